Source: an optimization exercise on an open RTL-to-GDS flow (aim: small area). Production flows keep margins and buffers that such runs may drop. Only simulation tests tie the RTL to the original design; equivalence was not proved. Order is by start time. A run may have started before the one above it ended, and the first run may already hold edits. Some runs may be left out. An edit can pass the tests and still lose a function that they never use. No activity file was given, so power comes from the tool's default toggle rates.

File: design/flow/design.v
parameter pig_size = 50;     
parameter snack_size = 60;
parameter vegetable_size = 60;
parameter trail_width = 50;  
parameter move = 50;  
parameter growth = 8;
parameter shrink = 32;
parameter trail_points = 8;  
parameter array_size = 32;  
parameter bit_width = 4;
parameter edge_length = 5;   
parameter minX = edge_length;    
parameter minY = edge_length;    
parameter maxX = 639;            
parameter maxY = 479;            
parameter startX = 300;  
parameter startY = 250;  
parameter startX_trail = 6;
parameter startY_trail = 5;
`timescale 1ns / 1ps
module clock_divider(clk, rst, one_hz_clk, fast_clk, fast_tick, blink_clk);
    input clk, rst;
    output reg one_hz_clk, fast_clk, blink_clk;
    output wire fast_tick;   
    reg hold_1;
    reg [14:0] one_hz_clk_dv_inc;
	reg [6:0] fast_clk_inc;
	reg [12:0] blink_clk_inc;
    localparam ONE_HZ_LIMIT = 29999;   
    localparam FAST_LIMIT   = 99;      
    localparam BLINK_LIMIT  = 4999;    
    assign fast_tick = !rst && (fast_clk_inc == FAST_LIMIT) && !fast_clk;
    always @(posedge clk) begin
        if (rst) begin
          one_hz_clk <= 1'b0;
          one_hz_clk_dv_inc <= 15'b0;
          fast_clk_inc <= 7'b0;
          fast_clk <= 1'b0;
          blink_clk_inc <= 13'b0;
          blink_clk <= 1'b0;
          hold_1 <= 1'b0;
        end
        else begin
          if (one_hz_clk_dv_inc == ONE_HZ_LIMIT) begin  
              one_hz_clk_dv_inc <= 15'b0;
              one_hz_clk <= hold_1;
              hold_1 <= ~hold_1;
          end
          else begin
              one_hz_clk_dv_inc <= one_hz_clk_dv_inc+1;
              one_hz_clk <= 0;
          end
          if (fast_clk_inc == FAST_LIMIT) begin
            fast_clk_inc <= 7'b0;
            fast_clk <= ~fast_clk;
          end
          else begin
            fast_clk_inc <= fast_clk_inc + 1;
          end
          if (blink_clk_inc == BLINK_LIMIT) begin
            blink_clk_inc <= 13'b0;
            blink_clk <= ~blink_clk;
          end
          else begin
            blink_clk_inc <= blink_clk_inc + 1;
          end
        end
    end
endmodule
`timescale 1ns / 1ps
module counter(new_round, rst, clk, clk_1, count_s1, count_s0, game_over, game_state);
	input new_round, clk, clk_1, rst, game_state;
    output reg game_over;
	output wire [3:0] count_s1, count_s0;
	reg [5:0] count_s;
  always @(posedge clk) begin
		if (rst || new_round) begin  
			count_s <= 15;
            game_over <= 0;
		end
		else if (game_state && clk_1) begin  
			if (count_s == 0) begin
				game_over <= 1;
			end
			else begin
				count_s <= count_s - 1;
			end
		end
	end
	assign count_s1 = count_s / 10;
	assign count_s0 = count_s % 10;
endmodule
`timescale 1ns / 1ps
module Debouncer(rst, clk, button, press);
	input rst, clk, button;
    output reg press;
	reg state;
	reg in, in_0;
	reg [11:0] cnt;
	localparam LOCKOUT = 2999;   
    always @(posedge clk) begin
		in_0 <= button; 
	end
	always @(posedge clk) begin
		in <= in_0; 
	end
    always @ (posedge clk) begin		
        if (rst) begin
            state <= 0;
            cnt <= 0;
            press <= 0;
        end
        if (state == 0 && in == 1) begin
			state <= 1;
            press <= 1;
			cnt <= 0;
		end
        else if (state == 1) begin
			cnt <= cnt + 1;
            press <= 0;
		end
        if (cnt == LOCKOUT) begin  
			state <= 0;
			cnt <= 0;
            press <= 0;
		end
	 end
endmodule
`timescale 1ns / 1ps
module pig_locator(clk, game_over, game_state, is_fifth_round, vegetable_consumed, rst, up, down, right, left, snackX, snackY, vegetableX, vegetableY, posX, posY_end, posX_end, pig_growth, posY, score, new_round, extra_move);
parameter pig_size = 50;     
parameter snack_size = 60;
parameter vegetable_size = 60;
parameter trail_width = 50;  
parameter move = 50;  
parameter growth = 8;
parameter shrink = 32;
parameter trail_points = 8;  
parameter array_size = 32;  
parameter bit_width = 4;
parameter edge_length = 5;   
parameter minX = edge_length;    
parameter minY = edge_length;    
parameter maxX = 639;            
parameter maxY = 479;            
parameter startX = 300;  
parameter startY = 250;  
parameter startX_trail = 6;
parameter startY_trail = 5;
    input clk, game_state, is_fifth_round, rst, up, down, right, left, game_over;
	input [10:0] snackX, snackY;
  	input [10:0] vegetableX, vegetableY;
    output reg signed[10:0] posY, posX, pig_growth;
	output wire signed[10:0] posY_end, posX_end;
	output reg [7:0] score;
	output reg new_round;
    output reg vegetable_consumed;
    reg up2, down2, left2, right2;
    reg [3:0] last_dir;   
	output reg signed [10:0] extra_move;
    reg signed [10:0] extra_move_perp;   
    wire signed [10:0] posX_minus_move;
    wire signed [10:0] posY_minus_move;
    wire signed [10:0] posX_plus_move;
    wire signed [10:0] posY_plus_move;
    wire signed [10:0] posX_end_plus_move;
    wire signed [10:0] posY_end_plus_move;
    wire signed [10:0] pig_snack_overlapX_lower;
    wire signed [10:0] pig_snack_overlapX_upper;
    wire signed [10:0] pig_snack_overlapY_lower;
    wire signed [10:0] pig_snack_overlapY_upper;
    wire signed [10:0] pig_veg_overlapX_lower;
    wire signed [10:0] pig_veg_overlapX_upper;
    wire signed [10:0] pig_veg_overlapY_lower;
    wire signed [10:0] pig_veg_overlapY_upper;
    assign posX_minus_move = posX - move - extra_move;          
    assign posY_minus_move = posY - move - extra_move;          
    assign posX_plus_move = posX + move + extra_move;           
    assign posY_plus_move = posY + move + extra_move;           
    assign posX_end_plus_move = posX_end + move + extra_move;   
    assign posY_end_plus_move = posY_end + move + extra_move;   
	assign posY_end = posY + pig_size + pig_growth;
	assign posX_end = posX + pig_size + pig_growth;
    assign pig_snack_overlapX_lower = snackX - pig_size - pig_growth;
    assign pig_snack_overlapX_upper = snackX + snack_size;
    assign pig_snack_overlapY_lower = snackY - pig_size - pig_growth;
    assign pig_snack_overlapY_upper = snackY + snack_size;
    assign pig_veg_overlapX_lower = vegetableX - pig_size - pig_growth;
    assign pig_veg_overlapX_upper = vegetableX + vegetable_size;
    assign pig_veg_overlapY_lower = vegetableY - pig_size - pig_growth;
    assign pig_veg_overlapY_upper = vegetableY + vegetable_size;
    always @(posedge clk) begin
        if (rst) begin
            last_dir <= 0;
            extra_move <= 0;
            up2 <= 0;
            down2 <= 0;
            left2 <= 0;
            right2 <= 0;
        end
        else begin
            up2 <= up;
            down2 <= down;
            left2 <= left;
            right2 <= right;
            if (up2 && (posY_minus_move >= minY))
                last_dir <= 4'b1000;
            if (down2 && (posY_end_plus_move <= maxY))
                last_dir <= 4'b0100;
            if (left2 && (posX_minus_move >= minX))
                last_dir <= 4'b0010;
            if (right2 && ((posX_end_plus_move) <= maxX))
                last_dir <= 4'b0001;
        end
        if (last_dir == 4'b1000 && (left || right)) begin
            extra_move <= (pig_growth >> 1);
            extra_move_perp <= (pig_growth >> 1);
        end
        else if (last_dir == 4'b0100 && (left || right)) begin
            extra_move <= (pig_growth >> 1);
            extra_move_perp <= -(pig_growth >> 1);
        end
        else if (last_dir == 4'b0010 && (up || down)) begin
            extra_move <= (pig_growth >> 1);
            extra_move_perp <= (pig_growth >> 1);
        end
        else if (last_dir == 4'b0001 && (up || down)) begin
            extra_move <= (pig_growth >> 1);
            extra_move_perp <= -(pig_growth >> 1);
        end
        else begin
            extra_move <= 0;
            extra_move_perp <= 0;
        end
    end
    always @(posedge clk) begin
        if (rst) begin  
            posY <= startY;
            posX <= startX;
			pig_growth <= 0;
			new_round <= 0;
			score <= 0;
            vegetable_consumed <= 0;
        end
        else if (!game_over && game_state) begin
            if (up2 && (posY_minus_move >= minY)) begin
					if ((posY_minus_move) > pig_snack_overlapY_lower && (posY_minus_move) < pig_snack_overlapY_upper &&
                        posX > pig_snack_overlapX_lower && posX < pig_snack_overlapX_upper)
                    begin
						new_round <= 1;
						vegetable_consumed <= 0;
						score <= score + 1;
						pig_growth <= pig_growth + growth;
						posY <= posY - growth - move - extra_move;   
						posX <= posX - (growth>>1) + extra_move_perp;
					end
					else if ((posY_minus_move) > pig_veg_overlapY_lower && (posY_minus_move) < pig_veg_overlapY_upper &&
                        posX > pig_veg_overlapX_lower && posX < pig_veg_overlapX_upper)
                    begin
						if (is_fifth_round && !vegetable_consumed) begin
							pig_growth <= pig_growth - shrink;
							vegetable_consumed <= 1;
							posY <= posY - move + shrink - extra_move;  
							posX <= posX + (shrink >> 1) + extra_move_perp;  
						end
						else begin
							posY <= posY - move - extra_move;  
							posX <= posX + extra_move_perp;
						end
					end
					else begin 
						posY <= posY - move - extra_move;   
						posX <= posX + extra_move_perp;
					end
            end
            else if (down2 && ((posY_end_plus_move) <= maxY)) begin
                    if ((posY_plus_move) > pig_snack_overlapY_lower && (posY_plus_move) < pig_snack_overlapY_upper &&
                        posX > pig_snack_overlapX_lower && posX < pig_snack_overlapX_upper)
                    begin
                    	new_round <= 1;
						vegetable_consumed <= 0;
						score <= score + 1;
						pig_growth <= pig_growth + growth;
						posY <= posY + move + extra_move;   
						posX <= posX - (growth>>1) + extra_move_perp;
					end
					else if ((posY_plus_move) > pig_veg_overlapY_lower && (posY_plus_move) < pig_veg_overlapY_upper &&
                        posX > pig_veg_overlapX_lower && posX < pig_veg_overlapX_upper)
                    begin
						if (is_fifth_round && !vegetable_consumed) begin
                            pig_growth <= pig_growth - shrink;
							vegetable_consumed <= 1;
							posY <= posY + move + extra_move;   
							posX <= posX + (shrink >> 1) + extra_move_perp;  
						end
						else begin
							posY <= posY + move + extra_move;   
							posX <= posX + extra_move_perp;
						end
					end
					else begin
						posY <= posY + move + extra_move;   
						posX <= posX + extra_move_perp;
					end
            end
            else if (right2 && ((posX_end_plus_move) <= maxX)  ) begin
                    if (posY > pig_snack_overlapY_lower && posY < pig_snack_overlapY_upper &&
                        (posX_plus_move) > pig_snack_overlapX_lower && (posX_plus_move) < pig_snack_overlapX_upper)
                    begin
						new_round <= 1;
						vegetable_consumed <= 0;
						score <= score + 1;
						pig_growth <= pig_growth + growth;
						posX <= posX + move + extra_move;   
						posY <= posY - (growth>>1) + extra_move_perp;
					end
					else if (posY > pig_veg_overlapY_lower && posY < pig_veg_overlapY_upper &&
                        (posX_plus_move) > pig_veg_overlapX_lower && (posX_plus_move) < pig_veg_overlapX_upper)
                    begin
						if (is_fifth_round && !vegetable_consumed) begin
                            pig_growth <= pig_growth - shrink;
							vegetable_consumed <= 1;
							posX <= posX + move + extra_move;   
							posY <= posY + (shrink >> 1) + extra_move_perp;  
						end
						else begin
							posX <= posX + move + extra_move;   
							posY <= posY + extra_move_perp;
						end
					end
					else begin
						posX <= posX + move + extra_move;   
						posY <= posY + extra_move_perp;
					end
            end
            else if (left2 && (posX_minus_move >= minX)) begin
                    if (posY > pig_snack_overlapY_lower && posY < pig_snack_overlapY_upper &&
                        (posX_minus_move) > pig_snack_overlapX_lower && (posX_minus_move) < pig_snack_overlapX_upper)
                    begin
						new_round <= 1;
						vegetable_consumed <= 0;
						score <= score + 1;
						pig_growth <= pig_growth + growth;
						posX <= posX - growth - move - extra_move;  
						posY <= posY - (growth>>1) + extra_move_perp;
					end
					else if (posY > pig_veg_overlapY_lower && posY < pig_veg_overlapY_upper &&
                        (posX_minus_move) > pig_veg_overlapX_lower && (posX_minus_move) < pig_veg_overlapX_upper)
                    begin
						if (is_fifth_round && !vegetable_consumed) begin
                            pig_growth <= pig_growth - shrink;
							vegetable_consumed <= 1;
							posX <= posX - move + shrink - extra_move;   
							posY <= posY + (shrink >> 1) + extra_move_perp;
						end
						else begin
							posX <= posX - move - extra_move;   
							posY <= posY + extra_move_perp;
						end
					end
					else begin
						posX <= posX - move - extra_move;   
						posY <= posY + extra_move_perp;
					end
            end
			else begin
				new_round <= 0;
			end
        end
    end
endmodule
`timescale 1ns / 1ps
module snack_locator(clk, rst, new_round, pigX, pigY, pig_growth, posX, posY, start, posX_end, posY_end);
	input start, clk, rst, new_round;
	input wire [10:0] pigX, pigY, pig_growth;
	output reg [10:0] posX, posY;
	output wire [10:0] posX_end, posY_end;
parameter pig_size = 50;     
parameter snack_size = 60;
parameter vegetable_size = 60;
parameter trail_width = 50;  
parameter move = 50;  
parameter growth = 8;
parameter shrink = 32;
parameter trail_points = 8;  
parameter array_size = 32;  
parameter bit_width = 4;
parameter edge_length = 5;   
parameter minX = edge_length;    
parameter minY = edge_length;    
parameter maxX = 639;            
parameter maxY = 479;            
parameter startX = 300;  
parameter startY = 250;  
parameter startX_trail = 6;
parameter startY_trail = 5;
	reg[9:0] countX, countY;
	assign posX_end = posX + snack_size;
	assign posY_end = posY + snack_size;
	always @(posedge clk) begin
		if (rst) begin
			posX <= 0;
			posY <= 0;
			countX = minX;
            countY = minY;
		end
        else if (start || new_round) begin
            if (countX >= posX - snack_size - pig_growth && countX <= posX + pig_size &&
                countY >= posY - snack_size - pig_growth && countY <= posY + pig_size)                                                                            
            begin
                if (countY - pig_size > minY)
                    countY = countY - pig_size;   
                else if (countY + pig_size < maxY - snack_size)
                    countY = countY + pig_size;   
                else if (countX - pig_size > minX)
                    countX = countX - pig_size;   
                else if (countX + pig_size < maxX - snack_size)
                    countX = countX + pig_size;   
            end
            posX <= countX;	 
			posY <= countY;
        end
		else begin
			if (countX == maxX - snack_size)
				countX = minX;
			else
				countX = countX+1;
			if (countY == maxY - snack_size)
				countY = minY;
			else
				countY = countY+1;
		end
	end
endmodule
`timescale 1ns / 1ps
module vegetable_locator(clk, rst, start, new_round, pigX, pigY, pig_growth, posX, posY, posX_end, posY_end);
    input start, clk, rst, new_round;
	input wire [10:0] pigX, pigY, pig_growth;
    output reg [10:0] posX, posY;
    output wire [10:0] posX_end, posY_end;
parameter pig_size = 50;     
parameter snack_size = 60;
parameter vegetable_size = 60;
parameter trail_width = 50;  
parameter move = 50;  
parameter growth = 8;
parameter shrink = 32;
parameter trail_points = 8;  
parameter array_size = 32;  
parameter bit_width = 4;
parameter edge_length = 5;   
parameter minX = edge_length;    
parameter minY = edge_length;    
parameter maxX = 639;            
parameter maxY = 479;            
parameter startX = 300;  
parameter startY = 250;  
parameter startX_trail = 6;
parameter startY_trail = 5;
    reg[9:0] countX, countY;
    assign posX_end = posX + vegetable_size;
    assign posY_end = posY + vegetable_size;
    always @(posedge clk) begin
        if (rst) begin
            posX <= 0;
            posY <= 0;
            countX = 300;
            countY = 300;
        end
        else if (start || new_round) begin
            if (countX >= pigX - vegetable_size - pig_growth && countX <= pigX + pig_size &&
                countY >= pigY - vegetable_size - pig_growth && countY <= pigY + pig_size)                                                                            
            begin
                if (countY - pig_size > minY)
                    countY = countY - pig_size;   
                else if (countY + pig_size < maxY - vegetable_size)
                    countY = countY + pig_size;   
                else if (countX - pig_size > minX)
                    countX = countX - pig_size;   
                else if (countX + pig_size < maxX - vegetable_size)
                    countX = countX + pig_size;   
            end
            posX <= countX;   
            posY <= countY;
        end
        else begin
            if (countX == maxX - vegetable_size)
                countX = minX;
            else
                countX = countX+1;
            if (countY == maxY - vegetable_size)
                countY = minY;
            else
                countY = countY+1;
        end
    end
endmodule
`timescale 1ns / 1ps
module trail_locator(clk, rst, new_round, game_state, game_over, round, up, down, left, right, pigX, pigY, trailX, trailY, pig_growth, extra_move);
    input clk, rst, game_state, up, down, left, right, game_over, new_round;
	input [7:0] round;
    input [9:0] pigX, pigY, pig_growth;
    input signed [10:0] extra_move;
parameter pig_size = 50;     
parameter snack_size = 60;
parameter vegetable_size = 60;
parameter trail_width = 50;  
parameter move = 50;  
parameter growth = 8;
parameter shrink = 32;
parameter trail_points = 8;  
parameter array_size = 32;  
parameter bit_width = 4;
parameter edge_length = 5;   
parameter minX = edge_length;    
parameter minY = edge_length;    
parameter maxX = 639;            
parameter maxY = 479;            
parameter startX = 300;  
parameter startY = 250;  
parameter startX_trail = 6;
parameter startY_trail = 5;
    output reg [array_size-1:0] trailX, trailY;
	wire [9:0] ta;
	reg [4:0] tempX, tempY;
	reg first_move;
	reg [5:0] num_points;
	reg signed[10:0] pig_growth2;
	reg up2, down2, left2, right2;
	assign ta = bit_width*num_points;
    always @(posedge clk) begin
		if (!rst) begin
			up2<=up;
			right2<=right;
			down2<=down;
			left2<=left;
		end
        if (rst) begin
			trailX <= {array_size{1'b1}};
			trailY <= {array_size{1'b1}};
			num_points <= 0;
			tempX <= 0;
			tempY <= 0;
			up2<=0;
			right2<=0;
			down2<=0;
			left2<=0;
			first_move <= 0;
		  end
		  else if (!game_over && game_state && ((up2&&pigY>=minY+move+extra_move) || (down2&&pigY+pig_size+pig_growth+move+extra_move<=maxY) || (right2&&pigX+pig_size+pig_growth+move+extra_move<=maxX) || (left2&&pigX>=minX+move+extra_move))) begin
            if (first_move == 0) begin
				first_move <= 1;
				trailX[ta +: bit_width] <= startX_trail;
				trailY[ta +: bit_width] <= startY_trail;
				if (up2) begin
					tempX <= startX_trail;
					tempY <= startY_trail - 1;
				end
				else if (down2) begin
					tempX <= startX_trail;
					tempY <= startY_trail + 1;
				end
				if (right2) begin
					tempX <= startX_trail + 1;
					tempY <= startY_trail;
				end
				if (left2) begin
					tempX <= startX_trail - 1;
					tempY <= startY_trail;
				end
			end
			else if (up2) begin
				tempX <= tempX;
				tempY <= tempY - 1;
            end
            else if (down2) begin
				tempX <= tempX;
				tempY <= tempY + 1;
            end
            else if (right2) begin
				tempX <= tempX + 1;
				tempY <= tempY;
            end
            else if (left2) begin
				tempX <= tempX - 1;
				tempY <= tempY;
            end
			if (first_move != 0) begin
				trailX[ta +: bit_width] <= tempX;
				trailY[ta +: bit_width] <= tempY;
			end
			if (num_points == 2*round) begin
				num_points <= 0;
			end
			else if (num_points == trail_points-1) begin
				num_points <= 0;
			end
			else begin
				num_points <= num_points+1;
			end
        end
    end
endmodule
`timescale 1ns / 1ps
module ss_display(clk, fast_tick, blink_clk, game_over, rst, score, count_s1, count_s0, seg, an);
    input clk, fast_tick, blink_clk, rst, game_over;
    input wire [6:0] score;
	input wire [3:0] count_s1, count_s0;
    output reg [7:0] seg;    
    output wire [3:0] an;     
    reg [3:0] a;
    wire [3:0] score_1, score_2;
    assign score_1 = score % 10;
    assign score_2 = score / 10;
    always @(posedge clk) begin
        if (rst) begin
            a <= 1;
        end
        else if (fast_tick) begin
            if (a == 4'b1000) begin
                a <= 4'b0001;
            end
            else begin
                a <= a << 1;   
            end
        end
    end
    assign an = ~a;
    always @(*) begin
        if (rst == 1) begin
            seg = 8'b11111111;
        end
        else if (game_over && blink_clk) begin
            seg = 8'b11111111;
        end
        else if (game_over == 0) begin
            case (a)
                4'b0001: begin
                    case (count_s0)
                        0: begin
                            seg = ~8'b00111111;
                        end
                        1: begin
                            seg = ~8'b00000110;
                        end
                        2: begin
                            seg = ~8'b01011011;
                        end
                        3: begin
                            seg = ~8'b01001111;
                        end
                        4: begin
                            seg = ~8'b01100110;
                        end
                        5: begin
                            seg = ~8'b01101101;
                        end
                        6: begin
                            seg = ~8'b01111101;
                        end
                        7: begin
                            seg = ~8'b00000111;
                        end
                        8: begin
                            seg = ~8'b01111111;
                        end
                        9: begin
                            seg = ~8'b01100111;
                        end
                        default: begin
                            seg = 8'b11111111;
                        end
                    endcase
                end
                4'b0010: begin
                    case (count_s1)
                        0: begin
                            seg = ~8'b00111111;
                        end
                        1: begin
                            seg = ~8'b00000110;
                        end
                        2: begin
                            seg = ~8'b01011011;
                        end
                        3: begin
                            seg = ~8'b01001111;
                        end
                        4: begin
                            seg = ~8'b01100110;
                        end
                        5: begin
                            seg = ~8'b01101101;
                        end
                        6: begin
                            seg = ~8'b01111101;
                        end
                        7: begin
                            seg = ~8'b00000111;
                        end
                        8: begin
                            seg = ~8'b01111111;
                        end
                        9: begin
                            seg = ~8'b01100111;
                        end
                        default: begin
                            seg = 8'b11111111;
                        end
                    endcase
                end
                4'b0100: begin
                    seg = 8'b11111111;
                end
                4'b1000: begin
                    seg = 8'b11111111;
                end
                default: begin
                    seg = 8'b11111111;
                end
            endcase
        end
        else begin
            case (a)
                4'b0001: begin
                    case (score_1)
                        0: begin
                            seg = ~8'b00111111;
                        end
                        1: begin
                            seg = ~8'b00000110;
                        end
                        2: begin
                            seg = ~8'b01011011;
                        end
                        3: begin
                            seg = ~8'b01001111;
                        end
                        4: begin
                            seg = ~8'b01100110;
                        end
                        5: begin
                            seg = ~8'b01101101;
                        end
                        6: begin
                            seg = ~8'b01111101;
                        end
                        7: begin
                            seg = ~8'b00000111;
                        end
                        8: begin
                            seg = ~8'b01111111;
                        end
                        9: begin
                            seg = ~8'b01100111;
                        end
                        default: begin
                            seg = 8'b11111111;
                        end
                    endcase
                end
                4'b0010: begin
                    case (score_2)
                        0: begin
                            seg = ~8'b00111111;
                        end
                        1: begin
                            seg = ~8'b00000110;
                        end
                        2: begin
                            seg = ~8'b01011011;
                        end
                        3: begin
                            seg = ~8'b01001111;
                        end
                        4: begin
                            seg = ~8'b01100110;
                        end
                        5: begin
                            seg = ~8'b01101101;
                        end
                        6: begin
                            seg = ~8'b01111101;
                        end
                        7: begin
                            seg = ~8'b00000111;
                        end
                        8: begin
                            seg = ~8'b01111111;
                        end
                        9: begin
                            seg = ~8'b01100111;
                        end
                        default: begin
                            seg = 8'b11111111;
                        end
                       endcase
                   end
                   4'b0100: begin
                        seg = 8'b11111111;
                   end
                   4'b1000: begin
                        seg = 8'b11111111;
                   end
                   default: begin
                        seg = 8'b11111111;
                   end
             endcase
        end
    end
endmodule
`timescale 1ns / 1ps
module vga640x480(
	input wire dclk,			 
	input wire clr,	     
    input game_state,
	input game_over,
	input display_blue,
    input is_fifth_round,
    input vegetable_consumed,
	input wire [10:0] pigX,
	input wire [10:0] pigY,
	input wire [10:0] pigX_end,
	input wire [10:0] pigY_end,
	input wire [10:0] snackX,
	input wire [10:0] snackY,
	input wire [10:0] snackY_end, 
	input wire [10:0] snackX_end,
	input wire [10:0] vegetableX,
	input wire [10:0] vegetableY,
	input wire [10:0] vegetableY_end, 
	input wire [10:0] vegetableX_end,
	input wire [31:0] trailX,
	input wire [31:0] trailY,
	output wire hsync,		 
	output wire vsync,		 
	output reg [2:0] red,	 
	output reg [2:0] green,  
	output reg [1:0] blue	 
	);
parameter pig_size = 50;     
parameter snack_size = 60;
parameter vegetable_size = 60;
parameter trail_width = 50;  
parameter move = 50;  
parameter growth = 8;
parameter shrink = 32;
parameter trail_points = 8;  
parameter array_size = 32;  
parameter bit_width = 4;
parameter edge_length = 5;   
parameter minX = edge_length;    
parameter minY = edge_length;    
parameter maxX = 639;            
parameter maxY = 479;            
parameter startX = 300;  
parameter startY = 250;  
parameter startX_trail = 6;
parameter startY_trail = 5;
parameter hpixels = 800; 
parameter vlines = 521;  
parameter hpulse = 96; 	 
parameter vpulse = 2; 	 
parameter hbp = 144; 	 
parameter hfp = 784; 	 
parameter vbp = 31; 		 
parameter vfp = 511; 	 
reg [9:0] hc;
reg [9:0] vc;
wire [9:0] vga_pigX, vga_pigY;			 
wire [9:0] vga_pigX_end, vga_pigY_end;	 
wire [9:0] vga_snackX, vga_snackY;			 
wire [9:0] vga_snackX_end, vga_snackY_end;	 
wire [9:0] vga_vegetableX, vga_vegetableY;			 
wire [9:0] vga_vegetableX_end, vga_vegetableY_end;	 
reg displayPig, displaySnack, displayVegetable;
wire displayFart;
always @(posedge dclk)
begin
	if (clr == 1)
	begin
		hc <= 0;
		vc <= 0;
	end
	else
	begin
		if (hc < hpixels - 1)
			hc <= hc + 1;
		else
		begin
			hc <= 0;
			if (vc < vlines - 1)
				vc <= vc + 1;
			else
				vc <= 0;
		end
	end
end
assign hsync = (hc < hpulse) ? 0:1;
assign vsync = (vc < vpulse) ? 0:1;
assign vga_pigX = pigX + hbp;
assign vga_pigY = pigY + vbp;
assign vga_pigX_end = hbp + pigX_end;
assign vga_pigY_end = vbp + pigY_end;
assign vga_snackX = snackX + hbp;
assign vga_snackY = snackY + vbp;
assign vga_snackX_end = snackX_end + hbp;
assign vga_snackY_end = snackY_end + vbp;
assign vga_vegetableX = vegetableX + hbp;
assign vga_vegetableY = vegetableY + vbp;
assign vga_vegetableX_end = vegetableX_end + hbp;
assign vga_vegetableY_end = vegetableY_end + vbp;
reg [trail_points-1:0] TEST;
integer i;
assign displayFart = | TEST;
always @(posedge dclk) begin
	displayPig <= (hc >= vga_pigX && hc <= vga_pigX_end && vc >= vga_pigY && vc <= vga_pigY_end);
	displaySnack <= (hc >= vga_snackX && hc <= vga_snackX_end && vc >= vga_snackY && vc <= vga_snackY_end);
	if (is_fifth_round && !vegetable_consumed)
		displayVegetable <= (hc >= vga_vegetableX && hc <= vga_vegetableX_end && vc >= vga_vegetableY && vc <= vga_vegetableY_end);
	else
		displayVegetable <= 0;
	for(i = 0; i < trail_points; i=i+1) begin
		TEST[i] <= (trailX[bit_width*i +: bit_width] != 31 && trailY[bit_width*i +: bit_width] != 31 && hc >= (hbp + trail_width*trailX[bit_width*i +: bit_width]) && hc <= (hbp + trail_width*trailX[bit_width*i +: bit_width] + trail_width) && vc >= (vbp + trail_width*trailY[bit_width*i +: bit_width]) && vc <= (vbp + trail_width*trailY[bit_width*i +: bit_width] + trail_width));	
	end
end
reg [1:0] game_over_count;
always @(*) begin
	if (vc >= vbp && vc < vfp)
	begin
        if (hc >= hbp && hc < (hbp+640)) begin	 
			if (game_over && game_state && display_blue) begin   
				if (((hc >= hbp+edge_length+200 && hc <= hbp+edge_length+250) || (hc >= hbp+edge_length+384 && hc <= hbp+edge_length+434)) && vc >= vbp+edge_length+120 && vc <= vbp+edge_length+170) begin
					red = 3'b111;
					green = 3'b111;
					blue = 2'b11;
				end
				else if (hc >= hbp+edge_length+50 && hc <= hbp+edge_length+584 && vc >= vbp+edge_length+220 && vc <= vbp+edge_length+270) begin
					red = 3'b111;
					green = 3'b111;
					blue = 2'b11;
				end
				else if (((hc >= hbp+edge_length+50 && hc <= hbp+edge_length+100) || (hc >= hbp+edge_length+534 && hc <= hbp+edge_length+584)) && vc >= vbp+edge_length+270 && vc <= vbp+edge_length+320) begin
					red = 3'b111;
					green = 3'b111;
					blue = 2'b11;
				end
				else begin
					red = 3'b000;
					green = 3'b000;
					blue = 2'b11;
				end
			end
			else begin  
				if (displayPig) begin   
					red = 3'b111;
					green = 3'b000;
					blue = 2'b11;
				end
				else if (game_state && displaySnack) begin   
					red = 3'b000;
					green = 3'b000;
					blue = 2'b11;
				end
				else if (game_state && displayVegetable) begin   
					red = 3'b000;
					green = 3'b111;
					blue = 2'b00;
				end
				else if (game_state && displayFart) begin  
					red = 3'b111;
					green = 3'b100;
					blue = 2'b00;
				end
				else begin	 
					red = 3'b111;
					green = 3'b111;
					blue = 2'b11;    
				end
			end
        end
        else begin	 
            red = 0;
            green = 0;
            blue = 0;
        end
	end
	else
	begin
		red = 0;
		green = 0;
		blue = 0;
	end
end
endmodule
`timescale 1ns / 1ps
module top(rst, clk, start, btnU, btnR, btnD, btnL, seg, an, led, hsync, vsync, red, green, blue);
parameter pig_size = 50;     
parameter snack_size = 60;
parameter vegetable_size = 60;
parameter trail_width = 50;  
parameter move = 50;  
parameter growth = 8;
parameter shrink = 32;
parameter trail_points = 8;  
parameter array_size = 32;  
parameter bit_width = 4;
parameter edge_length = 5;   
parameter minX = edge_length;    
parameter minY = edge_length;    
parameter maxX = 639;            
parameter maxY = 479;            
parameter startX = 300;  
parameter startY = 250;  
parameter startX_trail = 6;
parameter startY_trail = 5;
    input rst, start, clk, btnU, btnR, btnD, btnL;
	output [7:0] seg;
	output [3:0] an;
    output reg [7:0] led;
	output wire hsync;		 
	output wire vsync;		 
	output wire [2:0] red;	 
	output wire [2:0] green;  
	output wire [1:0] blue;	 
    reg [1:0] game_over_count;
    reg display_blue;
    reg rst1, rst2, start1, start2;
    wire RST, NEW_START;
    reg game_state, START;
    wire[7:0] score;
    wire is_fifth_round, vegetable_consumed;
    wire [array_size-1:0] trailX, trailY;
    wire [3:0] s_0, s_1;
    wire clk_1, clk_fast, clk_blink, fast_tick;
    wire game_over, game_over1, new_round;
    wire btnU_press, btnD_press, btnR_press, btnL_press;
    wire [9:0] pigX, pigY, snackX, snackY, snackX_end, snackY_end, pigX_end, pigY_end, pig_growth;
    wire [9:0] vegetableX, vegetableY, vegetableX_end, vegetableY_end;
    wire signed [10:0] extra_move;
    wire [10:0] pigX_w, pigY_w, pigX_end_w, pigY_end_w, pig_growth_w;
    wire [10:0] snackX_w, snackY_w, snackX_end_w, snackY_end_w;
    wire [10:0] vegetableX_w, vegetableY_w, vegetableX_end_w, vegetableY_end_w;
    assign pigX = pigX_w[9:0];
    assign pigY = pigY_w[9:0];
    assign pigX_end = pigX_end_w[9:0];
    assign pigY_end = pigY_end_w[9:0];
    assign pig_growth = pig_growth_w[9:0];
    assign snackX = snackX_w[9:0];
    assign snackY = snackY_w[9:0];
    assign snackX_end = snackX_end_w[9:0];
    assign snackY_end = snackY_end_w[9:0];
    assign vegetableX = vegetableX_w[9:0];
    assign vegetableY = vegetableY_w[9:0];
    assign vegetableX_end = vegetableX_end_w[9:0];
    assign vegetableY_end = vegetableY_end_w[9:0];
    reg[trail_points-1:0] TEST;
    wire game_over3;
	assign game_over3 = | TEST;
    integer i;
    always @(posedge clk) begin
        if (!RST && !game_over) begin
            led <= score;
        end
        else if (!RST && game_over) begin
            led <= 0;
        end
		if (!RST && clk_1) begin
			if (game_over && game_state) begin
				game_over_count <= game_over_count + 1;
			end
			if (game_over_count == 2) begin
				display_blue <= 1;
			end
		end
        if (RST) begin
            game_state <= 0;
            START <= 0;
            TEST <= 0;
            game_over_count <= 0;
            display_blue <= 0;
        end
		else if(game_state) begin
			START <= 0;
			for(i = 0; i < trail_points; i=i+1) begin
                TEST[i] <= (trailX[bit_width*i +: bit_width] != 31 && trailY[bit_width*i +: bit_width] != 31 &&
                    ((pigX > trail_width*trailX[bit_width*i +: bit_width] && pigX < trail_width*trailX[bit_width*i +: bit_width] + trail_width) ||
                    (pigX_end > trail_width*trailX[bit_width*i +: bit_width] && pigX_end < trail_width*trailX[bit_width*i +: bit_width] + trail_width) ||
                    (pigX <= trail_width*trailX[bit_width*i +: bit_width] && pigX_end >= trail_width*trailX[bit_width*i +: bit_width] + trail_width)) &&
                    ((pigY > trail_width*trailY[bit_width*i +: bit_width] && pigY < trail_width*trailY[bit_width*i +: bit_width] + trail_width) ||
                    (pigY_end > trail_width*trailY[bit_width*i +: bit_width] && pigY_end < trail_width*trailY[bit_width*i +: bit_width] + trail_width) ||
                    (pigY <= trail_width*trailY[bit_width*i +: bit_width] && pigY_end >= trail_width*trailY[bit_width*i +: bit_width] + trail_width)));
            end
		end
		else if (NEW_START && !game_state) begin
            game_state <= 1;
            START <= 1;
        end
        rst1 <= rst;
        rst2 <= rst1;
        start1 <= start;
        start2 <= start1;
    end
	assign RST = rst1 ^ rst2;
    assign NEW_START = start1 ^ start2;
    assign game_over = game_over1 || game_over3;
    assign is_fifth_round = score != 0 && (score % 5) == 0;
    clock_divider CD(.rst(RST), .clk(clk), .one_hz_clk(clk_1), .fast_clk(clk_fast), .fast_tick(fast_tick),
        .blink_clk(clk_blink));
    counter COUNT(.new_round(new_round), .rst(RST), .clk(clk), .clk_1(clk_1), .count_s1(s_1), .count_s0(s_0),
        .game_over(game_over1), .game_state(game_state));
    Debouncer DEBOUNCEU(.rst(RST), .clk(clk), .button(btnU), .press(btnU_press));
    Debouncer DEBOUNCED(.rst(RST), .clk(clk), .button(btnD), .press(btnD_press));
    Debouncer DEBOUNCER(.rst(RST), .clk(clk), .button(btnR), .press(btnR_press));
    Debouncer DEBOUNCEL(.rst(RST), .clk(clk), .button(btnL), .press(btnL_press));
    pig_locator PIG(.game_state(game_state), .is_fifth_round(is_fifth_round), .clk(clk), .game_over(game_over),
        .rst(RST), .snackX({1'b0, snackX}), .vegetable_consumed(vegetable_consumed), .vegetableX({1'b0, vegetableX}), .vegetableY({1'b0, vegetableY}),
        .snackY({1'b0, snackY}), .up(btnU_press), .down(btnD_press),
        .right(btnR_press), .left(btnL_press), .posX(pigX_w), .posY(pigY_w), .new_round(new_round),
        .posX_end(pigX_end_w), .posY_end(pigY_end_w), .pig_growth(pig_growth_w), .score(score), .extra_move(extra_move));
    snack_locator SNACK(.clk(clk), .rst(RST), .new_round(new_round), .pigX({1'b0, pigX}), .pigY({1'b0, pigY}), .pig_growth({1'b0, pig_growth}),
		.posX(snackX_w), .posX_end(snackX_end_w),
        .posY_end(snackY_end_w), .posY(snackY_w), .start(START));
    vegetable_locator VEGETABLE(.pigX({1'b0, pigX}), .pigY({1'b0, pigY}), .pig_growth({1'b0, pig_growth}), .clk(clk), .rst(RST), .start(START), .new_round(new_round),
        .posX(vegetableX_w), .posY(vegetableY_w), .posX_end(vegetableX_end_w), .posY_end(vegetableY_end_w));
    trail_locator TRAIL(.clk(clk), .rst(RST), .round(score), .game_state(game_state), .new_round(new_round), .game_over(game_over), .up(btnU_press), .down(btnD_press),
        .left(btnL_press), .right(btnR_press), .pigX(pigX), .pigY(pigY), .pig_growth(pig_growth), .trailX(trailX),
        .trailY(trailY), .extra_move(extra_move));
    ss_display SS(.clk(clk), .fast_tick(fast_tick), .blink_clk(clk_blink), .game_over(game_over), .rst(RST), .score(score[6:0]),
        .count_s1(s_1), .count_s0(s_0), .seg(seg), .an(an));
    vga640x480 VGA(.game_state(game_state), .is_fifth_round(is_fifth_round), .vegetable_consumed(vegetable_consumed),
        .dclk(clk), .clr(RST), .game_over(game_over), .display_blue(display_blue),
        .pigX({1'b0, pigX}), .pigX_end({1'b0, pigX_end}), .pigY_end({1'b0, pigY_end}), .pigY({1'b0, pigY}), .snackX({1'b0, snackX}), .snackY({1'b0, snackY}),
        .snackY_end({1'b0, snackY_end}), .snackX_end({1'b0, snackX_end}), .vegetableX({1'b0, vegetableX}), .vegetableY({1'b0, vegetableY}),
        .vegetableX_end({1'b0, vegetableX_end}), .vegetableY_end({1'b0, vegetableY_end}), .trailX(trailX), .trailY(trailY),
        .hsync(hsync), .vsync(vsync), .red(red), .green(green), .blue(blue));
endmodule
File: design/flow/run.sh
#!/bin/bash
# synth_recipe.tcl (not shown) runs the flow's synth.tcl, then flattens the netlist and writes it again
# the make line also repeats each setting of config.mk as NAME=value (left out here)
make -C /OpenROAD-flow-scripts/flow DESIGN_CONFIG=/design/flow/config.mk WORK_HOME=/design/flow/orfs CLKGATE_MAP_FILE= SYNTH_SCRIPT=/design/flow/synth_recipe.tcl finish
File: design/flow/config.mk
export PLATFORM = sky130hd
export DESIGN_NAME = top
export DESIGN_NICKNAME = top
export VERILOG_FILES = /design/flow/design.v
export SDC_FILE = /design/flow/constraint.sdc
export NUM_CORES = 4
export LEC_CHECK = 0
export CAP_MARGIN = 20
export CORE_MARGIN = 2
export CORE_UTILIZATION = 40
export PLACE_DENSITY = 0.6
export SLEW_MARGIN = 20
File: design/flow/constraint.sdc
create_clock -name core_clock -period 12.0 [get_ports {clk}]
set_input_delay 2.4000 -clock core_clock [delete_from_list [all_inputs] [get_ports {clk}]]
set_output_delay 2.4000 -clock core_clock [all_outputs]
set_load 0.01 [all_outputs]
==> results_dict.tcl, run 1 <==
set metrics [dict create \
    postCtsSetupRepairBufs 0 \
    wl_met1_microns 110000 \
    drive_gt1_share_pct 3.99 \
    yosysMostFrequentCell "ha_1" \
    yosys.area.top_type "ha_1" \
    vias 65849 \
    pwr-share-seq_pct 10.0 \
    drv_cap 0 \
    min_path_cells 0 \
    crit_top_cell "a21oi_1" \
    synth_edf_count 8 \
    fill_cells 17700 \
    pin_count 37 \
    async_reset_ff_share_pct 0 \
    worstPathCellList "nor2_1 -> inv_1 -> ha_1 -> nor2b_1 -> a21oi_1 -> a21oi_2 -> maj3_1 -> nand2_1 -> o311ai_2 -> xnor2_1 -> ha_1 -> a21oi_1 -> xnor2_1 -> o21ai_0 -> a21oi_1 -> nor3_1 -> o21ai_0 -> clkdlybuf4s50_1" \
    postCtsHoldBufs 0 \
    rr_worst_depth 25 \
    num_antenna_cells 0 \
    p_int_mw 7.95 \
    die_w_microns 428 \
    ys_seq_area_share_pct 11.0 \
    yosys_most_used_dff "dfxtp_1" \
    end_kind "output port" \
    setup_ws_ns 3.58 \
    tns_ns 0 \
    power.density_nw_per_um2 221 \
    drc 0 \
    p_leak_nw 37.8 \
    cts.repair.resized 0 \
    avgViaCountPerCell 5.84 \
    cts_sinks 391 \
    nets 10886 \
    setup_viol 0 \
    hp-class "reg2reg" \
    cts_root_buf "clkbuf_16" \
    cts_buffers 54 \
    dieArea_sq_um 183000 \
    wl_met2_microns 112000 \
    swShare_pct 53.5 \
    die_y_microns 428 \
    clk_latency_ns 0.70 \
    synth.top_cells.by_area "ha_1 34%, dfxtp_1 11%, xnor2_1 6.5%" \
    avgRoutedWirePerCell_microns 22.3 \
    hold_viol 0 \
    wirelength_microns 251000 \
    num_rows 155 \
    dr.pass1.iters 6 \
    tritoncts "yes" \
    yosysWarningCount 10 \
    p_sw_mw 9.13 \
    cp.required_ns 9.60 \
    dpl_worst_slack_ns 3.92 \
    drtAntennaViolNets 0 \
    finalMaxSlewViolations 0 \
    grt_max_degree 56 \
    pwr-share-clk_pct 10.7 \
    initialDrtViolationCount 4849 \
    worst_pin_slew_ns 1.18 \
    syn_area_per_cell_sq_um 8.10 \
    initial_core_util_pct 40.3 \
    port_buffers 35 \
    status "finished clean" \
    synth_common_cells "1939 x ha_1, 636 x a21oi_1, 614 x inv_1, 560 x nand2_1, 550 x nor2_1" \
    dp_hpwl_microns 190000 \
    htreeDepth 2 \
    antenna_found_initial 4 \
    synth_cells 8884 \
    final_util_pct 43.3 \
    crit_slowest_cell "dfxtp_1" \
    synth_top_area_share_pct 33.7 \
    ys_ff_latch 391 \
    rrSetupSlack_ns 4.42 \
    core_sq_um 179000 \
    maxSlewHeadroom_pct 21.1 \
    highest_layer "met4" \
    cp_max_fo 25 \
    fmax_mhz 119 \
    cp-start-kind "register" \
    ys_types 100 \
    rsz0062_at_grt "no" \
    clock_skew_ns 0.0555 \
    grt_first_pass_wirelength_microns 382000 \
    worstPathArrival_ns 6.02 \
    slowest_delay_ns 0.90 \
    min_period_ns 8.42 \
    syn2layout_area_growth_pct 7.60 \
    clk_path_buf_depth 3 \
    min_period_over_period_pct 70.2 \
    clk_pin_slew_ns 0.06 \
    overflow 0 \
    ir_drop_mv 0.166 \
    wl_met3_microns 14600 \
    pwr-share-comb_pct 79.3 \
    syn_area_sq_um 72000 \
    place_congestion 0.968 \
    grt.total_usage_pct 26.5 \
    crit_type "reg2out" \
    grt_pass1_vias 63822 \
]
-- area by class of cell --
cell class              count  area, sq um  area share [%]
clock buffers              71         1540            1.98
clock inverters            29          432           0.558
inverters                 629         2370            3.06
multi-input cells        7634        60900            78.6
flip-flops and latches    391         7950            10.3
well taps                2355         2950            3.81
repair buffers            162         1300            1.68
-- cells by family (layout without fill, tap and decap cells) --
family | Yosys count | after routing | synth area share [%]
AOI/OAI and AO/OA | 2102 | 2102 | 18.7
xor gates and xnor gates | 794 | 794 | 9.67
adders and majority gates | 2010 | 2010 | 35.7
buffers and inverters | 859 | 891 | 4.60
DFF | 391 | 391 | 11.0
muxes | 131 | 131 | 1.88
other | 1 | 1 | 0.00521
and+or+nand+nor | 2596 | 2596 | 18.5
-- layout by cell type, fill, tap and decap left out, types with 22 or more instances in the layout --
cell type / n
xor2_1: 261
nor2b_1: 262
nor3_1: 157
xnor2_1: 524
nor2_1: 549
a221oi_1: 27
nand4b_1: 44
nand2b_1: 268
dfxtp_2: 32
o21bai_1: 41
a21oi_1: 635
nor4_1: 49
a21o_1: 257
a21boi_0: 23
o21a_1: 228
fa_1: 68
inv_1: 613
buf_4: 127
o21ai_0: 433
o311ai_0: 30
nand4_1: 139
o211ai_1: 34
o22ai_1: 32
and2_1: 36
o2111ai_1: 24
clkdlybuf4s50_1: 35
clkbuf_16: 55
a211oi_1: 44
nand2_1: 560
ha_1: 1939
a31oi_1: 66
o221ai_1: 22
o31ai_1: 28
or3_1: 68
and3_1: 98
dfxtp_1: 351
mux2i_1: 111
nand3_1: 238
-- registers in the layout (all words and copies together), names as in the netlist, 12 cells and up --
name	count
DEBOUNCED.cnt	12
DEBOUNCER.cnt	12
DEBOUNCEU.cnt	12
DEBOUNCEL.cnt	12
CD.blink_clk_inc	13
TRAIL.trailX	32
CD.one_hz_clk_dv_inc	15
TRAIL.trailY	32
-- power by group through the flow --
stage          combinational, mW  sequential, mW  clock [mW]
2_1_floorplan               9.23            1.71           0
3_3_place_gp                12.9            1.73           0
3_5_place_dp                13.2            1.73           0
4_1_cts                     13.3            1.70        1.86
5_1_grt                     15.0            1.73        1.90
6_report                    13.5            1.71        1.82
-- layer usage --
metal / track usage, % / up-vias
met5: 0 / -
met4: 12.7 / 0
met3: 2.83 / 472
met2: 43.7 / 1994
met1: 34.3 / 31410
li1: - / 31973
-- worst max-delay path, delay by kind of cell (launching register included) --
family	cells	cell delay [ns]
AOI/OAI and AO/OA	7	1.64
xor gates and xnor gates	2	0.82
adders and majority gates	3	0.72
buffers and inverters	2	0.73
DFF	1	0.90
and+or+nand+nor	4	0.55
-- worst paths after layout --
check / startpoint / end
min: DEBOUNCEL.in_0 / DEBOUNCEL.in
max reg2reg: PIG.posY[1] / PIG.posX[4]
min reg2reg: DEBOUNCEL.in_0 / DEBOUNCEL.in
max: PIG.score[5] / seg[4]
-- metrics by stage --
stage	area [sq um]	total power [mW]	cells	hold WS [ns]
6_report	77400	17.1	11271	0.328
3_3_place_gp	75400	14.6	11171	0.317
2_1_floorplan	72000	10.9	8884	0.310
4_1_cts	77400	16.9	11271	0.334
5_1_grt	77400	18.6	11271	0.337
3_5_place_dp	75400	14.9	11171	0.321
==> run 2, diff against run 1 <==
==> design/flow/design.v (replaced) <==
`timescale 1ns / 1ps
module Debouncer(rst, clk, button, press);
	input rst, clk, button;
    output reg press;
	reg state;
	reg in, in_0;
	reg [11:0] cnt;
	localparam LOCKOUT = 2999;   
    always @(posedge clk) begin
		in_0 <= button; 
	end
	always @(posedge clk) begin
		in <= in_0; 
	end
    always @ (posedge clk) begin		
        if (rst) begin
            state <= 0;
            cnt <= 0;
            press <= 0;
        end
        if (state == 0 && in == 1) begin
			state <= 1;
            press <= 1;
			cnt <= 0;
		end
        else if (state == 1) begin
			cnt <= cnt + 1;
            press <= 0;
		end
        if (cnt == LOCKOUT) begin  
			state <= 0;
			cnt <= 0;
            press <= 0;
		end
	 end
endmodule
`timescale 1ns / 1ps
module top(rst, clk, start, btnU, btnR, btnD, btnL, seg, an, led, hsync, vsync, red, green, blue);
    input rst, start, clk, btnU, btnR, btnD, btnL;
    output reg [7:0] seg;
    output [3:0] an;
    output reg [7:0] led;
    output wire hsync;
    output wire vsync;
    output reg [2:0] red;
    output reg [2:0] green;
    output reg [1:0] blue;
    reg rst1, rst2, start1, start2;
    always @(posedge clk) begin
        rst1 <= rst;
        rst2 <= rst1;
        start1 <= start;
        start2 <= start1;
    end
    wire RST = rst1 ^ rst2;
    wire NEW_START = start1 ^ start2;
    reg [6:0] c100;
    reg [5:0] c50;
    reg [3:0] c12;
    reg clk_1;
    wire w100 = (c100 == 7'd99);
    wire w50 = w100 && (c50 == 6'd49);
    always @(posedge clk) begin
        if (RST) begin
            c100 <= 0;
            c50 <= 0;
            c12 <= 0;
            clk_1 <= 0;
        end else begin
            c100 <= w100 ? 7'd0 : c100 + 7'd1;
            if (w100) c50 <= (c50 == 6'd49) ? 6'd0 : c50 + 6'd1;
            if (w50) c12 <= (c12 == 4'd11) ? 4'd0 : c12 + 4'd1;
            clk_1 <= w50 && (c12 == 4'd11);
        end
    end
    wire fast_tick = !RST && w100 && !c50[0];
    wire blink_clk = c12[0];
    wire pU, pD, pL, pR;
    Debouncer DEBOUNCEU(.rst(RST), .clk(clk), .button(btnU), .press(pU));
    Debouncer DEBOUNCED(.rst(RST), .clk(clk), .button(btnD), .press(pD));
    Debouncer DEBOUNCER(.rst(RST), .clk(clk), .button(btnR), .press(pR));
    Debouncer DEBOUNCEL(.rst(RST), .clk(clk), .button(btnL), .press(pL));
    reg game_state, START;
    reg [1:0] blue_st;           
    wire display_blue = (blue_st == 2'd3);
    reg go3;                     
    reg game_over1;              
    wire game_over = game_over1 | go3;
    reg signed [10:0] posX, posY, pig_growth;
    reg [7:0] score;
    reg new_round, veg_consumed;
    wire is_fifth_round = (score != 0) && (score % 5 == 0);
    reg [3:0] count_s;
    always @(posedge clk) begin
        if (RST || new_round) begin
            count_s <= 4'd15;
            game_over1 <= 0;
        end else if (game_state && clk_1) begin
            if (count_s == 0) game_over1 <= 1;
            else count_s <= count_s - 4'd1;
        end
    end
    wire ge10 = (count_s >= 4'd10);
    wire [3:0] s1 = {3'b000, ge10};
    wire [3:0] s0 = ge10 ? count_s - 4'd10 : count_s;
    reg up2, down2, left2, right2;
    reg ld_v, ld_vert, ld_neg;   
    reg [9:0] em;                
    reg em_neg;                  
    wire [10:0] em11 = {1'b0, em};
    wire [10:0] k = 11'd50 + em11;
    wire [10:0] g = 11'd50 + pig_growth;
    wire [10:0] posX_end = posX + g;
    wire [10:0] posY_end = posY + g;
    wire signed [10:0] pYm = posY - k;
    wire signed [10:0] pYp = posY + k;
    wire signed [10:0] pXm = posX - k;
    wire signed [10:0] pXp = posX + k;
    wire signed [10:0] pYep = posY_end + k;
    wire signed [10:0] pXep = posX_end + k;
    wire uv = pYm >= 11'sd5;
    wire dv = pYep <= 11'sd479;
    wire rv = pXep <= 11'sd639;
    wire lv = pXm >= 11'sd5;
    wire s_up = up2 & uv;
    wire s_dn = ~s_up & down2 & dv;
    wire s_rt = ~s_up & ~s_dn & right2 & rv;
    wire s_lf = ~s_up & ~s_dn & ~s_rt & left2 & lv;
    wire vert = s_up | s_dn;
    wire any_move = vert | s_rt | s_lf;
    wire signed [10:0] candM = s_up ? pYm : s_dn ? pYp : s_rt ? pXp : pXm;
    wire signed [10:0] cX = vert ? posX : candM;
    wire signed [10:0] cY = vert ? candM : posY;
    wire [9:0] snackX, snackY, vegX, vegY;
    wire signed [10:0] sXlo = {1'b0, snackX} - g;
    wire signed [10:0] sYlo = {1'b0, snackY} - g;
    wire signed [10:0] sXhi = {1'b0, snackX} + 11'd60;
    wire signed [10:0] sYhi = {1'b0, snackY} + 11'd60;
    wire signed [10:0] vXlo = {1'b0, vegX} - g;
    wire signed [10:0] vYlo = {1'b0, vegY} - g;
    wire signed [10:0] vXhi = {1'b0, vegX} + 11'd60;
    wire signed [10:0] vYhi = {1'b0, vegY} + 11'd60;
    wire hit_snack = cY > sYlo && cY < sYhi && cX > sXlo && cX < sXhi;
    wire hit_veg = cY > vYlo && cY < vYhi && cX > vXlo && cX < vXhi;
    wire eat_veg = ~hit_snack & hit_veg & is_fifth_round & ~veg_consumed;
    wire negdir = s_up | s_lf;
    wire [10:0] adjM = (negdir & hit_snack) ? -11'd8 : (negdir & eat_veg) ? 11'd32 : 11'd0;
    wire [10:0] adjP = hit_snack ? -11'd4 : eat_veg ? 11'd16 : 11'd0;
    wire [10:0] emp = em_neg ? -em11 : em11;
    wire [10:0] newM = candM + adjM;
    wire [10:0] newP = (vert ? posX : posY) + emp + adjP;
    wire turn = ld_v && (ld_vert ? (pL || pR) : (pU || pD));
    always @(posedge clk) begin
        if (RST) begin
            ld_v <= 0;
            up2 <= 0;
            down2 <= 0;
            left2 <= 0;
            right2 <= 0;
        end else begin
            up2 <= pU;
            down2 <= pD;
            left2 <= pL;
            right2 <= pR;
            if (right2 && rv) begin
                ld_v <= 1; ld_vert <= 0; ld_neg <= 1;
            end else if (left2 && lv) begin
                ld_v <= 1; ld_vert <= 0; ld_neg <= 0;
            end else if (down2 && dv) begin
                ld_v <= 1; ld_vert <= 1; ld_neg <= 1;
            end else if (up2 && uv) begin
                ld_v <= 1; ld_vert <= 1; ld_neg <= 0;
            end
        end
        em <= turn ? pig_growth[10:1] : 10'd0;
        em_neg <= ld_neg;
    end
    always @(posedge clk) begin
        if (RST) begin
            posY <= 250;
            posX <= 300;
            pig_growth <= 0;
            new_round <= 0;
            score <= 0;
            veg_consumed <= 0;
        end else if (!game_over && game_state) begin
            if (any_move) begin
                if (hit_snack) begin
                    new_round <= 1;
                    veg_consumed <= 0;
                    score <= score + 8'd1;
                    pig_growth <= pig_growth + 11'd8;
                end else if (eat_veg) begin
                    veg_consumed <= 1;
                    pig_growth <= pig_growth - 11'd32;
                end
                posX <= vert ? newP : newM;
                posY <= vert ? newM : newP;
            end else begin
                new_round <= 0;
            end
        end
    end
    wire [9:0] pigX = posX[9:0];
    wire [9:0] pigY = posY[9:0];
    wire [9:0] pigXe = posX_end[9:0];
    wire [9:0] pigYe = posY_end[9:0];
    wire [9:0] pg10 = pig_growth[9:0];
    reg [9:0] sX, sY, scX, scY;
    assign snackX = sX;
    assign snackY = sY;
    wire [12:0] sDx = {3'b000, sX} - {3'b000, pg10} - 13'd60;
    wire [12:0] sDy = {3'b000, sY} - {3'b000, pg10} - 13'd60;
    wire s_rel = !sDx[12] && ({3'b000, scX} >= sDx) && ({1'b0, scX} <= {1'b0, sX} + 11'd50) &&
                 !sDy[12] && ({3'b000, scY} >= sDy) && ({1'b0, scY} <= {1'b0, sY} + 11'd50);
    wire s_up_ok = (scY < 10'd50) || (scY > 10'd55);
    wire s_dn_ok = scY < 10'd369;
    wire s_lf_ok = (scX < 10'd50) || (scX > 10'd55);
    wire s_rt_ok = scX < 10'd529;
    wire [9:0] s_nY = (s_rel && s_up_ok) ? scY - 10'd50 : (s_rel && s_dn_ok) ? scY + 10'd50 : scY;
    wire [9:0] s_nX = (s_rel && !s_up_ok && !s_dn_ok && s_lf_ok) ? scX - 10'd50 :
                      (s_rel && !s_up_ok && !s_dn_ok && s_rt_ok) ? scX + 10'd50 : scX;
    always @(posedge clk) begin
        if (RST) begin
            sX <= 0;
            sY <= 0;
            scX <= 5;
            scY <= 5;
        end else if (START || new_round) begin
            scX <= s_nX;
            scY <= s_nY;
            sX <= s_nX;
            sY <= s_nY;
        end else begin
            scX <= (scX == 10'd579) ? 10'd5 : scX + 10'd1;
            scY <= (scY == 10'd419) ? 10'd5 : scY + 10'd1;
        end
    end
    reg [9:0] vX, vY, vcX, vcY;
    assign vegX = vX;
    assign vegY = vY;
    wire [12:0] vDx = {3'b000, pigX} - {3'b000, pg10} - 13'd60;
    wire [12:0] vDy = {3'b000, pigY} - {3'b000, pg10} - 13'd60;
    wire v_rel = !vDx[12] && ({3'b000, vcX} >= vDx) && ({1'b0, vcX} <= {1'b0, pigX} + 11'd50) &&
                 !vDy[12] && ({3'b000, vcY} >= vDy) && ({1'b0, vcY} <= {1'b0, pigY} + 11'd50);
    wire v_up_ok = (vcY < 10'd50) || (vcY > 10'd55);
    wire v_dn_ok = vcY < 10'd369;
    wire v_lf_ok = (vcX < 10'd50) || (vcX > 10'd55);
    wire v_rt_ok = vcX < 10'd529;
    wire [9:0] v_nY = (v_rel && v_up_ok) ? vcY - 10'd50 : (v_rel && v_dn_ok) ? vcY + 10'd50 : vcY;
    wire [9:0] v_nX = (v_rel && !v_up_ok && !v_dn_ok && v_lf_ok) ? vcX - 10'd50 :
                      (v_rel && !v_up_ok && !v_dn_ok && v_rt_ok) ? vcX + 10'd50 : vcX;
    always @(posedge clk) begin
        if (RST) begin
            vX <= 0;
            vY <= 0;
            vcX <= 300;
            vcY <= 300;
        end else if (START || new_round) begin
            vcX <= v_nX;
            vcY <= v_nY;
            vX <= v_nX;
            vY <= v_nY;
        end else begin
            vcX <= (vcX == 10'd579) ? 10'd5 : vcX + 10'd1;
            vcY <= (vcY == 10'd419) ? 10'd5 : vcY + 10'd1;
        end
    end
    reg [31:0] trailX, trailY;
    reg [3:0] tempX, tempY;
    reg first_move;
    reg [2:0] np;
    wire [11:0] tyd = {2'b00, pigY} + {2'b00, pg10} + {2'b00, em};
    wire [11:0] txd = {2'b00, pigX} + {2'b00, pg10} + {2'b00, em};
    wire t_ok = (up2 && {1'b0, pigY} >= 11'd55 + em11) || (down2 && tyd <= 12'd379) ||
                (right2 && txd <= 12'd539) || (left2 && {1'b0, pigX} >= 11'd55 + em11);
    wire t_move = !game_over && game_state && t_ok;
    wire np_wrap = (np == 3'd7) || (score[7:2] == 6'd0 && np == {score[1:0], 1'b0});
    wire [3:0] wX = first_move ? tempX : 4'd6;
    wire [3:0] wY = first_move ? tempY : 4'd5;
    integer i;
    always @(posedge clk) begin
        if (RST) begin
            trailX <= 32'hffffffff;
            trailY <= 32'hffffffff;
            np <= 0;
            tempX <= 0;
            tempY <= 0;
            first_move <= 0;
        end else if (t_move) begin
            if (!first_move) begin
                first_move <= 1;
                if (left2) begin
                    tempX <= 4'd5; tempY <= 4'd5;
                end else if (right2) begin
                    tempX <= 4'd7; tempY <= 4'd5;
                end else if (up2) begin
                    tempX <= 4'd6; tempY <= 4'd4;
                end else if (down2) begin
                    tempX <= 4'd6; tempY <= 4'd6;
                end
            end else if (up2) tempY <= tempY - 4'd1;
            else if (down2) tempY <= tempY + 4'd1;
            else if (right2) tempX <= tempX + 4'd1;
            else if (left2) tempX <= tempX - 4'd1;
            for (i = 0; i < 8; i = i + 1)
                if (np == i) begin
                    trailX[4*i +: 4] <= wX;
                    trailY[4*i +: 4] <= wY;
                end
            np <= np_wrap ? 3'd0 : np + 3'd1;
        end
    end
    reg [15:0] ovX, ovY;
    integer t;
    always @(*) begin
        for (t = 0; t < 16; t = t + 1) begin
            ovX[t] = ({2'b00, pigX} > 12'd50 * t && {2'b00, pigX} < 12'd50 * t + 12'd50) ||
                     ({2'b00, pigXe} > 12'd50 * t && {2'b00, pigXe} < 12'd50 * t + 12'd50) ||
                     ({2'b00, pigX} <= 12'd50 * t && {2'b00, pigXe} >= 12'd50 * t + 12'd50);
            ovY[t] = ({2'b00, pigY} > 12'd50 * t && {2'b00, pigY} < 12'd50 * t + 12'd50) ||
                     ({2'b00, pigYe} > 12'd50 * t && {2'b00, pigYe} < 12'd50 * t + 12'd50) ||
                     ({2'b00, pigY} <= 12'd50 * t && {2'b00, pigYe} >= 12'd50 * t + 12'd50);
        end
    end
    reg hit_trail;
    always @(*) begin
        hit_trail = 0;
        for (i = 0; i < 8; i = i + 1)
            hit_trail = hit_trail | (ovX[trailX[4*i +: 4]] & ovY[trailY[4*i +: 4]]);
    end
    always @(posedge clk) begin
        if (!RST) led <= game_over ? 8'd0 : score;
        if (RST) begin
            game_state <= 0;
            START <= 0;
            go3 <= 0;
            blue_st <= 0;
        end else begin
            if (clk_1) begin
                if (blue_st == 2'd2) blue_st <= 2'd3;
                else if (game_over && game_state && blue_st != 2'd3) blue_st <= blue_st + 2'd1;
            end
            if (game_state) begin
                START <= 0;
                go3 <= hit_trail;
            end else if (NEW_START) begin
                game_state <= 1;
                START <= 1;
            end
        end
    end
    reg [1:0] digit;
    always @(posedge clk) begin
        if (RST) digit <= 0;
        else if (fast_tick) digit <= digit + 2'd1;
    end
    assign an = ~(4'b0001 << digit);
    wire [6:0] sc = score[6:0];
    wire [3:0] sc1 = sc % 10;
    wire [3:0] sc2 = sc / 10;
    wire [3:0] dval = game_over ? (digit[0] ? sc2 : sc1) : (digit[0] ? s1 : s0);
    reg [7:0] dseg;
    always @(*) begin
        case (dval)
            4'd0: dseg = ~8'b00111111;
            4'd1: dseg = ~8'b00000110;
            4'd2: dseg = ~8'b01011011;
            4'd3: dseg = ~8'b01001111;
            4'd4: dseg = ~8'b01100110;
            4'd5: dseg = ~8'b01101101;
            4'd6: dseg = ~8'b01111101;
            4'd7: dseg = ~8'b00000111;
            4'd8: dseg = ~8'b01111111;
            4'd9: dseg = ~8'b01100111;
            default: dseg = 8'hff;
        endcase
        if (RST || (game_over && blink_clk) || digit[1]) seg = 8'hff;
        else seg = dseg;
    end
    reg [9:0] hc, vc;
    always @(posedge clk) begin
        if (RST) begin
            hc <= 0;
            vc <= 0;
        end else if (hc < 10'd799) begin
            hc <= hc + 10'd1;
        end else begin
            hc <= 0;
            vc <= (vc < 10'd520) ? vc + 10'd1 : 10'd0;
        end
    end
    assign hsync = (hc >= 10'd96);
    assign vsync = (vc >= 10'd2);
    wire [9:0] vpx = pigX + 10'd144;
    wire [9:0] vpxe = pigXe + 10'd144;
    wire [9:0] vpy = pigY + 10'd31;
    wire [9:0] vpye = pigYe + 10'd31;
    wire [9:0] vsx = sX + 10'd144;
    wire [9:0] vsxe = sX + 10'd204;
    wire [9:0] vsy = sY + 10'd31;
    wire [9:0] vsye = sY + 10'd91;
    wire [9:0] vvx = vX + 10'd144;
    wire [9:0] vvxe = vX + 10'd204;
    wire [9:0] vvy = vY + 10'd31;
    wire [9:0] vvye = vY + 10'd91;
    reg [15:0] colm, rowm;
    always @(*) begin
        for (t = 0; t < 16; t = t + 1) begin
            colm[t] = ({1'b0, hc} >= 11'd144 + 11'd50 * t) && ({1'b0, hc} <= 11'd194 + 11'd50 * t);
            rowm[t] = ({1'b0, vc} >= 11'd31 + 11'd50 * t) && ({1'b0, vc} <= 11'd81 + 11'd50 * t);
        end
    end
    reg show_trail;
    always @(*) begin
        show_trail = 0;
        for (i = 0; i < 8; i = i + 1)
            show_trail = show_trail | (colm[trailX[4*i +: 4]] & rowm[trailY[4*i +: 4]]);
    end
    reg dPig, dSnack, dVeg, dFart;
    always @(posedge clk) begin
        dPig <= hc >= vpx && hc <= vpxe && vc >= vpy && vc <= vpye;
        dSnack <= hc >= vsx && hc <= vsxe && vc >= vsy && vc <= vsye;
        dVeg <= is_fifth_round && !veg_consumed && hc >= vvx && hc <= vvxe && vc >= vvy && vc <= vvye;
        dFart <= show_trail;
    end
    wire eyes = ((hc >= 10'd349 && hc <= 10'd399) || (hc >= 10'd533 && hc <= 10'd583)) && vc >= 10'd156 && vc <= 10'd206;
    wire lips = hc >= 10'd199 && hc <= 10'd733 && vc >= 10'd256 && vc <= 10'd306;
    wire frown = ((hc >= 10'd199 && hc <= 10'd249) || (hc >= 10'd683 && hc <= 10'd733)) && vc >= 10'd306 && vc <= 10'd356;
    always @(*) begin
        if (vc >= 10'd31 && vc < 10'd511 && hc >= 10'd144 && hc < 10'd784) begin
            if (game_over && game_state && display_blue) begin
                if (eyes || lips || frown) begin
                    red = 3'b111; green = 3'b111; blue = 2'b11;
                end else begin
                    red = 3'b000; green = 3'b000; blue = 2'b11;
                end
            end else if (dPig) begin
                red = 3'b111; green = 3'b000; blue = 2'b11;
            end else if (game_state && dSnack) begin
                red = 3'b000; green = 3'b000; blue = 2'b11;
            end else if (game_state && dVeg) begin
                red = 3'b000; green = 3'b111; blue = 2'b00;
            end else if (game_state && dFart) begin
                red = 3'b111; green = 3'b100; blue = 2'b00;
            end else begin
                red = 3'b111; green = 3'b111; blue = 2'b11;
            end
        end else begin
            red = 0; green = 0; blue = 0;
        end
    end
endmodule
==> results_dict.tcl, run 2 <==
set metrics [dict create \
    num_antenna_cells 0 \
    yosys.area.top_type "ha_1" \
    rr_worst_depth 47 \
    hp-class "reg2reg" \
    tritoncts "yes" \
    hold_viol 0 \
    tns_ns 0 \
    maxSlewHeadroom_pct 18.8 \
    cts_sinks 342 \
    num_rows 120 \
    clock_skew_ns 0.0331 \
    cp_max_fo 33 \
    synth_common_cells "565 x ha_1, 522 x a21oi_1, 494 x nor2_1, 479 x nand2_1, 332 x dfxtp_1" \
    port_buffers 35 \
    syn_area_per_cell_sq_um 7.61 \
    status "finished clean" \
    synth_edf_count 10 \
    wirelength_microns 154000 \
    post_dp_cell_area_sq_um 44800 \
    layout.cells.most_common "ha_1" \
    pin_count 37 \
    fin_area_sq_um 46500 \
    power.density_nw_per_um2 262 \
    drc 0 \
    p_leak_nw 19.3 \
    worstPathArrival_ns 11.46 \
    finalMaxSlewViolations 0 \
    crit_slowest_cell "a2111oi_0" \
    final_cell_mix "564 x ha_1, 521 x a21oi_1, 492 x nor2_1" \
    placed_cells 6881 \
    fmax_mhz 91.2 \
    crit_top_cell "a21oi_1" \
    drv_cap 0 \
    final_cells 6965 \
    synth_top_area_share_pct 16.3 \
    syn2layout_area_growth_pct 7.54 \
    dpl_worst_slack_ns 0.939 \
    setup_ws_ns 1.04 \
    initialDrtViolationCount 4554 \
    grt.total_usage_pct 26.9 \
    synth_cells 5685 \
    critPathBufInv 7 \
    die_w_microns 333 \
    min_period_ns 10.96 \
    dieArea_sq_um 111000 \
    synth.top_cells.by_area "ha_1 16%, dfxtp_1 15%, a21oi_1 6.0%" \
    setup_viol 0 \
    antenna_found_initial 3 \
    ir_drop_mv 0.168 \
    avgRoutedWirePerCell_microns 22.1 \
    overflow 0 \
    place_congestion 0.978 \
    drive_gt1_share_pct 7.10 \
    initial_core_util_pct 40.4 \
    min_period_over_period_pct 91.3 \
    cts_buffers 45 \
    clk_pin_slew_ns 0.07 \
    path_delay_family "compound AO/OA/AOI/OAI gates" \
    ys_seq_area_share_pct 16.1 \
    path_depth 47 \
    async_reset_ff_share_pct 0 \
    grt_pass1_vias 40092 \
    grt_first_pass_wirelength_microns 239000 \
    yosysMostFrequentCell "ha_1" \
    cp.required_ns 12.50 \
    reg.largest.list "trailX: 32 flops, trailY: 32 flops" \
    die_y_microns 333 \
    end_kind "register" \
    worst_pin_slew_ns 1.22 \
    cts_root_buf "clkbuf_16" \
    ys_types 118 \
    core_sq_um 107000 \
    rsz0062_at_grt "no" \
    clk_latency_ns 0.65 \
    yosysWarningCount 2 \
    htreeDepth 2 \
    nets 6136 \
    ys_ff_latch 342 \
    dr.pass1.iters 8 \
    drtAntennaViolNets 0 \
    slowest_delay_ns 0.57 \
    crit_type "reg2reg" \
    dp_hpwl_microns 116000 \
    yosys_most_used_dff "dfxtp_1" \
    cp-start-kind "register" \
    grt_max_degree 118 \
    clk_path_buf_depth 3 \
    syn_area_sq_um 43300 \
    min_path_cells 0 \
    vias 42998 \
    avgViaCountPerCell 6.17 \
]
-- run 2: cell count changes after synthesis, moves of 112 or more --
cell	previous run	this run
a21oi_1	636	522
nand2b_1	268	106
o21ai_0	434	322
xor2_1	264	117
xnor2_1	530	236
o21a_1	228	75
ha_1	1939	565
nor2b_1	262	88
inv_1	614	255
-- run 2: what timing repair did --
item                                   CTS  global route
setup endpoints to repair                0             2
buffers inserted                         0             0
hold buffers                             0             0
endpoints found under the hold margin    0             0
gates resized for setup                  0             8
-- run 2: final timing paths --
path | startpoint | end | slack (ns)
min reg2reg | DEBOUNCER.in_0 | DEBOUNCER.in | 0.33
max | pig_growth[5] | posY[10] | 1.04
min | DEBOUNCER.in_0 | DEBOUNCER.in | 0.33
max reg2reg | pig_growth[5] | posY[10] | 1.04
-- run 2: area by class of cell --
class                   instances  area (sq um)
fillers                     10859         60700
multi-input cells            4731         34100
flip-flops and latches        342          6950
well taps                    1403          1760
clock buffers                  60          1300
repair buffers                136          1120
inverters                     270          1030
clock inverters                23           313
-- run 2: report_power, final --
group / switching, mW / internal, mW / total (mW)
clock: 0.603 / 0.861 / 1.46
combinational: 5.61 / 3.47 / 9.08
sequential: 0.339 / 1.29 / 1.63
total: 6.55 / 5.62 / 12.2
-- run 2: layer usage --
metal / track usage (%) / routed length, microns / vias to the layer above
li1: - / - / 20401
met1: 37.0 / 67800 / 20428
met2: 42.0 / 67400 / 1825
met3: 4.35 / 12800 / 344
met4: 10.5 / 6150 / 0
met5: 0 / 0 / -
-- run 2: kinds of logic (layout without fill, tap and decap cells) --
family | after synthesis | count (layout) | share of synthesized area (%)
xor+xnor | 353 | 353 | 7.15
other cells | 1 | 1 | 0.00867
mux | 146 | 146 | 5.88
buf+inv | 612 | 489 | 5.53
simple gates | 1951 | 1951 | 22.1
fa+ha+maj | 606 | 606 | 18.2
compound gates | 1674 | 1674 | 25.1
flops | 342 | 342 | 16.1
-- run 2: metrics by stage --
step | hold WS (ns) | util [%] | power (mW)
2_1_floorplan | 0.310 | - | 7.82
3_3_place_gp | 0.311 | 41.8 | 10.4
3_5_place_dp | 0.312 | 41.8 | 10.4
4_1_cts | 0.326 | 43.3 | 12.0
5_1_grt | 0.327 | 43.4 | 13.1
6_report | 0.325 | 43.4 | 12.2
==> run 3, diff against run 2 <==
--- a/design/flow/design.v
+++ b/design/flow/design.v
@@ -1,38 +1,20 @@
 `timescale 1ns / 1ps
 module Debouncer(rst, clk, button, press);
-	input rst, clk, button;
+    input rst, clk, button;
     output reg press;
-	reg state;
-	reg in, in_0;
-	reg [11:0] cnt;
-	localparam LOCKOUT = 2999;   
-    always @(posedge clk) begin
-		in_0 <= button; 
-	end
-	always @(posedge clk) begin
-		in <= in_0; 
-	end
-    always @ (posedge clk) begin		
-        if (rst) begin
-            state <= 0;
-            cnt <= 0;
-            press <= 0;
-        end
-        if (state == 0 && in == 1) begin
-			state <= 1;
-            press <= 1;
-			cnt <= 0;
-		end
-        else if (state == 1) begin
-			cnt <= cnt + 1;
-            press <= 0;
-		end
-        if (cnt == LOCKOUT) begin  
-			state <= 0;
-			cnt <= 0;
-            press <= 0;
-		end
-	 end
+    reg state;
+    reg in, in_0;
+    reg [11:0] cnt;
+    wire hit = (cnt == 12'h9c6);
+    always @(posedge clk) begin
+        in_0 <= button;
+        in <= in_0;
+        press <= !hit && !state && in;
+        if (state) state <= !hit && !rst;
+        else state <= !hit && in;
+        if (hit || !state) cnt <= 12'd1;
+        else cnt <= {cnt[10:0], cnt[11] ^ cnt[10]};
+    end
 endmodule
 `timescale 1ns / 1ps
 module top(rst, clk, start, btnU, btnR, btnD, btnL, seg, an, led, hsync, vsync, red, green, blue);
@@ -45,6 +27,27 @@
     output reg [2:0] red;
     output reg [2:0] green;
     output reg [1:0] blue;
+    function automatic ule(input [10:0] a, input [10:0] b);
+        integer n;
+        reg r;
+        begin
+            r = 1'b1;
+            for (n = 0; n < 11; n = n + 1) r = (~a[n] & b[n]) | ((~a[n] | b[n]) & r);
+            ule = r;
+        end
+    endfunction
+    function automatic ult(input [10:0] a, input [10:0] b);
+        integer n;
+        reg r;
+        begin
+            r = 1'b0;
+            for (n = 0; n < 11; n = n + 1) r = (~a[n] & b[n]) | ((~a[n] | b[n]) & r);
+            ult = r;
+        end
+    endfunction
+    function automatic slt(input [10:0] a, input [10:0] b);
+        slt = ult({~a[10], a[9:0]}, {~b[10], b[9:0]});
+    endfunction
     reg rst1, rst2, start1, start2;
     always @(posedge clk) begin
         rst1 <= rst;
@@ -58,16 +61,16 @@
     reg [5:0] c50;
     reg [3:0] c12;
     reg clk_1;
-    wire w100 = (c100 == 7'd99);
+    wire w100 = (c100 == 7'h5d);
     wire w50 = w100 && (c50 == 6'd49);
     always @(posedge clk) begin
         if (RST) begin
-            c100 <= 0;
+            c100 <= 7'd1;
             c50 <= 0;
             c12 <= 0;
             clk_1 <= 0;
         end else begin
-            c100 <= w100 ? 7'd0 : c100 + 7'd1;
+            c100 <= w100 ? 7'd1 : {c100[5:0], c100[6] ^ c100[5]};
             if (w100) c50 <= (c50 == 6'd49) ? 6'd0 : c50 + 6'd1;
             if (w50) c12 <= (c12 == 4'd11) ? 4'd0 : c12 + 4'd1;
             clk_1 <= w50 && (c12 == 4'd11);
@@ -86,10 +89,12 @@
     reg go3;                     
     reg game_over1;              
     wire game_over = game_over1 | go3;
-    reg signed [10:0] posX, posY, pig_growth;
+    reg [10:0] posX, posY, pig_growth;
     reg [7:0] score;
+    reg [3:0] sc1, sc2;          
     reg new_round, veg_consumed;
-    wire is_fifth_round = (score != 0) && (score % 5 == 0);
+    wire is_fifth_round = (score != 0) &&
+        (score[7] ? (sc1 == 4'd2 || sc1 == 4'd7) : (sc1 == 4'd0 || sc1 == 4'd5));
     reg [3:0] count_s;
     always @(posedge clk) begin
         if (RST || new_round) begin
@@ -112,36 +117,36 @@
     wire [10:0] g = 11'd50 + pig_growth;
     wire [10:0] posX_end = posX + g;
     wire [10:0] posY_end = posY + g;
-    wire signed [10:0] pYm = posY - k;
-    wire signed [10:0] pYp = posY + k;
-    wire signed [10:0] pXm = posX - k;
-    wire signed [10:0] pXp = posX + k;
-    wire signed [10:0] pYep = posY_end + k;
-    wire signed [10:0] pXep = posX_end + k;
-    wire uv = pYm >= 11'sd5;
-    wire dv = pYep <= 11'sd479;
-    wire rv = pXep <= 11'sd639;
-    wire lv = pXm >= 11'sd5;
+    wire [10:0] pYm = posY - k;
+    wire [10:0] pYp = posY + k;
+    wire [10:0] pXm = posX - k;
+    wire [10:0] pXp = posX + k;
+    wire [10:0] pYep = posY_end + k;
+    wire [10:0] pXep = posX_end + k;
+    wire uv = !slt(pYm, 11'd5);
+    wire dv = !slt(11'd479, pYep);
+    wire rv = !slt(11'd639, pXep);
+    wire lv = !slt(pXm, 11'd5);
     wire s_up = up2 & uv;
     wire s_dn = ~s_up & down2 & dv;
     wire s_rt = ~s_up & ~s_dn & right2 & rv;
     wire s_lf = ~s_up & ~s_dn & ~s_rt & left2 & lv;
     wire vert = s_up | s_dn;
     wire any_move = vert | s_rt | s_lf;
-    wire signed [10:0] candM = s_up ? pYm : s_dn ? pYp : s_rt ? pXp : pXm;
-    wire signed [10:0] cX = vert ? posX : candM;
-    wire signed [10:0] cY = vert ? candM : posY;
-    wire [9:0] snackX, snackY, vegX, vegY;
-    wire signed [10:0] sXlo = {1'b0, snackX} - g;
-    wire signed [10:0] sYlo = {1'b0, snackY} - g;
-    wire signed [10:0] sXhi = {1'b0, snackX} + 11'd60;
-    wire signed [10:0] sYhi = {1'b0, snackY} + 11'd60;
-    wire signed [10:0] vXlo = {1'b0, vegX} - g;
-    wire signed [10:0] vYlo = {1'b0, vegY} - g;
-    wire signed [10:0] vXhi = {1'b0, vegX} + 11'd60;
-    wire signed [10:0] vYhi = {1'b0, vegY} + 11'd60;
-    wire hit_snack = cY > sYlo && cY < sYhi && cX > sXlo && cX < sXhi;
-    wire hit_veg = cY > vYlo && cY < vYhi && cX > vXlo && cX < vXhi;
+    wire [10:0] candM = s_up ? pYm : s_dn ? pYp : s_rt ? pXp : pXm;
+    wire [10:0] cX = vert ? posX : candM;
+    wire [10:0] cY = vert ? candM : posY;
+    reg [9:0] sX, sY, vX, vY;
+    wire [10:0] sXlo = {1'b0, sX} - g;
+    wire [10:0] sYlo = {1'b0, sY} - g;
+    wire [10:0] sXhi = {1'b0, sX} + 11'd60;
+    wire [10:0] sYhi = {1'b0, sY} + 11'd60;
+    wire [10:0] vXlo = {1'b0, vX} - g;
+    wire [10:0] vYlo = {1'b0, vY} - g;
+    wire [10:0] vXhi = {1'b0, vX} + 11'd60;
+    wire [10:0] vYhi = {1'b0, vY} + 11'd60;
+    wire hit_snack = slt(sYlo, cY) && slt(cY, sYhi) && slt(sXlo, cX) && slt(cX, sXhi);
+    wire hit_veg = slt(vYlo, cY) && slt(cY, vYhi) && slt(vXlo, cX) && slt(cX, vXhi);
     wire eat_veg = ~hit_snack & hit_veg & is_fifth_round & ~veg_consumed;
     wire negdir = s_up | s_lf;
     wire [10:0] adjM = (negdir & hit_snack) ? -11'd8 : (negdir & eat_veg) ? 11'd32 : 11'd0;
@@ -182,6 +187,8 @@
             pig_growth <= 0;
             new_round <= 0;
             score <= 0;
+            sc1 <= 0;
+            sc2 <= 0;
             veg_consumed <= 0;
         end else if (!game_over && game_state) begin
             if (any_move) begin
@@ -189,6 +196,15 @@
                     new_round <= 1;
                     veg_consumed <= 0;
                     score <= score + 8'd1;
+                    if (sc2 == 4'd12 && sc1 == 4'd7) begin
+                        sc2 <= 0;
+                        sc1 <= 0;
+                    end else if (sc1 == 4'd9) begin
+                        sc2 <= sc2 + 4'd1;
+                        sc1 <= 0;
+                    end else begin
+                        sc1 <= sc1 + 4'd1;
+                    end
                     pig_growth <= pig_growth + 11'd8;
                 end else if (eat_veg) begin
                     veg_consumed <= 1;
@@ -206,62 +222,54 @@
     wire [9:0] pigXe = posX_end[9:0];
     wire [9:0] pigYe = posY_end[9:0];
     wire [9:0] pg10 = pig_growth[9:0];
-    reg [9:0] sX, sY, scX, scY;
-    assign snackX = sX;
-    assign snackY = sY;
-    wire [12:0] sDx = {3'b000, sX} - {3'b000, pg10} - 13'd60;
-    wire [12:0] sDy = {3'b000, sY} - {3'b000, pg10} - 13'd60;
-    wire s_rel = !sDx[12] && ({3'b000, scX} >= sDx) && ({1'b0, scX} <= {1'b0, sX} + 11'd50) &&
-                 !sDy[12] && ({3'b000, scY} >= sDy) && ({1'b0, scY} <= {1'b0, sY} + 11'd50);
-    wire s_up_ok = (scY < 10'd50) || (scY > 10'd55);
-    wire s_dn_ok = scY < 10'd369;
-    wire s_lf_ok = (scX < 10'd50) || (scX > 10'd55);
-    wire s_rt_ok = scX < 10'd529;
-    wire [9:0] s_nY = (s_rel && s_up_ok) ? scY - 10'd50 : (s_rel && s_dn_ok) ? scY + 10'd50 : scY;
-    wire [9:0] s_nX = (s_rel && !s_up_ok && !s_dn_ok && s_lf_ok) ? scX - 10'd50 :
-                      (s_rel && !s_up_ok && !s_dn_ok && s_rt_ok) ? scX + 10'd50 : scX;
+    wire [10:0] P60 = {1'b0, pg10} + 11'd60;
+    function automatic [19:0] place(input [9:0] x, input [9:0] y, input [9:0] cx, input [9:0] cy,
+                                    input [10:0] p60);
+        reg rel, up_ok, dn_ok, lf_ok, rt_ok;
+        reg [11:0] ex, ey;
+        reg [9:0] nx, ny;
+        begin
+            ex = {2'b00, x} - {1'b0, p60};
+            ey = {2'b00, y} - {1'b0, p60};
+            rel = !ex[11] && ule(ex[10:0], {1'b0, cx}) && ule({1'b0, cx}, {1'b0, x} + 11'd50) &&
+                  !ey[11] && ule(ey[10:0], {1'b0, cy}) && ule({1'b0, cy}, {1'b0, y} + 11'd50);
+            up_ok = (cy < 10'd50) || (cy > 10'd55);
+            dn_ok = cy < 10'd369;
+            lf_ok = (cx < 10'd50) || (cx > 10'd55);
+            rt_ok = cx < 10'd529;
+            nx = cx;
+            ny = cy;
+            if (rel) begin
+                if (up_ok) ny = cy - 10'd50;
+                else if (dn_ok) ny = cy + 10'd50;
+                else if (lf_ok) nx = cx - 10'd50;
+                else if (rt_ok) nx = cx + 10'd50;
+            end
+            place = {nx, ny};
+        end
+    endfunction
+    reg [9:0] scX, scY, vcX, vcY;
+    wire [19:0] s_n = place(sX, sY, scX, scY, P60);
+    wire [19:0] v_n = place(pigX, pigY, vcX, vcY, P60);
+    wire place_now = START || new_round;
     always @(posedge clk) begin
         if (RST) begin
             sX <= 0;
             sY <= 0;
             scX <= 5;
             scY <= 5;
-        end else if (START || new_round) begin
-            scX <= s_nX;
-            scY <= s_nY;
-            sX <= s_nX;
-            sY <= s_nY;
-        end else begin
-            scX <= (scX == 10'd579) ? 10'd5 : scX + 10'd1;
-            scY <= (scY == 10'd419) ? 10'd5 : scY + 10'd1;
-        end
-    end
-    reg [9:0] vX, vY, vcX, vcY;
-    assign vegX = vX;
-    assign vegY = vY;
-    wire [12:0] vDx = {3'b000, pigX} - {3'b000, pg10} - 13'd60;
-    wire [12:0] vDy = {3'b000, pigY} - {3'b000, pg10} - 13'd60;
-    wire v_rel = !vDx[12] && ({3'b000, vcX} >= vDx) && ({1'b0, vcX} <= {1'b0, pigX} + 11'd50) &&
-                 !vDy[12] && ({3'b000, vcY} >= vDy) && ({1'b0, vcY} <= {1'b0, pigY} + 11'd50);
-    wire v_up_ok = (vcY < 10'd50) || (vcY > 10'd55);
-    wire v_dn_ok = vcY < 10'd369;
-    wire v_lf_ok = (vcX < 10'd50) || (vcX > 10'd55);
-    wire v_rt_ok = vcX < 10'd529;
-    wire [9:0] v_nY = (v_rel && v_up_ok) ? vcY - 10'd50 : (v_rel && v_dn_ok) ? vcY + 10'd50 : vcY;
-    wire [9:0] v_nX = (v_rel && !v_up_ok && !v_dn_ok && v_lf_ok) ? vcX - 10'd50 :
-                      (v_rel && !v_up_ok && !v_dn_ok && v_rt_ok) ? vcX + 10'd50 : vcX;
-    always @(posedge clk) begin
-        if (RST) begin
             vX <= 0;
             vY <= 0;
             vcX <= 300;
             vcY <= 300;
-        end else if (START || new_round) begin
-            vcX <= v_nX;
-            vcY <= v_nY;
-            vX <= v_nX;
-            vY <= v_nY;
+        end else if (place_now) begin
+            {scX, scY} <= s_n;
+            {sX, sY} <= s_n;
+            {vcX, vcY} <= v_n;
+            {vX, vY} <= v_n;
         end else begin
+            scX <= (scX == 10'd579) ? 10'd5 : scX + 10'd1;
+            scY <= (scY == 10'd419) ? 10'd5 : scY + 10'd1;
             vcX <= (vcX == 10'd579) ? 10'd5 : vcX + 10'd1;
             vcY <= (vcY == 10'd419) ? 10'd5 : vcY + 10'd1;
         end
@@ -270,10 +278,12 @@
     reg [3:0] tempX, tempY;
     reg first_move;
     reg [2:0] np;
-    wire [11:0] tyd = {2'b00, pigY} + {2'b00, pg10} + {2'b00, em};
-    wire [11:0] txd = {2'b00, pigX} + {2'b00, pg10} + {2'b00, em};
-    wire t_ok = (up2 && {1'b0, pigY} >= 11'd55 + em11) || (down2 && tyd <= 12'd379) ||
-                (right2 && txd <= 12'd539) || (left2 && {1'b0, pigX} >= 11'd55 + em11);
+    wire [11:0] pe12 = {2'b00, pg10} + {2'b00, em};
+    wire [11:0] tyd = {2'b00, pigY} + pe12;
+    wire [11:0] txd = {2'b00, pigX} + pe12;
+    wire [10:0] em55 = 11'd55 + em11;
+    wire t_ok = (up2 && ule(em55, {1'b0, pigY})) || (down2 && tyd <= 12'd379) ||
+                (right2 && txd <= 12'd539) || (left2 && ule(em55, {1'b0, pigX}));
     wire t_move = !game_over && game_state && t_ok;
     wire np_wrap = (np == 3'd7) || (score[7:2] == 6'd0 && np == {score[1:0], 1'b0});
     wire [3:0] wX = first_move ? tempX : 4'd6;
@@ -356,9 +366,6 @@
         else if (fast_tick) digit <= digit + 2'd1;
     end
     assign an = ~(4'b0001 << digit);
-    wire [6:0] sc = score[6:0];
-    wire [3:0] sc1 = sc % 10;
-    wire [3:0] sc2 = sc / 10;
     wire [3:0] dval = game_over ? (digit[0] ? sc2 : sc1) : (digit[0] ? s1 : s0);
     reg [7:0] dseg;
     always @(*) begin
@@ -378,37 +385,48 @@
         if (RST || (game_over && blink_clk) || digit[1]) seg = 8'hff;
         else seg = dseg;
     end
-    reg [9:0] hc, vc;
+    reg [9:0] hx, vy;
     always @(posedge clk) begin
         if (RST) begin
-            hc <= 0;
-            vc <= 0;
-        end else if (hc < 10'd799) begin
-            hc <= hc + 10'd1;
+            hx <= 10'd880;
+            vy <= 10'd993;
+        end else if (hx != 10'd655) begin
+            hx <= hx + 10'd1;
         end else begin
-            hc <= 0;
-            vc <= (vc < 10'd520) ? vc + 10'd1 : 10'd0;
+            hx <= 10'd880;
+            vy <= (vy != 10'd489) ? vy + 10'd1 : 10'd993;
         end
     end
-    assign hsync = (hc >= 10'd96);
-    assign vsync = (vc >= 10'd2);
-    wire [9:0] vpx = pigX + 10'd144;
-    wire [9:0] vpxe = pigXe + 10'd144;
-    wire [9:0] vpy = pigY + 10'd31;
-    wire [9:0] vpye = pigYe + 10'd31;
-    wire [9:0] vsx = sX + 10'd144;
-    wire [9:0] vsxe = sX + 10'd204;
-    wire [9:0] vsy = sY + 10'd31;
-    wire [9:0] vsye = sY + 10'd91;
-    wire [9:0] vvx = vX + 10'd144;
-    wire [9:0] vvxe = vX + 10'd204;
-    wire [9:0] vvy = vY + 10'd31;
-    wire [9:0] vvye = vY + 10'd91;
+    assign hsync = !(hx >= 10'd880 && hx <= 10'd975);
+    assign vsync = !(vy == 10'd993 || vy == 10'd994);
+    wire hA = hx < 10'd656;      
+    wire vA = vy < 10'd490;      
+    function automatic h_ge(input [9:0] h, input a, input [9:0] x);
+        h_ge = (x < 10'd880) ? (a & ule({1'b0, x}, {1'b0, h})) : (a | ule({1'b0, x}, {1'b0, h}));
+    endfunction
+    function automatic h_le(input [9:0] h, input a, input [9:0] x);
+        h_le = (x < 10'd880) ? (!a | ule({1'b0, h}, {1'b0, x})) : (!a & ule({1'b0, h}, {1'b0, x}));
+    endfunction
+    function automatic v_ge(input [9:0] v, input a, input [9:0] y);
+        v_ge = (y < 10'd993) ? (a & ule({1'b0, y}, {1'b0, v})) : (a | ule({1'b0, y}, {1'b0, v}));
+    endfunction
+    function automatic v_le(input [9:0] v, input a, input [9:0] y);
+        v_le = (y < 10'd993) ? (!a | ule({1'b0, v}, {1'b0, y})) : (!a & ule({1'b0, v}, {1'b0, y}));
+    endfunction
+    wire [9:0] dsx = hx - sX;
+    wire [9:0] dsy = vy - sY;
+    wire [9:0] dvx = hx - vX;
+    wire [9:0] dvy = vy - vY;
+    wire in_snack = dsx <= 10'd60 && !(sX >= 10'd820 && sX <= 10'd879) &&
+                    dsy <= 10'd60 && !(sY >= 10'd933 && sY <= 10'd992);
+    wire in_veg = dvx <= 10'd60 && !(vX >= 10'd820 && vX <= 10'd879) &&
+                  dvy <= 10'd60 && !(vY >= 10'd933 && vY <= 10'd992);
+    wire in_pig = h_ge(hx, hA, pigX) && h_le(hx, hA, pigXe) && v_ge(vy, vA, pigY) && v_le(vy, vA, pigYe);
     reg [15:0] colm, rowm;
     always @(*) begin
         for (t = 0; t < 16; t = t + 1) begin
-            colm[t] = ({1'b0, hc} >= 11'd144 + 11'd50 * t) && ({1'b0, hc} <= 11'd194 + 11'd50 * t);
-            rowm[t] = ({1'b0, vc} >= 11'd31 + 11'd50 * t) && ({1'b0, vc} <= 11'd81 + 11'd50 * t);
+            colm[t] = (t < 14) && ({1'b0, hx} >= 11'd50 * t) && ({1'b0, hx} <= 11'd50 * t + 11'd50);
+            rowm[t] = (t < 10) && ({1'b0, vy} >= 11'd50 * t) && ({1'b0, vy} <= 11'd50 * t + 11'd50);
         end
     end
     reg show_trail;
@@ -419,16 +437,16 @@
     end
     reg dPig, dSnack, dVeg, dFart;
     always @(posedge clk) begin
-        dPig <= hc >= vpx && hc <= vpxe && vc >= vpy && vc <= vpye;
-        dSnack <= hc >= vsx && hc <= vsxe && vc >= vsy && vc <= vsye;
-        dVeg <= is_fifth_round && !veg_consumed && hc >= vvx && hc <= vvxe && vc >= vvy && vc <= vvye;
+        dPig <= in_pig;
+        dSnack <= in_snack;
+        dVeg <= is_fifth_round && !veg_consumed && in_veg;
         dFart <= show_trail;
     end
-    wire eyes = ((hc >= 10'd349 && hc <= 10'd399) || (hc >= 10'd533 && hc <= 10'd583)) && vc >= 10'd156 && vc <= 10'd206;
-    wire lips = hc >= 10'd199 && hc <= 10'd733 && vc >= 10'd256 && vc <= 10'd306;
-    wire frown = ((hc >= 10'd199 && hc <= 10'd249) || (hc >= 10'd683 && hc <= 10'd733)) && vc >= 10'd306 && vc <= 10'd356;
+    wire eyes = ((hx >= 10'd205 && hx <= 10'd255) || (hx >= 10'd389 && hx <= 10'd439)) && vy >= 10'd125 && vy <= 10'd175;
+    wire lips = hx >= 10'd55 && hx <= 10'd589 && vy >= 10'd225 && vy <= 10'd275;
+    wire frown = ((hx >= 10'd55 && hx <= 10'd105) || (hx >= 10'd539 && hx <= 10'd589)) && vy >= 10'd275 && vy <= 10'd325;
     always @(*) begin
-        if (vc >= 10'd31 && vc < 10'd511 && hc >= 10'd144 && hc < 10'd784) begin
+        if (vy < 10'd480 && hx < 10'd640) begin
             if (game_over && game_state && display_blue) begin
                 if (eyes || lips || frown) begin
                     red = 3'b111; green = 3'b111; blue = 2'b11;
--- a/design/flow/config.mk
+++ b/design/flow/config.mk
@@ -5,6 +5,7 @@
 export SDC_FILE = /design/flow/constraint.sdc
 export NUM_CORES = 4
 export LEC_CHECK = 0
+export ABC_AREA = 1
 export CAP_MARGIN = 20
 export CORE_MARGIN = 2
 export CORE_UTILIZATION = 40
==> results_dict.tcl, run 3 <==
set metrics [dict create \
    dp_hpwl_microns 114000 \
    synth_top_area_share_pct 18.5 \
    initialDrtViolationCount 4913 \
    port_buffers 35 \
    crit_top_cell "nand2_1" \
    end_kind "register" \
    setup_viol 0 \
    syn_area_sq_um 36900 \
    power.density_nw_per_um2 296 \
    grt_first_pass_wirelength_microns 226000 \
    min_period_over_period_pct 81.0 \
    clock_skew_ns 0.0428 \
    cts_buffers 47 \
    crit_type "reg2reg" \
    worst_pin_slew_ns 1.16 \
    ir_drop_mv 0.246 \
    cts.repair.resized 0 \
    reg.largest.list "trailX: 32 flops, trailY: 32 flops" \
    cp-start-kind "register" \
    clk_path_buf_depth 3 \
    wl_met3_microns 14700 \
    tritoncts "yes" \
    avgRoutedWirePerCell_microns 21.1 \
    grt.total_usage_pct 30.6 \
    cts_sinks 350 \
    num_rows 111 \
    tns_ns 0 \
    finalMaxSlewViolations 0 \
    yosysWarningCount 2 \
    final_util_pct 43.8 \
    ys_ff_latch 350 \
    drtAntennaViolNets 0 \
    vias 41033 \
    fmax_mhz 103 \
    layout.cells.most_common "nand2_1" \
    core_sq_um 91500 \
    num_antenna_cells 0 \
    critPathBufInv 11 \
    hp-class "reg2reg" \
    nets 6164 \
    postCtsHoldBufs 0 \
    maxSlewHeadroom_pct 22.1 \
    syn_area_per_cell_sq_um 6.25 \
    drv_cap 0 \
    wl_met2_microns 62200 \
    yosys.area.top_type "dfxtp_1" \
    highest_layer "met4" \
    dieArea_sq_um 94700 \
    syn2layout_area_growth_pct 8.66 \
    hold_viol 0 \
    ys_types 82 \
    status "finished clean" \
    postCtsSetupRepairBufs 0 \
    die_w_microns 308 \
    grt_pass1_vias 37382 \
    drive_gt1_share_pct 4.36 \
    htreeDepth 2 \
    initial_core_util_pct 40.3 \
    yosysMostFrequentCell "nand2_1" \
    grt_max_degree 75 \
    synth_common_cells "1244 x nand2_1, 806 x inv_1, 531 x nor2_1, 444 x o21ai_0, 439 x a21oi_1" \
    crit_slowest_cell "xor2_1" \
    ys_seq_area_share_pct 19.3 \
    clk_latency_ns 0.65 \
    async_reset_ff_share_pct 0 \
    yosys_most_used_dff "dfxtp_1" \
    min_period_ns 9.72 \
    cts_root_buf "clkbuf_16" \
    synth_edf_count 10 \
    p_leak_nw 18.9 \
    die_y_microns 308 \
    slowest_delay_ns 0.79 \
    wirelength_microns 149000 \
    cp_max_fo 32 \
    avgViaCountPerCell 5.81 \
    drc 0 \
    worstPathArrival_ns 10.19 \
    antenna_found_initial 2 \
    path_delay_family "simple AND/OR/NAND/NOR gates" \
    final_cell_mix "1243 x nand2_1, 805 x inv_1, 529 x nor2_1" \
    pin_count 37 \
    wl_met1_microns 65700 \
    cp.required_ns 12.47 \
    dr.pass1.iters 6 \
    synth_cells 5902 \
    clk_pin_slew_ns 0.06 \
    rsz0062_at_grt "no" \
    synth.top_cells.by_area "dfxtp_1 18%, nand2_1 13%, ha_1 9.9%" \
    overflow 0 \
    place_congestion 1.05 \
]
-- run 3: cell types whose count changed in the layout (fill, tap and decap cells not counted), moves of 141 or more --
| cell | previous run | this run |
|---|---|---|
| xnor2_1 | 235 | 49 |
| a21o_1 | 160 | 19 |
| ha_1 | 564 | 291 |
| nand2_1 | 478 | 1243 |
| inv_1 | 253 | 805 |
| nand3_1 | 180 | 393 |
-- run 3: layer usage --
layer | global-route usage [%] | vias up
li1 | - | 19832
met2 | 46.0 | 1967
met4 | 12.4 | 0
met1 | 42.5 | 18852
met3 | 6.19 | 382
met5 | 0 | -
-- run 3: path summary, 6_finish.rpt --
check            endpoint      startpoint  slack (ns)  cells past startpoint
min reg2reg  DEBOUNCED.in  DEBOUNCED.in_0        0.32                      0
max reg2reg      posY[10]   pig_growth[4]        2.28                     56
max              posY[10]   pig_growth[4]        2.28                     56
min          DEBOUNCED.in  DEBOUNCED.in_0        0.32                      0
-- run 3: cell type report --
class	count	area, sq um
fill	9701	51400
multi-input combinational	4498	25800
sequential	350	7110
inverter	846	3180
tap	1186	1480
clock buffer	65	1400
timing repair buffer	98	823
clock inverter	18	295
-- run 3: kinds of logic (layout without fill, tap and decap cells) --
group | Yosys count | in the layout | synth area share [%]
flops | 350 | 350 | 19.3
mux | 3 | 3 | 0.0882
fa+ha+maj | 321 | 321 | 11.4
buf+inv | 1054 | 1027 | 10.9
compound gates | 1478 | 1478 | 24.3
other cells | 1 | 1 | 0.0102
simple gates | 2473 | 2473 | 28.7
xor+xnor | 222 | 222 | 5.27
-- run 3: power by group --
group | internal (mW) | switching [mW] | leakage [nW]
registers | 1.32 | 0.231 | 2.87
logic | 2.56 | 6.23 | 15.2
clock network | 0.943 | 0.594 | 0.823
-- run 3: worst reg2reg max path, delay by kind of cell, from the launching register on --
| family | cells | cell delay, ns |
|---|---|---|
| XOR/XNOR | 4 | 1.35 |
| AND/OR/NAND/NOR | 30 | 3.37 |
| adder cells (fa/ha/maj) | 5 | 1.83 |
| buffers and inverters | 11 | 1.94 |
| AO/OA/AOI/OAI | 6 | 0.71 |
| flip-flops | 1 | 0.31 |
-- run 3: through the flow --
stage | hold WS [ns] | cells | power, mW | instance area, sq um | setup slack (ns)
2_1_floorplan | 0.310 | 5902 | 7.18 | 36900 | 4.50
3_3_place_gp | 0.310 | 6978 | 10.0 | 38400 | 2.70
3_5_place_dp | 0.312 | 6978 | 9.97 | 38400 | 2.52
4_1_cts | 0.317 | 7061 | 11.6 | 40100 | 2.47
5_1_grt | 0.320 | 7061 | 12.7 | 40100 | 1.56
6_report | 0.316 | 7061 | 11.9 | 40100 | 2.28
==> run 4, diff against run 3 <==
--- a/design/flow/design.v
+++ b/design/flow/design.v
@@ -114,15 +114,22 @@
     reg em_neg;                  
     wire [10:0] em11 = {1'b0, em};
     wire [10:0] k = 11'd50 + em11;
+    wire [10:0] e100 = 11'd100 + em11;
     wire [10:0] g = 11'd50 + pig_growth;
-    wire [10:0] posX_end = posX + g;
-    wire [10:0] posY_end = posY + g;
-    wire [10:0] pYm = posY - k;
+    wire [10:0] vXs = {1'b0, posX[9:0]} + {1'b0, pig_growth[9:0]};
+    wire [10:0] vYs = {1'b0, posY[9:0]} + {1'b0, pig_growth[9:0]};
+    wire [9:0] pigXe = vXs[9:0] + 10'd50;
+    wire [9:0] pigYe = vYs[9:0] + 10'd50;
+    wire [11:0] uX = {1'b0, vXs} + {1'b0, e100};    
+    wire [11:0] uY = {1'b0, vYs} + {1'b0, e100};
+    wire [11:0] mX = {2'b00, posX[9:0]} - {1'b0, k};   
+    wire [11:0] mY = {2'b00, posY[9:0]} - {1'b0, k};
+    wire [10:0] pYm = {mY[10] ^ posY[10], mY[9:0]};
+    wire [10:0] pXm = {mX[10] ^ posX[10], mX[9:0]};
+    wire [10:0] pYep = {uY[10] ^ posY[10] ^ pig_growth[10], uY[9:0]};
+    wire [10:0] pXep = {uX[10] ^ posX[10] ^ pig_growth[10], uX[9:0]};
     wire [10:0] pYp = posY + k;
-    wire [10:0] pXm = posX - k;
     wire [10:0] pXp = posX + k;
-    wire [10:0] pYep = posY_end + k;
-    wire [10:0] pXep = posX_end + k;
     wire uv = !slt(pYm, 11'd5);
     wire dv = !slt(11'd479, pYep);
     wire rv = !slt(11'd639, pXep);
@@ -219,15 +226,12 @@
     end
     wire [9:0] pigX = posX[9:0];
     wire [9:0] pigY = posY[9:0];
-    wire [9:0] pigXe = posX_end[9:0];
-    wire [9:0] pigYe = posY_end[9:0];
     wire [9:0] pg10 = pig_growth[9:0];
     wire [10:0] P60 = {1'b0, pg10} + 11'd60;
-    function automatic [19:0] place(input [9:0] x, input [9:0] y, input [9:0] cx, input [9:0] cy,
+    function automatic [3:0] place(input [9:0] x, input [9:0] y, input [9:0] cx, input [9:0] cy,
                                     input [10:0] p60);
         reg rel, up_ok, dn_ok, lf_ok, rt_ok;
         reg [11:0] ex, ey;
-        reg [9:0] nx, ny;
         begin
             ex = {2'b00, x} - {1'b0, p60};
             ey = {2'b00, y} - {1'b0, p60};
@@ -237,21 +241,22 @@
             dn_ok = cy < 10'd369;
             lf_ok = (cx < 10'd50) || (cx > 10'd55);
             rt_ok = cx < 10'd529;
-            nx = cx;
-            ny = cy;
-            if (rel) begin
-                if (up_ok) ny = cy - 10'd50;
-                else if (dn_ok) ny = cy + 10'd50;
-                else if (lf_ok) nx = cx - 10'd50;
-                else if (rt_ok) nx = cx + 10'd50;
-            end
-            place = {nx, ny};
+            place = {rel && !up_ok && !dn_ok && lf_ok, rel && !up_ok && !dn_ok && !lf_ok && rt_ok,
+                     rel && up_ok, rel && !up_ok && dn_ok};
         end
     endfunction
     reg [9:0] scX, scY, vcX, vcY;
-    wire [19:0] s_n = place(sX, sY, scX, scY, P60);
-    wire [19:0] v_n = place(pigX, pigY, vcX, vcY, P60);
+    wire [3:0] s_mv = place(sX, sY, scX, scY, P60);
+    wire [3:0] v_mv = place(pigX, pigY, vcX, vcY, P60);
     wire place_now = START || new_round;
+    function automatic [9:0] step(input [9:0] c, input pl, input minus, input plus, input wrap);
+        step = (!pl && wrap) ? 10'd5 :
+               c + (!pl ? 10'd1 : minus ? 10'd974 : plus ? 10'd50 : 10'd0);
+    endfunction
+    wire [9:0] scX_n = step(scX, place_now, s_mv[3], s_mv[2], scX == 10'd579);
+    wire [9:0] scY_n = step(scY, place_now, s_mv[1], s_mv[0], scY == 10'd419);
+    wire [9:0] vcX_n = step(vcX, place_now, v_mv[3], v_mv[2], vcX == 10'd579);
+    wire [9:0] vcY_n = step(vcY, place_now, v_mv[1], v_mv[0], vcY == 10'd419);
     always @(posedge clk) begin
         if (RST) begin
             sX <= 0;
@@ -262,28 +267,25 @@
             vY <= 0;
             vcX <= 300;
             vcY <= 300;
-        end else if (place_now) begin
-            {scX, scY} <= s_n;
-            {sX, sY} <= s_n;
-            {vcX, vcY} <= v_n;
-            {vX, vY} <= v_n;
         end else begin
-            scX <= (scX == 10'd579) ? 10'd5 : scX + 10'd1;
-            scY <= (scY == 10'd419) ? 10'd5 : scY + 10'd1;
-            vcX <= (vcX == 10'd579) ? 10'd5 : vcX + 10'd1;
-            vcY <= (vcY == 10'd419) ? 10'd5 : vcY + 10'd1;
+            scX <= scX_n;
+            scY <= scY_n;
+            vcX <= vcX_n;
+            vcY <= vcY_n;
+            if (place_now) begin
+                sX <= scX_n;
+                sY <= scY_n;
+                vX <= vcX_n;
+                vY <= vcY_n;
+            end
         end
     end
     reg [31:0] trailX, trailY;
     reg [3:0] tempX, tempY;
     reg first_move;
     reg [2:0] np;
-    wire [11:0] pe12 = {2'b00, pg10} + {2'b00, em};
-    wire [11:0] tyd = {2'b00, pigY} + pe12;
-    wire [11:0] txd = {2'b00, pigX} + pe12;
-    wire [10:0] em55 = 11'd55 + em11;
-    wire t_ok = (up2 && ule(em55, {1'b0, pigY})) || (down2 && tyd <= 12'd379) ||
-                (right2 && txd <= 12'd539) || (left2 && ule(em55, {1'b0, pigX}));
+    wire t_ok = (up2 && !mY[11] && mY[10:0] >= 11'd5) || (down2 && uY <= 12'd479) ||
+                (right2 && uX <= 12'd639) || (left2 && !mX[11] && mX[10:0] >= 11'd5);
     wire t_move = !game_over && game_state && t_ok;
     wire np_wrap = (np == 3'd7) || (score[7:2] == 6'd0 && np == {score[1:0], 1'b0});
     wire [3:0] wX = first_move ? tempX : 4'd6;
==> results_dict.tcl, run 4 <==
set metrics [dict create \
    drive_gt1_share_pct 3.95 \
    syn_area_sq_um 36200 \
    clk_latency_ns 0.66 \
    cts_buffers 44 \
    wirelength_microns 147000 \
    power_mw 12.8 \
    setup_viol 0 \
    yosysWarningCount 2 \
    dp_hpwl_microns 114000 \
    initialDrtViolationCount 4001 \
    hold_viol 0 \
    cp-start-kind "register" \
    core_sq_um 89900 \
    avgRoutedWirePerCell_microns 21.0 \
    avgViaCountPerCell 5.73 \
    crit_slowest_cell "dfxtp_1" \
    antenna_found_initial 7 \
    worst_pin_slew_ns 1.18 \
    clk_path_buf_depth 3 \
    cp-startpoint "posY[4]" \
    final_cells 6998 \
    fmax_mhz 106 \
    setup_ws_ns 2.55 \
    synth_common_cells "1160 x nand2_1, 827 x inv_1, 645 x nor2_1, 447 x o21ai_0, 392 x a21oi_1" \
    placed_cells 6915 \
    tns_ns 0 \
    finalMaxSlewViolations 0 \
    slowest_delay_ns 0.69 \
    layout.cells.most_common "nand2_1" \
    htreeDepth 2 \
    hold_slack_ns 0.325 \
    min_period_ns 9.45 \
    worstPathArrival_ns 10.02 \
    tritoncts "yes" \
    dr.pass1.iters 8 \
    postCtsSetupRepairBufs 0 \
    end_kind "register" \
    final_util_pct 43.8 \
    syn2layout_area_growth_pct 8.74 \
    vias 40064 \
    p_leak_nw 19.0 \
    postCtsHoldBufs 0 \
    yosysMostFrequentCell "nand2_1" \
    place_congestion 1.04 \
    crit_top_cell "nand2_1" \
    reg.largest.list "trailX: 32 flops, trailY: 32 flops" \
    dpl_worst_slack_ns 2.69 \
    path_depth 53 \
    critPathBufInv 6 \
    drv_cap 0 \
    wl_met3_microns 11900 \
    async_reset_ff_share_pct 0 \
    crit_type "reg2reg" \
    highest_layer "met5" \
    cp.required_ns 12.57 \
    hp-class "reg2reg" \
    synth_edf_count 10 \
    worstReg2RegStart "posY[4]" \
    hp-start "DEBOUNCEU.in_0" \
    die_w_microns 305 \
    cp_max_fo 44 \
    num_rows 110 \
    nets 6119 \
    synth_cells 5816 \
    grt.total_usage_pct 30.6 \
    ys_ff_latch 350 \
    ys_seq_area_share_pct 19.6 \
    drtAntennaViolNets 0 \
    rr_worst_depth 53 \
    dieArea_sq_um 92900 \
    yosys.area.top_type "dfxtp_1" \
    final_cell_mix "1159 x nand2_1, 826 x inv_1, 643 x nor2_1" \
    cts_sinks 350 \
    fin_area_sq_um 39400 \
    cts_root_buf "clkbuf_16" \
    initial_core_util_pct 40.3 \
    syn_area_per_cell_sq_um 6.22 \
    status "finished clean" \
    ir_drop_mv 0.175 \
    grt_first_pass_wirelength_microns 222000 \
    rsz0062_at_grt "no" \
    maxSlewHeadroom_pct 20.8 \
    clk_pin_slew_ns 0.06 \
    min_path_cells 0 \
    drc 0 \
    grt_max_degree 80 \
    ys_types 78 \
    post_dp_cell_area_sq_um 37800 \
    path_delay_family "simple AND/OR/NAND/NOR gates" \
    synth_top_area_share_pct 18.8 \
    power.density_nw_per_um2 325 \
    die_y_microns 305 \
    grt_pass1_vias 37138 \
    synth.top_cells.by_area "dfxtp_1 19%, nand2_1 12%, ha_1 10%" \
    yosys_most_used_dff "dfxtp_1" \
    pin_count 37 \
    wl_met1_microns 60900 \
    overflow 0 \
    clock_skew_ns 0.0791 \
    wl_met2_microns 65700 \
    port_buffers 35 \
    cts.repair.resized 0 \
    min_period_over_period_pct 78.8 \
]
==> run 4: cell types whose count changed after synthesis, sizes merged, moves of 11 or more <==
cell,previous run,this run
a31oi,44,55
xor2,172,160
o221ai,47,34
o311ai,22,5
nand2,1261,1173
inv,822,845
clkbuf,172,147
nor2,542,654
nand3b,25,37
a21oi,442,393
==> run 4: layer usage <==
| metal | global-route usage, % | vias up |
|---|---|---|
| met2 | 49.8 | 1799 |
| met1 | 38.5 | 18386 |
| li1 | - | 19444 |
| met3 | 5.18 | 429 |
| met5 | 0 | - |
| met4 | 16.4 | 6 |
==> run 4: path summary, 6_finish.rpt <==
path	slack (ns)	end
hold reg to reg	0.33	DEBOUNCEU.in
setup reg to reg	2.55	posX[10]
hold / removal	0.33	DEBOUNCEU.in
setup / recovery	2.55	posX[10]
==> run 4: logic make-up after synthesis <==
family,after synthesis,share of synthesized area [%]
adder cells (fa/ha/maj),328,11.9
other,2,0.0208
multiplexers,1,0.0311
buffers and inverters,1048,11.0
AND/OR/NAND/NOR,2495,29.3
XOR/XNOR,204,4.94
flip-flops,350,19.6
AO/OA/AOI/OAI,1388,23.0
==> run 4: final cells by class <==
type | count | area [sq um]
inverter | 863 | 3240
antenna | 2 | 5.00
clock inverter | 20 | 318
tap | 1176 | 1470
multi-input combinational | 4435 | 25200
timing repair buffer | 92 | 778
fill | 9664 | 50500
clock buffer | 60 | 1250
sequential | 350 | 7110
==> run 4: power breakdown <==
group	switching [mW]	internal (mW)	total (mW)
clock	0.601	0.850	1.45
combinational	6.68	2.92	9.60
sequential	0.379	1.36	1.74
==> run 5, diff against run 4 <==
==> design/flow/flow/run.sh (new file) <==
#!/bin/bash
set -uo pipefail
W=$PWD
rm -rf "$W/scripts_area"
cp -r "$FLOW_HOME/scripts" "$W/scripts_area"
cp "$W/flow/abc_area.script" "$W/scripts_area/abc_area.script"
export SCRIPTS_DIR="$W/scripts_area"
bash "$W/standard.sh" finish > "$W/standard_flow.log" 2>&1
status=$?
tail -40 "$W/standard_flow.log"
exit $status
==> design/flow/flow/abc_area.script (new file) <==
strash
&get -n
&fraig -x
&put
scorr
dc2
strash
&get -n
&synch2
&put
dc2
strash
dch -f
map -a
mfs2
strash
&get -n
&synch2
&put
dc2
strash
dch -f
map -a
mfs2
strash
dch -f
map -a
topo
dnsize -c
==> design/flow/standard.sh (new file) <==
#!/bin/bash
# synth_recipe.tcl (not shown) runs the flow's synth.tcl, then flattens the netlist and writes it again
# the make line also repeats each setting of config.mk as NAME=value (left out here)
make -C /OpenROAD-flow-scripts/flow DESIGN_CONFIG=/design/flow/config.mk WORK_HOME=/design/flow/orfs CLKGATE_MAP_FILE= SYNTH_SCRIPT=/design/flow/synth_recipe.tcl "${@:-finish}"
removed: design/flow/run.sh
==> results_dict.tcl, run 5 <==
set metrics [dict create \
    status "finished clean" \
    p_leak_nw 13.7 \
    dpl_worst_slack_ns 1.92 \
    cts_sinks 350 \
    port_buffers 35 \
    overflow 0 \
    cp-start-kind "register" \
    power_mw 6.70 \
    drtAntennaViolNets 0 \
    hold_viol 0 \
    worstReg2RegStart "em[4]" \
    drv_cap 0 \
    drive_gt1_share_pct 3.15 \
    core_sq_um 80300 \
    htreeDepth 2 \
    min_period_over_period_pct 86.5 \
    use_met1_pct 43.9 \
    dp_hpwl_microns 104000 \
    crit_slowest_cell "nor2_1" \
    synth-simple-area-share_pct 19.5 \
    yosys_most_used_dff "dfxtp_1" \
    slowest_delay_ns 0.62 \
    die_y_microns 288 \
    vias 36394 \
    reg.largest.list "trailX: 32 flops, trailY: 32 flops" \
    maxSlewHeadroom_pct 16.0 \
    grt_pass1_vias 33141 \
    ir_drop_mv 0.168 \
    ys_ff_latch 350 \
    async_reset_ff_share_pct 0 \
    synth_cells 4899 \
    cts_root_buf "clkbuf_16" \
    cts_buffers 45 \
    fin_area_sq_um 36100 \
    dr.pass1.iters 6 \
    dieArea_sq_um 83100 \
    synth_top_area_share_pct 21.1 \
    multi_input_area_sq_um 22200 \
    clk_latency_ns 0.64 \
    yosysWarningCount 2 \
    post_dp_cell_area_sq_um 34500 \
    finalMaxSlewViolations 0 \
    grt.total_usage_pct 31.4 \
    clk_path_buf_depth 3 \
    synth_edf_count 10 \
    hold_slack_ns 0.327 \
    power.density_nw_per_um2 185 \
    grt_use_met3_pct 6.56 \
    fmax_mhz 96.3 \
    postCtsSetupRepairBufs 0 \
    syn_area_sq_um 32300 \
    met2_usage_pct 46.7 \
    initial_core_util_pct 40.2 \
    grt_max_degree 62 \
    cp-startpoint "em[4]" \
    antenna_found_initial 3 \
    ys_types 52 \
    fill_cells 8480 \
    grt_first_pass_wirelength_microns 202000 \
    syn_area_per_cell_sq_um 6.60 \
    initialDrtViolationCount 3832 \
    cp.required_ns 12.44 \
    pin_count 37 \
    end_kind "register" \
    synth_mux_area_share_pct 0 \
    regArea_sq_um 7110 \
    final_cells 6146 \
    worst_pin_slew_ns 1.26 \
    tritoncts "yes" \
    final_util_pct 45.0 \
    nets 5381 \
    hp-start "DEBOUNCER.in_0" \
    synth_common_cells "808 x clkinv_1, 694 x nor2_1, 557 x a21oi_1, 545 x o21ai_0, 494 x nand2_1" \
    drc 0 \
    yosys.area_share.xor_xnor_pct 5.48 \
    setup_ws_ns 1.62 \
    setup_viol 0 \
    top_usage_layer "met2" \
    cts.repair.resized 0 \
    num_rows 104 \
    die_w_microns 288 \
    cp_max_fo 11 \
    crit_type "reg2reg" \
    place_congestion 1.01 \
    hp-class "reg2reg" \
    avgRoutedWirePerCell_microns 21.7 \
    crit_top_cell "clkinv_1" \
    worstPathArrival_ns 10.82 \
    layout.cells.most_common "clkinv_1" \
    syn2layout_area_growth_pct 11.8 \
    postCtsHoldBufs 0 \
    placed_cells 6061 \
    synth-compound-area-share_pct 30.2 \
    synth_top_family_by_area "compound AO/OA/AOI/OAI gates" \
    synth.top_cells.by_area "dfxtp_1 21%, ha_1 11%, clkinv_1 9.4%" \
    yosys.area.top_type "dfxtp_1" \
    rsz0062_at_grt "no" \
    ys_seq_area_share_pct 22.0 \
    synthAdderAreaFrac_pct 13.4 \
    min_period_ns 10.38 \
    wirelength_microns 133000 \
    clock_skew_ns 0.0377 \
    final_cell_mix "807 x clkinv_1, 689 x nor2_1, 557 x a21oi_1" \
    tns_ns 0 \
    yosysMostFrequentCell "clkinv_1" \
    clk_pin_slew_ns 0.06 \
    avgViaCountPerCell 5.92 \
]
## run 5: cell types whose count changed after synthesis, moves of 98 or more
cell,delta
clkinv_1,+790
o21ai_0,+98
nand2_1,-666
inv_1,-827
a21oi_1,+165
clkbuf_1,-147
o211ai_1,-143
nand3_1,-199
## run 5: worst paths after layout
path | end | depth (start not counted) | slack [ns]
worst min-delay path | DEBOUNCER.in | 0 | 0.33
worst max-delay path | posX[10] | 47 | 1.62
worst min register to register | DEBOUNCER.in | 0 | 0.33
worst max register to register | posX[10] | 47 | 1.62
## run 5: cell families after synthesis
logic type,count (synthesis)
other,2
xor gates and xnor gates,202
buffers and inverters,813
AOI/OAI and AO/OA,1668
DFF,350
and+or+nand+nor,1536
adders and majority gates,328
## run 5: area by class of cell
type / instances / share of cell area, %
antenna: 1 / 0.00693
clock buffer: 59 / 3.54
clock inverter: 25 / 1.00
inverter: 808 / 8.41
multi-input combinational: 3753 / 61.6
sequential: 350 / 19.7
tap: 1060 / 3.67
timing repair buffer: 90 / 2.11
## run 5: per-layer routing
layer | routed length (microns) | vias up
met4 | 6060 | 8
met1 | 58700 | 16846
met3 | 13300 | 357
met2 | 55000 | 1741
met5 | 57 | -
li1 | - | 17442
## run 5: where the power goes
group / leakage, nW / switching (mW) / total (mW) / internal, mW
Clock: 0.802 / 0.617 / 1.51 / 0.891
Combinational: 10.1 / 2.55 / 3.68 / 1.13
Sequential: 2.87 / 0.211 / 1.51 / 1.30
Total: 13.7 / 3.38 / 6.70 / 3.32
## run 5: critical path, delay by kind of cell (launching register included)
family / cells / cell delay [ns]
flops: 1 / 0.52
compound gates: 18 / 2.78
fa+ha+maj: 4 / 1.61
buf+inv: 10 / 2.16
simple gates: 12 / 2.43
xor+xnor: 3 / 0.73
==> run 6, diff against run 5 <==
==> design/flow/flow/run.sh (replaced) <==
#!/bin/bash
set -uo pipefail
W=$PWD
rm -rf "$W/scripts_area"
cp -r "$FLOW_HOME/scripts" "$W/scripts_area"
cp "$W/flow/abc_area.script" "$W/scripts_area/abc_area.script"
export SCRIPTS_DIR="$W/scripts_area"
export ADDER_MAP_FILE=
bash "$W/standard.sh" finish > "$W/standard_flow.log" 2>&1
status=$?
tail -40 "$W/standard_flow.log"
exit $status
==> design/flow/flow/abc_area.script (replaced) <==
strash
&get -n
&fraig -x
&put
scorr
dc2
strash
&get -n
&deepsyn -T 240
&put
dc2
strash
dch -f
map -a
mfs2
strash
dch -f
map -a
topo
dnsize -c
==> design/flow/config.mk (replaced) <==
export PLATFORM = sky130hd
export DESIGN_NAME = top
export DESIGN_NICKNAME = top
export VERILOG_FILES = /design/flow/design.v
export SDC_FILE = /design/flow/constraint.sdc
export NUM_CORES = 4
export LEC_CHECK = 0
export ABC_AREA = 1
export CAP_MARGIN = 0
export CORE_MARGIN = 2
export CORE_UTILIZATION = 50
export CTS_CLUSTER_DIAMETER = 80
export CTS_CLUSTER_SIZE = 30
export PLACE_DENSITY = 0.65
export SLEW_MARGIN = 0
==> results_dict.tcl, run 6 <==
set metrics [dict create \
    worst_pin_slew_ns 1.53 \
    htreeDepth 1 \
    tritoncts "yes" \
    clk_pin_slew_ns 0.10 \
    die_w_microns 243 \
    min_path_cells 0 \
    synth_top_area_share_pct 23.8 \
    synth_edf_count 10 \
    die_y_microns 243 \
    crit_top_cell "nand2_1" \
    r2r_end "posX[10]" \
    power_mw 9.01 \
    ys_ff_latch 350 \
    path_delay_family "simple AND/OR/NAND/NOR gates" \
    yosysMostFrequentCell "nor2_1" \
    power.density_nw_per_um2 286 \
    overflow 0 \
    pin_count 37 \
    grt_max_degree 46 \
    dp_hpwl_microns 99500 \
    fmax_mhz 93.9 \
    drv_cap 2 \
    p_leak_nw 11.4 \
    nets 4931 \
    drtAntennaViolNets 0 \
    async_reset_ff_share_pct 0 \
    ir_drop_mv 0.159 \
    final_cell_mix "1049 x nor2_1, 779 x clkinv_1, 680 x nand2_1" \
    synth_common_cells "1052 x nor2_1, 782 x clkinv_1, 681 x nand2_1, 426 x o21ai_0, 340 x dfxtp_1" \
    crit_slowest_cell "dfxtp_2" \
    cts_buffers 27 \
    vias 36024 \
    num_rows 87 \
    grt_pass1_vias 32254 \
    setup_viol 0 \
    path_depth 71 \
    ys_seq_area_share_pct 24.8 \
    dr.pass1.iters 9 \
    syn_area_per_cell_sq_um 5.97 \
    antenna_found_initial 3 \
    clock_skew_ns 0.0570 \
    port_buffers 35 \
    avgViaCountPerCell 6.32 \
    wirelength_microns 128000 \
    hp-class "reg2reg" \
    dieArea_sq_um 59200 \
    reg.largest.list "trailX: 32 flops, trailY: 32 flops" \
    yosys.area.top_type "dfxtp_1" \
    synth_cells 4793 \
    drive_gt1_share_pct 3.09 \
    ys_types 59 \
    hold_viol 0 \
    finalMaxSlewViolations 16 \
    clk_latency_ns 0.64 \
    grt.total_usage_pct 41.5 \
    placed_cells 5651 \
    status "finished with violations" \
    cts_root_buf "clkbuf_16" \
    violations "max-capacitance violations, max-slew violations" \
    rr_worst_depth 71 \
    rsz0062_at_grt "no" \
    avgRoutedWirePerCell_microns 22.4 \
    cp-start-kind "register" \
    syn2layout_area_growth_pct 9.95 \
    slowest_delay_ns 0.43 \
    worstReg2RegStart "posY[4]" \
    clk_path_buf_depth 3 \
    maxSlewHeadroom_pct -3.19 \
    worstPathArrival_ns 11.17 \
    crit_type "reg2reg" \
    rrSetupSlack_ns 1.35 \
    drc 0 \
    place_congestion 1.08 \
    cp_max_fo 17 \
    min_period_over_period_pct 88.8 \
    initialDrtViolationCount 4689 \
    final_cells 5702 \
    min_period_ns 10.65 \
    synth.top_cells.by_area "dfxtp_1 24%, nor2_1 14%, clkinv_1 10%" \
    tns_ns 0 \
    yosys_most_used_dff "dfxtp_1" \
    end_kind "register" \
    min_to "DEBOUNCER.in" \
    layout.cells.most_common "nor2_1" \
    cts_sinks 350 \
    cp.required_ns 12.52 \
    syn_area_sq_um 28600 \
    grt_first_pass_wirelength_microns 192000 \
    critPathBufInv 12 \
    initial_core_util_pct 50.7 \
    core_sq_um 56500 \
    hp-start "DEBOUNCER.in_0" \
    yosysWarningCount 2 \
]
run 6: cell types whose count changed in the layout (fill, tap and decap cells not counted), sizes merged, moves of 26 or more:
cell    change
clkinv     -35
a21oi     -237
nand2     +187
fa         -30
o21bai     -33
a22oi      +65
o21ai     -119
xor2       -63
nand3      -32
clkbuf     -29
ha        -296
o22ai      +26
nor2      +358
run 6: routing by layer:
metal	vias to the layer above	share of wire, %	track usage (%)
met5	-	0.020	0
met4	4	5.6	19.8
met3	438	13	12.4
met2	2325	40	60.0
met1	16395	41	56.2
li1	16862	-	-
run 6: how the worst max path moves through the flow:
stage            start  endpoint  slack [ns]
3_5_place_dp   posY[1]  posX[10]        1.03
5_1_grt        posY[4]  posY[10]        0.12
4_1_cts        posY[1]  posX[10]        0.94
3_3_place_gp   posY[1]  posY[10]        1.31
6_report       posY[4]  posX[10]        1.35
2_1_floorplan  posY[4]  posX[10]        2.04
run 6: area by class of cell:
class	instances	area [sq um]
multi-input combinational	3656	18600
sequential	350	7110
timing repair buffer	107	891
clock inverter	19	293
fill	5795	25000
tap	756	946
inverter	782	2940
antenna	2	5.00
clock buffer	30	708
run 6: report_power, final:
part	switching [mW]	internal, mW
logic	4.72	1.78
clock network	0.558	0.471
registers	0.189	1.29
run 6: metrics by stage:
step                util, %  area, sq um  hold slack [ns]  setup slack [ns]
floorplan                 -        28600            0.310              2.04
global placement       53.9        30400            0.310              1.31
detailed placement     53.9        30400            0.312              1.03
CTS                    55.7        31400            0.338             0.936
global route           55.7        31500            0.341             0.120
finish                 55.7        31500            0.335              1.35
run 6: kinds of logic (layout without fill, tap and decap cells):
logic type | after synthesis | in the layout | synth area share (%)
compound gates | 1404 | 1404 | 30.4
xor+xnor | 149 | 149 | 4.56
fa+ha+maj | 11 | 11 | 0.385
buf+inv | 787 | 938 | 10.4
flops | 350 | 350 | 24.8
mux | 1 | 1 | 0.0350
other cells | 1 | 3 | 0.0131
simple gates | 2090 | 2090 | 29.4
run 6: repair_timing:
item,4_1_cts,5_1_grt
hold buffers,0,0
setup buffers,0,0
resized for setup,0,8
endpoints found under the setup margin,0,4
run 6: worst register-to-register path: cells and delay by family, from the launching register on:
family / cells / cell delay (ns)
AOI/OAI and AO/OA: 21 / 2.69
DFF: 1 / 0.43
xor gates and xnor gates: 3 / 0.67
buffers and inverters: 12 / 2.03
and+or+nand+nor: 35 / 4.69
==> run 7, diff against run 6 <==
--- a/design/flow/design.v
+++ b/design/flow/design.v
@@ -5,14 +5,14 @@
     reg state;
     reg in, in_0;
     reg [11:0] cnt;
-    wire hit = (cnt == 12'h9c6);
+    wire hit = &cnt;
     always @(posedge clk) begin
         in_0 <= button;
         in <= in_0;
         press <= !hit && !state && in;
         if (state) state <= !hit && !rst;
         else state <= !hit && in;
-        if (hit || !state) cnt <= 12'd1;
+        if (hit || !state) cnt <= 12'h215;
         else cnt <= {cnt[10:0], cnt[11] ^ cnt[10]};
     end
 endmodule
@@ -57,20 +57,19 @@
     end
     wire RST = rst1 ^ rst2;
     wire NEW_START = start1 ^ start2;
-    reg [6:0] c100;
+    reg [9:0] hx, vy;
     reg [5:0] c50;
     reg [3:0] c12;
     reg clk_1;
-    wire w100 = (c100 == 7'h5d);
+    wire w100 = hx == 10'd979 || hx == 10'd55 || hx == 10'd155 || hx == 10'd255 ||
+                hx == 10'd355 || hx == 10'd455 || hx == 10'd555 || hx == 10'd655;
     wire w50 = w100 && (c50 == 6'd49);
     always @(posedge clk) begin
         if (RST) begin
-            c100 <= 7'd1;
             c50 <= 0;
             c12 <= 0;
             clk_1 <= 0;
         end else begin
-            c100 <= w100 ? 7'd1 : {c100[5:0], c100[6] ^ c100[5]};
             if (w100) c50 <= (c50 == 6'd49) ? 6'd0 : c50 + 6'd1;
             if (w50) c12 <= (c12 == 4'd11) ? 4'd0 : c12 + 4'd1;
             clk_1 <= w50 && (c12 == 4'd11);
@@ -387,7 +386,6 @@
         if (RST || (game_over && blink_clk) || digit[1]) seg = 8'hff;
         else seg = dseg;
     end
-    reg [9:0] hx, vy;
     always @(posedge clk) begin
         if (RST) begin
             hx <= 10'd880;
==> design/flow/flow/abc_area.script (replaced) <==
strash
&get -n
&fraig -x
&put
scorr
dc2
strash
&get -n
&deepsyn -T 60
&put
dc2
strash
dch -f
map -a
mfs2
strash
dch -f
map -a
topo
dnsize -c
==> design/flow/config.mk (replaced) <==
export PLATFORM = sky130hd
export DESIGN_NAME = top
export DESIGN_NICKNAME = top
export VERILOG_FILES = /design/flow/design.v
export SDC_FILE = /design/flow/constraint.sdc
export NUM_CORES = 4
export LEC_CHECK = 0
export ABC_AREA = 1
export CAP_MARGIN = 10
export CORE_MARGIN = 2
export CORE_UTILIZATION = 55
export CTS_CLUSTER_DIAMETER = 80
export CTS_CLUSTER_SIZE = 30
export PLACE_DENSITY = 0.7
export SLEW_MARGIN = 10
==> results_dict.tcl, run 7 <==
set metrics [dict create \
    postCtsSetupRepairBufs 0 \
    avgRoutedWirePerCell_microns 22.5 \
    grt.total_usage_pct 45.4 \
    p_int_mw 3.58 \
    hp-start "DEBOUNCEU.in_0" \
    r2r_end "posY[10]" \
    hold_viol 0 \
    end_kind "register" \
    syn_area_sq_um 28400 \
    wl_met2_microns 47400 \
    syn2layout_area_growth_pct 10.2 \
    syn_area_per_cell_sq_um 5.93 \
    min_period_over_period_pct 90.9 \
    rr_worst_depth 58 \
    min_path_cells 0 \
    postCtsHoldBufs 0 \
    power_mw 9.20 \
    p_sw_mw 5.62 \
    synth.top_cells.by_area "dfxtp_1 23%, nor2_1 14%, clkinv_1 10%" \
    wirelength_microns 126000 \
    wl_met1_microns 49300 \
    worstPathArrival_ns 11.46 \
    ys_types 55 \
    crit_top_cell "nor2_1" \
    yosys_most_used_dff "dfxtp_1" \
    nets 4907 \
    port_buffers 35 \
    pin_count 37 \
    drc 0 \
    synth_common_cells "1035 x nor2_1, 766 x clkinv_1, 715 x nand2_1, 429 x o21ai_0, 333 x dfxtp_1" \
    cp-startpoint "posY[1]" \
    clk_pin_slew_ns 0.10 \
    crit_slowest_cell "nor2_1" \
    yosysWarningCount 2 \
    grt_pass1_vias 31790 \
    clk_path_buf_depth 3 \
    tritoncts "yes" \
    dp_hpwl_microns 96700 \
    finalMaxSlewViolations 0 \
    final_cell_mix "1035 x nor2_1, 765 x clkinv_1, 714 x nand2_1" \
    ys_ff_latch 343 \
    clock_skew_ns 0.0480 \
    dieArea_sq_um 53400 \
    ir_drop_mv 0.207 \
    die_y_microns 231 \
    reg.largest.list "trailX: 32 flops, trailY: 32 flops" \
    drtAntennaViolNets 0 \
    worstReg2RegStart "posY[1]" \
    layout.cells.most_common "nor2_1" \
    place_congestion 1.14 \
    tns_ns 0 \
    status "finished clean" \
    cts.repair.resized 0 \
    worst_pin_slew_ns 1.40 \
    hp-class "reg2reg" \
    setup_viol 0 \
    yosysMostFrequentCell "nor2_1" \
    regArea_sq_um 6970 \
    cts_sinks 343 \
    clk_latency_ns 0.66 \
    antenna_found_initial 8 \
    min_to "DEBOUNCEU.in" \
    synth_top_area_share_pct 23.5 \
    min_period_ns 10.91 \
    cp.required_ns 12.55 \
    cp-start-kind "register" \
    rsz0062_at_grt "no" \
    cts_root_buf "clkbuf_16" \
    drv_cap 0 \
    async_reset_ff_share_pct 0 \
    cts_buffers 29 \
    yosys.area.top_type "dfxtp_1" \
    num_rows 83 \
    cp_max_fo 23 \
    dr.pass1.iters 9 \
    avgViaCountPerCell 6.48 \
    fmax_mhz 91.7 \
    pwr-share-seq_pct 16.7 \
    vias 36303 \
    p_leak_nw 11.5 \
    power.density_nw_per_um2 294 \
    swShare_pct 61.1 \
    core_sq_um 51200 \
    ys_seq_area_share_pct 24.5 \
    die_w_microns 231 \
    htreeDepth 1 \
    initialDrtViolationCount 5850 \
    overflow 0 \
    rrSetupSlack_ns 1.09 \
    highest_layer "met5" \
    grt_first_pass_wirelength_microns 188000 \
    fill_cells 5011 \
    wl_met3_microns 20200 \
    drive_gt1_share_pct 2.97 \
    grt_max_degree 62 \
    synth_edf_count 10 \
    slowest_delay_ns 0.60 \
    pwr-share-clk_pct 13.0 \
    crit_type "reg2reg" \
    initial_core_util_pct 55.4 \
    maxSlewHeadroom_pct 5.54 \
    pwr-share-comb_pct 70.2 \
    multi_input_area_sq_um 18500 \
    synth_cells 4783 \
]
[run 7: critical path: cells and delay by family (launching register included)]
kind                      cells  cell delay [ns]
and+or+nand+nor              29             4.64
AOI/OAI and AO/OA            16             2.94
buffers and inverters         8             1.85
xor gates and xnor gates      5             0.82
DFF                           1             0.53
[run 7: power by group through the flow]
stage               sequential, mW  clock [mW]  combinational [mW]
floorplan                     1.47           0                4.00
CTS                           1.52        1.20                6.03
global route                  1.55        1.25                6.79
global placement              1.54           0                6.07
finish                        1.54        1.20                6.46
detailed placement            1.54           0                6.00
[run 7: how the worst max path moves through the flow]
stage	slack (ns)	endpoint	depth (start not counted)
after floorplan	2.05	posY[10]	61
after global placement	1.92	posY[10]	58
after detailed placement	1.66	posY[10]	58
after CTS	1.56	posX[10]	58
after global routing	0.03	posX[10]	58
final	1.09	posY[10]	58
[run 7: per-layer routing]
| layer | vias up | GRT usage (%) |
|---|---|---|
| met5 | - | 0 |
| met4 | 12 | 26.1 |
| met3 | 625 | 16.3 |
| met2 | 2749 | 62.0 |
| met1 | 16169 | 61.2 |
| li1 | 16748 | - |
[run 7: logic make-up after synthesis]
| family | count (synthesis) | synth area share (%) |
|---|---|---|
| other cells | 1 | 0.0132 |
| fa+ha+maj | 18 | 0.635 |
| simple gates | 2127 | 30.3 |
| xor+xnor | 145 | 4.47 |
| flops | 343 | 24.5 |
| compound gates | 1378 | 29.8 |
| buf+inv | 771 | 10.3 |
[run 7: final cells by class]
cell class	count	share of cell area, %
diodes	1	0.00800
clock buffers	30	2.36
clock inverters	23	1.78
inverters	766	9.19
multi-input cells	3669	59.2
flip-flops and latches	343	22.3
well taps	680	2.72
repair buffers	91	2.46
[run 7: through the flow]
| stage | utilization [%] | setup slack, ns | hold WS, ns | std cells | cell area, sq um |
|---|---|---|---|---|---|
| 3_5_place_dp | 58.6 | 1.66 | 0.315 | 5549 | 30000 |
| 6_report | 61.1 | 1.09 | 0.338 | 5603 | 31300 |
| 3_3_place_gp | 58.6 | 1.92 | 0.311 | 5549 | 30000 |
| 4_1_cts | 61.1 | 1.56 | 0.340 | 5602 | 31300 |
| 5_1_grt | 61.1 | 0.0346 | 0.348 | 5602 | 31300 |
| 2_1_floorplan | - | 2.05 | 0.310 | 4783 | 28400 |
==> run 8, diff against run 7 <==
--- a/design/flow/config.mk
+++ b/design/flow/config.mk
@@ -6,10 +6,10 @@
 export NUM_CORES = 4
 export LEC_CHECK = 0
 export ABC_AREA = 1
-export CAP_MARGIN = 10
+export CAP_MARGIN = 20
 export CORE_MARGIN = 2
 export CORE_UTILIZATION = 55
 export CTS_CLUSTER_DIAMETER = 80
 export CTS_CLUSTER_SIZE = 30
 export PLACE_DENSITY = 0.7
-export SLEW_MARGIN = 10
+export SLEW_MARGIN = 20
==> results_dict.tcl, run 8 <==
set metrics [dict create \
    status "finished clean" \
    yosys_most_used_dff "dfxtp_1" \
    num_antenna_cells 0 \
    worst_pin_slew_ns 1.21 \
    yosysMostFrequentCell "nor2_1" \
    syn_area_per_cell_sq_um 5.93 \
    p_leak_nw 11.5 \
    crit_top_cell "nor2_1" \
    avgViaCountPerCell 6.48 \
    syn2layout_area_growth_pct 10.2 \
    p_int_mw 3.58 \
    drive_gt1_share_pct 2.97 \
    ys_types 55 \
    power.density_nw_per_um2 294 \
    p_sw_mw 5.62 \
    pwr-share-comb_pct 70.2 \
    slowest_delay_ns 0.59 \
    ir_drop_mv 0.207 \
    place_congestion 1.14 \
    crit_type "reg2reg" \
    port_buffers 35 \
    overflow 0 \
    final_cell_mix "1035 x nor2_1, 765 x clkinv_1, 714 x nand2_1" \
    final_cells 5602 \
    fill_cells 5011 \
    layout.cells.most_common "nor2_1" \
    maxSlewHeadroom_pct 19.3 \
    worstPathArrival_ns 11.47 \
    nets 4907 \
    cts.repair.resized 0 \
    grt_pass1_vias 31790 \
    dr.pass1.iters 7 \
    end_kind "register" \
    avgRoutedWirePerCell_microns 22.5 \
    clk_latency_ns 0.66 \
    cts_buffers 29 \
    initialDrtViolationCount 5787 \
    critPathBufInv 8 \
    synth_edf_count 10 \
    synth_top_area_share_pct 23.5 \
    clk_path_buf_depth 3 \
    dp_hpwl_microns 96700 \
    rsz0062_at_grt "no" \
    tns_ns 0 \
    cp.required_ns 12.54 \
    dieArea_sq_um 53400 \
    pwr-share-seq_pct 16.7 \
    core_sq_um 51200 \
    antenna_found_initial 8 \
    ys_seq_area_share_pct 24.5 \
    hold_viol 0 \
    grt_first_pass_wirelength_microns 188000 \
    htreeDepth 1 \
    clk_pin_slew_ns 0.10 \
    cp-start-kind "register" \
    grt_max_degree 62 \
    async_reset_ff_share_pct 0 \
    num_rows 83 \
    grt.total_usage_pct 45.4 \
    yosysWarningCount 2 \
    cts_root_buf "clkbuf_16" \
    final_util_pct 61.1 \
    clock_skew_ns 0.0487 \
    pin_count 37 \
    finalMaxSlewViolations 0 \
    die_y_microns 231 \
    drv_cap 0 \
    cp_max_fo 23 \
    crit_slowest_cell "nor2_1" \
    min_period_over_period_pct 91.1 \
    synth_common_cells "1035 x nor2_1, 766 x clkinv_1, 715 x nand2_1, 429 x o21ai_0, 333 x dfxtp_1" \
    reg.largest.list "trailX: 32 flops, trailY: 32 flops" \
    min_period_ns 10.93 \
    die_w_microns 231 \
    pwr-share-clk_pct 13.0 \
    path_delay_family "simple AND/OR/NAND/NOR gates" \
    swShare_pct 61.1 \
    postCtsHoldBufs 0 \
    drc 0 \
    synth_cells 4783 \
    placed_cells 5549 \
    vias 36273 \
    postCtsSetupRepairBufs 0 \
    wirelength_microns 126000 \
    yosys.area.top_type "dfxtp_1" \
    ys_ff_latch 343 \
    tritoncts "yes" \
    fmax_mhz 91.5 \
    syn_area_sq_um 28400 \
    setup_viol 0 \
    synth.top_cells.by_area "dfxtp_1 23%, nor2_1 14%, clkinv_1 10%" \
    drtAntennaViolNets 0 \
    hp-class "reg2reg" \
    cts_sinks 343 \
    initial_core_util_pct 55.4 \
]
[run 8: cell counts after synthesis]
Identical to the previous run, type by type.
[run 8: layout make-up]
| class | instances | area (sq um) | area share [%] |
|---|---|---|---|
| multi-input combinational | 3669 | 18500 | 59.2 |
| sequential | 343 | 6970 | 22.3 |
| inverter | 766 | 2880 | 9.19 |
| tap | 680 | 851 | 2.72 |
| timing repair buffer | 91 | 771 | 2.46 |
| clock buffer | 30 | 739 | 2.36 |
| clock inverter | 23 | 556 | 1.78 |
[run 8: worst paths after layout]
| check | endpoint | from | cells past startpoint | slack, ns |
|---|---|---|---|---|
| setup / recovery | posX[10] | posY[1] | 58 | 1.07 |
| hold / removal | DEBOUNCEU.in | DEBOUNCEU.in_0 | 0 | 0.34 |
| setup reg to reg | posX[10] | posY[1] | 58 | 1.07 |
| hold reg to reg | DEBOUNCEU.in | DEBOUNCEU.in_0 | 0 | 0.34 |
[run 8: cells by family after synthesis]
group / Yosys count / synth area share (%)
simple gates: 2127 / 30.3
compound gates: 1378 / 29.8
buf+inv: 771 / 10.3
flops: 343 / 24.5
xor+xnor: 145 / 4.47
fa+ha+maj: 18 / 0.635
other cells: 1 / 0.0132
[run 8: per-layer routing]
layer / share of wire [%] / GRT usage [%] / vias up
li1: - / - / 16756
met1: 39 / 61.2 / 16134
met2: 38 / 62.0 / 2762
met3: 16 / 16.3 / 609
met4: 7.2 / 26.1 / 12
met5: 0.062 / 0 / -
[run 8: through the flow]
step / hold WS [ns] / area (sq um) / total power, mW / setup slack [ns]
after floorplan: 0.310 / 28400 / 5.47 / 2.05
after global placement: 0.311 / 30000 / 7.61 / 1.92
after detailed placement: 0.315 / 30000 / 7.55 / 1.66
after CTS: 0.340 / 31300 / 8.75 / 1.56
after global routing: 0.348 / 31300 / 9.59 / 0.0346
final: 0.338 / 31300 / 9.21 / 1.07
[run 8: power by group through the flow]
stage | Clock (mW) | Sequential [mW] | Combinational, mW
after global placement | 0 | 1.54 | 6.07
final | 1.20 | 1.54 | 6.46
after CTS | 1.20 | 1.52 | 6.03
after detailed placement | 0 | 1.54 | 6.00
after global routing | 1.25 | 1.55 | 6.79
after floorplan | 0 | 1.47 | 4.00
==> run 9, diff against run 8 <==
==> design/flow/config.mk (replaced) <==
export PLATFORM = sky130hd
export DESIGN_NAME = top
export DESIGN_NICKNAME = top
export VERILOG_FILES = /design/flow/design.v
export SDC_FILE = /design/flow/constraint.sdc
export NUM_CORES = 4
export LEC_CHECK = 0
export ABC_AREA = 1
export CAP_MARGIN = 10
export CORE_MARGIN = 2
export CORE_UTILIZATION = 62
export CTS_CLUSTER_DIAMETER = 80
export CTS_CLUSTER_SIZE = 30
export PLACE_DENSITY = 0.75
export SLEW_MARGIN = 10
==> results_dict.tcl, run 9 <==
set metrics [dict create \
    worstPathArrival_ns 11.22 \
    grt_max_degree 61 \
    grt.total_usage_pct 51.7 \
    wirelength_microns 128000 \
    yosys_most_used_dff "dfxtp_1" \
    multi_input_area_sq_um 18500 \
    drv_cap 0 \
    syn2layout_area_growth_pct 9.05 \
    core_sq_um 45300 \
    initial_core_util_pct 62.7 \
    ir_drop_mv 0.347 \
    synth_cells 4783 \
    hold_viol 0 \
    fmax_mhz 93.5 \
    layout.cells.most_common "nor2_1" \
    htreeDepth 1 \
    crit_type "reg2reg" \
    synth.top_cells.by_area "dfxtp_1 23%, nor2_1 14%, clkinv_1 10%" \
    cts_buffers 27 \
    grt_first_pass_wirelength_microns 191000 \
    die_y_microns 218 \
    avgViaCountPerCell 6.82 \
    rr_worst_depth 57 \
    ys_ff_latch 343 \
    placed_cells 5462 \
    yosys.area.top_type "dfxtp_1" \
    cp.required_ns 12.53 \
    final_cell_mix "1034 x nor2_1, 765 x clkinv_1, 714 x nand2_1" \
    tritoncts "yes" \
    clk_latency_ns 0.67 \
    synth_edf_count 10 \
    dieArea_sq_um 47500 \
    p_leak_nw 11.4 \
    antenna_found_initial 2 \
    hp-start "DEBOUNCEL.in_0" \
    clk_pin_slew_ns 0.10 \
    pin_count 37 \
    cts_sinks 343 \
    drive_gt1_share_pct 2.75 \
    min_period_ns 10.69 \
    yosysMostFrequentCell "nor2_1" \
    rrSetupSlack_ns 1.31 \
    grt_pass1_vias 33318 \
    cp_max_fo 19 \
    r2r_end "posY[10]" \
    finalMaxSlewViolations 0 \
    synth_common_cells "1035 x nor2_1, 766 x clkinv_1, 715 x nand2_1, 429 x o21ai_0, 333 x dfxtp_1" \
    setup_viol 0 \
    maxSlewHeadroom_pct 2.72 \
    min_path_cells 0 \
    final_cells 5516 \
    die_w_microns 218 \
    clk_path_buf_depth 3 \
    reg.largest.list "trailX: 32 flops, trailY: 32 flops" \
    dr.pass1.iters 12 \
    post_dp_cell_area_sq_um 29800 \
    slowest_delay_ns 0.69 \
    crit_slowest_cell "o311ai_0" \
    ys_seq_area_share_pct 24.5 \
    cp-start-kind "register" \
    drtAntennaViolNets 0 \
    yosysWarningCount 2 \
    clock_skew_ns 0.0541 \
    avgRoutedWirePerCell_microns 23.2 \
    power.density_nw_per_um2 294 \
    syn_area_sq_um 28400 \
    status "finished clean" \
    worst_pin_slew_ns 1.45 \
    tns_ns 0 \
    min_to "DEBOUNCEL.in" \
    cts_root_buf "clkbuf_16" \
    rsz0062_at_grt "no" \
    hp-class "reg2reg" \
    drc 0 \
    ys_types 55 \
    initialDrtViolationCount 6708 \
    end_kind "register" \
    vias 37601 \
    syn_area_per_cell_sq_um 5.93 \
    dp_hpwl_microns 96600 \
    nets 4899 \
    fill_cells 4111 \
    num_rows 78 \
    place_congestion 1.17 \
    regArea_sq_um 6970 \
    port_buffers 35 \
    power_mw 9.09 \
    min_period_over_period_pct 89.1 \
    async_reset_ff_share_pct 0 \
    overflow 0 \
    worstReg2RegStart "posY[1]" \
    synth_top_area_share_pct 23.5 \
    fin_area_sq_um 31000 \
]
## run 9: cell counts after synthesis
No cell type changed its count.
## run 9: per-layer routing
| layer | part of all wire (%) | global-route usage (%) |
|---|---|---|
| met4 | 7.6 | 28.9 |
| met5 | 0 | 0 |
| met3 | 18 | 21.0 |
| met2 | 38 | 72.6 |
| met1 | 36 | 66.8 |
## run 9: critical path: cells and delay by family (launching register included)
| kind | cells | cell delay (ns) |
|---|---|---|
| xor+xnor | 5 | 0.76 |
| buf+inv | 6 | 1.47 |
| simple gates | 29 | 4.86 |
| flops | 1 | 0.49 |
| compound gates | 17 | 3.01 |
## run 9: kinds of logic after synthesis
logic type	synth area share [%]
buffers and inverters	10.3
AO/OA/AOI/OAI	29.8
flip-flops	24.5
adder cells (fa/ha/maj)	0.635
AND/OR/NAND/NOR	30.3
other	0.0132
XOR/XNOR	4.47
## run 9: how the worst max path moves through the flow
stage | cells after the start | startpoint | to | slack (ns)
floorplan | 61 | pig_growth[4] | posY[10] | 2.05
global placement | 57 | posY[1] | posY[10] | 1.94
detailed placement | 57 | posY[1] | posX[10] | 1.66
CTS | 57 | posY[1] | posY[10] | 1.60
global route | 57 | posY[1] | posY[10] | 0.24
finish | 57 | posY[1] | posY[10] | 1.31
## run 9: area by class of cell
class                   count  share of cell area (%)
diodes                      3                  0.0243
flip-flops and latches    343                    22.5
inverters                 766                    9.29
repair buffers             85                    2.34
well taps                 600                    2.43
clock buffers              30                    2.25
clock inverters            20                    1.33
multi-input cells        3669                    59.8
## run 9: where the power goes
group	internal, mW	switching [mW]	leakage (nW)
sequential	1.30	0.254	2.83
combinational	1.74	4.69	8.09
clock	0.489	0.608	0.521
## run 9: through the flow
stage	hold slack, ns	util, %	setup WS (ns)
3_5_place_dp	0.312	65.9	1.66
3_3_place_gp	0.310	65.9	1.94
4_1_cts	0.338	68.3	1.60
2_1_floorplan	0.310	-	2.05
5_1_grt	0.352	68.3	0.236
6_report	0.336	68.3	1.31
## run 9: timing repair
item / in CTS / in global routing
resized for setup: 0 / 1
hold buffers: 0 / 0
setup endpoints to repair: 0 / 1
buffers inserted: 0 / 0
==> run 10, diff against run 9 <==
--- a/design/flow/flow/run.sh
+++ b/design/flow/flow/run.sh
@@ -6,6 +6,7 @@
 cp "$W/flow/abc_area.script" "$W/scripts_area/abc_area.script"
 export SCRIPTS_DIR="$W/scripts_area"
 export ADDER_MAP_FILE=
+export BUFFER_PORTS_ARGS="-buffer_cell sky130_fd_sc_hd__buf_1"
 bash "$W/standard.sh" finish > "$W/standard_flow.log" 2>&1
 status=$?
 tail -40 "$W/standard_flow.log"
--- a/design/flow/config.mk
+++ b/design/flow/config.mk
@@ -8,8 +8,8 @@
 export ABC_AREA = 1
 export CAP_MARGIN = 10
 export CORE_MARGIN = 2
-export CORE_UTILIZATION = 62
+export CORE_UTILIZATION = 55
 export CTS_CLUSTER_DIAMETER = 80
 export CTS_CLUSTER_SIZE = 30
-export PLACE_DENSITY = 0.75
+export PLACE_DENSITY = 0.7
 export SLEW_MARGIN = 10
==> results_dict.tcl, run 10 <==
set metrics [dict create \
    cp.required_ns 12.53 \
    worstPathArrival_ns 11.30 \
    syn_area_sq_um 28400 \
    fill_cells 5144 \
    clk_pin_slew_ns 0.10 \
    avgViaCountPerCell 6.45 \
    placed_cells 5545 \
    path_delay_family "simple AND/OR/NAND/NOR gates" \
    power_mw 8.96 \
    dr.pass1.iters 8 \
    num_rows 83 \
    die_w_microns 231 \
    antenna_found_initial 4 \
    rsz0062_at_grt "no" \
    finalMaxSlewViolations 0 \
    clk_path_buf_depth 3 \
    vias 36098 \
    die_y_microns 231 \
    critPathBufInv 8 \
    async_reset_ff_share_pct 0 \
    avgRoutedWirePerCell_microns 22.3 \
    cp_max_fo 23 \
    grt_max_degree 51 \
    grt_first_pass_wirelength_microns 189000 \
    hold_viol 0 \
    crit_top_cell "nor2_1" \
    synth_common_cells "1035 x nor2_1, 766 x clkinv_1, 715 x nand2_1, 429 x o21ai_0, 333 x dfxtp_1" \
    synth.top_cells.by_area "dfxtp_1 23%, nor2_1 14%, clkinv_1 10%" \
    power.density_nw_per_um2 289 \
    num_antenna_cells 0 \
    syn2layout_area_growth_pct 9.12 \
    worst_pin_slew_ns 1.34 \
    grt_pass1_vias 32349 \
    wirelength_microns 125000 \
    p_leak_nw 11.4 \
    synth_top_area_share_pct 23.5 \
    maxSlewHeadroom_pct 9.79 \
    yosys.area.top_type "dfxtp_1" \
    final_cell_mix "1035 x nor2_1, 765 x clkinv_1, 714 x nand2_1" \
    ys_seq_area_share_pct 24.5 \
    cts_sinks 343 \
    ys_ff_latch 343 \
    initial_core_util_pct 55.4 \
    cts_buffers 28 \
    drive_gt1_share_pct 2.83 \
    setup_viol 0 \
    pin_count 37 \
    postCtsHoldBufs 0 \
    dieArea_sq_um 53400 \
    reg.largest.list "trailX: 32 flops, trailY: 32 flops" \
    clock_skew_ns 0.0397 \
    postCtsSetupRepairBufs 0 \
    ir_drop_mv 0.249 \
    fin_area_sq_um 31000 \
    initialDrtViolationCount 5837 \
    cts_root_buf "clkbuf_16" \
    dpl_worst_slack_ns 1.68 \
    drv_cap 0 \
    synth_cells 4783 \
    nets 4902 \
    crit_type "reg2reg" \
    place_congestion 1.14 \
    clk_latency_ns 0.66 \
    synth_edf_count 10 \
    ys_types 55 \
    crit_slowest_cell "o311ai_0" \
    layout.cells.most_common "nor2_1" \
    drc 0 \
    min_period_ns 10.76 \
    cp-start-kind "register" \
    syn_area_per_cell_sq_um 5.93 \
    port_buffers 35 \
    hp-class "reg2reg" \
    overflow 0 \
    end_kind "register" \
    post_dp_cell_area_sq_um 29700 \
    setup_ws_ns 1.24 \
    yosysMostFrequentCell "nor2_1" \
    tritoncts "yes" \
    yosysWarningCount 2 \
    final_cells 5597 \
    grt.total_usage_pct 45.3 \
    core_sq_um 51200 \
    slowest_delay_ns 0.62 \
    dp_hpwl_microns 96100 \
    cts.repair.resized 0 \
    min_period_over_period_pct 89.7 \
    rrSetupSlack_ns 1.24 \
    tns_ns 0 \
    fmax_mhz 92.9 \
    status "finished clean" \
    drtAntennaViolNets 0 \
    htreeDepth 1 \
    yosys_most_used_dff "dfxtp_1" \
]
run 10: cell counts after synthesis:
No cell type changed its count.
run 10: cells by family after synthesis:
kind of cell             count (synthesis)  share of synthesized area (%)
buffers and inverters                  771                           10.3
adder cells (fa/ha/maj)                 18                          0.635
AND/OR/NAND/NOR                       2127                           30.3
other                                    1                         0.0132
XOR/XNOR                               145                           4.47
AO/OA/AOI/OAI                         1378                           29.8
flip-flops                             343                           24.5
run 10: path summary, 6_finish.rpt:
check	start	end	cells after the start
setup reg to reg	posY[1]	posX[10]	58
hold / removal	DEBOUNCEL.in_0	DEBOUNCEL.in	0
setup / recovery	posY[1]	posX[10]	58
hold reg to reg	DEBOUNCEL.in_0	DEBOUNCEL.in	0
run 10: per-layer routing:
metal / vias to the layer above / wire (microns) / global-route usage, %
met5: - / 34 / 0
li1: 16707 / - / -
met2: 2620 / 47300 / 62.6
met1: 16217 / 49200 / 61.7
met3: 548 / 19800 / 15.4
met4: 6 / 8280 / 24.1
run 10: worst reg2reg max path, delay by kind of cell, from the launching register on:
family,cells,cell delay [ns]
simple gates,29,4.72
flops,1,0.50
compound gates,16,2.78
buf+inv,8,1.83
xor+xnor,5,0.81
run 10: final cells by class:
cell class / count / area (sq um) / area share [%]
Timing Repair Buffer: 87 / 522 / 1.68
Clock inverter: 21 / 508 / 1.64
Sequential cell: 343 / 6970 / 22.5
Clock buffer: 31 / 732 / 2.36
Inverter: 766 / 2880 / 9.28
Tap cell: 680 / 851 / 2.75
Multi-Input combinational cell: 3669 / 18500 / 59.8
run 10: power breakdown:
| part | switching [mW] | leakage [nW] | internal, mW | total (mW) |
|---|---|---|---|---|
| logic | 4.54 | 8.01 | 1.71 | 6.25 |
| registers | 0.258 | 2.83 | 1.30 | 1.55 |
| clock network | 0.638 | 0.564 | 0.520 | 1.16 |
run 10: stage by stage:
step / hold WS, ns / utilization [%]
detailed placement: 0.312 / 58.1
global placement: 0.311 / 58.1
global route: 0.341 / 60.5
finish: 0.337 / 60.5
CTS: 0.337 / 60.5
floorplan: 0.310 / -
==> run 11, diff against run 10 <==
--- a/design/flow/flow/run.sh
+++ b/design/flow/flow/run.sh
@@ -7,6 +7,9 @@
 export SCRIPTS_DIR="$W/scripts_area"
 export ADDER_MAP_FILE=
 export BUFFER_PORTS_ARGS="-buffer_cell sky130_fd_sc_hd__buf_1"
+CTS_SIZE=$(sed -n 's/^export CTS_CLUSTER_SIZE = //p' "$W/config.mk")
+CTS_DIAM=$(sed -n 's/^export CTS_CLUSTER_DIAMETER = //p' "$W/config.mk")
+export CTS_ARGS="-sink_clustering_enable -repair_clock_nets -dont_use_dummy_load -sink_clustering_size ${CTS_SIZE:-30} -sink_clustering_max_diameter ${CTS_DIAM:-80}"
 bash "$W/standard.sh" finish > "$W/standard_flow.log" 2>&1
 status=$?
 tail -40 "$W/standard_flow.log"
==> results_dict.tcl, run 11 <==
set metrics [dict create \
    hp-class "reg2reg" \
    crit_type "reg2reg" \
    slowest_delay_ns 0.64 \
    cp_max_fo 23 \
    num_rows 83 \
    drv_cap 0 \
    pin_count 37 \
    hold_slack_ns 0.335 \
    cts_root_buf "clkbuf_16" \
    clk_latency_ns 0.66 \
    ys_ff_latch 343 \
    die_w_microns 231 \
    synth_common_cells "1035 x nor2_1, 766 x clkinv_1, 715 x nand2_1, 429 x o21ai_0, 333 x dfxtp_1" \
    hp-start "DEBOUNCEL.in_0" \
    async_reset_ff_share_pct 0 \
    crit_top_cell "nor2_1" \
    cp-start-kind "register" \
    worstPathArrival_ns 11.30 \
    synth_edf_count 10 \
    reg.largest.list "trailX: 32 flops, trailY: 32 flops" \
    yosys_most_used_dff "dfxtp_1" \
    grt_max_degree 51 \
    dr.pass1.iters 12 \
    nets 4902 \
    clk_path_buf_depth 3 \
    synth.top_cells.by_area "dfxtp_1 23%, nor2_1 14%, clkinv_1 10%" \
    p_leak_nw 11.2 \
    drtAntennaViolNets 0 \
    avgRoutedWirePerCell_microns 22.3 \
    power.density_nw_per_um2 284 \
    initialDrtViolationCount 5790 \
    crit_slowest_cell "o311ai_0" \
    vias 36100 \
    postCtsHoldBufs 0 \
    hold_viol 0 \
    layout.cells.most_common "nor2_1" \
    syn_area_sq_um 28400 \
    yosysMostFrequentCell "nor2_1" \
    synth_top_family_by_area "simple AND/OR/NAND/NOR gates" \
    synth_cells 4783 \
    clk_pin_slew_ns 0.10 \
    yosys.area.top_type "dfxtp_1" \
    worst_pin_slew_ns 1.34 \
    synthAdderAreaFrac_pct 0.635 \
    maxSlewHeadroom_pct 9.58 \
    yosys.area_share.xor_xnor_pct 4.47 \
    min_path_cells 0 \
    antenna_found_initial 6 \
    final_util_pct 59.5 \
    cp.required_ns 12.46 \
    port_buffers 35 \
    overflow 0 \
    clock_skew_ns 0.0927 \
    r2r_end "posX[10]" \
    avgViaCountPerCell 6.47 \
    wirelength_microns 124000 \
    ys_types 55 \
    finalMaxSlewViolations 0 \
    status "finished clean" \
    final_cells 5576 \
    ys_seq_area_share_pct 24.5 \
    drc 0 \
    cts_sinks 343 \
    initial_core_util_pct 55.4 \
    dp_hpwl_microns 96100 \
    synth_top_area_share_pct 23.5 \
    power_mw 8.65 \
    end_kind "register" \
    grt_first_pass_wirelength_microns 188000 \
    final_cell_mix "1035 x nor2_1, 765 x clkinv_1, 714 x nand2_1" \
    core_sq_um 51200 \
    min_period_ns 10.83 \
    rsz0062_at_grt "no" \
    syn_area_per_cell_sq_um 5.93 \
    worstReg2RegStart "posY[2]" \
    synth-compound-area-share_pct 29.8 \
    place_congestion 1.14 \
    drive_gt1_share_pct 2.37 \
    rrSetupSlack_ns 1.17 \
    yosysWarningCount 2 \
    ir_drop_mv 0.251 \
    synth-simple-area-share_pct 30.3 \
    rr_worst_depth 58 \
    synth_mux_area_share_pct 0 \
    grt_pass1_vias 32262 \
    fmax_mhz 92.3 \
    cts.repair.resized 0 \
    die_y_microns 231 \
    grt.total_usage_pct 45.2 \
    htreeDepth 1 \
    tns_ns 0 \
    dieArea_sq_um 53400 \
    cts_buffers 28 \
    postCtsSetupRepairBufs 0 \
    tritoncts "yes" \
    setup_viol 0 \
    min_period_over_period_pct 90.3 \
    min_to "DEBOUNCEL.in" \
    syn2layout_area_growth_pct 7.25 \
    placed_cells 5545 \
]
==> run 11: cell count changes in the layout (fill, tap and decap cells not counted), sizes merged <==
| cell | previous run | this run |
|---|---|---|
| diode | 0 | 3 |
| clkinv | 782 | 765 |
| clkbuf | 31 | 28 |
| inv | 5 | 1 |
==> run 11: logic make-up after synthesis <==
kind of cell / count (synthesis)
AOI/OAI and AO/OA: 1378
xor gates and xnor gates: 145
buffers and inverters: 771
DFF: 343
adders and majority gates: 18
other: 1
and+or+nand+nor: 2127
==> run 11: area by class of cell <==
| type | count | area [sq um] |
|---|---|---|
| Inverter | 766 | 2880 |
| Clock buffer | 28 | 701 |
| Multi-Input combinational cell | 3669 | 18500 |
| Sequential cell | 343 | 6970 |
| Fill cell | 5214 | 20800 |
| Antenna cell | 3 | 7.51 |
| Timing Repair Buffer | 87 | 522 |
| Tap cell | 680 | 851 |
==> run 11: per-layer routing <==
layer / global-route usage (%) / routed length, microns
met4: 23.4 / 7990
met5: 0 / 53
met2: 62.5 / 47400
met1: 61.5 / 48800
met3: 15.4 / 19900
==> run 11: worst max-delay path by stage <==
stage,depth (start not counted),slack [ns],startpoint,endpoint
3_5_place_dp,58,1.68,posY[2],posY[10]
4_1_cts,58,1.56,posY[2],posX[10]
2_1_floorplan,61,2.05,pig_growth[4],posY[10]
3_3_place_gp,58,2.04,posY[2],posX[10]
6_report,58,1.17,posY[2],posX[10]
5_1_grt,58,0.13,posY[2],posX[10]
==> run 11: critical path: cells and delay by family (launching register included) <==
| family | cells | cell delay, ns |
|---|---|---|
| XOR/XNOR | 5 | 0.89 |
| flip-flops | 1 | 0.60 |
| AND/OR/NAND/NOR | 29 | 4.71 |
| AO/OA/AOI/OAI | 16 | 2.63 |
| buffers and inverters | 8 | 1.82 |
==> run 11: through the flow <==
| step | area, sq um | setup slack [ns] |
|---|---|---|
| 2_1_floorplan | 28400 | 2.05 |
| 3_3_place_gp | 29700 | 2.04 |
| 3_5_place_dp | 29700 | 1.68 |
| 4_1_cts | 30400 | 1.56 |
| 5_1_grt | 30400 | 0.134 |
| 6_report | 30400 | 1.17 |
==> run 11: power breakdown <==
part	total [mW]	internal [mW]	switching, mW	leakage [nW]
clock	0.848	0.407	0.441	0.345
sequential	1.56	1.30	0.260	2.83
combinational	6.25	1.71	4.54	8.01
total	8.65	3.42	5.24	11.2
==> run 12, diff against run 11 <==
--- a/design/flow/config.mk
+++ b/design/flow/config.mk
@@ -8,8 +8,8 @@
 export ABC_AREA = 1
 export CAP_MARGIN = 10
 export CORE_MARGIN = 2
-export CORE_UTILIZATION = 55
+export CORE_UTILIZATION = 60
 export CTS_CLUSTER_DIAMETER = 80
 export CTS_CLUSTER_SIZE = 30
-export PLACE_DENSITY = 0.7
+export PLACE_DENSITY = 0.75
 export SLEW_MARGIN = 10
==> results_dict.tcl, run 12 <==
set metrics [dict create \
    status "finished clean" \
    syn_area_per_cell_sq_um 5.93 \
    initial_core_util_pct 60.8 \
    setup_viol 0 \
    cp-start-kind "register" \
    tns_ns 0 \
    layout.cells.most_common "nor2_1" \
    wirelength_microns 124000 \
    power.density_nw_per_um2 290 \
    drv_cap 0 \
    grt_first_pass_wirelength_microns 186000 \
    drc 0 \
    p_leak_nw 11.2 \
    core_sq_um 46700 \
    fmax_mhz 93.1 \
    cp_max_fo 23 \
    clk_path_buf_depth 3 \
    ys_types 55 \
    clk_pin_slew_ns 0.11 \
    grt.total_usage_pct 48.3 \
    port_buffers 35 \
    synth-compound-area-share_pct 29.8 \
    num_rows 79 \
    pin_count 37 \
    synth_edf_count 10 \
    synth-simple-area-share_pct 30.3 \
    grt_max_degree 45 \
    dieArea_sq_um 49100 \
    synth_common_cells "1035 x nor2_1, 766 x clkinv_1, 715 x nand2_1, 429 x o21ai_0, 333 x dfxtp_1" \
    cts_sinks 343 \
    min_period_ns 10.74 \
    synth.top_cells.by_area "dfxtp_1 23%, nor2_1 14%, clkinv_1 10%" \
    drive_gt1_share_pct 2.35 \
    cts_root_buf "clkbuf_16" \
    syn_area_sq_um 28400 \
    avgViaCountPerCell 6.66 \
    hold_viol 0 \
    postCtsHoldBufs 0 \
    final_cell_mix "1034 x nor2_1, 765 x clkinv_1, 714 x nand2_1" \
    cp.required_ns 12.46 \
    finalMaxSlewViolations 0 \
    yosys.area.top_type "dfxtp_1" \
    fill_cells 4466 \
    drtAntennaViolNets 0 \
    async_reset_ff_share_pct 0 \
    initialDrtViolationCount 6097 \
    grt_pass1_vias 32342 \
    synth_top_family_by_area "simple AND/OR/NAND/NOR gates" \
    maxSlewHeadroom_pct 6.93 \
    worst_pin_slew_ns 1.38 \
    synthAdderAreaFrac_pct 0.635 \
    clk_latency_ns 0.63 \
    htreeDepth 1 \
    ir_drop_mv 0.179 \
    synth_cells 4783 \
    synth_mux_area_share_pct 0 \
    crit_top_cell "nor2_1" \
    synth_top_area_share_pct 23.5 \
    dr.pass1.iters 7 \
    antenna_found_initial 2 \
    yosysWarningCount 2 \
    cts_buffers 25 \
    syn2layout_area_growth_pct 6.68 \
    slowest_delay_ns 0.68 \
    yosys_most_used_dff "dfxtp_1" \
    die_y_microns 221 \
    ys_ff_latch 343 \
    hp-class "reg2reg" \
    reg.largest.list "trailX: 32 flops, trailY: 32 flops" \
    worstPathArrival_ns 11.20 \
    dp_hpwl_microns 95600 \
    nets 4900 \
    end_kind "register" \
    crit_type "reg2reg" \
    yosys.area_share.xor_xnor_pct 4.47 \
    crit_slowest_cell "dfxtp_1" \
    rsz0062_at_grt "no" \
    yosysMostFrequentCell "nor2_1" \
    hold_slack_ns 0.272 \
    place_congestion 1.15 \
    vias 36631 \
    multi_input_area_sq_um 18500 \
    ys_seq_area_share_pct 24.5 \
    min_period_over_period_pct 89.5 \
    tritoncts "yes" \
    overflow 0 \
    regArea_sq_um 6970 \
    die_w_microns 221 \
    avgRoutedWirePerCell_microns 22.6 \
    clock_skew_ns 0.0857 \
]
==> run 12: cell count changes in the layout (fill, tap and decap cells not counted) <==
cell       delta
a311oi_2      -1
buf_4         +1
nor2_1        -1
nor3_1        -1
nor2_2        +1
diode_2       -1
o311ai_1      +1
nor3_2        +1
a311oi_1      +1
clkbuf_16     -3
o311ai_0      -1
==> run 12: metrics by stage <==
stage / instance area (sq um) / power, mW / setup WS [ns] / instances / util (%)
detailed placement: 29600 / 7.50 / 1.56 / 5473 / 63.5
global placement: 29600 / 7.54 / 1.84 / 5473 / 63.5
global route: 30300 / 9.13 / 0.126 / 5498 / 64.9
CTS: 30300 / 8.29 / 1.47 / 5498 / 64.9
finish: 30300 / 8.78 / 1.26 / 5500 / 64.9
floorplan: 28400 / 5.47 / 2.05 / 4783 / -
==> run 12: timing repair <==
| action | CTS | global route |
|---|---|---|
| buffers inserted | 0 | 0 |
| setup endpoints to repair | 0 | 1 |
| resized for setup | 0 | 1 |
==> run 12: routing by layer <==
layer / global-route usage, % / vias up / wire, microns
li1: - / 16718 / -
met1: 63.4 / 16299 / 46400
met2: 66.9 / 2989 / 47300
met3: 18.4 / 623 / 21600
met4: 28.7 / 2 / 8940
met5: 0 / - / 13
==> run 12: path summary, 6_finish.rpt <==
kind                            slack [ns]  cells past startpoint           start      endpoint
worst min-delay path                  0.27                      0  DEBOUNCEL.in_0  DEBOUNCEL.in
worst min register to register        0.27                      0  DEBOUNCEL.in_0  DEBOUNCEL.in
worst max register to register        1.26                     58         posY[4]      posX[10]
worst max-delay path                  1.26                     58         posY[4]      posX[10]
==> run 12: layout make-up <==
type                    count  area share (%)
clock buffers              25            2.07
well taps                 607            2.51
inverters                 766            9.50
multi-input cells        3669            61.2
flip-flops and latches    343            23.0
repair buffers             88            1.75
diodes                      2          0.0165
==> run 12: power breakdown <==
| part | internal [mW] | switching [mW] |
|---|---|---|
| Clock | 0.366 | 0.428 |
| Combinational | 1.73 | 4.72 |
| Sequential | 1.30 | 0.243 |
==> run 12: critical path: cells and delay by family (launching register included) <==
kind | cells | cell delay, ns
xor gates and xnor gates | 4 | 0.77
AOI/OAI and AO/OA | 19 | 3.39
buffers and inverters | 10 | 2.13
and+or+nand+nor | 25 | 3.59
DFF | 1 | 0.68
==> run 12: cell families after synthesis <==
kind of cell | after synthesis
and+or+nand+nor | 2127
AOI/OAI and AO/OA | 1378
buffers and inverters | 771
DFF | 343
xor gates and xnor gates | 145
adders and majority gates | 18
other | 1
==> run 13, diff against run 12 <==
==> design/flow/flow/abc_area.script (replaced) <==
strash
&get -n
&fraig -x
&put
scorr
dc2
strash
&get -n
&deepsyn -T 60
&put
dc2
strash
&get -n
&dch -f
&nf -R 30 -p -F 8 -a
&put
mfs2
strash
&get -n
&dch -f
&nf -R 30 -p -F 8 -a
&put
topo
dnsize -c
--- a/design/flow/config.mk
+++ b/design/flow/config.mk
@@ -8,8 +8,8 @@
 export ABC_AREA = 1
 export CAP_MARGIN = 10
 export CORE_MARGIN = 2
-export CORE_UTILIZATION = 60
+export CORE_UTILIZATION = 55
 export CTS_CLUSTER_DIAMETER = 80
 export CTS_CLUSTER_SIZE = 30
-export PLACE_DENSITY = 0.75
+export PLACE_DENSITY = 0.7
 export SLEW_MARGIN = 10
==> results_dict.tcl, run 13 <==
set metrics [dict create \
    status "finished clean" \
    met2_usage_pct 58.0 \
    use_met1_pct 57.7 \
    grt_use_met3_pct 12.7 \
    yosysMostFrequentCell "nor2_1" \
    grt.total_usage_pct 41.4 \
    yosys_most_used_dff "dfxtp_1" \
    tritoncts "yes" \
    layout.cells.most_common "nor2_1" \
    initialDrtViolationCount 5111 \
    power.density_nw_per_um2 172 \
    setup_viol 0 \
    hold_viol 0 \
    rsz0062_at_grt "no" \
    regArea_sq_um 6970 \
    drive_gt1_share_pct 3.55 \
    finalMaxSlewViolations 0 \
    min_period_ns 10.90 \
    avgRoutedWirePerCell_microns 24.5 \
    reg.largest.list "trailX: 32 flops, trailY: 32 flops" \
    cp-start-kind "register" \
    hp-class "reg2reg" \
    crit_top_cell "maj3_1" \
    vias 31988 \
    min_period_over_period_pct 90.8 \
    syn_area_per_cell_sq_um 7.25 \
    dp_hpwl_microns 82700 \
    p_leak_nw 10.2 \
    yosysWarningCount 2 \
    htreeDepth 1 \
    initial_core_util_pct 55.4 \
    critPathBufInv 2 \
    antenna_found_initial 5 \
    wirelength_microns 114000 \
    cp.required_ns 12.53 \
    path_delay_family "compound AO/OA/AOI/OAI gates" \
    fill_cells 4889 \
    postCtsSetupRepairBufs 0 \
    fmax_mhz 91.7 \
    dr.pass1.iters 7 \
    cts_root_buf "clkbuf_16" \
    yosys.area.top_type "dfxtp_1" \
    nets 3976 \
    dpl_worst_slack_ns 1.28 \
    ir_drop_mv 0.174 \
    postCtsHoldBufs 0 \
    num_rows 82 \
    end_kind "register" \
    die_w_microns 228 \
    synth_top_area_share_pct 24.1 \
    overflow 0 \
    synth.top_cells.by_area "dfxtp_1 24%, xnor2_1 6.8%, a21oi_1 6.2%" \
    cts_buffers 23 \
    grt_pass1_vias 28007 \
    synth_edf_count 10 \
    clk_pin_slew_ns 0.11 \
    clk_path_buf_depth 3 \
    drv_cap 0 \
    final_cell_mix "419 x nor2_1, 413 x nand2_1, 343 x a21oi_1" \
    ys_seq_area_share_pct 25.2 \
    syn2layout_area_growth_pct 8.41 \
    crit_slowest_cell "a221oi_1" \
    dieArea_sq_um 52200 \
    syn_area_sq_um 27700 \
    clk_latency_ns 0.60 \
    slowest_delay_ns 0.92 \
    maxSlewHeadroom_pct 6.27 \
    worstPathArrival_ns 11.43 \
    place_congestion 1.02 \
    drc 0 \
    setup_ws_ns 1.10 \
    tns_ns 0 \
    core_sq_um 50000 \
    die_y_microns 228 \
    worst_pin_slew_ns 1.41 \
    grt_max_degree 91 \
    crit_type "reg2reg" \
    top_usage_layer "met2" \
    ys_types 66 \
    cp_max_fo 15 \
    clock_skew_ns 0.0651 \
    synth_common_cells "420 x nor2_1, 413 x nand2_1, 343 x a21oi_1, 341 x o21ai_0, 333 x dfxtp_1" \
    drtAntennaViolNets 0 \
    synth_cells 3818 \
    pin_count 37 \
    grt_first_pass_wirelength_microns 169000 \
    ys_ff_latch 343 \
    cts.repair.resized 0 \
    multi_input_area_sq_um 20300 \
    cts_sinks 343 \
    port_buffers 35 \
    async_reset_ff_share_pct 0 \
    avgViaCountPerCell 6.89 \
]
## run 13: report_power, final
part	internal, mW	switching [mW]
logic	1.02	1.92
clock network	0.339	0.405
registers	1.26	0.219
## run 13: metal layers
| layer | vias up | routed length (microns) |
|---|---|---|
| met5 | - | 126 |
| met2 | 2241 | 44600 |
| met1 | 14649 | 45800 |
| li1 | 14675 | - |
| met3 | 413 | 16700 |
| met4 | 10 | 6230 |
## run 13: cell families (layout without fill, tap and decap cells)
logic type	count (synthesis)	in the layout	share of synthesized area (%)
AND/OR/NAND/NOR	1546	1546	26.5
AO/OA/AOI/OAI	1343	1343	30.8
flip-flops	343	343	25.2
XOR/XNOR	329	329	10.4
buffers and inverters	119	268	1.68
adder cells (fa/ha/maj)	96	96	3.47
multiplexers	41	41	1.96
other	1	4	0.0135
## run 13: final timing paths
kind	start	depth (start not counted)	to	slack, ns
worst max-delay path	posY[1]	40	posX[10]	1.10
worst min-delay path	DEBOUNCED.in_0	0	DEBOUNCED.in	0.32
worst max register to register	posY[1]	40	posX[10]	1.10
worst min register to register	DEBOUNCED.in_0	0	DEBOUNCED.in	0.32
## run 13: final cells by class
| cell class | instances | share of cell area (%) |
|---|---|---|
| antenna | 3 | 0.0250 |
| clock buffer | 23 | 1.92 |
| inverter | 114 | 1.43 |
| multi-input combinational | 3356 | 67.7 |
| sequential | 343 | 23.2 |
| tap | 672 | 2.80 |
| timing repair buffer | 131 | 2.88 |
## run 13: per-stage QoR
| step | utilization, % | power (mW) | instance area (sq um) | std cells | hold slack, ns |
|---|---|---|---|---|---|
| CTS | 60.1 | 5.03 | 30000 | 4639 | 0.327 |
| finish | 60.1 | 5.17 | 30000 | 4642 | 0.323 |
| global route | 60.1 | 5.41 | 30000 | 4639 | 0.330 |
| global placement | 58.9 | 4.30 | 29400 | 4616 | 0.311 |
| detailed placement | 58.9 | 4.29 | 29400 | 4616 | 0.315 |
| floorplan | - | 3.31 | 27700 | 3818 | 0.310 |
==> run 14, diff against run 13 <==
==> design/flow/flow/abc_area.script (replaced) <==
strash
&get -n
&fraig -x
&put
scorr
dc2
strash
&get -n
&deepsyn -T 60
&put
dc2
strash
&get -n
&dch -f
&nf -R 30 -p -F 16 -A 4 -a
&put
mfs2
strash
&get -n
&dch -f
&nf -R 30 -p -F 16 -A 4 -a
&put
topo
dnsize -c
--- a/design/flow/config.mk
+++ b/design/flow/config.mk
@@ -8,8 +8,8 @@
 export ABC_AREA = 1
 export CAP_MARGIN = 10
 export CORE_MARGIN = 2
-export CORE_UTILIZATION = 55
+export CORE_UTILIZATION = 60
 export CTS_CLUSTER_DIAMETER = 80
 export CTS_CLUSTER_SIZE = 30
-export PLACE_DENSITY = 0.7
+export PLACE_DENSITY = 0.75
 export SLEW_MARGIN = 10
==> results_dict.tcl, run 14 <==
set metrics [dict create \
    status "finished clean" \
    maxSlewHeadroom_pct 16.5 \
    dieArea_sq_um 48100 \
    tns_ns 0 \
    slowest_delay_ns 0.86 \
    worstReg2RegStart "posX[4]" \
    hold_slack_ns 0.337 \
    r2r_end "posX[10]" \
    reg.largest.list "trailX: 32 flops, trailY: 32 flops" \
    port_buffers 35 \
    yosysWarningCount 2 \
    crit_type "reg2reg" \
    syn_area_sq_um 27800 \
    tritoncts "yes" \
    path_delay_family "compound AO/OA/AOI/OAI gates" \
    worstPathArrival_ns 10.94 \
    drive_gt1_share_pct 3.73 \
    pin_count 37 \
    post_dp_cell_area_sq_um 29500 \
    p_sw_mw 2.57 \
    cp_max_fo 25 \
    pwr-share-comb_pct 58.0 \
    cts_root_buf "clkbuf_16" \
    fin_area_sq_um 30100 \
    cts_buffers 24 \
    clk_latency_ns 0.59 \
    synth_top_area_share_pct 24.0 \
    min_path_cells 0 \
    swShare_pct 48.9 \
    ys_ff_latch 343 \
    initial_core_util_pct 61.0 \
    min_to "DEBOUNCEU.in" \
    final_cell_mix "442 x nor2_1, 428 x nand2_1, 361 x a21oi_1" \
    clk_pin_slew_ns 0.10 \
    postCtsSetupRepairBufs 0 \
    clk_path_buf_depth 3 \
    crit_slowest_cell "xnor2_1" \
    pwr-share-clk_pct 14.2 \
    num_rows 78 \
    vias 32246 \
    die_w_microns 219 \
    yosysMostFrequentCell "nor2_1" \
    p_leak_nw 10.4 \
    num_antenna_cells 0 \
    antenna_found_initial 1 \
    end_kind "register" \
    grt_pass1_vias 28095 \
    initialDrtViolationCount 4960 \
    pwr-share-seq_pct 27.8 \
    avgViaCountPerCell 6.98 \
    dr.pass1.iters 10 \
    final_cells 4618 \
    grt_max_degree 87 \
    cp.required_ns 12.43 \
    dp_hpwl_microns 80300 \
    cp-startpoint "posX[4]" \
    min_period_over_period_pct 87.7 \
    final_util_pct 66.0 \
    layout.cells.most_common "nor2_1" \
    worst_pin_slew_ns 1.25 \
    ys_types 70 \
    rrSetupSlack_ns 1.48 \
    critPathBufInv 2 \
    synth_cells 3863 \
    hold_viol 0 \
    cts_sinks 343 \
    drtAntennaViolNets 0 \
    async_reset_ff_share_pct 0 \
    clock_skew_ns 0.0666 \
    die_y_microns 219 \
    min_period_ns 10.52 \
    postCtsHoldBufs 0 \
    fmax_mhz 95.1 \
    yosys_most_used_dff "dfxtp_1" \
    power.density_nw_per_um2 175 \
    synth_common_cells "442 x nor2_1, 428 x nand2_1, 361 x a21oi_1, 347 x o21ai_0, 333 x dfxtp_1" \
    drv_cap 0 \
    grt.total_usage_pct 44.3 \
    synth.top_cells.by_area "dfxtp_1 24%, a21oi_1 6.5%, o21ai_0 6.2%" \
    syn2layout_area_growth_pct 8.21 \
    hp-start "DEBOUNCEU.in_0" \
    p_int_mw 2.69 \
    rsz0062_at_grt "no" \
    nets 4027 \
    overflow 0 \
    cp-start-kind "register" \
    finalMaxSlewViolations 0 \
    placed_cells 4594 \
    syn_area_per_cell_sq_um 7.20 \
    avgRoutedWirePerCell_microns 23.7 \
    core_sq_um 45600 \
    rr_worst_depth 40 \
    fill_cells 4164 \
    drc 0 \
    synth_edf_count 10 \
    htreeDepth 1 \
    grt_first_pass_wirelength_microns 166000 \
    ys_seq_area_share_pct 25.1 \
    hp-class "reg2reg" \
    ir_drop_mv 0.181 \
    setup_viol 0 \
    place_congestion 1.08 \
    yosys.area.top_type "dfxtp_1" \
    wirelength_microns 109000 \
    cts.repair.resized 0 \
]
run 14: cells by family (layout without fill, tap and decap cells):
| logic type | Yosys count | count (layout) | synth area share, % |
|---|---|---|---|
| AOI/OAI and AO/OA | 1348 | 1348 | 30.4 |
| xor gates and xnor gates | 327 | 327 | 10.4 |
| adders and majority gates | 81 | 81 | 2.92 |
| buffers and inverters | 112 | 267 | 1.58 |
| DFF | 343 | 343 | 25.1 |
| muxes | 44 | 44 | 2.30 |
| other | 1 | 1 | 0.0135 |
| and+or+nand+nor | 1607 | 1607 | 27.4 |
run 14: worst max path at each step:
stage                     to  slack (ns)  depth (start not counted)
finish              posX[10]        1.48                         40
detailed placement  posY[10]        1.80                         40
global route        posY[10]        0.63                         41
CTS                 posX[10]        1.77                         40
floorplan           posY[10]        1.23                         39
global placement    posY[10]        2.10                         40
run 14: layout make-up:
cell class	instances	area, sq um	share of cell area, %
multi-input cells	3408	20500	68.0
flip-flops and latches	343	6970	23.2
repair buffers	136	902	3.00
well taps	600	751	2.50
clock buffers	24	601	2.00
inverters	107	403	1.34
run 14: stage by stage:
stage / setup WS, ns / power, mW
after floorplan: 1.23 / 3.44
after global placement: 2.10 / 4.39
after detailed placement: 1.80 / 4.39
after CTS: 1.77 / 5.13
after global routing: 0.625 / 5.52
final: 1.48 / 5.27
run 14: power by group through the flow:
stage	logic, mW	clock network [mW]	registers [mW]
3_3_place_gp	2.91	0	1.48
6_report	3.06	0.747	1.47
5_1_grt	3.25	0.788	1.48
2_1_floorplan	1.98	0	1.46
3_5_place_dp	2.90	0	1.48
4_1_cts	2.92	0.751	1.46
run 14: per-layer routing:
layer,track usage (%),wire [microns]
met1,61.4,43700
met2,62.1,42900
met3,13.2,16300
met4,21.8,6460
met5,0,10
run 14: worst reg2reg max path, delay by kind of cell, from the launching register on:
kind,cells,cell delay [ns]
compound gates,21,4.08
xor+xnor,9,3.42
fa+ha+maj,3,1.17
buf+inv,2,0.59
flops,1,0.30
mux,1,0.39
simple gates,4,0.40

## afterwards: timing with drivers on the ports
The results above use ideal ports. As a check the final layouts listed here were re-extracted and re-timed, cells and wires unchanged.
Step 1 (the two cells are an assumption about what drives the block):
set clk [get_ports {clk}]
set_driving_cell -lib_cell sky130_fd_sc_hd__clkbuf_16 $clk
set_driving_cell -lib_cell sky130_fd_sc_hd__buf_2 [delete_from_list [all_inputs] $clk]
Step 2 adds t to the input delays and takes it off the output delays; t is the mean of the earliest and latest rising clock arrival at the registers after step 1. Input paths then give back, and output paths get back, about the clock's delay inside the block.
Slacks: ideal ports / drivers / drivers and shift; pairs: ideal ports / drivers.
run | t (ns) | setup slack, ns | worst setup path at the end | latest minus earliest clock arrival (ns)
run 1 | 0.744 | 3.576 / 3.505 / 4.250 | register to output | 0.056 / 0.055
run 2 | 0.696 | 1.038 / 1.038 / 1.038 | register to register | 0.033 / 0.033
run 3 | 0.700 | 2.276 / 2.276 / 2.276 | register to register | 0.043 / 0.044
run 4 | 0.689 | 2.547 / 2.547 / 2.547 | register to register | 0.079 / 0.079
run 5 | 0.690 | 1.618 / 1.618 / 1.618 | register to register | 0.038 / 0.038
run 6 | 0.677 | 1.348 / 1.348 / 1.348 | register to register | 0.057 / 0.058
run 7 | 0.708 | 1.093 / 1.093 / 1.093 | register to register | 0.049 / 0.050
run 8 | 0.708 | 1.074 / 1.074 / 1.074 | register to register | 0.050 / 0.051
run 9 | 0.704 | 1.309 / 1.309 / 1.309 | register to register | 0.054 / 0.054
run 10 | 0.711 | 1.238 / 1.238 / 1.238 | register to register | 0.040 / 0.040
run 11 | 0.676 | 1.168 / 1.168 / 1.168 | register to register | 0.093 / 0.092
run 12 | 0.647 | 1.264 / 1.264 / 1.264 | register to register | 0.085 / 0.085
run 13 | 0.625 | 1.099 / 1.099 / 1.099 | register to register | 0.066 / 0.065
run 14 | 0.619 | 1.481 / 1.481 / 1.481 | register to register | 0.071 / 0.070
